Source: an optimization exercise on an open RTL-to-GDS flow (aim: small area). Production flows keep margins and buffers that such runs may drop.
Where RTL was checked, it was by simulation tests only, not by an equivalence proof against the original.
Order is by start time. A run may have started before the one above it ended, and the first run may already hold edits.
Some runs may be left out. An edit can pass the tests and still lose a function that they never use.
Function not checked in run 3: the RTL went through the layout flow alone.
The clock port is modelled as an ideal driver; clocking choices that lean on that would not hold on a real chip.
Power figures rest on the tool's default switching activity, not on a simulated workload.

--- run.sh ---
#!/bin/bash
# synth_recipe.tcl (not shown) runs the flow's synth.tcl, then flattens the netlist and writes it again
# the make line also repeats each setting of config.mk as NAME=value (left out here)
make -C /OpenROAD-flow-scripts/flow DESIGN_CONFIG=/design/flow/config.mk WORK_HOME=/design/flow/orfs CLKGATE_MAP_FILE= SYNTH_SCRIPT=/design/flow/synth_recipe.tcl finish
--- constraint.sdc ---
create_clock -name core_clock -period 10.0 [get_ports {clk}]
set_input_delay 2.0000 -clock core_clock [delete_from_list [all_inputs] [get_ports {clk}]]
set_output_delay 2.0000 -clock core_clock [all_outputs]
set_load 0.01 [all_outputs]
--- config.mk ---
export PLATFORM = sky130hd
export DESIGN_NAME = FSM_top
export DESIGN_NICKNAME = FSM_top
export VERILOG_FILES = /design/flow/design.v
export SDC_FILE = /design/flow/constraint.sdc
export NUM_CORES = 4
export LEC_CHECK = 0
export CAP_MARGIN = 20
export CORE_MARGIN = 2
export CORE_UTILIZATION = 40
export SLEW_MARGIN = 20
--- design.v ---
`timescale 1ns / 1ps
module seven_seg_display (
input [3:0] bcd,  
output reg [6:0] seg  
);
always @(*) begin
case (bcd)
    4'b0000: seg = 7'b0000001;  
    4'b0001: seg = 7'b1001111;  
    4'b0010: seg = 7'b0010010;  
    4'b0011: seg = 7'b0000110;  
    4'b0100: seg = 7'b1001100;  
    4'b0101: seg = 7'b0100100;  
    4'b0110: seg = 7'b0100000;  
    4'b0111: seg = 7'b0001111;  
    4'b1000: seg = 7'b0000000;  
    4'b1001: seg = 7'b0000100;  
    default: seg = 7'b1111111;  
    endcase
end
endmodule
`timescale 1ns / 1ps
module clock_divider #(parameter DIVISOR = 50000000) (  
input clk_in,
input reset,
output reg clk_out,
output tick  
);
reg [31:0] counter;
assign tick = (counter == (DIVISOR - 1)) && !clk_out;
always @(posedge clk_in or posedge reset) begin
    if (reset) begin
        counter <= 0;
        clk_out <= 0;
    end else begin
        if (counter == (DIVISOR - 1)) begin
        counter <= 0;
        clk_out <= ~clk_out;  
    end else
        counter <= counter + 1;
    end
end
endmodule
`timescale 1ns / 1ps
module FSM(emerg_in, g_f,f_f,s_f,emerg_out,reset,clk,tick,Disp_1,Disp_2);
input emerg_in, g_f,f_f,s_f,reset,clk;
input tick;  
output reg emerg_out;
output reg [3:0] Disp_1;  
output reg [3:0] Disp_2;  
reg [1:0] state;
parameter[1:0] GROUND=2'b00, FIRST=2'b01, SECOND=2'b10, EMERGENCY=2'b11;
parameter[3:0] D_ZERO = 4'b0000, D_ONE=4'b0001,D_TWO=4'b0010,D_THREE=4'b0011;
always@(posedge clk or posedge reset) begin
if (reset) begin  
    emerg_out <= 0;
    state <= GROUND;
    Disp_1 <= D_ZERO; 
    Disp_2 <= D_ZERO;
end
else if (!tick) begin
end
else if (emerg_in) begin
    state <= EMERGENCY;
    emerg_out <= 1;
    Disp_1 <= 4'b0000;
    Disp_2 <= 4'b0000;
end
else
    case(state)
    GROUND: begin
        Disp_1 <= D_ZERO;  
        if (f_f) begin
        state <= FIRST;
        Disp_2 <= D_ONE;
        end
        else if (s_f) begin
        state <= SECOND;
        Disp_2 <= D_TWO;
        end
        else begin
        state <= GROUND;
        Disp_2 <= D_ZERO;
        end
        end
    FIRST: begin
        Disp_1 <= D_ONE;
        if (g_f) begin
        state <= GROUND;
        Disp_2 <= D_ZERO;
        end
        else if (s_f) begin
        state <= SECOND;
        Disp_2 <= D_TWO;
        end
        else begin
        state <= FIRST;
        Disp_2 <= D_ONE;
        end
        end
    SECOND: begin
        Disp_1 <= D_TWO;
        if (g_f) begin
        state <= GROUND;
        Disp_2 <= D_ZERO;
        end
        else if (f_f) begin
        state <= FIRST; 
        Disp_2 <= D_ONE;
        end
        else begin
        state <= SECOND;
        Disp_2 <= D_TWO;
        end
        end
    EMERGENCY: begin  
        emerg_out <= 1;
        Disp_2 <= Disp_1;  
        end
    endcase
end
endmodule
`timescale 1ns / 1ps
module LED(
    input  [3:0] Disp_2,        
    input clk,
    input reset,
    input new_clock,  
    output reg [2:0] next_LED
    );
    always@(posedge clk or posedge reset) begin
        if (reset)
        next_LED <= 3'b001;
        else if (new_clock)
        case (Disp_2)
        4'b0000 : next_LED <= 3'b001;
        4'b0001 : next_LED <= 3'b010;
        4'b0010 : next_LED <= 3'b100;
    endcase
end
endmodule
`timescale 1ns / 1ps
module display_multiplexing(clk,reset,Disp_1,Disp_2, seg,an);
input clk;
input reset;
input [3:0] Disp_1;
input [3:0] Disp_2;
output [6:0] seg;
output reg [7:0] an;
reg clk_usable;
wire clk_usable_rise;  
parameter DIVISOR = 50000; 
reg [16:0] count;
assign clk_usable_rise = (count == DIVISOR - 1) && !clk_usable;
    always @(posedge clk or posedge reset) 
    begin
        if (reset)
        begin
            count <= 0;
            clk_usable <= 0;
        end
        else if (count == DIVISOR - 1)
        begin
            count <= 0;
            clk_usable <= ~clk_usable;
        end 
        else 
        begin
            count <= count + 1;
        end
    end
reg [3:0] Disp_Current;
seven_seg_display ss_disp (.bcd(Disp_Current),.seg(seg));
always @(posedge clk or posedge reset) begin
if (reset) begin
    an <= 8'b0111_1111;
    Disp_Current <= 4'b1111;
end
else if (clk_usable_rise)
case (an)
        8'b1111_1110: begin  
            an <= 8'b1111_1101;
            Disp_Current <= Disp_2;  
        end
        8'b1111_1101: begin  
            an <= 8'b1111_1011;
            Disp_Current <= 4'b1111; 
        end
        8'b1111_1011: begin  
            an <= 8'b1111_0111;
            Disp_Current <= 4'b1111; 
        end
        8'b1111_0111: begin  
            an <= 8'b1110_1111;
            Disp_Current <= 4'b1111; 
        end
        8'b1110_1111: begin  
            an <= 8'b1101_1111;
            Disp_Current <= 4'b1111; 
        end
        8'b1101_1111: begin  
            an <= 8'b1011_1111;
            Disp_Current <= 4'b1111;
        end
        8'b1011_1111: begin  
            an <= 8'b0111_1111;
            Disp_Current <= 4'b1111; 
        end
        8'b0111_1111: begin  
            an <= 8'b1111_1110; 
            Disp_Current <= Disp_1;  
        end
        default: begin  
            an <= 8'b1111_1110; 
            Disp_Current <= 4'b1001;  
        end
    endcase
end
endmodule
`timescale 1ns / 1ps
module motor_driver(
    input clk,           
    input reset,
    input [1:0] c_f,  
    input [1:0] n_f,  
    output [2:0] motor
);
    reg [2:0] control;  
    localparam integer periodLength = 1000;  
    localparam integer fastPulse = 700;  
    localparam integer slowPulse = 400;
    integer pulseLength;  
    integer counter;
    always@(posedge clk or posedge reset) begin
        if (reset) begin
            counter <= 0;
            control <= 3'b000;
            pulseLength <= 0;
        end
        else begin
        if(counter<periodLength) 
            counter <= counter + 1;
        else
            counter <= 0;
        case({c_f, n_f})   
            4'b0001: control <= 3'b001;
            4'b0010: control <= 3'b101;
            4'b0100: control <= 3'b010;
            4'b0110: control <= 3'b001;            
            4'b1000: control <= 3'b110;
            4'b1001: control <= 3'b010;
            default: control <= 3'b000;  
         endcase
         pulseLength <= (control[2])? fastPulse : slowPulse;
        end
    end
    assign motor[0] = control[0];
    assign motor[1] = control[1];
    assign motor[2] = (pulseLength>counter)? 1'b1: 1'b0;
endmodule
`timescale 1ns / 1ps
module FSM_top(emerg_in, g_f,f_f,s_f,emerg_out,motor, reset,clk,seg,next_LED, an);
input emerg_in, g_f,f_f,s_f,reset,clk;
output [6:0] seg;
output [7:0] an;
output wire emerg_out;
output wire [2:0] motor;
output wire [2:0] next_LED;  
wire [3:0] Disp_1;  
wire [3:0] Disp_2;  
wire new_clock;  
wire new_clock_tick;  
clock_divider #(.DIVISOR(5000)) d (.clk_in(clk), .reset(reset), .clk_out(new_clock), .tick(new_clock_tick));
FSM f (.emerg_in(emerg_in), .g_f(g_f),.f_f(f_f),.s_f(s_f),.emerg_out(emerg_out),.reset(reset),.clk(clk),.tick(new_clock_tick),.Disp_1(Disp_1),.Disp_2(Disp_2));
LED l (.Disp_2(Disp_2),.clk(clk),.reset(reset),.new_clock(new_clock_tick), .next_LED(next_LED));
display_multiplexing #(.DIVISOR(50)) d2 (.clk(clk),.reset(reset),.Disp_1(Disp_1),.Disp_2(Disp_2), .seg(seg),.an(an));
motor_driver mdrv (
    .clk(clk),
    .reset(reset),
    .c_f(Disp_1[1:0]),
    .n_f(Disp_2[1:0]),
    .motor(motor)
);
endmodule
==> notes.md, run 1 <==
outcome=finished clean; max cap viols=0; first-pass GRT wire length=19.83 mm; share of layout cells above drive strength 1=7.974%; number of buffers inserted by hold repair at cts=0; crit path DAT=2.54 ns; Worst Skew=0.01157 ns; Die H=124.8 um; Longest Clk Path Bufs=2; yosys warns=6; slowest stage delay, CP=0.53 ns; cell area after synthesis=5839 um^2; Layout Cells excl Fill=811; CORE AREA=14420 um^2; Clock Sink Count=111; Peak VDD IR=0.07695 mV; worst slew pin tran=0.7828 ns; Root Driver=clkbuf_16; insertion delay to the later sink of the worst-skew pair=0.35 ns; Setup Fix Bufs, Post-CTS=0; CP Class=flop to output port; WL final=11.30 mm; GPL Wtd Cong=0.8345; worst min-delay path class=flop to flop; Syn Nets=630; CP dominant cell by count=nor4_1; P_leak=2.911 nW; grt ovf=0; Distinct cells, synth=56; Max-slew headroom=47.81%; diode count=0; Syn Area/Cell=9.781 um^2; Via density=5.189; commonest non-fill, non-tap cell in the layout=dfrtp_1; H-Tree Depth=3; Layout area overhead=12.96%; Initial Util=40.48%; Clock transition at path regs=0.07 ns; largest fanout on the critical path=5; gr usage total=15.25%; setup violators final=0; Slowest cell on crit path=clkdlybuf4s50_1; final worst path period need=4.540 ns; TritonCTS clock tree=yes; worst hold margin=0.3722 ns; RR Endpoint=l.next_LED[2]$_DFFE_PP0P_; Slew Viols, Final=0; # rows=44; drt pass-1 iters=4; reg2reg start=d.counter[28]$_DFF_PP0_; Num CTS Buffers=9; main flop type after synthesis=dfrtp_1; vias in the first global route=4176; Critical path origin=mdrv.counter[10]$_DFF_PP0_; Worst R2R Path Depth=6; drt drc=0; asr flop ratio synth=100.0%; Seq/Total Area, Yosys=47.83%; cells after synthesis=597; Port Buffers=27; Setup TNS Final=0 ns; critical path required time=8.00 ns; most frequent cells in the layout=dfrtp_1 (99), nor2_1 (86), nand2_1 (52); nets=655; CP delay by family, top=simple AND/OR/NAND/NOR gates; CP Capture Type=output port; antenna viol nets, final=0; fin crit share=45.40%; Hold Crit Start=mdrv.control[2]$_DFF_PP0_; IO Count=28; largest net degree at the start of global routing=64; WP buf/inv=1; EDFF count, synth=0; Iter 0 DRT Violations=248; HPWL after DPL=7.878 mm; flop-to-flop setup slack=7.44 ns; post-CTS sizing=0; RSZ-0062 raised after global routing=false; Worst Setup EP=motor[2]; Seq cells post-synth=111; crit path cell chain=nor4_1, nand4_1, nor4_1, a31o_2, clkdlybuf4s50_1; vias=4208; Avg WL per Cell=13.94 um; crit path launch type=flop; power per cell area=125.9 nW/um^2; die area=15580 um^2; critical path depth=5; Die X=124.8 um; fmax=220.3 MHz; dpl cells=795; antenna violations before repair=0; Hold Violations, Final=0
## layer usage
| metal | track usage [%] | part of all wire, % |
|---|---|---|
| met3 | 3.823 | 3.3 |
| met1 | 19.88 | 48 |
| met2 | 25.75 | 48 |
| met5 | 0 | 0 |
| met4 | 3.399 | 0.96 |
## power breakdown
group	leakage, nW	switching [mW]	internal (mW)
combinational	1.32	0.0104	0.00305
clock	0.150	0.159	0.208
sequential	1.44	0.000120	0.449
## synth_stat cells, types with 14 or more instances
master | number | area share (%)
nor3_1 | 14 | 1.2
nor4_1 | 18 | 1.9
nand4_1 | 23 | 2.5
a21oi_1 | 16 | 1.4
xor2_1 | 34 | 5.1
ha_1 | 27 | 5.8
nand2_1 | 52 | 3.3
xnor2_1 | 41 | 6.1
nand3_1 | 26 | 2.2
dfrtp_1 | 99 | 42
nor2_1 | 86 | 5.5
inv_1 | 27 | 1.7
## worst register-to-register path: cells and delay by family (launching register included)
kind,cells,cell delay (ns)
DFF,1,0.42
and+or+nand+nor,4,1.38
buffers and inverters,1,0.27
muxes,1,0.37
## area by class of cell
type / count / area (um^2)
clock buffer: 13 / 260.3
clock inverter: 3 / 43.79
fill: 1370 / 7828
inverter: 27 / 103.9
multi-input combinational: 443 / 2873
sequential: 111 / 2793
tap: 184 / 230.2
timing repair buffer: 30 / 292.8
## kinds of logic (layout without fill, tap and decap cells)
kind of cell / after synthesis / in the layout / share of synthesized area [%]
other: 1 / 1 / 0.06422
muxes: 11 / 11 / 1.971
DFF: 111 / 111 / 47.83
AOI/OAI and AO/OA: 50 / 50 / 5.400
and+or+nand+nor: 279 / 279 / 24.66
xor gates and xnor gates: 75 / 75 / 11.25
buffers and inverters: 43 / 73 / 3.043
adders and majority gates: 27 / 27 / 5.785
## sequential cells by signal (all words and copies together), names as in the netlist
signal / cells
d.clk_out: 1
d.counter: 32
d2.Disp_Current: 4
d2.an: 8
d2.clk_usable: 1
d2.count: 17
f.Disp_1: 2
f.Disp_2: 2
f.emerg_out: 1
f.state: 2
l.next_LED: 3
mdrv.control: 3
mdrv.counter: 32
mdrv.pulseLength: 3
## how the worst min path moves through the flow
stage / endpoint / slack, ns / cells after the start
after detailed placement: mdrv.pulseLength[5]$_DFF_PP0_ / 0.37 / 0
after global routing: mdrv.pulseLength[5]$_DFF_PP0_ / 0.40 / 0
after CTS: mdrv.pulseLength[5]$_DFF_PP0_ / 0.38 / 0
final: mdrv.pulseLength[5]$_DFF_PP0_ / 0.37 / 0
after floorplan: mdrv.pulseLength[5]$_DFF_PP0_ / 0.35 / 0
after global placement: mdrv.pulseLength[5]$_DFF_PP0_ / 0.37 / 0
## through the flow
step	setup WS (ns)	util (%)	area, um^2	total power, mW
after CTS	5.437	45.73	6596	0.8418
after global routing	5.306	45.73	6596	0.8621
after detailed placement	5.835	43.62	6292	0.4720
after global placement	5.844	43.62	6292	0.4717
final	5.460	45.73	6596	0.8302
after floorplan	5.089	-	5839	0.4660
==> run 2, diff against run 1 <==
==> design.v (replaced) <==
`timescale 1ns / 1ps
module FSM_top(emerg_in, g_f, f_f, s_f, emerg_out, motor, reset, clk, seg, next_LED, an);
input emerg_in, g_f, f_f, s_f, reset, clk;
output [6:0] seg;
output [7:0] an;
output emerg_out;
output [2:0] motor;
output [2:0] next_LED;
reg [6:0] a;      
reg [2:0] r;      
reg [4:0] q;      
reg [1:0] d2;
reg [1:0] lf;
reg [9:0] pc;     
reg [2:0] ctl;    
reg m2;           
wire scan = (a == 7'd49);
wire wrap = (a == 7'd99);
wire step = wrap & (q == 5'd0) & (r[1:0] == 2'd2);
wire emerg = (d2 == 2'd3);
wire [1:0] disp1 = emerg ? 2'd0 : lf;
wire [1:0] disp2 = emerg ? 2'd0 : d2;
reg [1:0] nf;
always @(*) begin
    case (d2)
    2'd0: nf = f_f ? 2'd1 : s_f ? 2'd2 : 2'd0;
    2'd1: nf = g_f ? 2'd0 : s_f ? 2'd2 : 2'd1;
    default: nf = g_f ? 2'd0 : f_f ? 2'd1 : 2'd2;
    endcase
end
reg [2:0] ctl_n;
always @(*) begin
    case ({disp1, disp2})
    4'b0001: ctl_n = 3'b001;
    4'b0010: ctl_n = 3'b101;
    4'b0100: ctl_n = 3'b010;
    4'b0110: ctl_n = 3'b001;
    4'b1000: ctl_n = 3'b110;
    4'b1001: ctl_n = 3'b010;
    default: ctl_n = 3'b000;
    endcase
end
wire [9:0] pc_n = (pc == 10'd1000) ? 10'd0 : pc + 10'd1;
always @(posedge clk or posedge reset) begin
    if (reset) begin
        a <= 7'd0;
        r <= 3'd0;
        q <= 5'd0;
        d2 <= 2'd0;
        lf <= 2'd0;
        pc <= 10'd0;
        ctl <= 3'd0;
        m2 <= 1'b0;
    end else begin
        a <= wrap ? 7'd0 : a + 7'd1;
        if (scan) begin
            r <= r + 3'd1;
            q <= (q == 5'd24) ? 5'd0 : q + 5'd1;
        end
        if (step) begin
            lf <= disp2;
            d2 <= (emerg_in | emerg) ? 2'd3 : nf;
        end
        pc <= pc_n;
        ctl <= ctl_n;
        m2 <= ctl[2] ? (pc_n < 10'd700) : (pc_n < 10'd400);
    end
end
assign emerg_out = emerg;
assign next_LED = {lf == 2'd2, lf == 2'd1, lf == 2'd0};
assign motor = {m2, ctl[1:0]};
assign an = ~{r == 3'd0, r == 3'd7, r == 3'd6, r == 3'd5, r == 3'd4, r == 3'd3, r == 3'd2, r == 3'd1};
wire [1:0] dv2 = ((q == 5'd0) & (a < 7'd50)) ? lf : disp2;
wire [1:0] dv = (r == 3'd1) ? disp1 : dv2;
wire blank = (r != 3'd1) & (r != 3'd2);
assign seg = blank ? 7'b1111111 :
             (dv == 2'd0) ? 7'b0000001 :
             (dv == 2'd1) ? 7'b1001111 : 7'b0010010;
endmodule
==> notes.md, run 2 <==
Longest Clk Path Bufs=2 (unchanged); crit path cell chain=inv_1, ha_1, or4b_4, or3_4, a32oi_2, nor2_2, nor2_1, clkdlybuf4s50_1; Peak VDD IR=0.05409 mV (-30%); outcome=finished clean; Via density=5.126 (-1.2%); Clock transition at path regs=0.06 ns (about the same); Distinct cells, synth=53 (-5.4%); register area=825.8 um^2 (-70%); worst slew pin tran=0.6766 ns (-0.1063 ns); Slew Viols, Final=0 (unchanged); yosys warns=1 (-5); insertion delay to the later sink of the worst-skew pair=0.27 ns (-0.08 ns); nets=278 (-58%); Hold Violations, Final=0 (unchanged); gr usage total=14.75% (-0.50 points); drt drc=0 (unchanged); Syn Nets=255 (-60%); RSZ-0062 raised after global routing=false; Setup TNS Final=0 ns (unchanged); power consumption=0.2439 mW (-71%); Syn Area/Cell=9.055 um^2 (-7.4%); GPL Wtd Cong=0.8094 (-3.0%); Avg WL per Cell=12.92 um (-7.3%); antenna viol nets, final=0 (unchanged); number of fill cells=502 (-63%); final worst path period need=4.962 ns (+0.4221 ns); fmax=201.5 MHz (-8.5%); Root Driver=clkbuf_8; largest area contributor in the netlist=dfrtp_1; worst hold margin=0.5271 ns (+0.1549 ns); Port Buffers=27 (unchanged); first-pass GRT wire length=7.231 mm (-64%); commonest non-fill, non-tap cell in the layout=dfrtp_1; P_leak=1.051 nW (-64%); Worst Skew=0.003649 ns (-0.007920 ns); top cell type's share of synthesized area=39.31% (-3.1 points); Initial Util=41.40% (+0.91 points); drt pass-1 iters=4 (unchanged); crit path launch type=flop; Die H=76.47 um (-39%); vias=1671 (-60%); # rows=26 (-41%); CP Class=flop to output port; asr flop ratio synth=100.0% (unchanged); top flop regs=pc x10, a x7, q x5; fin crit share=49.62% (+4.2 points); die area=5848 um^2 (-62%); post-CTS sizing=0 (unchanged); setup violators final=0 (unchanged); CORE AREA=5075 um^2 (-65%); Max-slew headroom=54.55% (+6.7 points); CP Capture Type=output port; cell area after synthesis=2101 um^2 (-64%); largest net degree at the start of global routing=34 (-47%); share of layout cells above drive strength 1=7.813% (-0.16 points); top-count cell post-synth=dfrtp_1; Setup Fix Bufs, Post-CTS=0 (unchanged); crit path DAT=2.96 ns (+0.42 ns); main flop type after synthesis=dfrtp_1; Slowest cell on crit path=clkdlybuf4s50_1; Layout area overhead=18.11%; worst min-delay path class=flop to flop; max reg flops=10; Core Util, Final=48.89% (+3.2 points); synth cell count leaders=dfrtp_1 (33), inv_1 (25), nor2_1 (22), nand2_1 (20), ha_1 (17); largest fanout on the critical path=5 (unchanged); Seq/Total Area, Yosys=39.31% (-8.5 points); Die X=76.47 um (-39%); power per cell area=98.28 nW/um^2 (-22%); top cells by area, synth=dfrtp_1 (39%), ha_1 (10%), inv_1 (4.5%); Top reg by flops=pc; HPWL after DPL=3.018 mm (-62%); TritonCTS clock tree=yes; Num CTS Buffers=5 (-4); WL final=4.211 mm (-63%); Seq cells post-synth=33 (-70%); IO Count=28 (unchanged); Iter 0 DRT Violations=31 (-88%); most frequent cells in the layout=dfrtp_1 (33), clkdlybuf4s50_1 (27), inv_1 (25); critical path required time=8.00 ns (about the same); slowest stage delay, CP=0.56 ns (+0.03 ns); EDFF count, synth=0 (unchanged); diode count=0 (unchanged); H-Tree Depth=2 (-1); max cap viols=0 (unchanged); area of the multi-input gates=1109 um^2 (-61%); vias in the first global route=1602 (-62%); antenna violations before repair=0 (unchanged); number of buffers inserted by hold repair at cts=0 (unchanged); cells after synthesis=232 (-61%); grt ovf=0 (unchanged); Clock Sink Count=33 (-70%)
run 2: cell types whose count changed in the layout (fill, tap and decap cells not counted), sizes merged, moves of 13 or more:
cell / previous run / this run
nand2: 53 / 20
dfrtp: 99 / 33
xor2: 34 / 3
nand4: 23 / 3
nand3: 28 / 10
nor2: 86 / 23
nor3: 15 / 2
nor4: 19 / 4
xnor2: 41 / 8
run 2: worst paths after layout:
| path | from | endpoint | slack (ns) | cells after the start |
|---|---|---|---|---|
| setup / recovery | q[0]$_DFFE_PP0N_ | seg[3] | 5.04 | 8 |
| hold / removal | pc[0]$_DFF_PP0_ | pc[0]$_DFF_PP0_ | 0.53 | 1 |
| setup reg to reg | a[0]$_DFF_PP0_ | lf[1]$_DFFE_PP0P_ | 7.90 | 5 |
| hold reg to reg | pc[0]$_DFF_PP0_ | pc[0]$_DFF_PP0_ | 0.53 | 1 |
| max in group asynchronous | reset | q[2]$_DFFE_PP0N_ | 7.57 | 3 |
| min in group asynchronous | reset | pc[4]$_DFF_PP0_ | 2.12 | 3 |
run 2: logic make-up (layout without fill, tap and decap cells):
group | Yosys count | after routing | synth area share [%]
compound gates | 46 | 46 | 15.49
xor+xnor | 11 | 11 | 4.586
fa+ha+maj | 17 | 17 | 10.12
buf+inv | 38 | 62 | 7.921
flops | 33 | 33 | 39.31
mux | 4 | 4 | 2.025
simple gates | 83 | 83 | 20.55
run 2: worst max-delay path, delay by kind of cell (launching register included):
family	cells	cell delay [ns]
buffers and inverters	2	0.66
flip-flops	1	0.39
adder cells (fa/ha/maj)	1	0.23
AO/OA/AOI/OAI	1	0.28
AND/OR/NAND/NOR	4	1.12
run 2: cell type report:
class                   instances  area share (%)
clock buffers                   6           2.925
clock inverters                 2          0.4034
inverters                      25           3.782
multi-input cells             161           44.68
flip-flops and latches         33           33.28
well taps                      70           3.530
repair buffers                 29           11.40
run 2: power by group:
part	switching [mW]	internal (mW)	leakage, nW
combinational	0.00848	0.00617	0.587
clock	0.0455	0.0482	0.0450
sequential	0.000795	0.135	0.419
total	0.0547	0.189	1.05
run 2: through the flow:
stage	std cells	cell area [um^2]	setup WS, ns
after floorplan	232	2101	5.733
after global placement	317	2394	5.362
after detailed placement	318	2399	5.331
after CTS	326	2481	5.004
after global routing	326	2481	4.904
final	326	2481	5.038
run 2: routing by layer:
layer,track usage [%],share of wire (%)
met1,19.25,49
met2,25.13,47
met5,0,0
met3,3.081,3.0
met4,3.455,0.85
==> run 3, diff against run 2 <==
--- a/design.v
+++ b/design.v
@@ -7,5 +7,6 @@
 output [2:0] motor;
 output [2:0] next_LED;
-reg [6:0] a;      
+reg [5:0] a;      
+reg h;            
 reg [2:0] r;      
 reg [4:0] q;      
@@ -15,7 +16,7 @@
 reg [2:0] ctl;    
 reg m2;           
-wire scan = (a == 7'd49);
-wire wrap = (a == 7'd99);
-wire step = wrap & (q == 5'd0) & (r[1:0] == 2'd2);
+wire alast = (a[4:0] == 5'b01110);
+wire scan = alast & ~h;
+wire step = alast & h & (q == 5'd0) & (r[1:0] == 2'd2);
 wire emerg = (d2 == 2'd3);
 wire [1:0] disp1 = emerg ? 2'd0 : lf;
@@ -44,5 +45,6 @@
 always @(posedge clk or posedge reset) begin
     if (reset) begin
-        a <= 7'd0;
+        a <= 6'b011100;
+        h <= 1'b0;
         r <= 3'd0;
         q <= 5'd0;
@@ -53,5 +55,6 @@
         m2 <= 1'b0;
     end else begin
-        a <= wrap ? 7'd0 : a + 7'd1;
+        a <= {a[4:0], a[5] ^ a[0] ^ alast};
+        h <= h ^ alast;
         if (scan) begin
             r <= r + 3'd1;
@@ -71,5 +74,5 @@
 assign motor = {m2, ctl[1:0]};
 assign an = ~{r == 3'd0, r == 3'd7, r == 3'd6, r == 3'd5, r == 3'd4, r == 3'd3, r == 3'd2, r == 3'd1};
-wire [1:0] dv2 = ((q == 5'd0) & (a < 7'd50)) ? lf : disp2;
+wire [1:0] dv2 = ((q == 5'd0) & ~h) ? lf : disp2;
 wire [1:0] dv = (r == 3'd1) ? disp1 : dv2;
 wire blank = (r != 3'd1) & (r != 3'd2);
==> notes.md, run 3 <==
register area=829.5 um^2 (+0.45%); Num CTS Buffers=5 (unchanged); H-Tree Depth=2 (unchanged); antenna viol nets, final=0 (unchanged); Via density=4.947 (-3.5%); number of fill cells=445 (-11%); WL final=3.807 mm (-9.6%); drt pass-1 iters=4 (unchanged); Port Buffers=27 (unchanged); die area=5630 um^2 (-3.7%); Avg WL per Cell=12.69 um (-1.8%); worst min-delay path class=flop to flop; top flop regs=pc x10, a x6, q x5; Slew Viols, Final=0 (unchanged); Clock Sink Count=33 (unchanged); Seq/Total Area, Yosys=41.10% (+1.8 points); largest area contributor in the netlist=dfrtp_1; fin crit share=47.17% (-2.5 points); Die X=75.03 um (-1.9%); Distinct cells, synth=53 (unchanged); commonest non-fill, non-tap cell in the layout=dfrtp_1; TritonCTS clock tree=yes; Placed Area=2278 um^2 (-5.0%); Die H=75.03 um (-1.9%); HPWL after DPL=2.663 mm (-12%); final worst path period need=4.717 ns (-0.2451 ns); crit path launch type=flop; diode count=0 (unchanged); main flop type after synthesis=dfrtp_1; top cell type's share of synthesized area=37.20% (-2.1 points); number of buffers inserted by hold repair at cts=0 (unchanged); insertion delay to the later sink of the worst-skew pair=0.28 ns (about the same); grt ovf=0 (unchanged); Syn Nets=234 (-8.2%); top-count cell post-synth=dfrtp_1; cells after synthesis=211 (-9.1%); CORE AREA=4786 um^2 (-5.7%); worst slew pin tran=0.4684 ns (-0.2082 ns); Setup Fix Bufs, Post-CTS=0 (unchanged); Iter 0 DRT Violations=26 (-16%); CP Capture Type=output port; max cap viols=0 (unchanged); Top reg by flops=pc; crit path DAT=2.72 ns (-0.24 ns); setup violators final=0 (unchanged); vias in the first global route=1449 (-9.6%); design area=2370 um^2 (-4.5%); nets=255 (-8.3%); critical path required time=8.00 ns (about the same); drt drc=0 (unchanged); fmax=212.0 MHz (+5.2%); top cells by area, synth=dfrtp_1 (37%), ha_1 (11%), inv_1 (4.5%); Hold Violations, Final=0 (unchanged); CP Class=flop to output port; IO Count=28 (unchanged); max reg flops=10 (unchanged); synth cell count leaders=dfrtp_1 (30), inv_1 (24), nand2_1 (18), ha_1 (17); vias=1484 (-11%); Max-slew headroom=68.34% (+14 points); Longest Clk Path Bufs=2 (unchanged); first-pass GRT wire length=6.589 mm (-8.9%); cell area after synthesis=2018 um^2 (-3.9%); # rows=25 (-3.8%); most frequent cells in the layout=dfrtp_1 (30), clkdlybuf4s50_1 (27), inv_1 (24); largest fanout on the critical path=4 (-1); yosys warns=1 (unchanged); share of layout cells above drive strength 1=10.73% (+2.9 points); Clock transition at path regs=0.07 ns (about the same); gr usage total=15.39% (+0.64 points); Layout area overhead=17.42%; asr flop ratio synth=100.0% (unchanged); post-CTS sizing=0 (unchanged); antenna violations before repair=0 (unchanged); Setup TNS Final=0 ns (unchanged); largest net degree at the start of global routing=34 (unchanged); Initial Util=42.17% (+0.77 points); area of the multi-input gates=997.2 um^2 (-10%); Root Driver=clkbuf_8; Syn Area/Cell=9.565 um^2 (+5.6%); RSZ-0062 raised after global routing=false; Worst Skew=0.002397 ns (-0.001252 ns); EDFF count, synth=0 (unchanged); GPL Wtd Cong=0.8052 (-0.52%); outcome=finished clean; Seq cells post-synth=33 (unchanged)
-- run 3: area by class of cell --
cell class / instances / area share, %
clock buffer: 5 / 2.904
sequential: 33 / 35.01
tap: 67 / 3.537
multi-input combinational: 140 / 42.08
timing repair buffer: 28 / 11.72
inverter: 24 / 3.801
clock inverter: 3 / 0.9504
-- run 3: cells by family after synthesis --
logic type,count (synthesis),synth area share (%)
adder cells (fa/ha/maj),17,10.54
AO/OA/AOI/OAI,43,14.38
multiplexers,5,2.604
buffers and inverters,38,9.485
XOR/XNOR,7,3.038
AND/OR/NAND/NOR,68,18.85
flip-flops,33,41.10
-- run 3: metal layers --
metal	global-route usage (%)	vias up	part of all wire (%)
met5	0	-	0
met1	20.00	696	48
met2	24.76	34	46
met4	5.952	0	0.50
met3	3.882	2	5.3
li1	-	752	-
-- run 3: worst paths after layout --
kind / startpoint / endpoint / slack (ns) / cells after the start
hold reg to reg: a[2]$_DFF_PP1_ / a[3]$_DFF_PP1_ / 0.37 / 0
hold / removal: a[2]$_DFF_PP1_ / a[3]$_DFF_PP1_ / 0.37 / 0
max in group asynchronous: reset / a[4]$_DFF_PP1_ / 7.57 / 3
min in group asynchronous: reset / pc[3]$_DFF_PP0_ / 2.10 / 3
setup reg to reg: q[0]$_DFFE_PP0P_ / lf[1]$_DFFE_PP0P_ / 8.02 / 5
setup / recovery: q[0]$_DFFE_PP0P_ / seg[3] / 5.28 / 8
-- run 3: critical path, stage by stage, from the launching register on --
cell and delay [ns]:
dfrtp_1 0.39, inv_1 0.12, ha_1 0.22, nor4b_1 0.42, nand2_1 0.13, a32oi_1 0.30
nor2_1 0.09, nor2_1 0.18, clkdlybuf4s50_1 0.57
-- run 3: stage by stage --
step / instances / util [%] / worst slack, ns / hold slack, ns
5_1_grt: 300 / 49.52 / 5.068 / 0.3748
2_1_floorplan: 211 / - / 6.119 / 0.3540
3_5_place_dp: 292 / 47.61 / 5.606 / 0.3575
3_3_place_gp: 292 / 47.61 / 5.691 / 0.3569
6_report: 300 / 49.52 / 5.283 / 0.3666
4_1_cts: 300 / 49.52 / 5.262 / 0.3683
Power of run 3 is not shown: the default activity estimate is doubtful for this run.
==> run 4, diff against run 3 <==
--- a/design.v
+++ b/design.v
@@ -13,5 +13,6 @@
 reg [1:0] d2;
 reg [1:0] lf;
-reg [9:0] pc;     
+reg [8:0] ps;     
+reg [1:0] pg;     
 reg [2:0] ctl;    
 reg m2;           
@@ -42,5 +43,8 @@
     endcase
 end
-wire [9:0] pc_n = (pc == 10'd1000) ? 10'd0 : pc + 10'd1;
+wire pend = (pg == 2'b00) ? ((ps & 9'b111101111) == 9'b000100111) :
+            (pg == 2'b01) ? ((ps & 9'b110110101) == 9'b100100101) :
+                            ((ps & 9'b111110101) == 9'b100000100);
+wire [1:0] pg_n = pend ? {pg[0] & ~pg[1], ~pg[1]} : pg;
 always @(posedge clk or posedge reset) begin
     if (reset) begin
@@ -51,5 +55,6 @@
         d2 <= 2'd0;
         lf <= 2'd0;
-        pc <= 10'd0;
+        ps <= 9'b000001100;
+        pg <= 2'b00;
         ctl <= 3'd0;
         m2 <= 1'b0;
@@ -65,7 +70,8 @@
             d2 <= (emerg_in | emerg) ? 2'd3 : nf;
         end
-        pc <= pc_n;
+        ps <= {ps[7:0], ps[8] ^ ps[4] ^ pend};
+        pg <= pg_n;
         ctl <= ctl_n;
-        m2 <= ctl[2] ? (pc_n < 10'd700) : (pc_n < 10'd400);
+        m2 <= ctl[2] ? ~pg_n[1] : ~pg_n[0];
     end
 end
==> notes.md, run 4 <==
EDFF count, synth=0 (unchanged); largest fanout on the critical path=4 (unchanged); worst hold margin=0.3691 ns (+0.002489 ns); fin crit share=47.68% (+0.51 points); crit path launch type=flop; setup violators final=0 (unchanged); first-pass GRT wire length=5.989 mm (-9.1%); Setup TNS Final=0 ns (unchanged); asr flop ratio synth=100.0% (unchanged); slowest stage delay, CP=0.61 ns (+0.04 ns); top cells by area, synth=dfrtp_1 (41%), ha_1 (10%), dfstp_2 (7.5%); Simple-Gate Fraction of Synth Area=16.87% (-2.0 points); CP Capture Type=output port; Root Driver=clkbuf_8; number of fill cells=389 (-13%); drt pass-1 iters=4 (unchanged); vias in the first global route=1296 (-11%); Clock Power Share=47.0%; number of buffers inserted by hold repair at cts=0 (unchanged); Num CTS Buffers=5 (unchanged); WL final=3.514 mm (-7.7%); Hold Violations, Final=0 (unchanged); final worst path period need=4.768 ns (+0.05103 ns); die area=4941 um^2 (-12%); RSZ-0062 raised after global routing=false; vias=1261 (-15%); Via density=5.105 (+3.2%); # rows=24 (-4.0%); Setup Fix Bufs, Post-CTS=0 (unchanged); Seq/Total Area, Yosys=48.75% (+7.7 points); crit path DAT=2.77 ns (+0.05 ns); worst min-delay path class=flop to flop; antenna violations before repair=0 (unchanged); Synth Area in XOR/XNOR=1.495% (-1.5 points); power per cell area=124.7 nW/um^2; cell area after synthesis=1758 um^2 (-13%); H-Tree Depth=2 (unchanged); max reg flops=9 (-1); share of layout cells above drive strength 1=12.82% (+2.1 points); GPL Wtd Cong=0.7505 (-6.8%); sw frac=20.80%; post-synthesis mux area share=3.559% (+0.95 points); Pint=0.2140 mW; critical path required time=8.00 ns (about the same); Die X=70.30 um (-6.3%); largest area contributor in the netlist=dfrtp_1; crit path cell chain=inv_1, ha_1, or4b_4, o31ai_4, nand2_1, a22oi_1, clkdlybuf4s50_1; Iter 0 DRT Violations=62 (+140%); Longest Clk Path Bufs=2 (unchanged); Slew Viols, Final=0 (unchanged); synth cell count leaders=dfrtp_1 (29), nand2_1 (18), inv_1 (17), ha_1 (14), nor2_1 (11); CORE AREA=4294 um^2 (-10%); Avg WL per Cell=14.23 um (+12%); Syn Nets=186 (-21%); Flop pwr share=50.9%; yosys warns=1 (unchanged); largest net degree at the start of global routing=35 (+2.9%); Layout area overhead=23.20%; Seq cells post-synth=34 (+3.0%); worst slew pin tran=0.5587 ns (+0.09030 ns); CP Class=flop to output port; fmax=209.7 MHz (-1.1%); HPWL after DPL=2.582 mm (-3.0%); cells after synthesis=166 (-21%); Distinct cells, synth=46 (-13%); Initial Util=40.94% (-1.2 points); max cap viols=0 (unchanged); P_leak=0.9913 nW; outcome=finished clean; Clock transition at path regs=0.07 ns (about the same); top cell type's share of synthesized area=41.28% (+4.1 points); most frequent cells in the layout=dfrtp_1 (29), clkdlybuf4s50_1 (27), nand2_1 (18); main combinational cell family by area after synthesis=simple AND/OR/NAND/NOR gates; post-CTS sizing=0 (unchanged); TritonCTS clock tree=yes; insertion delay to the later sink of the worst-skew pair=0.28 ns (about the same); Slowest cell on crit path=clkdlybuf4s50_1; Psw=0.05618 mW; Max-slew headroom=62.23% (-6.1 points); combinational power share=2.1%; antenna viol nets, final=0 (unchanged); drt drc=0 (unchanged); Clock Sink Count=34 (+3.0%); compound-gate portion of the synthesized area=12.95% (-1.4 points); post-synthesis adder-cell area fraction=9.964% (-0.57 points); commonest non-fill, non-tap cell in the layout=dfrtp_1; gr usage total=15.59% (+0.19 points); Top reg by flops=ps; Worst Skew=0.003487 ns (+0.001090 ns); grt ovf=0 (unchanged); Die H=70.30 um (-6.3%); Peak VDD IR=0.08081 mV; nets=214 (-16%); Syn Area/Cell=10.59 um^2 (+11%); top flop regs=ps x9, a x6, q x5; top-count cell post-synth=dfrtp_1; IO Count=28 (unchanged); diode count=0 (unchanged); main flop type after synthesis=dfrtp_1; Port Buffers=27 (unchanged)
[run 4: cell count changes in the layout (fill, tap and decap cells not counted), moves of 3 or more]
| cell | change |
|---|---|
| nand3_1 | -6 |
| ha_1 | -3 |
| o21ai_0 | -5 |
| inv_1 | -7 |
[run 4: kinds of logic after synthesis]
family | Yosys count
buf+inv | 24
fa+ha+maj | 14
flops | 34
simple gates | 54
mux | 6
xor+xnor | 3
compound gates | 31
[run 4: path summary, 6_finish.rpt]
path	start	end	slack (ns)	cells past startpoint
hold reg to reg	a[2]$_DFF_PP1_	a[3]$_DFF_PP1_	0.37	0
min in group asynchronous	reset	a[0]$_DFF_PP0_	2.10	3
hold / removal	a[2]$_DFF_PP1_	a[3]$_DFF_PP1_	0.37	0
max in group asynchronous	reset	a[4]$_DFF_PP1_	7.58	3
setup / recovery	q[0]$_DFFE_PP0P_	seg[2]	5.23	7
setup reg to reg	a[2]$_DFF_PP1_	q[4]$_DFFE_PP0P_	8.11	5
[run 4: critical path: cells and delay by family (launching register included)]
family,cells,cell delay (ns)
AND/OR/NAND/NOR,2,0.63
AO/OA/AOI/OAI,2,0.57
flip-flops,1,0.40
buffers and inverters,2,0.69
adder cells (fa/ha/maj),1,0.19
[run 4: area by class of cell]
type	count	area, um^2	area share [%]
clock buffers	5	68.82	3.177
clock inverters	3	45.04	2.080
inverters	17	63.81	2.946
multi-input cells	108	788.3	36.40
flip-flops and latches	34	857.1	39.57
well taps	52	65.06	3.004
repair buffers	28	277.8	12.82
[run 4: routing by layer]
metal / wire length (um) / global-route usage, %
met1: 1595 / 17.96
met2: 1772 / 27.04
met3: 115 / 5.195
met4: 30 / 5.128
met5: 0 / 0
[run 4: power by group through the flow]
stage | logic, mW | clock network, mW | registers, mW
final | 0.00572 | 0.127 | 0.138
after global placement | 0.00578 | 0 | 0.140
after floorplan | 0.00253 | 0 | 0.140
after CTS | 0.00601 | 0.131 | 0.137
after global routing | 0.00662 | 0.138 | 0.137
after detailed placement | 0.00603 | 0 | 0.140
[run 4: metrics by stage]
stage / cells / instance area (um^2) / utilization (%) / power [mW] / setup slack, ns
2_1_floorplan: 166 / 1758 / - / 0.1426 / 6.043
3_3_place_gp: 239 / 2052 / 47.79 / 0.1459 / 5.571
3_5_place_dp: 239 / 2052 / 47.79 / 0.1461 / 5.512
4_1_cts: 247 / 2166 / 50.44 / 0.2746 / 5.169
5_1_grt: 247 / 2166 / 50.44 / 0.2826 / 5.049
6_report: 247 / 2166 / 50.44 / 0.2701 / 5.232
==> run 5, diff against run 4 <==
==> flow/run.sh (new file) <==
#!/bin/bash
# Own layout flow: the standard ORFS flow (standard.sh) with
#  - synthesis: the standard script, but no adder extraction (ADDER_MAP_FILE empty) and an
#    area-oriented ABC script for the final mapping (flow/synth_wrap.tcl, flow/abc_area.script);
#  - port buffers: buf_1 instead of the default choice;
#  - CTS: small clock buffers and no dummy loads.
# Each tool's output goes to logs in the work folder (ORFS's own logs are under orfs/logs).
set -euo pipefail
W=$(cd "$(dirname "${BASH_SOURCE[0]}")/.." && pwd)
cd "$W"
export AREA_ABC_SCRIPT="$W/flow/abc_area.script"
export FLOW_SYNTH_TCL="$W/synth_recipe.tcl"
bash standard.sh \
  SYNTH_SCRIPT="$W/flow/synth_wrap.tcl" \
  ADDER_MAP_FILE= \
  BUFFER_PORTS_ARGS="-buffer_cell sky130_fd_sc_hd__buf_1" \
  CTS_ARGS="-sink_clustering_enable -repair_clock_nets -dont_use_dummy_load -buf_list sky130_fd_sc_hd__clkbuf_4 -sink_clustering_size 40 -sink_clustering_max_diameter 100" \
  finish > "$W/flow_standard.log" 2>&1
==> flow/abc_area.script (new file) <==
&get -n
&st
&dch
&nf -R 1000
&st
&syn2
&dch
&nf -R 1000
&st
&dch -f
&nf -R 1000
&put
==> flow/synth_wrap.tcl (new file) <==
# Standard synthesis (the work folder's synth_recipe.tcl), with the final ABC mapping run
# with an area-oriented script instead of ORFS's speed script.
proc abc {args} {
  set i [lsearch -exact $args -script]
  if { $i >= 0 } {
    set args [lreplace $args [expr {$i + 1}] [expr {$i + 1}] $::env(AREA_ABC_SCRIPT)]
  }
  puts "abc (area script): $args"
  yosys abc {*}$args
}
source $::env(FLOW_SYNTH_TCL)
==> standard.sh (new file) <==
#!/bin/bash
# synth_recipe.tcl (not shown) runs the flow's synth.tcl, then flattens the netlist and writes it again
# the make line also repeats each setting of config.mk as NAME=value (left out here)
make -C /OpenROAD-flow-scripts/flow DESIGN_CONFIG=/design/flow/config.mk WORK_HOME=/design/flow/orfs CLKGATE_MAP_FILE= SYNTH_SCRIPT=/design/flow/synth_recipe.tcl "${@:-finish}"
removed: run.sh
==> notes.md, run 5 <==
outcome=finished clean; fmax=239.9 MHz (+14%); Slew Viols, Final=0 (unchanged); Syn Nets=146 (-22%); vias in the first global route=1003 (-23%); P_leak=0.7044 nW (-29%); top cells by area, synth=dfrtp_1 (49%), dfstp_2 (9.0%), a21oi_1 (5.1%); most frequent cells in the layout=dfrtp_1 (29), buf_1 (27), a21oi_1 (15); largest area contributor in the netlist=dfrtp_1; antenna viol nets, final=0 (unchanged); TritonCTS clock tree=yes; worst hold margin=0.3684 ns (-0.0007220 ns); number of buffers inserted by hold repair at cts=0 (unchanged); Syn Area/Cell=10.47 um^2 (-1.1%); diode count=0 (unchanged); drt pass-1 iters=4 (unchanged); CP Class=flop to output port; asr flop ratio synth=100.0% (unchanged); Avg WL per Cell=11.76 um (-17%); Die H=64.55 um (-8.2%); post-CTS sizing=0 (unchanged); insertion delay to the later sink of the worst-skew pair=0.32 ns (+0.04 ns); CORE AREA=3416 um^2 (-20%); reg2reg start=a[2]$_DFF_PP1_; final worst path period need=4.168 ns (-0.6002 ns); Seq/Total Area, Yosys=58.45% (+9.7 points); top cell type's share of synthesized area=49.49% (+8.2 points); Hold EP=ps[8]$_DFF_PP0_; Top reg by flops=ps; HPWL after DPL=1.775 mm (-31%); Clock transition at path regs=0.09 ns (+0.02 ns); Via density=5.033 (-1.4%); Place WS=6.205 ns (+0.6929 ns); commonest non-fill, non-tap cell in the layout=dfrtp_1; crit path DAT=2.17 ns (-0.60 ns); antenna violations before repair=0 (unchanged); Max-slew headroom=45.63% (-17 points); first-pass GRT wire length=4.271 mm (-29%); top-count cell post-synth=dfrtp_1; Worst Skew=0.01257 ns (+0.009079 ns); setup violators final=0 (unchanged); Seq cells post-synth=34 (unchanged); Hold Crit Start=ps[7]$_DFF_PP0_; Root Driver=clkbuf_4; RSZ-0062 raised after global routing=false; crit path launch type=flop; worst slew pin tran=0.8094 ns (+0.2507 ns); Worst Slack Setup Final=5.832 ns (+0.6002 ns); critical path required time=8.00 ns (about the same); nets=175 (-18%); Iter 0 DRT Violations=52 (-16%); GPL Wtd Cong=0.7733 (+3.0%); hold path depth=0 (unchanged); Hold Violations, Final=0 (unchanged); RR Endpoint=q[4]$_DFFE_PP0P_; main flop type after synthesis=dfrtp_1; fin crit share=41.68% (-6.0 points); number of fill cells=331 (-15%); Setup Fix Bufs, Post-CTS=0 (unchanged); cells after synthesis=140 (-16%); yosys warns=1 (unchanged); IO Count=28 (unchanged); grt ovf=0 (unchanged); Port Buffers=27 (unchanged); vias=1072 (-15%); cell area after synthesis=1466 um^2 (-17%); share of layout cells above drive strength 1=6.587% (-6.2 points); CP Capture Type=output port; worst min-delay path class=flop to flop; drt drc=0 (unchanged); area of the multi-input gates=541.8 um^2 (-31%); max reg flops=9 (unchanged); die area=4166 um^2 (-16%); Longest Clk Path Bufs=2 (unchanged); Setup TNS Final=0 ns (unchanged); synth cell count leaders=dfrtp_1 (29), a21oi_1 (15), nor2_1 (14), nand2_1 (11); # rows=21 (-13%); flop-to-flop setup slack=7.60 ns (-0.51 ns); power consumption=0.2034 mW (-25%); top flop regs=ps x9, a x6, q x5; Initial Util=42.93% (+2.0 points); EDFF count, synth=0 (unchanged); Worst R2R Path Depth=7 (+2); power per cell area=125.2 nW/um^2 (+0.35%); Peak VDD IR=0.04652 mV (-42%); gr usage total=13.58% (-2.0 points); Distinct cells, synth=31 (-33%); H-Tree Depth=2 (unchanged); Clock Sink Count=34 (unchanged); WL final=2.505 mm (-29%); largest net degree at the start of global routing=35 (unchanged); Die X=64.55 um (-8.2%); max cap viols=0 (unchanged); register area=857.1 um^2 (unchanged); largest fanout on the critical path=11 (+7); Layout area overhead=10.84%; Num CTS Buffers=5 (unchanged)
[run 5: changes by cell type in the layout (fill, tap and decap cells not counted), sizes merged, moves of 3 or more]
cell / delta
mux2i: -4
xor2: +3
clkdlybuf4s50: -27
a21oi: +9
ha: -14
nand2b: +5
inv: -17
buf: +27
clkinv: +6
o21ai: -4
nand2: -7
nand3: +4
a21o: -3
[run 5: layout make-up]
cell class	count	area share (%)
Timing Repair Buffer	28	6.697
Sequential cell	34	52.73
Multi-Input combinational cell	94	33.33
Tap cell	46	3.541
Inverter	6	1.386
Clock buffer	5	2.309
[run 5: cell families (layout without fill, tap and decap cells)]
logic type	after synthesis	after routing	synth area share, %
xor+xnor	8	8	4.778
flops	34	34	58.45
buf+inv	12	39	4.607
compound gates	28	28	11.26
simple gates	58	58	20.90
[run 5: stage by stage]
step                instance area (um^2)  util, %  cells
finish                              1625    47.58    213
global route                        1625    47.58    213
CTS                                 1625    47.58    213
detailed placement                  1588    46.48    208
global placement                    1588    46.48    208
floorplan                           1466        -    140
[run 5: how the worst max path moves through the flow]
stage,startpoint,cells after the start,to
2_1_floorplan,q[1]$_DFFE_PP0P_,8,seg[3]
3_3_place_gp,r[0]$_DFFE_PP0P_,6,seg[6]
3_5_place_dp,r[0]$_DFFE_PP0P_,6,seg[3]
4_1_cts,r[0]$_DFFE_PP0P_,6,seg[3]
5_1_grt,r[0]$_DFFE_PP0P_,6,seg[6]
6_report,r[0]$_DFFE_PP0P_,6,seg[2]
[run 5: critical path, stage by stage (launching register included)]
cell and delay (ns):
dfrtp_1 0.53, nor3b_1 0.44, nor2_1 0.16, a21oi_1 0.15, o22ai_1 0.12, o21ai_0 0.27
buf_1 0.19
[run 5: layer usage]
layer	GRT usage [%]	vias up	wire (um)
met5	0	-	0
met4	7.979	0	57
met3	4.167	7	115
met2	21.61	26	1141
met1	16.21	501	1191
li1	-	538	-
[run 5: where the power goes]
| group | switching (mW) | leakage (nW) | internal (mW) |
|---|---|---|---|
| combinational | 0.00334 | 0.245 | 0.00112 |
| sequential | 0 | 0.436 | 0.137 |
| clock | 0.0381 | 0.0230 | 0.0234 |
==> run 6, diff against run 5 <==
--- a/flow/run.sh
+++ b/flow/run.sh
@@ -15,4 +15,4 @@
   ADDER_MAP_FILE= \
   BUFFER_PORTS_ARGS="-buffer_cell sky130_fd_sc_hd__buf_1" \
-  CTS_ARGS="-sink_clustering_enable -repair_clock_nets -dont_use_dummy_load -buf_list sky130_fd_sc_hd__clkbuf_4 -sink_clustering_size 40 -sink_clustering_max_diameter 100" \
+  CTS_ARGS="-repair_clock_nets -dont_use_dummy_load -buf_list sky130_fd_sc_hd__clkbuf_8 -root_buf sky130_fd_sc_hd__clkbuf_16 -distance_between_buffers 500 -branching_point_buffers_distance 500" \
   finish > "$W/flow_standard.log" 2>&1
==> notes.md, run 6 <==
EDFF count, synth=0 (unchanged); antenna violations before repair=0 (unchanged); share of layout cells above drive strength 1=6.587% (unchanged); RSZ-0062 raised after global routing=false; top cell type's share of synthesized area=49.49% (unchanged); Worst R2R Path Depth=7 (unchanged); H-Tree Depth=2 (unchanged); Via density=5.103 (+1.4%); Layout Cells excl Fill=213 (unchanged); final worst path period need=4.101 ns (-0.06687 ns); cell area after synthesis=1466 um^2 (unchanged); compound-gate portion of the synthesized area=11.26% (unchanged); Clock transition at path regs=0.05 ns (-0.04 ns); Clock Sink Count=34 (unchanged); IO Count=28 (unchanged); post-synthesis adder-cell area fraction=0% (unchanged); TritonCTS clock tree=yes; fmax=243.9 MHz (+1.6%); Setup Fix Bufs, Post-CTS=0 (unchanged); post-synthesis mux area share=0% (unchanged); reg2reg start=a[2]$_DFF_PP1_; worst slew pin tran=0.8174 ns (+0.007998 ns); # rows=21 (unchanged); yosys warns=1 (unchanged); max reg flops=9 (unchanged); largest fanout on the critical path=11 (unchanged); Distinct cells, synth=31 (unchanged); RR Endpoint=q[4]$_DFFE_PP0P_; power per cell area=161.2 nW/um^2 (+29%); vias in the first global route=1002 (-0.10%); Slew Viols, Final=0 (unchanged); largest area contributor in the netlist=dfrtp_1; drt drc=0 (unchanged); outcome=finished clean; Pint=0.2265 mW (+40%); GPL Wtd Cong=0.7733 (unchanged); max cap viols=0 (unchanged); Flop pwr share=50.0% (-18 points); Hold Violations, Final=0 (unchanged); CP Class=flop to output port; gr usage total=13.80% (+0.23 points); Peak VDD IR=0.08125 mV (+75%); Port Buffers=27 (unchanged); Root Driver=clkbuf_16; Max-slew headroom=45.09% (-0.54 points); top flop regs=ps x9, a x6, q x5; vias=1087 (+1.4%); CP Capture Type=output port; Iter 0 DRT Violations=56 (+7.7%); nets=175 (unchanged); Num CTS Buffers=5 (unchanged); Top reg by flops=ps; Die X=64.55 um (unchanged); worst min-delay path class=flop to flop; synth cell count leaders=dfrtp_1 (29), a21oi_1 (15), nor2_1 (14), nand2_1 (11); grt ovf=0 (unchanged); top-count cell post-synth=dfrtp_1; diode count=0 (unchanged); drt pass-1 iters=4 (unchanged); flop-to-flop setup slack=7.61 ns (about the same); sw frac=17.94% (-2.4 points); Layout area overhead=16.81%; Seq/Total Area, Yosys=58.45% (unchanged); Clock Power Share=48.4% (+18 points); Simple-Gate Fraction of Synth Area=20.90% (unchanged); WL final=2.549 mm (+1.8%); critical path required time=8.00 ns (about the same); most frequent cells in the layout=dfrtp_1 (29), buf_1 (27), a21oi_1 (15); Seq cells post-synth=34 (unchanged); CORE AREA=3416 um^2 (unchanged); Die H=64.55 um (unchanged); number of buffers inserted by hold repair at cts=0 (unchanged); Initial Util=42.93% (unchanged); Syn Area/Cell=10.47 um^2 (unchanged); main combinational cell family by area after synthesis=simple AND/OR/NAND/NOR gates; Synth Area in XOR/XNOR=4.778% (unchanged); dpl cells=208 (unchanged); post-CTS sizing=0 (unchanged); Psw=0.04952 mW (+20%); fin crit share=41.01% (-0.67 points); top cells by area, synth=dfrtp_1 (49%), dfstp_2 (9.0%), a21oi_1 (5.1%); setup violators final=0 (unchanged); P_leak=0.7431 nW (+5.5%); Setup TNS Final=0 ns (unchanged); die area=4166 um^2 (unchanged); Worst Skew=0.005879 ns (-0.006688 ns); largest net degree at the start of global routing=35 (unchanged); Syn Nets=146 (unchanged); Place WS=6.205 ns (unchanged); commonest non-fill, non-tap cell in the layout=dfrtp_1; Longest Clk Path Bufs=2 (unchanged); insertion delay to the later sink of the worst-skew pair=0.27 ns (-0.05 ns); first-pass GRT wire length=4.333 mm (+1.5%); HPWL after DPL=1.775 mm (unchanged); Avg WL per Cell=11.97 um (+1.8%); asr flop ratio synth=100.0% (unchanged); hold path depth=0 (unchanged); Worst Slack Setup Final=5.899 ns (+0.06687 ns); antenna viol nets, final=0 (unchanged); Hold EP=ps[8]$_DFF_PP0_; main flop type after synthesis=dfrtp_1; power consumption=0.2761 mW (+36%); cells after synthesis=140 (unchanged); crit path DAT=2.10 ns (-0.07 ns); worst hold margin=0.3586 ns (-0.009712 ns); Hold Crit Start=ps[7]$_DFF_PP0_; combinational power share=1.6% (-0.6 points); crit path launch type=flop
==> run 6: through the flow <==
stage / util, % / area [um^2]
finish: 50.15 / 1713
global route: 50.15 / 1713
CTS: 50.15 / 1713
detailed placement: 46.48 / 1588
global placement: 46.48 / 1588
floorplan: - / 1466
==> run 6: logic make-up (layout without fill, tap and decap cells) <==
kind of cell,count (synthesis),count (layout)
simple gates,58,58
flops,34,34
buf+inv,12,39
xor+xnor,8,8
compound gates,28,28
==> run 6: power by group through the flow <==
stage / clock, mW / combinational (mW) / sequential (mW)
6_report: 0.134 / 0.00451 / 0.138
5_1_grt: 0.144 / 0.00536 / 0.138
2_1_floorplan: 0 / 0.00269 / 0.140
4_1_cts: 0.138 / 0.00474 / 0.138
3_5_place_dp: 0 / 0.00467 / 0.140
3_3_place_gp: 0 / 0.00453 / 0.140
==> run 6: how the worst max path moves through the flow <==
stage                     start  endpoint  slack, ns
2_1_floorplan  q[1]$_DFFE_PP0P_    seg[3]       6.21
3_3_place_gp   r[0]$_DFFE_PP0P_    seg[6]       6.22
3_5_place_dp   r[0]$_DFFE_PP0P_    seg[3]       6.20
4_1_cts        r[0]$_DFFE_PP0P_    seg[3]       5.88
5_1_grt        r[0]$_DFFE_PP0P_    seg[6]       5.60
6_report       r[0]$_DFFE_PP0P_    seg[2]       5.90
==> run 6: layout make-up <==
type | count | area [um^2]
clock buffers | 5 | 125.1
fillers | 317 | 1703
inverters | 6 | 22.52
multi-input cells | 94 | 541.8
flip-flops and latches | 34 | 857.1
well taps | 46 | 57.56
repair buffers | 28 | 108.9
==> run 6: worst max-delay path: stages (launching register included) <==
cell and delay (ns):
dfrtp_1 0.51, nor3b_1 0.44, nor2_1 0.16, a21oi_1 0.15, o22ai_1 0.12, o21ai_0 0.27, buf_1 0.19
==> run 6: layer usage <==
| layer | share of wire (%) | wire (um) | global-route usage [%] |
|---|---|---|---|
| met2 | 45 | 1151 | 21.09 |
| met3 | 6.3 | 160 | 5.208 |
| met1 | 46 | 1185 | 17.25 |
| met5 | 0 | 0 | 0 |
| met4 | 2.0 | 52 | 6.649 |
==> run 7, diff against run 6 <==
--- a/flow/run.sh
+++ b/flow/run.sh
@@ -15,4 +15,4 @@
   ADDER_MAP_FILE= \
   BUFFER_PORTS_ARGS="-buffer_cell sky130_fd_sc_hd__buf_1" \
-  CTS_ARGS="-repair_clock_nets -dont_use_dummy_load -buf_list sky130_fd_sc_hd__clkbuf_8 -root_buf sky130_fd_sc_hd__clkbuf_16 -distance_between_buffers 500 -branching_point_buffers_distance 500" \
+  CTS_ARGS="-sink_clustering_enable -repair_clock_nets -dont_use_dummy_load -buf_list sky130_fd_sc_hd__clkbuf_8 -root_buf sky130_fd_sc_hd__clkbuf_8 -sink_clustering_size 50 -sink_clustering_max_diameter 1000 -sink_clustering_levels 1" \
   finish > "$W/flow_standard.log" 2>&1
==> notes.md, run 7 <==
EDFF count, synth=0 (unchanged); TritonCTS clock tree=yes; cells after synthesis=140 (unchanged); largest fanout on the critical path=11 (unchanged); highest metal used=met4; final worst path period need=4.114 ns (+0.01356 ns); first-pass GRT wire length=4.278 mm (-1.3%); most frequent cells in the layout=dfrtp_1 (29), buf_1 (27), a21oi_1 (15); antenna viol nets, final=0 (unchanged); asr flop ratio synth=100.0% (unchanged); Max-slew headroom=44.98% (-0.11 points); nets=175 (unchanged); Die H=64.55 um (unchanged); worst min-delay path class=flop to flop; drt pass-1 iters=5 (+1); yosys warns=1 (unchanged); vias in the first global route=995 (-0.70%); commonest non-fill, non-tap cell in the layout=dfrtp_1; number of fill cells=324 (+2.2%); Longest Clk Path Bufs=2 (unchanged); Seq/Total Area, Yosys=58.45% (unchanged); insertion delay to the later sink of the worst-skew pair=0.28 ns (about the same); Hold EP=ps[8]$_DFF_PP0_; fmax=243.1 MHz (-0.33%); Clock Sink Count=34 (unchanged); reg2reg start=a[2]$_DFF_PP1_; top-count cell post-synth=dfrtp_1; cell area after synthesis=1466 um^2 (unchanged); top flop regs=ps x9, a x6, q x5; die area=4166 um^2 (unchanged); crit path launch type=flop; diode count=0 (unchanged); Seq cells post-synth=34 (unchanged); # rows=21 (unchanged); Iter 0 DRT Violations=66 (+18%); RR Endpoint=q[4]$_DFFE_PP0P_; share of layout cells above drive strength 1=6.587% (unchanged); WL final=2.504 mm (-1.8%); Worst Skew=0.01107 ns (+0.005193 ns); Worst R2R Path Depth=7 (unchanged); Layout area overhead=12.97%; H-Tree Depth=2 (unchanged); power per cell area=137.9 nW/um^2 (-14%); top cells by area, synth=dfrtp_1 (49%), dfstp_2 (9.0%), a21oi_1 (5.1%); slowest stage delay, CP=0.52 ns (about the same); Top reg by flops=ps; largest area contributor in the netlist=dfrtp_1; worst hold margin=0.3637 ns (+0.005040 ns); antenna violations before repair=0 (unchanged); Syn Area/Cell=10.47 um^2 (unchanged); vias=1069 (-1.7%); Syn Nets=146 (unchanged); Clock transition at path regs=0.06 ns (about the same); Flop pwr share=60.3% (+10 points); Place WS=6.205 ns (unchanged); Hold Crit Start=ps[7]$_DFF_PP0_; Avg WL per Cell=11.76 um (-1.8%); M1 wire length=1.196 mm (+0.93%); main flop type after synthesis=dfrtp_1; Num CTS Buffers=5 (unchanged); Clock Power Share=37.8% (-11 points); Setup Fix Bufs, Post-CTS=0 (unchanged); P_leak=0.7174 nW (-3.5%); critical path required time=8.00 ns (about the same); Initial Util=42.93% (unchanged); power consumption=0.2285 mW (-17%); post-CTS sizing=0 (unchanged); wire length on met2=1.110 mm (-3.6%); RSZ-0062 raised after global routing=false; Root Driver=clkbuf_8; CP Class=flop to output port; gr usage total=13.61% (-0.19 points); CORE AREA=3416 um^2 (unchanged); Peak VDD IR=0.05261 mV (-35%); Slowest cell on crit path=dfrtp_1; Worst Slack Setup Final=5.886 ns (-0.01356 ns); Hold Violations, Final=0 (unchanged); CP Capture Type=output port; largest net degree at the start of global routing=35 (unchanged); hold path depth=0 (unchanged); HPWL after DPL=1.775 mm (unchanged); crit path cell chain=nor3b_1, nor2_1, a21oi_1, o22ai_1, o21ai_0, buf_1; top cell type's share of synthesized area=49.49% (unchanged); Via density=5.019 (-1.7%); wire length on met3=145 um (-9.4%); drt drc=0 (unchanged); Slew Viols, Final=0 (unchanged); Pint=0.1836 mW (-19%); number of buffers inserted by hold repair at cts=0 (unchanged); setup violators final=0 (unchanged); GPL Wtd Cong=0.7733 (unchanged); crit path DAT=2.11 ns (about the same); fin crit share=41.14% (+0.14 points); max cap viols=0 (unchanged); IO Count=28 (unchanged); combinational power share=2.0% (+0.4 points); outcome=finished clean; grt ovf=0 (unchanged); flop-to-flop setup slack=7.60 ns (about the same); max reg flops=9 (unchanged); Die X=64.55 um (unchanged); sw frac=19.66% (+1.7 points); Psw=0.04491 mW (-9.3%); Setup TNS Final=0 ns (unchanged); worst slew pin tran=0.8190 ns (+0.001617 ns); Port Buffers=27 (unchanged); Distinct cells, synth=31 (unchanged); synth cell count leaders=dfrtp_1 (29), a21oi_1 (15), nor2_1 (14), nand2_1 (11)
[run 7: cell counts after synthesis]
Identical to the previous run, type by type.
[run 7: power by group through the flow]
stage	logic (mW)	registers [mW]	clock network [mW]
finish	0.00447	0.138	0.0863
floorplan	0.00269	0.140	0
global placement	0.00453	0.140	0
global route	0.00529	0.138	0.0948
CTS	0.00471	0.138	0.0895
detailed placement	0.00467	0.140	0
[run 7: layout make-up]
type                            instances  area [um^2]  share of cell area (%)
Clock buffer                            5        68.82                   4.154
Sequential cell                        34        857.1                   51.74
Timing Repair Buffer                   28        108.9                   6.571
Multi-Input combinational cell         94        541.8                   32.70
Inverter                                6        22.52                   1.360
Tap cell                               46        57.56                   3.474
[run 7: critical path: cells and delay by family (launching register included)]
family                 cells  cell delay (ns)
buffers and inverters      1             0.19
AND/OR/NAND/NOR            2             0.60
flip-flops                 1             0.52
AO/OA/AOI/OAI              3             0.54
[run 7: cells by family after synthesis]
family | count (synthesis) | share of synthesized area, %
compound gates | 28 | 11.26
xor+xnor | 8 | 4.778
simple gates | 58 | 20.90
buf+inv | 12 | 4.607
flops | 34 | 58.45
[run 7: how the worst max path moves through the flow]
stage,start,endpoint,slack (ns),cells after the start
finish,r[0]$_DFFE_PP0P_,seg[2],5.89,6
CTS,r[0]$_DFFE_PP0P_,seg[3],5.86,6
global placement,r[0]$_DFFE_PP0P_,seg[6],6.22,6
detailed placement,r[0]$_DFFE_PP0P_,seg[3],6.20,6
global route,r[0]$_DFFE_PP0P_,seg[6],5.58,6
floorplan,q[1]$_DFFE_PP0P_,seg[3],6.21,8
[run 7: stage by stage]
stage / util [%] / cells / cell area [um^2]
floorplan: - / 140 / 1466
global placement: 46.48 / 208 / 1588
detailed placement: 46.48 / 208 / 1588
CTS: 48.50 / 213 / 1657
global route: 48.50 / 213 / 1657
finish: 48.50 / 213 / 1657
[run 7: routing by layer]
metal	track usage, %	vias to the layer above
met5	0	-
met1	16.33	496
met3	5.729	8
met4	6.383	0
li1	-	534
met2	21.22	31
==> run 8, diff against run 7 <==
==> design.v (replaced) <==
`timescale 1ns / 1ps
module FSM_top(emerg_in, g_f, f_f, s_f, emerg_out, motor, reset, clk, seg, next_LED, an);
input emerg_in, g_f, f_f, s_f, reset, clk;
output [6:0] seg;
output [7:0] an;
output emerg_out;
output [2:0] motor;
output [2:0] next_LED;
reg [5:0] a;      
reg h;            
reg [2:0] r;      
reg [4:0] q;      
reg [1:0] d2;
reg [1:0] lf;
reg [8:0] ps;     
reg [1:0] pg;     
reg [2:0] ctl;    
reg m2;           
wire alast = (a[4:0] == 5'b01110);
wire scan = alast & ~h;
wire q0 = (q == 5'd0);
wire step = alast & h & q0 & r[1] & ~r[0];
wire emerg = d2[1] & d2[0];
wire c1 = lf[0] & ~emerg;
wire c2 = lf[1] & ~emerg;
wire n1 = d2[0] & ~d2[1];
wire n2 = d2[1] & ~d2[0];
wire c0 = ~c1 & ~c2;
wire n0 = ~d2[0] & ~d2[1];
wire [1:0] nf;
assign nf[0] = d2[1] ? (~g_f & f_f) : d2[0] ? (~g_f & ~s_f) : f_f;
assign nf[1] = d2[1] ? (~g_f & ~f_f) : d2[0] ? (~g_f & s_f) : (~f_f & s_f);
wire [2:0] ctl_n;
assign ctl_n[0] = (c0 & (n1 | n2)) | (c1 & n2);
assign ctl_n[1] = (c1 & n0) | (c2 & ~d2[1]);
assign ctl_n[2] = (c0 & n2) | (c2 & n0);
wire pend = ~pg[0] ? ((ps & 9'b111101111) == 9'b000100111) :
            ~pg[1] ? ((ps & 9'b110110101) == 9'b100100101) :
                     ((ps & 9'b111110101) == 9'b100000100);
wire [1:0] pg_n = pend ? {pg[0] & ~pg[1], ~pg[1]} : pg;
always @(posedge clk or posedge reset) begin
    if (reset) begin
        a <= 6'b011100;
        h <= 1'b0;
        r <= 3'd0;
        q <= 5'd0;
        d2 <= 2'd0;
        lf <= 2'd0;
        ps <= 9'b000001100;
        pg <= 2'b00;
        ctl <= 3'd0;
        m2 <= 1'b0;
    end else begin
        a <= {a[4:0], a[5] ^ a[0] ^ alast};
        h <= h ^ alast;
        if (scan) begin
            r <= r + 3'd1;
            q <= (q[4] & q[3]) ? 5'd0 : q + 5'd1;
        end
        if (step) begin
            lf <= {n2, n1};
            d2 <= (emerg_in | emerg) ? 2'd3 : nf;
        end
        ps <= {ps[7:0], ps[8] ^ ps[4] ^ pend};
        pg <= pg_n;
        ctl <= ctl_n;
        m2 <= ctl[2] ? ~pg_n[1] : ~pg_n[0];
    end
end
assign emerg_out = emerg;
assign next_LED = {lf[1], lf[0], ~(lf[1] | lf[0])};
assign motor = {m2, ctl[1:0]};
assign an = ~{r == 3'd0, r == 3'd7, r == 3'd6, r == 3'd5, r == 3'd4, r == 3'd3, r == 3'd2, r == 3'd1};
wire sel = q0 & ~h;
wire blank = r[2] | ~(r[1] ^ r[0]);
wire is1 = r[0] ? c1 : sel ? lf[0] : n1;
wire is2 = r[0] ? c2 : sel ? lf[1] : n2;
assign seg = {blank | is1, blank, blank | is2, blank | is1, blank | is1, blank | is1 | is2, blank | ~is2};
endmodule
==> flow/run.sh (replaced) <==
#!/bin/bash
# Own layout flow: the standard ORFS flow (standard.sh) with
#  - synthesis: the standard script, but no adder extraction (ADDER_MAP_FILE empty) and an
#    area-oriented ABC script for the final mapping (flow/synth_wrap.tcl). Synthesis is run
#    once with each flow/abc_*.script and the script giving the smallest cell area is kept;
#  - port buffers: buf_1 instead of the default choice;
#  - CTS: clkbuf_4 clock buffers and no dummy loads.
# Each run's output goes to a log in the work folder (ORFS's own logs are under orfs/logs).
set -euo pipefail
W=$(cd "$(dirname "${BASH_SOURCE[0]}")/.." && pwd)
cd "$W"
export FLOW_SYNTH_TCL="$W/synth_recipe.tcl"
SYNTH_ARGS=(SYNTH_SCRIPT="$W/flow/synth_wrap.tcl" ADDER_MAP_FILE=)
STAT="$W/orfs/reports/${FLOW_PLATFORM:-sky130hd}/FSM_top/base/synth_stat.txt"

best=""
best_area=""
for s in "$W"/flow/abc_*.script; do
  name=$(basename "$s" .script)
  rm -rf "$W/orfs"
  if AREA_ABC_SCRIPT="$s" bash standard.sh "${SYNTH_ARGS[@]}" synth > "$W/synth_$name.log" 2>&1; then
    area=$(awk '/Chip area for module/ {print $NF}' "$STAT" | tail -1)
    echo "$name: $area" >> "$W/synth_choice.log"
    if [[ -n "$area" ]] && { [[ -z "$best" ]] || awk -v a="$area" -v b="$best_area" 'BEGIN { exit !(a < b) }'; }; then
      best="$s"
      best_area="$area"
    fi
  else
    echo "$name: failed" >> "$W/synth_choice.log"
  fi
done
[[ -n "$best" ]] || best="$W/flow/abc_a5.script"
echo "chosen: $(basename "$best") $best_area" >> "$W/synth_choice.log"

rm -rf "$W/orfs"
AREA_ABC_SCRIPT="$best" bash standard.sh "${SYNTH_ARGS[@]}" \
  BUFFER_PORTS_ARGS="-buffer_cell sky130_fd_sc_hd__buf_1" \
  CTS_ARGS="-sink_clustering_enable -repair_clock_nets -dont_use_dummy_load -buf_list sky130_fd_sc_hd__clkbuf_4 -sink_clustering_size 40 -sink_clustering_max_diameter 100" \
  finish > "$W/flow_standard.log" 2>&1
==> flow/abc_a11.script (new file) <==
strash
dc2
balance; rewrite; refactor; balance; rewrite; rewrite -z; balance; refactor -z; rewrite -z; balance
&get -n
&st
&dch -f
&nf -R 1000
&put
mfs2
strash
&get -n
&dch -f
&nf -R 1000
&put
==> flow/abc_a2.script (new file) <==
&get -n
&st
&dch
&nf -R 1000
&put
==> flow/abc_a5.script (new file) <==
&get -n
&st
&dch
&nf -R 1000
&st
&syn2
&dch
&nf -R 1000
&st
&dch -f
&nf -R 1000
&put
==> flow/abc_a6.script (new file) <==
strash
dc2
strash
dch -f
amap
topo
==> flow/abc_a9.script (new file) <==
&get -n
&st
&dch
&nf -R 1000
&st
&dc2
&dch -f
&nf -R 1000
&st
&dc2
&dch -f
&nf -R 1000
&st
&dc2
&dch -f
&nf -R 1000
&st
&dc2
&dch -f
&nf -R 1000
&st
&dc2
&dch -f
&nf -R 1000
&put
removed: flow/abc_area.script
==> notes.md, run 8 <==
hold path depth=0 (unchanged); number of buffers inserted by hold repair at cts=0 (unchanged); Root Driver=clkbuf_4; Simple-Gate Fraction of Synth Area=19.88% (-1.0 points); EDFF count, synth=0 (unchanged); CP delay by family, top=simple AND/OR/NAND/NOR gates; Seq/Total Area, Yosys=58.95% (+0.50 points); asr flop ratio synth=100.0% (unchanged); Psw=0.04297 mW (-4.3%); vias in the first global route=991 (-0.40%); reg2reg start=a[2]$_DFF_PP1_; combinational power share=2.3% (+0.3 points); slowest stage delay, CP=0.42 ns (-0.10 ns); CP Capture Type=output port; antenna violations before repair=0 (unchanged); Syn Nets=143 (-2.1%); HPWL after DPL=1.863 mm (+4.9%); Clock transition at path regs=0.11 ns (+0.05 ns); crit path cell chain=or2_0, nor4_1, a21oi_1, o21ai_0, nand2b_1, buf_1; RSZ-0062 raised after global routing=false; Setup Fix Bufs, Post-CTS=0 (unchanged); critical path required time=8.00 ns (about the same); insertion delay to the later sink of the worst-skew pair=0.33 ns (+0.05 ns); setup violators final=0 (unchanged); number of fill cells=332 (+2.5%); Clock Sink Count=34 (unchanged); TritonCTS clock tree=yes; Max-slew headroom=53.55% (+8.6 points); synth cell count leaders=dfrtp_1 (29), nand2_1 (16), nor2_1 (12), a21oi_1 (10), o21ai_0 (9); Hold Violations, Final=0 (unchanged); cell area after synthesis=1454 um^2 (-0.85%); WL final=2.601 mm (+3.9%); compound-gate portion of the synthesized area=11.62% (+0.36 points); power per cell area=127.2 nW/um^2 (-7.8%); final worst path period need=4.065 ns (-0.04951 ns); main combinational cell family by area after synthesis=simple AND/OR/NAND/NOR gates; Top reg by flops=ps; Synth Area in XOR/XNOR=4.217% (-0.56 points); Slowest cell on crit path=dfrtp_1; Flop pwr share=67.0% (+6.7 points); Num CTS Buffers=5 (unchanged); GPL Wtd Cong=0.7733 (unchanged); gr usage total=13.70% (+0.090 points); worst slew pin tran=0.6871 ns (-0.1319 ns); max cap viols=0 (unchanged); Longest Clk Path Bufs=2 (unchanged); worst min-delay path class=flop to flop; diode count=0 (unchanged); grt ovf=0 (unchanged); Die X=64.29 um (-0.40%); Worst Setup EP=seg[1]; # rows=21 (unchanged); Peak VDD IR=0.06589 mV (+25%); IO Count=28 (unchanged); Slew Viols, Final=0 (unchanged); drt pass-1 iters=4 (-1); fmax=246.0 MHz (+1.2%); RR Endpoint=q[3]$_DFFE_PP0P_; largest net degree at the start of global routing=20 (-43%); post-synthesis mux area share=1.463% (+1.5 points); commonest non-fill, non-tap cell in the layout=dfrtp_1; first-pass GRT wire length=4.305 mm (+0.63%); Pint=0.1622 mW (-12%); drt drc=0 (unchanged); fin crit share=40.65% (-0.50 points); post-synthesis adder-cell area fraction=0% (unchanged); cells after synthesis=137 (-2.1%); Seq cells post-synth=34 (unchanged); WP buf/inv=1 (unchanged); P_leak=0.6664 nW (-7.1%); Layout area overhead=10.93%; Clock Power Share=30.7% (-7.1 points); Die H=64.29 um (-0.40%); largest area contributor in the netlist=dfrtp_1; yosys warns=1 (unchanged); most frequent cells in the layout=dfrtp_1 (29), buf_1 (27), nand2_1 (16); top-count cell post-synth=dfrtp_1; flop-to-flop setup slack=7.63 ns (+0.03 ns); CP Class=flop to output port; sw frac=20.94% (+1.3 points); Worst R2R Path Depth=6 (-1); main flop type after synthesis=dfrtp_1; max reg flops=9 (unchanged); vias=1068 (-0.094%); Initial Util=42.56% (-0.37 points); Critical path origin=q[3]$_DFFE_PP0P_; top flop regs=ps x9, a x6, q x5; CORE AREA=3416 um^2 (unchanged); crit path DAT=2.06 ns (-0.05 ns); power consumption=0.2052 mW (-10%); Core Util, Final=47.22% (-1.3 points); nets=172 (-1.7%); Port Buffers=27 (unchanged); Via density=5.086 (+1.3%); Avg WL per Cell=12.39 um (+5.4%); top cells by area, synth=dfrtp_1 (50%), dfstp_2 (9.0%), nand2_1 (4.1%); H-Tree Depth=2 (unchanged); critical path depth=6 (unchanged); antenna viol nets, final=0 (unchanged); Worst Skew=0.03131 ns (+0.02024 ns); Setup TNS Final=0 ns (unchanged); top cell type's share of synthesized area=49.91% (+0.43 points); Distinct cells, synth=33 (+6.5%); post-CTS sizing=0 (unchanged); crit path launch type=flop; die area=4133 um^2 (-0.79%); Syn Area/Cell=10.61 um^2 (+1.3%); largest fanout on the critical path=6 (-5); share of layout cells above drive strength 1=6.707% (+0.12 points); outcome=finished clean; Iter 0 DRT Violations=63 (-4.5%)
run 8: cell types whose count changed in the layout (fill, tap and decap cells not counted), sizes merged, moves of 3 or more:
cell,previous run,this run
clkinv,6,3
xnor2,3,6
xor2,5,1
o21ai,4,9
a21oi,15,10
nand2b,6,3
nand2,11,16
run 8: kinds of logic after synthesis:
group / after synthesis
simple gates: 57
compound gates: 28
buf+inv: 9
mux: 2
xor+xnor: 7
flops: 34
run 8: final cells by class:
cell class	instances	area (um^2)	share of cell area [%]
multi-input combinational	94	540.5	33.51
sequential	34	857.1	53.14
clock buffer	5	37.54	2.327
timing repair buffer	28	108.9	6.749
tap	46	57.56	3.569
inverter	3	11.26	0.6982
run 8: routing by layer:
metal  share of wire (%)  routed length [um]  GRT usage, %
met1                  46                1202         17.14
met5                   0                   0             0
met4                 1.2                  32         6.383
met3                 4.5                 117         4.754
met2                  48                1248         21.22
run 8: worst min-delay path by stage:
stage	slack, ns	end	startpoint
floorplan	0.35	a[2]$_DFF_PP1_	a[1]$_DFF_PP0_
global placement	0.36	a[4]$_DFF_PP1_	a[3]$_DFF_PP1_
detailed placement	0.36	a[4]$_DFF_PP1_	a[3]$_DFF_PP1_
CTS	0.36	a[2]$_DFF_PP1_	a[1]$_DFF_PP0_
global route	0.35	a[2]$_DFF_PP1_	a[1]$_DFF_PP0_
finish	0.35	a[2]$_DFF_PP1_	a[1]$_DFF_PP0_
run 8: stage by stage:
step           setup slack, ns  std cells  hold slack, ns  instance area (um^2)
2_1_floorplan            6.354        137          0.3472                  1454
3_3_place_gp             6.333        205          0.3556                  1575
3_5_place_dp             6.257        205          0.3575                  1575
4_1_cts                  5.910        210          0.3570                  1613
5_1_grt                  5.682        210          0.3519                  1613
6_report                 5.935        210          0.3517                  1613
run 8: power by group through the flow:
| stage | Combinational, mW | Clock [mW] | Sequential [mW] |
|---|---|---|---|
| after detailed placement | 0.00485 | 0 | 0.140 |
| after global placement | 0.00457 | 0 | 0.140 |
| after CTS | 0.00485 | 0.0659 | 0.138 |
| after floorplan | 0.00278 | 0 | 0.140 |
| after global routing | 0.00543 | 0.0719 | 0.138 |
| final | 0.00469 | 0.0630 | 0.138 |
==> run 9, diff against run 8 <==
--- a/design.v
+++ b/design.v
@@ -19,5 +19,6 @@
 wire alast = (a[4:0] == 5'b01110);
 wire scan = alast & ~h;
-wire q0 = (q == 5'd0);
+wire q0 = q[4] & (q[2:0] == 3'b010);
+wire qlast = (q[3:0] == 4'b1001);
 wire step = alast & h & q0 & r[1] & ~r[0];
 wire emerg = d2[1] & d2[0];
@@ -44,5 +45,5 @@
         h <= 1'b0;
         r <= 3'd0;
-        q <= 5'd0;
+        q <= 5'b10010;
         d2 <= 2'd0;
         lf <= 2'd0;
@@ -56,5 +57,5 @@
         if (scan) begin
             r <= r + 3'd1;
-            q <= (q[4] & q[3]) ? 5'd0 : q + 5'd1;
+            q <= {q[3:0], q[4] ^ q[1] ^ qlast};
         end
         if (step) begin
==> flow/abc_d3.script (new file) <==
&get -n
&st
&deepsyn -I 1 -J 50
&dch -f
&nf -R 1000
&put
==> flow/abc_d7.script (new file) <==
&get -n
&st
&deepsyn -I 1 -J 50
&dch
&nf -R 1000
&put
==> flow/abc_d8.script (new file) <==
&get -n
&st
&deepsyn -I 1 -J 50 -S 7
&dch -f
&nf -R 1000
&put
==> flow/abc_d9.script (new file) <==
&get -n
&st
&deepsyn -I 2 -J 100 -S 3
&dch -f
&nf -R 1000
&st
&dch -f
&nf -R 1000
&put
removed: flow/abc_a2.script
removed: flow/abc_a6.script
removed: flow/abc_a9.script
==> notes.md, run 9 <==
outcome=finished clean; Slew Viols, Final=0 (unchanged); Seq cells post-synth=34 (unchanged); Initial Util=42.30% (-0.27 points); largest area contributor in the netlist=dfrtp_1; WL final=2.196 mm (-16%); crit path DAT=1.88 ns (-0.18 ns); Distinct cells, synth=33 (unchanged); P_leak=0.7053 nW (+5.8%); Peak VDD IR=0.05862 mV (-11%); synth cell count leaders=dfrtp_1 (27), nand2_1 (11), nor2_1 (9), a21oi_1 (7), dfstp_2 (7); insertion delay to the later sink of the worst-skew pair=0.33 ns (about the same); Core Util, Final=46.99% (-0.23 points); largest fanout on the critical path=4 (-2); IO Count=28 (unchanged); Syn Area/Cell=11.29 um^2 (+6.4%); Worst Skew=0.02624 ns (-0.005071 ns); Via density=4.955 (-2.6%); combinational power share=2.0% (-0.3 points); power per cell area=129.0 nW/um^2 (+1.4%); cells after synthesis=126 (-8.0%); Syn Nets=132 (-7.7%); Hold Crit Start=a[2]$_DFF_PP1_; Worst R2R Path Depth=7 (+1); nets=160 (-7.0%); Place WS=6.460 ns (+0.2028 ns); Root Driver=clkbuf_4; first-pass GRT wire length=3.919 mm (-9.0%); RR Endpoint=m2$_DFF_PP0_; top flop regs=ps x9, a x6, q x5; setup violators final=0 (unchanged); # rows=21 (unchanged); Clock Power Share=30.5% (-0.2 points); Hold Violations, Final=0 (unchanged); die area=4049 um^2 (-2.0%); flop-to-flop setup slack=7.96 ns (+0.33 ns); worst slew pin tran=0.6892 ns (+0.002158 ns); Port Buffers=27 (unchanged); most frequent cells in the layout=dfrtp_1 (27), buf_1 (27), nand2_1 (11); critical path required time=8.00 ns (about the same); main flop type after synthesis=dfrtp_1; largest net degree at the start of global routing=35 (+75%); sw frac=20.63% (-0.31 points); Hold EP=a[3]$_DFF_PP1_; worst min-delay path class=flop to flop; drt drc=0 (unchanged); antenna violations before repair=0 (unchanged); Clock transition at path regs=0.07 ns (-0.04 ns); CP Class=flop to output port; register area=859.6 um^2 (+0.29%); number of buffers inserted by hold repair at cts=0 (unchanged); reg2reg start=pg[1]$_DFF_PP0_; Longest Clk Path Bufs=2 (unchanged); final worst path period need=3.878 ns (-0.1871 ns); H-Tree Depth=2 (unchanged); max cap viols=0 (unchanged); Layout area overhead=11.08%; CP Capture Type=output port; grt ovf=0 (unchanged); EDFF count, synth=0 (unchanged); top cell type's share of synthesized area=47.49% (-2.4 points); crit path launch type=flop; Worst Slack Setup Final=6.122 ns (+0.1871 ns); share of layout cells above drive strength 1=9.211% (+2.5 points); top cells by area, synth=dfrtp_1 (47%), dfstp_2 (13%), buf_4 (3.2%); number of fill cells=325 (-2.1%); post-CTS sizing=0 (unchanged); HPWL after DPL=1.570 mm (-16%); Top reg by flops=ps; diode count=0 (unchanged); Max-slew headroom=53.80% (+0.25 points); Setup TNS Final=0 ns (unchanged); vias in the first global route=892 (-10%); Num CTS Buffers=5 (unchanged); Flop pwr share=67.4% (+0.4 points); top-count cell post-synth=dfrtp_1; asr flop ratio synth=100.0% (unchanged); Clock Sink Count=34 (unchanged); Pint=0.1619 mW (-0.21%); worst hold margin=0.3674 ns (+0.01575 ns); Iter 0 DRT Violations=72 (+14%); hold path depth=0 (unchanged); gr usage total=12.71% (-0.99 points); TritonCTS clock tree=yes; cell area after synthesis=1423 um^2 (-2.2%); area of the multi-input gates=500.5 um^2 (-7.4%); drt pass-1 iters=4 (unchanged); GPL Wtd Cong=0.7688 (-0.58%); max reg flops=9 (unchanged); antenna viol nets, final=0 (unchanged); yosys warns=1 (unchanged); Setup Fix Bufs, Post-CTS=0 (unchanged); Seq/Total Area, Yosys=60.42% (+1.5 points); Psw=0.04206 mW (-2.1%); fmax=257.9 MHz (+4.8%); Die X=63.64 um (-1.0%); CORE AREA=3363 um^2 (-1.5%); vias=981 (-8.1%); Die H=63.64 um (-1.0%); RSZ-0062 raised after global routing=false; Avg WL per Cell=11.09 um (-10%); fin crit share=38.78% (-1.9 points)
## run 9: changes by cell type after synthesis, sizes merged, moves of 3 or more
| cell | delta |
|---|---|
| nand2 | -5 |
| o21ai | -4 |
| a21oi | -3 |
| clkinv | +3 |
| mux2 | +3 |
| nor2 | -3 |
| nor2b | +3 |
| xnor2 | -3 |
| xor2 | +3 |
## run 9: cell families after synthesis
group | after synthesis | synth area share [%]
simple gates | 47 | 17.33
flops | 34 | 60.42
compound gates | 21 | 9.323
buf+inv | 12 | 4.749
xor+xnor | 7 | 4.310
mux | 5 | 3.870
## run 9: how the worst max path moves through the flow
| stage | from | to | slack, ns | cells past startpoint |
|---|---|---|---|---|
| 4_1_cts | q[1]$_DFFE_PP1P_ | seg[0] | 6.11 | 7 |
| 2_1_floorplan | r[0]$_DFFE_PP0P_ | seg[3] | 6.61 | 4 |
| 3_3_place_gp | q[1]$_DFFE_PP1P_ | seg[0] | 6.50 | 7 |
| 5_1_grt | q[1]$_DFFE_PP1P_ | seg[0] | 5.91 | 7 |
| 3_5_place_dp | q[1]$_DFFE_PP1P_ | seg[0] | 6.46 | 7 |
| 6_report | q[1]$_DFFE_PP1P_ | seg[0] | 6.12 | 7 |
## run 9: routing by layer
| metal | up-vias | track usage (%) | part of all wire, % |
|---|---|---|---|
| li1 | 487 | - | - |
| met1 | 469 | 15.92 | 46 |
| met2 | 19 | 18.95 | 48 |
| met3 | 6 | 5.000 | 4.3 |
| met4 | 0 | 6.522 | 2.0 |
| met5 | - | 0 | 0 |
## run 9: final cells by class
class / count / area share, %
clock buffers: 5 / 2.375
repair buffers: 27 / 6.413
well taps: 46 / 3.642
multi-input cells: 80 / 31.67
flip-flops and latches: 34 / 54.39
inverters: 6 / 1.504
## run 9: power by group through the flow
stage	logic, mW	clock network, mW	registers [mW]
global placement	0.00415	0	0.140
floorplan	0.00264	0	0.140
global route	0.00504	0.0717	0.138
CTS	0.00441	0.0646	0.138
finish	0.00415	0.0622	0.138
detailed placement	0.00446	0	0.140
## run 9: worst max-delay path, stage by stage, from the launching register on
cell	delay (ns)
dfstp_2	0.55
nand2_1	0.05
nor3_1	0.19
a21oi_1	0.14
a21oi_1	0.18
a22oi_1	0.12
or2_0	0.21
buf_1	0.13
## run 9: stage by stage
stage,cells,power (mW),instance area (um^2)
floorplan,126,0.1428,1423
global route,198,0.2143,1580
finish,198,0.2039,1580
CTS,198,0.2065,1575
detailed placement,193,0.1446,1538
global placement,193,0.1443,1536
==> run 10, diff against run 9 <==
--- a/flow/run.sh
+++ b/flow/run.sh
@@ -34,6 +34,7 @@
 
 rm -rf "$W/orfs"
+export MANUAL_CLKBUF=sky130_fd_sc_hd__clkbuf_16 MANUAL_CLK_GROUPS=1
 AREA_ABC_SCRIPT="$best" bash standard.sh "${SYNTH_ARGS[@]}" \
   BUFFER_PORTS_ARGS="-buffer_cell sky130_fd_sc_hd__buf_1" \
-  CTS_ARGS="-sink_clustering_enable -repair_clock_nets -dont_use_dummy_load -buf_list sky130_fd_sc_hd__clkbuf_4 -sink_clustering_size 40 -sink_clustering_max_diameter 100" \
+  PRE_CTS_TCL="$W/flow/clock_buffers.tcl" CTS_ARGS="-clk_nets clk" \
   finish > "$W/flow_standard.log" 2>&1
==> flow/clock_buffers.tcl (new file) <==
# Clock buffering by hand (run as ORFS's PRE_CTS_TCL hook; clock_tree_synthesis is then
# told to build on the clock port's net only, which it skips as it has one sink): the clock
# sinks are split into MANUAL_CLK_GROUPS groups by position (k-means), each group is driven
# by one MANUAL_CLKBUF buffer at its centroid, and, with MANUAL_CLK_ROOT set, the clock port
# drives one root buffer of that cell which drives the group buffers.
set block [ord::get_db_block]
set master [[ord::get_db] findMaster $::env(MANUAL_CLKBUF)]
set k $::env(MANUAL_CLK_GROUPS)
set clknet [$block findNet clk]
set sinks {}
foreach it [$clknet getITerms] {
  set bb [[$it getInst] getBBox]
  lappend sinks [list $it [expr {([$bb xMin] + [$bb xMax]) / 2.0}] [expr {([$bb yMin] + [$bb yMax]) / 2.0}]]
}
set sinks [lsort -real -index 1 $sinks]
set n [llength $sinks]
# start centres: spread along x
set cs {}
for {set i 0} {$i < $k} {incr i} {
  set s [lindex $sinks [expr {int(($i + 0.5) * $n / $k)}]]
  lappend cs [list [lindex $s 1] [lindex $s 2]]
}
for {set iter 0} {$iter < 50} {incr iter} {
  set groups {}
  for {set i 0} {$i < $k} {incr i} { lappend groups {} }
  foreach s $sinks {
    set best 0; set bd 1e30
    for {set i 0} {$i < $k} {incr i} {
      set c [lindex $cs $i]
      set d [expr {abs([lindex $s 1] - [lindex $c 0]) + abs([lindex $s 2] - [lindex $c 1])}]
      if {$d < $bd} { set bd $d; set best $i }
    }
    lset groups $best [concat [lindex $groups $best] [list $s]]
  }
  set ncs {}
  for {set i 0} {$i < $k} {incr i} {
    set g [lindex $groups $i]
    if {[llength $g] == 0} { lappend ncs [lindex $cs $i]; continue }
    set sx 0; set sy 0
    foreach s $g { set sx [expr {$sx + [lindex $s 1]}]; set sy [expr {$sy + [lindex $s 2]}] }
    lappend ncs [list [expr {$sx / [llength $g]}] [expr {$sy / [llength $g]}]]
  }
  set cs $ncs
}
set rootnet $clknet
if {[info exists ::env(MANUAL_CLK_ROOT)] && $::env(MANUAL_CLK_ROOT) ne ""} {
  set rootnet [odb::dbNet_create $block clknet_root]
  $rootnet setSigType CLOCK
  set root [odb::dbInst_create $block [[ord::get_db] findMaster $::env(MANUAL_CLK_ROOT)] clkbuf_root]
  [$root findITerm A] connect $clknet
  [$root findITerm X] connect $rootnet
  set sx 0; set sy 0
  foreach c $cs { set sx [expr {$sx + [lindex $c 0]}]; set sy [expr {$sy + [lindex $c 1]}] }
  $root setLocation [expr {int($sx / $k)}] [expr {int($sy / $k)}]
  $root setPlacementStatus PLACED
}
for {set i 0} {$i < $k} {incr i} {
  set g [lindex $groups $i]
  if {[llength $g] == 0} { continue }
  set net [odb::dbNet_create $block clknet_leaf_$i]
  $net setSigType CLOCK
  foreach s $g { set it [lindex $s 0]; $it disconnect; $it connect $net }
  set buf [odb::dbInst_create $block $master clkbuf_leaf_$i]
  [$buf findITerm A] connect $rootnet
  [$buf findITerm X] connect $net
  set c [lindex $cs $i]
  $buf setLocation [expr {int([lindex $c 0])}] [expr {int([lindex $c 1])}]
  $buf setPlacementStatus PLACED
  puts "clock buffer $i: [llength $g] sinks"
}
==> notes.md, run 10 <==
die area=4049 um^2 (unchanged); HPWL after DPL=1.570 mm (unchanged); Clock transition at path regs=0.11 ns (+0.04 ns); Seq/Total Area, Yosys=60.42% (unchanged); outcome=finished clean; IO Count=28 (unchanged); Critical path origin=q[1]$_DFFE_PP1P_; WL final=2.119 mm (-3.5%); drt pass-1 iters=4 (unchanged); slowest stage delay, CP=0.57 ns (+0.02 ns); CP dominant cell by count=a21oi_1; power per cell area=121.8 nW/um^2 (-5.6%); crit path cell chain=nand2_1, nor3_1, a21oi_1, a21oi_1, a22oi_1, or2_0, buf_1; main flop type after synthesis=dfrtp_1; final worst path period need=3.752 ns (-0.1262 ns); Setup TNS Final=0 ns (unchanged); worst slew pin tran=0.6885 ns (-0.0007517 ns); design area=1568 um^2 (-0.79%); max cap viols=0 (unchanged); Max-slew headroom=53.85% (about the same); CP Capture Type=output port; largest area contributor in the netlist=dfrtp_1; flop-to-flop setup slack=7.97 ns (about the same); Iter 0 DRT Violations=76 (+5.6%); Placed Area=1538 um^2 (unchanged); fin crit share=37.52% (-1.3 points); reg2reg start=pg[1]$_DFF_PP0_; nets=156 (-2.5%); Die H=63.64 um (unchanged); vias=946 (-3.6%); number of buffers inserted by hold repair at cts=0 (unchanged); top cell type's share of synthesized area=47.49% (unchanged); largest fanout on the critical path=4 (unchanged); Peak VDD IR=0.08623 mV (+47%); RSZ-0062 raised after global routing=false; CORE AREA=3363 um^2 (unchanged); fmax=266.6 MHz (+3.4%); Port Buffers=27 (unchanged); critical path required time=8.00 ns (about the same); Distinct cells, synth=33 (unchanged); Initial Util=42.30% (unchanged); crit path DAT=1.75 ns (-0.13 ns); EDFF count, synth=0 (unchanged); asr flop ratio synth=100.0% (unchanged); first-pass GRT wire length=3.774 mm (-3.7%); Worst Setup EP=seg[0]; top-count cell post-synth=dfrtp_1; largest net degree at the start of global routing=35 (unchanged); Via density=4.876 (-1.6%); # rows=21 (unchanged); Slew Viols, Final=0 (unchanged); Hold Violations, Final=0 (unchanged); Die X=63.64 um (unchanged); Avg WL per Cell=10.92 um (-1.5%); Top reg by flops=ps; RR Endpoint=m2$_DFF_PP0_; Worst R2R Path Depth=7 (unchanged); top flop regs=ps x9, a x6, q x5; grt ovf=0 (unchanged); worst min-delay path class=flop to flop; cells after synthesis=126 (unchanged); vias in the first global route=858 (-3.8%); Syn Nets=132 (unchanged); yosys warns=1 (unchanged); drt drc=0 (unchanged); insertion delay to the later sink of the worst-skew pair=0.17 ns (-0.16 ns); max reg flops=9 (unchanged); P_leak=0.6946 nW (-1.5%); synth cell count leaders=dfrtp_1 (27), nand2_1 (11), nor2_1 (9), a21oi_1 (7), dfstp_2 (7); gr usage total=10.93% (-1.8 points); Worst Skew=0.004185 ns (-0.02205 ns); GPL Wtd Cong=0.7688 (unchanged); CP Class=flop to output port; setup violators final=0 (unchanged); post-CTS sizing=0 (unchanged); crit path launch type=flop; Seq cells post-synth=34 (unchanged); antenna viol nets, final=0 (unchanged); share of layout cells above drive strength 1=6.757% (-2.5 points); Slowest cell on crit path=dfstp_2; cell area after synthesis=1423 um^2 (unchanged); Syn Area/Cell=11.29 um^2 (unchanged); Layout area overhead=10.20%; most frequent cells in the layout=dfrtp_1 (27), buf_1 (27), nand2_1 (11); diode count=0 (unchanged); Setup Fix Bufs, Post-CTS=0 (unchanged); top cells by area, synth=dfrtp_1 (47%), dfstp_2 (13%), buf_4 (3.2%); antenna violations before repair=0 (unchanged)
==> run 10: cells by family after synthesis <==
| logic type | Yosys count | synth area share (%) |
|---|---|---|
| AOI/OAI and AO/OA | 21 | 9.323 |
| xor gates and xnor gates | 7 | 4.310 |
| buffers and inverters | 12 | 4.749 |
| DFF | 34 | 60.42 |
| muxes | 5 | 3.870 |
| and+or+nand+nor | 47 | 17.33 |
==> run 10: through the flow <==
stage	setup WS (ns)	hold slack [ns]	cells	util, %	total power, mW
6_report	6.249	0.3725	194	46.61	0.1909
5_1_grt	6.046	0.3810	194	46.61	0.2002
4_1_cts	6.454	0.3562	194	46.47	0.1834
3_5_place_dp	6.460	0.3562	193	45.72	0.1446
3_3_place_gp	6.504	0.3502	193	45.68	0.1443
2_1_floorplan	6.608	0.3456	126	-	0.1428
==> run 10: how the worst min path moves through the flow <==
stage / from / end / slack [ns] / depth (start not counted)
after floorplan: ps[7]$_DFF_PP0_ / ps[8]$_DFF_PP0_ / 0.35 / 0
after global placement: ps[7]$_DFF_PP0_ / ps[8]$_DFF_PP0_ / 0.35 / 0
after detailed placement: ps[2]$_DFF_PP1_ / ps[3]$_DFF_PP1_ / 0.36 / 0
after CTS: ps[2]$_DFF_PP1_ / ps[3]$_DFF_PP1_ / 0.36 / 0
after global routing: ps[2]$_DFF_PP1_ / ps[3]$_DFF_PP1_ / 0.38 / 0
final: ps[2]$_DFF_PP1_ / ps[3]$_DFF_PP1_ / 0.37 / 0
==> run 10: power by group <==
part	internal (mW)	total [mW]	leakage [nW]	switching, mW
clock	0.0187	0.0492	0.0123	0.0305
sequential	0.138	0.138	0.444	0
combinational	0.000870	0.00416	0.238	0.00329
==> run 10: worst max-delay path: cells and delay by family (launching register included) <==
kind	cells	cell delay [ns]
flops	1	0.57
buf+inv	1	0.13
compound gates	3	0.44
simple gates	3	0.45
==> run 10: per-layer routing <==
| layer | up-vias | part of all wire, % | GRT usage [%] |
|---|---|---|---|
| met2 | 16 | 49 | 18.95 |
| met5 | - | 0 | 0 |
| met4 | 0 | 0.76 | 0.8152 |
| li1 | 475 | - | - |
| met3 | 2 | 4.3 | 0.8929 |
| met1 | 453 | 46 | 15.57 |
==> run 10: final cells by class <==
| cell class | count | area [um^2] |
|---|---|---|
| plain buffers | 1 | 25.02 |
| multi-input cells | 80 | 500.5 |
| fillers | 328 | 1795 |
| well taps | 46 | 57.56 |
| repair buffers | 27 | 101.3 |
| flip-flops and latches | 34 | 859.6 |
| inverters | 6 | 23.77 |
==> run 11, diff against run 10 <==
--- a/flow/run.sh
+++ b/flow/run.sh
@@ -34,5 +34,5 @@
 
 rm -rf "$W/orfs"
-export MANUAL_CLKBUF=sky130_fd_sc_hd__clkbuf_16 MANUAL_CLK_GROUPS=1
+export MANUAL_CLKBUF=sky130_fd_sc_hd__clkbuf_8 MANUAL_CLK_GROUPS=2 MANUAL_CLK_ROOT=sky130_fd_sc_hd__clkbuf_1
 AREA_ABC_SCRIPT="$best" bash standard.sh "${SYNTH_ARGS[@]}" \
   BUFFER_PORTS_ARGS="-buffer_cell sky130_fd_sc_hd__buf_1" \
==> notes.md, run 11 <==
top-count cell post-synth=dfrtp_1; CP Capture Type=output port; grt ovf=0 (unchanged); HPWL after DPL=1.570 mm (unchanged); number of fill cells=324 (-1.2%); crit path launch type=flop; critical path required time=8.00 ns (about the same); top cell type's share of synthesized area=47.49% (unchanged); Setup Fix Bufs, Post-CTS=0 (unchanged); slowest stage delay, CP=0.56 ns (about the same); Syn Area/Cell=11.29 um^2 (unchanged); Die X=63.64 um (unchanged); Clock transition at path regs=0.09 ns (-0.02 ns); final worst path period need=3.937 ns (+0.1851 ns); power per cell area=125.3 nW/um^2 (+2.9%); Seq/Total Area, Yosys=60.42% (unchanged); vias in the first global route=885 (+3.1%); max reg flops=9 (unchanged); GPL Wtd Cong=0.7688 (unchanged); Worst Skew=0.01250 ns (+0.008315 ns); Place WS=6.460 ns (unchanged); asr flop ratio synth=100.0% (unchanged); Syn Nets=132 (unchanged); RSZ-0062 raised after global routing=false; crit path cell chain=nand2_1, nor3_1, a21oi_1, a21oi_1, a22oi_1, or2_0, buf_1; CP delay by family, top=flip-flops; Iter 0 DRT Violations=55 (-28%); Layout area overhead=10.64%; post-CTS sizing=0 (unchanged); # rows=21 (unchanged); top flop regs=ps x9, a x6, q x5; yosys warns=1 (unchanged); gr usage total=11.15% (+0.23 points); Initial Util=42.30% (unchanged); first-pass GRT wire length=3.836 mm (+1.6%); CORE AREA=3363 um^2 (unchanged); vias=948 (+0.21%); Setup TNS Final=0 ns (unchanged); Slew Viols, Final=0 (unchanged); Die H=63.64 um (unchanged); number of buffers inserted by hold repair at cts=0 (unchanged); Hold Violations, Final=0 (unchanged); EDFF count, synth=0 (unchanged); Port Buffers=27 (unchanged); main flop type after synthesis=dfrtp_1; crit path DAT=1.94 ns (+0.19 ns); Layout Cells excl Fill=196 (+1.0%); fin crit share=39.37% (+1.9 points); Worst Slack Setup Final=6.063 ns (-0.1851 ns); synth cell count leaders=dfrtp_1 (27), nand2_1 (11), nor2_1 (9), a21oi_1 (7), dfstp_2 (7); WP buf/inv=1 (unchanged); dpl cells=193 (unchanged); top cells by area, synth=dfrtp_1 (47%), dfstp_2 (13%), buf_4 (3.2%); P_leak=0.6979 nW (+0.47%); drt pass-1 iters=4 (unchanged); antenna viol nets, final=0 (unchanged); Seq cells post-synth=34 (unchanged); largest net degree at the start of global routing=35 (unchanged); Via density=4.837 (-0.81%); largest fanout on the critical path=4 (unchanged); Distinct cells, synth=33 (unchanged); outcome=finished clean; setup violators final=0 (unchanged); drt drc=0 (unchanged); die area=4049 um^2 (unchanged); insertion delay to the later sink of the worst-skew pair=0.38 ns (+0.21 ns); WL final=2.158 mm (+1.8%); Slowest cell on crit path=dfstp_2; IO Count=28 (unchanged); critical path depth=7 (unchanged); cell area after synthesis=1423 um^2 (unchanged); nets=158 (+1.3%); antenna violations before repair=0 (unchanged); fmax=254.0 MHz (-4.7%); Worst R2R Path Depth=7 (unchanged); diode count=0 (unchanged); Max-slew headroom=53.78% (-0.075 points); worst slew pin tran=0.6896 ns (+0.001119 ns); hold path depth=0 (unchanged); CP dominant cell by count=a21oi_1; worst min-delay path class=flop to flop; largest area contributor in the netlist=dfrtp_1; Top reg by flops=ps; Peak VDD IR=0.07332 mV (-15%); CP Class=flop to output port; max cap viols=0 (unchanged); most frequent cells in the layout=dfrtp_1 (27), buf_1 (27), nand2_1 (11); Avg WL per Cell=11.01 um (+0.80%); share of layout cells above drive strength 1=7.333% (+0.58 points); cells after synthesis=126 (unchanged)
run 11: cell counts after synthesis:
Identical to the previous run, type by type.
run 11: final timing paths:
| check | startpoint | endpoint | slack [ns] |
|---|---|---|---|
| min in group asynchronous | reset | ps[7]$_DFF_PP0_ | 1.62 |
| hold / removal | a[2]$_DFF_PP1_ | a[3]$_DFF_PP1_ | 0.37 |
| setup / recovery | q[1]$_DFFE_PP1P_ | seg[0] | 6.06 |
| hold reg to reg | a[2]$_DFF_PP1_ | a[3]$_DFF_PP1_ | 0.37 |
| max in group asynchronous | reset | q[4]$_DFFE_PP1P_ | 8.00 |
| setup reg to reg | pg[1]$_DFF_PP0_ | m2$_DFF_PP0_ | 7.97 |
run 11: logic make-up after synthesis:
| kind of cell | synth area share (%) |
|---|---|
| and+or+nand+nor | 17.33 |
| buffers and inverters | 4.749 |
| DFF | 60.42 |
| muxes | 3.870 |
| AOI/OAI and AO/OA | 9.323 |
| xor gates and xnor gates | 4.310 |
run 11: per-layer routing:
metal	track usage, %	share of wire, %
met5	0	0
met4	1.359	1.2
met3	1.607	4.7
met2	19.47	48
met1	15.11	46
run 11: area by class of cell:
| type | count | area [um^2] | area share, % |
|---|---|---|---|
| Sequential cell | 34 | 859.6 | 54.61 |
| Tap cell | 46 | 57.56 | 3.657 |
| Inverter | 6 | 23.77 | 1.510 |
| Timing Repair Buffer | 27 | 101.3 | 6.439 |
| Multi-Input combinational cell | 80 | 500.5 | 31.80 |
| Buffer | 3 | 31.28 | 1.987 |
run 11: where the power goes:
part	internal [mW]	switching (mW)	leakage, nW
Clock	0.0197	0.0358	0.0156
Sequential	0.138	0	0.444
Combinational	0.000870	0.00330	0.238
Total	0.158	0.0391	0.698
run 11: metrics by stage:
stage	cell area (um^2)	hold WS [ns]	util, %	power [mW]
2_1_floorplan	1423	0.3456	-	0.1428
3_3_place_gp	1536	0.3502	45.68	0.1443
3_5_place_dp	1538	0.3562	45.72	0.1446
4_1_cts	1569	0.3562	46.65	0.1878
5_1_grt	1574	0.3786	46.80	0.2065
6_report	1574	0.3699	46.80	0.1972
==> run 12, diff against run 11 <==
--- a/flow/run.sh
+++ b/flow/run.sh
@@ -34,5 +34,5 @@
 
 rm -rf "$W/orfs"
-export MANUAL_CLKBUF=sky130_fd_sc_hd__clkbuf_8 MANUAL_CLK_GROUPS=2 MANUAL_CLK_ROOT=sky130_fd_sc_hd__clkbuf_1
+export MANUAL_CLKBUF=sky130_fd_sc_hd__clkbuf_16 MANUAL_CLK_GROUPS=1
 AREA_ABC_SCRIPT="$best" bash standard.sh "${SYNTH_ARGS[@]}" \
   BUFFER_PORTS_ARGS="-buffer_cell sky130_fd_sc_hd__buf_1" \
--- a/config.mk
+++ b/config.mk
@@ -6,6 +6,6 @@
 export NUM_CORES = 4
 export LEC_CHECK = 0
-export CAP_MARGIN = 20
+export CAP_MARGIN = 0
 export CORE_MARGIN = 2
 export CORE_UTILIZATION = 40
-export SLEW_MARGIN = 20
+export SLEW_MARGIN = 0
==> notes.md, run 12 <==
outcome=finished clean; Die X=63.64 um (unchanged); gr usage total=10.93% (-0.23 points); Worst Skew=0.004174 ns (-0.008325 ns); Hold Crit Start=ps[2]$_DFF_PP1_; crit path DAT=1.75 ns (-0.19 ns); GPL Wtd Cong=0.7688 (unchanged); largest net degree at the start of global routing=35 (unchanged); Syn Area/Cell=11.29 um^2 (unchanged); Psw=0.03374 mW (-14%); Slowest cell on crit path=dfstp_2; max reg flops=9 (unchanged); sw frac=17.68% (-2.2 points); number of buffers inserted by hold repair at cts=0 (unchanged); fin crit share=37.50% (-1.9 points); Avg WL per Cell=10.90 um (-1.0%); reg2reg start=a[2]$_DFF_PP1_; Clock transition at path regs=0.11 ns (+0.02 ns); Clock Power Share=25.7% (-2.4 points); drt drc=0 (unchanged); crit path launch type=flop; compound-gate portion of the synthesized area=9.323% (unchanged); WL final=2.114 mm (-2.0%); CP Capture Type=output port; drt pass-1 iters=4 (unchanged); Seq/Total Area, Yosys=60.42% (unchanged); worst min-delay path class=flop to flop; # rows=21 (unchanged); crit path cell chain=nand2_1, nor3_1, a21oi_1, a21oi_1, a22oi_1, or2_0, buf_1; max cap viols=0 (unchanged); die area=4049 um^2 (unchanged); Layout area overhead=9.763%; power per cell area=122.2 nW/um^2 (-2.4%); cell area after synthesis=1423 um^2 (unchanged); main combinational cell family by area after synthesis=simple AND/OR/NAND/NOR gates; most frequent cells in the layout=dfrtp_1 (27), buf_1 (27), nand2_1 (11); post-CTS sizing=0 (unchanged); CP Class=flop to output port; top cells by area, synth=dfrtp_1 (47%), dfstp_2 (13%), buf_4 (3.2%); Peak VDD IR=0.08173 mV (+11%); insertion delay to the later sink of the worst-skew pair=0.17 ns (-0.21 ns); grt ovf=0 (unchanged); P_leak=0.6873 nW (-1.5%); Hold Violations, Final=0 (unchanged); Flop pwr share=72.1% (+2.4 points); cells after synthesis=126 (unchanged); Seq cells post-synth=34 (unchanged); post-synthesis adder-cell area fraction=0% (unchanged); top flop regs=ps x9, a x6, q x5; Max-slew headroom=22.17% (-32 points); WP buf/inv=1 (unchanged); asr flop ratio synth=100.0% (unchanged); Slew Viols, Final=0 (unchanged); Setup TNS Final=0 ns (unchanged); EDFF count, synth=0 (unchanged); Via density=4.871 (+0.71%); post-synthesis mux area share=3.870% (unchanged); Syn Nets=132 (unchanged); Pint=0.1571 mW (-0.62%); critical path required time=8.00 ns (about the same); main flop type after synthesis=dfrtp_1; CP dominant cell by count=a21oi_1; Initial Util=42.30% (unchanged); antenna viol nets, final=0 (unchanged); slowest stage delay, CP=0.56 ns (about the same); design area=1562 um^2 (-0.79%); Critical path origin=q[1]$_DFFE_PP1P_; fmax=266.7 MHz (+5.0%); final worst path period need=3.750 ns (-0.1865 ns); nets=156 (-1.3%); top-count cell post-synth=dfrtp_1; top cell type's share of synthesized area=47.49% (unchanged); largest fanout on the critical path=4 (unchanged); first-pass GRT wire length=3.774 mm (-1.6%); Distinct cells, synth=33 (unchanged); setup violators final=0 (unchanged); CORE AREA=3363 um^2 (unchanged); Simple-Gate Fraction of Synth Area=17.33% (unchanged); worst hold margin=0.3724 ns (+0.002522 ns); Top reg by flops=ps; synth cell count leaders=dfrtp_1 (27), nand2_1 (11), nor2_1 (9), a21oi_1 (7), dfstp_2 (7); antenna violations before repair=0 (unchanged); Synth Area in XOR/XNOR=4.310% (unchanged); share of layout cells above drive strength 1=5.405% (-1.9 points); CP delay by family, top=flip-flops; Iter 0 DRT Violations=70 (+27%); largest area contributor in the netlist=dfrtp_1; vias=945 (-0.32%); Placed Area=1536 um^2 (about the same); vias in the first global route=858 (-3.1%); yosys warns=1 (unchanged); Port Buffers=27 (unchanged); RSZ-0062 raised after global routing=false; combinational power share=2.1% (about the same); Die H=63.64 um (unchanged); IO Count=28 (unchanged); HPWL after DPL=1.570 mm (about the same); worst slew pin tran=1.158 ns (+0.4689 ns); diode count=0 (unchanged); Setup Fix Bufs, Post-CTS=0 (unchanged)
run 12: cell counts after synthesis:
Identical to the previous run, type by type.
run 12: worst paths after layout:
path | end | slack [ns] | depth (start not counted)
worst max-delay path | seg[0] | 6.25 | 7
worst min-delay path | ps[3]$_DFF_PP1_ | 0.37 | 0
worst max register to register | q[0]$_DFFE_PP0P_ | 7.71 | 5
worst min register to register | ps[3]$_DFF_PP1_ | 0.37 | 0
max in group asynchronous | m2$_DFF_PP0_ | 7.56 | 2
min in group asynchronous | a[5]$_DFF_PP0_ | 1.94 | 2
run 12: routing by layer:
layer  vias to the layer above  GRT usage, %  share of wire (%)
met5                         -             0                  0
met4                         0        0.8152               0.76
met3                         2        0.8929                4.4
met2                        16         18.95                 49
met1                       453         15.57                 46
li1                        474             -                  -
run 12: cells by family (layout without fill, tap and decap cells):
family          count (synthesis)  after routing
buf+inv                        12             34
flops                          34             34
mux                             5              5
xor+xnor                        7              7
compound gates                 21             21
simple gates                   47             47
run 12: final cells by class:
| type | instances | area (um^2) |
|---|---|---|
| fillers | 328 | 1802 |
| flip-flops and latches | 34 | 859.6 |
| multi-input cells | 80 | 495.5 |
| repair buffers | 27 | 101.3 |
| well taps | 46 | 57.56 |
| plain buffers | 1 | 25.02 |
| inverters | 6 | 22.52 |
run 12: metrics by stage:
stage               cells  power [mW]  worst slack [ns]  utilization (%)
finish                194      0.1908             6.250            46.43
global placement      193      0.1443             6.504            45.68
detailed placement    193      0.1445             6.460            45.68
floorplan             126      0.1428             6.608                -
global route          194      0.2001             6.046            46.43
CTS                   194      0.1833             6.454            46.43
run 12: power groups by stage:
stage          Clock (mW)  Combinational (mW)  Sequential (mW)
2_1_floorplan           0             0.00264            0.140
3_3_place_gp            0             0.00415            0.140
3_5_place_dp            0             0.00440            0.140
4_1_cts            0.0388             0.00435            0.140
5_1_grt            0.0575             0.00498            0.138
6_report           0.0491             0.00410            0.138
==> run 13, diff against run 12 <==
--- a/flow/run.sh
+++ b/flow/run.sh
@@ -5,6 +5,4 @@
 #    once with each flow/abc_*.script and the script giving the smallest cell area is kept;
 #  - port buffers: buf_1 instead of the default choice;
-#  - CTS: clkbuf_4 clock buffers and no dummy loads.
-# Each run's output goes to a log in the work folder (ORFS's own logs are under orfs/logs).
 set -euo pipefail
 W=$(cd "$(dirname "${BASH_SOURCE[0]}")/.." && pwd)
==> notes.md, run 13 <==
gr usage total=10.93% (unchanged); crit path DAT=1.75 ns (about the same); top cell type's share of synthesized area=47.49% (unchanged); critical path required time=8.00 ns (about the same); nets=156 (unchanged); top-count cell post-synth=dfrtp_1; vias=945 (unchanged); synth cell count leaders=dfrtp_1 (27), nand2_1 (11), nor2_1 (9), a21oi_1 (7), dfstp_2 (7); diode count=0 (unchanged); largest fanout on the critical path=4 (unchanged); drt pass-1 iters=4 (unchanged); antenna viol nets, final=0 (unchanged); grt ovf=0 (unchanged); asr flop ratio synth=100.0% (unchanged); fin crit share=37.50% (unchanged); main flop type after synthesis=dfrtp_1; number of buffers inserted by hold repair at cts=0 (unchanged); antenna violations before repair=0 (unchanged); # rows=21 (unchanged); Distinct cells, synth=33 (unchanged); crit path launch type=flop; insertion delay to the later sink of the worst-skew pair=0.17 ns (about the same); Layout area overhead=9.763% (unchanged); Top reg by flops=ps; P_leak=0.6873 nW (unchanged); Setup Fix Bufs, Post-CTS=0 (unchanged); RSZ-0062 raised after global routing=false; WL final=2.114 mm (unchanged); largest area contributor in the netlist=dfrtp_1; final worst path period need=3.750 ns (unchanged); IO Count=28 (unchanged); post-CTS sizing=0 (unchanged); drt drc=0 (unchanged); fmax=266.7 MHz (unchanged); top flop regs=ps x9, a x6, q x5; worst slew pin tran=1.158 ns (unchanged); Setup TNS Final=0 ns (unchanged); max cap viols=0 (unchanged); GPL Wtd Cong=0.7688 (unchanged); GRT met1 Usage=15.57% (unchanged); met2 Resource Use GR=18.95% (unchanged); Avg WL per Cell=10.90 um (unchanged); Worst Skew=0.004174 ns (unchanged); Die X=63.64 um (unchanged); design area=1562 um^2 (unchanged); vias in the first global route=858 (unchanged); cell area after synthesis=1423 um^2 (unchanged); most frequent cells in the layout=dfrtp_1 (27), buf_1 (27), nand2_1 (11); M3 GR Usage=0.8929% (unchanged); Slew Viols, Final=0 (unchanged); Via density=4.871 (unchanged); power per cell area=122.2 nW/um^2 (unchanged); HPWL after DPL=1.570 mm (unchanged); CP Capture Type=output port; Max-slew headroom=22.17% (unchanged); Placed Area=1536 um^2 (unchanged); Seq cells post-synth=34 (unchanged); top cells by area, synth=dfrtp_1 (47%), dfstp_2 (13%), buf_4 (3.2%); CORE AREA=3363 um^2 (unchanged); Syn Area/Cell=11.29 um^2 (unchanged); Die H=63.64 um (unchanged); CP Class=flop to output port; Peak VDD IR=0.08173 mV (unchanged); Port Buffers=27 (unchanged); first-pass GRT wire length=3.774 mm (unchanged); setup violators final=0 (unchanged); Hold Violations, Final=0 (unchanged); EDFF count, synth=0 (unchanged); Syn Nets=132 (unchanged); cells after synthesis=126 (unchanged); yosys warns=1 (unchanged); worst min-delay path class=flop to flop; outcome=finished clean; Seq/Total Area, Yosys=60.42% (unchanged); GRT busiest layer=met2; Initial Util=42.30% (unchanged); max reg flops=9 (unchanged); share of layout cells above drive strength 1=5.405% (unchanged); largest net degree at the start of global routing=35 (unchanged); Iter 0 DRT Violations=70 (unchanged); Clock transition at path regs=0.11 ns (about the same); die area=4049 um^2 (unchanged)
run 13: cell counts in the layout (fill, tap and decap cells not counted):
No cell type changed its count.
run 13: logic make-up after synthesis:
kind of cell	after synthesis	share of synthesized area, %
AO/OA/AOI/OAI	21	9.323
XOR/XNOR	7	4.310
buffers and inverters	12	4.749
flip-flops	34	60.42
multiplexers	5	3.870
AND/OR/NAND/NOR	47	17.33
run 13: stage by stage:
stage / hold WS, ns / utilization, % / std cells / total power, mW / setup slack (ns)
after global placement: 0.3502 / 45.68 / 193 / 0.1443 / 6.504
after CTS: 0.3562 / 46.43 / 194 / 0.1833 / 6.454
after global routing: 0.3810 / 46.43 / 194 / 0.2001 / 6.046
after detailed placement: 0.3562 / 45.68 / 193 / 0.1445 / 6.460
final: 0.3724 / 46.43 / 194 / 0.1908 / 6.250
after floorplan: 0.3456 / - / 126 / 0.1428 / 6.608
run 13: path summary, 6_finish.rpt:
kind | startpoint | endpoint | slack (ns) | cells past startpoint
min in group asynchronous | reset | a[5]$_DFF_PP0_ | 1.94 | 2
max in group asynchronous | reset | m2$_DFF_PP0_ | 7.56 | 2
worst min-delay path | ps[2]$_DFF_PP1_ | ps[3]$_DFF_PP1_ | 0.37 | 0
worst max register to register | a[2]$_DFF_PP1_ | q[0]$_DFFE_PP0P_ | 7.71 | 5
worst min register to register | ps[2]$_DFF_PP1_ | ps[3]$_DFF_PP1_ | 0.37 | 0
worst max-delay path | q[1]$_DFFE_PP1P_ | seg[0] | 6.25 | 7
run 13: layout make-up:
cell class              instances  area [um^2]
multi-input cells              80        495.5
well taps                      46        57.56
inverters                       6        22.52
repair buffers                 27        101.3
flip-flops and latches         34        859.6
fillers                       328         1802
plain buffers                   1        25.02
run 13: critical path: stages (launching register included):
cell,delay [ns]
dfstp_2,0.56
nand2_1,0.05
nor3_1,0.19
a21oi_1,0.14
a21oi_1,0.18
a22oi_1,0.12
or2_0,0.21
buf_1,0.13
run 13: metal layers:
metal / part of all wire (%) / wire length (um)
met1: 46 / 964
met2: 49 / 1041
met3: 4.4 / 92
met4: 0.76 / 16
met5: 0 / 0
run 13: report_power, final:
group | switching, mW | internal [mW] | total [mW]
clock | 0.0305 | 0.0187 | 0.0491
sequential | 0 | 0.138 | 0.138
combinational | 0.00326 | 0.000845 | 0.00410
==> run 14, diff against run 13 <==
--- a/flow/run.sh
+++ b/flow/run.sh
@@ -28,5 +28,5 @@
   fi
 done
-[[ -n "$best" ]] || best="$W/flow/abc_a5.script"
+[[ -n "$best" ]] || best="$W/flow/abc_d3.script"
 echo "chosen: $(basename "$best") $best_area" >> "$W/synth_choice.log"
 
==> flow/abc_dl2.script (new file) <==
&get -n
&st
&deepsyn -I 20 -J 300 -S 5
&dch -f
&nf -R 1000
&put
==> flow/abc_ds1.script (new file) <==
&get -n
&st
&deepsyn -I 1 -J 50 -S 1
&dch -f
&nf -R 1000
&put
==> flow/abc_ds12.script (new file) <==
&get -n
&st
&deepsyn -I 1 -J 50 -S 12
&dch -f
&nf -R 1000
&put
==> flow/abc_ds5.script (new file) <==
&get -n
&st
&deepsyn -I 1 -J 50 -S 5
&dch -f
&nf -R 1000
&put
removed: flow/abc_a5.script
removed: flow/abc_d7.script
==> notes.md, run 14 <==
HPWL after DPL=1.570 mm (unchanged); crit path launch type=flop; outcome=finished clean; drt drc=0 (unchanged); cells after synthesis=126 (unchanged); Clock transition at path regs=0.11 ns (about the same); diode count=0 (unchanged); Peak VDD IR=0.08173 mV (unchanged); crit path cell chain=nand2_1, nor3_1, a21oi_1, a21oi_1, a22oi_1, or2_0, buf_1; Avg WL per Cell=10.90 um (unchanged); Hold Crit Start=ps[2]$_DFF_PP1_; number of buffers inserted by hold repair at cts=0 (unchanged); largest fanout on the critical path=4 (unchanged); Layout area overhead=9.763% (unchanged); Top reg by flops=ps; Die H=63.64 um (unchanged); Setup TNS Final=0 ns (unchanged); Syn Area/Cell=11.29 um^2 (unchanged); antenna violations before repair=0 (unchanged); Seq/Total Area, Yosys=60.42% (unchanged); critical path required time=8.00 ns (about the same); main flop type after synthesis=dfrtp_1; design area=1562 um^2 (unchanged); first-pass GRT wire length=3.774 mm (unchanged); fmax=266.7 MHz (unchanged); cell area after synthesis=1423 um^2 (unchanged); GPL Wtd Cong=0.7688 (unchanged); Hold Violations, Final=0 (unchanged); Critical path origin=q[1]$_DFFE_PP1P_; power consumption=0.1908 mW (unchanged); WL final=2.114 mm (unchanged); CP dominant cell by count=a21oi_1; vias in the first global route=858 (unchanged); Seq cells post-synth=34 (unchanged); Iter 0 DRT Violations=70 (unchanged); top cell type's share of synthesized area=47.49% (unchanged); crit path DAT=1.75 ns (about the same); top cells by area, synth=dfrtp_1 (47%), dfstp_2 (13%), buf_4 (3.2%); fin crit share=37.50% (unchanged); worst min-delay path class=flop to flop; Core Util, Final=46.43% (unchanged); largest net degree at the start of global routing=35 (unchanged); dpl cells=193 (unchanged); Die X=63.64 um (unchanged); setup violators final=0 (unchanged); Worst Skew=0.004174 ns (unchanged); # rows=21 (unchanged); P_leak=0.6873 nW (unchanged); max cap viols=0 (unchanged); drt pass-1 iters=4 (unchanged); reg2reg start=a[2]$_DFF_PP1_; yosys warns=1 (unchanged); insertion delay to the later sink of the worst-skew pair=0.17 ns (about the same); Port Buffers=27 (unchanged); Initial Util=42.30% (unchanged); RSZ-0062 raised after global routing=false; top-count cell post-synth=dfrtp_1; Layout Cells excl Fill=194 (unchanged); post-CTS sizing=0 (unchanged); largest area contributor in the netlist=dfrtp_1; Placed Area=1536 um^2 (unchanged); top flop regs=ps x9, a x6, q x5; CP Capture Type=output port; synth cell count leaders=dfrtp_1 (27), nand2_1 (11), nor2_1 (9), a21oi_1 (7), dfstp_2 (7); CP Class=flop to output port; asr flop ratio synth=100.0% (unchanged); antenna viol nets, final=0 (unchanged); EDFF count, synth=0 (unchanged); Max-slew headroom=22.17% (unchanged); WP buf/inv=1 (unchanged); slowest stage delay, CP=0.56 ns (about the same); max reg flops=9 (unchanged); Setup Fix Bufs, Post-CTS=0 (unchanged); grt ovf=0 (unchanged); die area=4049 um^2 (unchanged); Slowest cell on crit path=dfstp_2; Distinct cells, synth=33 (unchanged); CP delay by family, top=flip-flops; worst slew pin tran=1.158 ns (unchanged); vias=945 (unchanged); CORE AREA=3363 um^2 (unchanged); number of fill cells=328 (unchanged); power per cell area=122.2 nW/um^2 (unchanged); gr usage total=10.93% (unchanged); Via density=4.871 (unchanged); Slew Viols, Final=0 (unchanged); final worst path period need=3.750 ns (unchanged); Syn Nets=132 (unchanged); most frequent cells in the layout=dfrtp_1 (27), buf_1 (27), nand2_1 (11); nets=156 (unchanged); share of layout cells above drive strength 1=5.405% (unchanged); IO Count=28 (unchanged)
==> run 14: cell counts in the layout (fill, tap and decap cells not counted) <==
Identical to the previous run, type by type.
==> run 14: final timing paths <==
check	endpoint	slack [ns]	depth (start not counted)
hold / removal	ps[3]$_DFF_PP1_	0.37	0
min in group asynchronous	a[5]$_DFF_PP0_	1.94	2
max in group asynchronous	m2$_DFF_PP0_	7.56	2
hold reg to reg	ps[3]$_DFF_PP1_	0.37	0
setup / recovery	seg[0]	6.25	7
setup reg to reg	q[0]$_DFFE_PP0P_	7.71	5
==> run 14: final cells by class <==
type | count | area, um^2 | share of cell area (%)
plain buffers | 1 | 25.02 | 1.603
well taps | 46 | 57.56 | 3.686
multi-input cells | 80 | 495.5 | 31.73
inverters | 6 | 22.52 | 1.442
flip-flops and latches | 34 | 859.6 | 55.05
repair buffers | 27 | 101.3 | 6.490
==> run 14: layer usage <==
layer | track usage [%] | vias up | share of wire (%)
li1 | - | 474 | -
met5 | 0 | - | 0
met1 | 15.57 | 453 | 46
met4 | 0.8152 | 0 | 0.76
met2 | 18.95 | 16 | 49
met3 | 0.8929 | 2 | 4.4
==> run 14: per-stage QoR <==
| step | setup slack (ns) | hold WS (ns) |
|---|---|---|
| 2_1_floorplan | 6.608 | 0.3456 |
| 3_3_place_gp | 6.504 | 0.3502 |
| 3_5_place_dp | 6.460 | 0.3562 |
| 4_1_cts | 6.454 | 0.3562 |
| 5_1_grt | 6.046 | 0.3810 |
| 6_report | 6.250 | 0.3724 |
==> run 14: power by group <==
part / internal [mW] / total (mW) / switching (mW)
Combinational: 0.000845 / 0.00410 / 0.00326
Sequential: 0.138 / 0.138 / 0
Clock: 0.0187 / 0.0491 / 0.0305
Total: 0.157 / 0.191 / 0.0337
==> run 14: logic make-up (layout without fill, tap and decap cells) <==
| group | count (synthesis) | in the layout | share of synthesized area [%] |
|---|---|---|---|
| AOI/OAI and AO/OA | 21 | 21 | 9.323 |
| xor gates and xnor gates | 7 | 7 | 4.310 |
| buffers and inverters | 12 | 34 | 4.749 |
| DFF | 34 | 34 | 60.42 |
| muxes | 5 | 5 | 3.870 |
| and+or+nand+nor | 47 | 47 | 17.33 |
==> run 15, diff against run 14 <==
--- a/flow/run.sh
+++ b/flow/run.sh
@@ -28,9 +28,9 @@
   fi
 done
-[[ -n "$best" ]] || best="$W/flow/abc_d3.script"
+[[ -n "$best" ]] || best="$W/flow/abc_a5.script"
 echo "chosen: $(basename "$best") $best_area" >> "$W/synth_choice.log"
 
 rm -rf "$W/orfs"
-export MANUAL_CLKBUF=sky130_fd_sc_hd__clkbuf_16 MANUAL_CLK_GROUPS=1
+export MANUAL_CLKBUF=sky130_fd_sc_hd__buf_12 MANUAL_CLK_GROUPS=1
 AREA_ABC_SCRIPT="$best" bash standard.sh "${SYNTH_ARGS[@]}" \
   BUFFER_PORTS_ARGS="-buffer_cell sky130_fd_sc_hd__buf_1" \
==> flow/abc_a5.script (new file) <==
&get -n
&st
&dch
&nf -R 1000
&st
&syn2
&dch
&nf -R 1000
&st
&dch -f
&nf -R 1000
&put
==> flow/abc_d7.script (new file) <==
&get -n
&st
&deepsyn -I 1 -J 50
&dch
&nf -R 1000
&put
removed: flow/abc_dl2.script
removed: flow/abc_ds1.script
removed: flow/abc_ds12.script
removed: flow/abc_ds5.script
==> notes.md, run 15 <==
asr flop ratio synth=100.0% (unchanged); HPWL after DPL=1.570 mm (unchanged); Worst R2R Path Depth=5 (unchanged); drt drc=0 (unchanged); slowest stage delay, CP=0.57 ns (about the same); share of layout cells above drive strength 1=5.405% (unchanged); drt pass-1 iters=4 (unchanged); synth cell count leaders=dfrtp_1 (27), nand2_1 (11), nor2_1 (9), a21oi_1 (7), dfstp_2 (7); GPL Wtd Cong=0.7688 (unchanged); antenna violations before repair=0 (unchanged); EDFF count, synth=0 (unchanged); antenna viol nets, final=0 (unchanged); worst min-delay path class=flop to flop; insertion delay to the later sink of the worst-skew pair=0.15 ns (-0.02 ns); Syn Area/Cell=11.29 um^2 (unchanged); Core Util, Final=46.28% (-0.15 points); diode count=0 (unchanged); gr usage total=10.93% (unchanged); number of buffers inserted by hold repair at cts=0 (unchanged); cells after synthesis=126 (unchanged); final worst path period need=3.726 ns (-0.02448 ns); crit path cell chain=nand2_1, nor3_1, a21oi_1, a21oi_1, a22oi_1, or2_0, buf_1; Via density=4.881 (+0.21%); max cap viols=0 (unchanged); Initial Util=42.30% (unchanged); Worst Skew=0.003459 ns (-0.0007149 ns); Setup Fix Bufs, Post-CTS=0 (unchanged); Hold Violations, Final=0 (unchanged); # rows=21 (unchanged); Clock transition at path regs=0.11 ns (about the same); top-count cell post-synth=dfrtp_1; setup violators final=0 (unchanged); RSZ-0062 raised after global routing=false; Top reg by flops=ps; die area=4049 um^2 (unchanged); top cells by area, synth=dfrtp_1 (47%), dfstp_2 (13%), buf_4 (3.2%); worst slew pin tran=1.158 ns (+0.0000004470 ns); WL final=2.106 mm (-0.38%); CP Capture Type=output port; Seq/Total Area, Yosys=60.42% (unchanged); Setup TNS Final=0 ns (unchanged); hold path depth=0 (unchanged); Port Buffers=27 (unchanged); power per cell area=120.8 nW/um^2 (-1.1%); reg2reg start=a[2]$_DFF_PP1_; yosys warns=1 (unchanged); first-pass GRT wire length=3.774 mm (unchanged); crit path DAT=1.73 ns (-0.02 ns); Placed Area=1536 um^2 (unchanged); RR Endpoint=q[0]$_DFFE_PP0P_; flop-to-flop setup slack=7.70 ns (about the same); max reg flops=9 (unchanged); Max-slew headroom=22.17% (unchanged); critical path required time=8.00 ns (about the same); most frequent cells in the layout=dfrtp_1 (27), buf_1 (27), nand2_1 (11); vias in the first global route=858 (unchanged); power consumption=0.1881 mW (-1.4%); Hold Crit Start=ps[2]$_DFF_PP1_; largest fanout on the critical path=4 (unchanged); outcome=finished clean; number of fill cells=329 (+0.30%); CORE AREA=3363 um^2 (unchanged); Die H=63.64 um (unchanged); IO Count=28 (unchanged); Syn Nets=132 (unchanged); Distinct cells, synth=33 (unchanged); nets=156 (unchanged); Avg WL per Cell=10.86 um (-0.38%); CP Class=flop to output port; Die X=63.64 um (unchanged); Iter 0 DRT Violations=70 (unchanged); CP dominant cell by count=a21oi_1; cell area after synthesis=1423 um^2 (unchanged); largest area contributor in the netlist=dfrtp_1; largest net degree at the start of global routing=35 (unchanged); area of the multi-input gates=495.5 um^2 (unchanged); Layout area overhead=9.411%; Seq cells post-synth=34 (unchanged); Hold EP=ps[3]$_DFF_PP1_; WP buf/inv=1 (unchanged); main flop type after synthesis=dfrtp_1; Peak VDD IR=0.07260 mV (-11%); fmax=268.4 MHz (+0.66%); register area=859.6 um^2 (unchanged); CP delay by family, top=flip-flops; vias=947 (+0.21%); top cell type's share of synthesized area=47.49% (unchanged); Slew Viols, Final=0 (unchanged); grt ovf=0 (unchanged); Critical path origin=q[1]$_DFFE_PP1P_; crit path launch type=flop; Slowest cell on crit path=dfstp_2; P_leak=0.6844 nW (-0.43%); top flop regs=ps x9, a x6, q x5; design area=1556 um^2 (-0.32%); fin crit share=37.26% (-0.24 points); post-CTS sizing=0 (unchanged)
## run 15: final cells by class
cell class,instances,share of cell area [%]
well taps,46,3.698
multi-input cells,80,31.83
inverters,6,1.447
flip-flops and latches,34,55.23
repair buffers,27,6.511
plain buffers,1,1.286
## run 15: cell families after synthesis
logic type             after synthesis  share of synthesized area [%]
multiplexers                         5                          3.870
flip-flops                          34                          60.42
XOR/XNOR                             7                          4.310
AO/OA/AOI/OAI                       21                          9.323
buffers and inverters               12                          4.749
AND/OR/NAND/NOR                     47                          17.33
## run 15: routing by layer
metal  vias to the layer above  global-route usage [%]  routed length, um
li1                        474                       -                  -
met4                         0                  0.8152                 16
met5                         -                       0                  0
met1                       455                   15.57                957
met3                         2                  0.8929                 92
met2                        16                   18.95               1041
## run 15: per-stage QoR
step / instances / hold slack, ns / setup slack (ns)
floorplan: 126 / 0.3456 / 6.608
global placement: 193 / 0.3502 / 6.504
detailed placement: 193 / 0.3562 / 6.460
CTS: 194 / 0.3562 / 6.454
global route: 194 / 0.3817 / 6.068
finish: 194 / 0.3730 / 6.274
## run 15: how the worst max path moves through the flow
stage | slack, ns | end | cells past startpoint
4_1_cts | 6.45 | seg[0] | 7
5_1_grt | 6.07 | seg[0] | 7
2_1_floorplan | 6.61 | seg[3] | 4
6_report | 6.27 | seg[0] | 7
3_5_place_dp | 6.46 | seg[0] | 7
3_3_place_gp | 6.50 | seg[0] | 7
## run 15: report_power, final
group          total, mW  leakage [nW]  internal, mW  switching [mW]
Clock             0.0464       0.00940        0.0164          0.0301
Sequential         0.138         0.444         0.138               0
Combinational    0.00410         0.231      0.000845         0.00326
==> run 16, diff against run 15 <==
--- a/config.mk
+++ b/config.mk
@@ -8,4 +8,5 @@
 export CAP_MARGIN = 0
 export CORE_MARGIN = 2
-export CORE_UTILIZATION = 40
+export CORE_UTILIZATION = 70
+export PLACE_DENSITY = 0.85
 export SLEW_MARGIN = 0
==> notes.md, run 16 <==
outcome=finished clean; Placed Area=1520 um^2 (-1.1%); Initial Util=73.26% (+31 points); top cells by area, synth=dfrtp_1 (47%), dfstp_2 (13%), buf_4 (3.2%); most frequent cells in the layout=dfrtp_1 (27), buf_1 (27), nand2_1 (11); Port Buffers=27 (unchanged); combinational power share=2.2% (about the same); Distinct cells, synth=33 (unchanged); GPL Wtd Cong=0.8149 (+6.0%); Clock transition at path regs=0.12 ns (about the same); CP dominant cell by count=a21oi_1; dpl cells=175 (-9.3%); Core Util, Final=79.32% (+33 points); drt pass-1 iters=4 (unchanged); top-count cell post-synth=dfrtp_1; cell area after synthesis=1423 um^2 (unchanged); Layout area overhead=8.268%; Syn Nets=132 (unchanged); number of fill cells=118 (-64%); Slew Viols, Final=0 (unchanged); sw frac=18.25% (+0.53 points); crit path launch type=flop; grt ovf=0 (unchanged); Flop pwr share=72.7% (-0.4 points); vias=970 (+2.4%); power per cell area=122.9 nW/um^2 (+1.7%); main flop type after synthesis=dfrtp_1; fin crit share=37.21% (-0.046 points); largest fanout on the critical path=4 (unchanged); Iter 0 DRT Violations=17 (-76%); antenna violations before repair=0 (unchanged); final worst path period need=3.721 ns (-0.004630 ns); worst hold margin=0.3740 ns (+0.0009950 ns); Setup Fix Bufs, Post-CTS=0 (unchanged); Psw=0.03455 mW (+3.7%); gr usage total=22.72% (+12 points); IO Count=28 (unchanged); register area=859.6 um^2 (unchanged); Hold Violations, Final=0 (unchanged); max cap viols=0 (unchanged); max reg flops=9 (unchanged); number of buffers inserted by hold repair at cts=0 (unchanged); design area=1540 um^2 (-1.0%); EDFF count, synth=0 (unchanged); Top reg by flops=ps; Setup TNS Final=0 ns (unchanged); share of layout cells above drive strength 1=6.040% (+0.63 points); synth cell count leaders=dfrtp_1 (27), nand2_1 (11), nor2_1 (9), a21oi_1 (7), dfstp_2 (7); antenna viol nets, final=0 (unchanged); Slowest cell on crit path=dfstp_2; post-CTS sizing=0 (unchanged); slowest stage delay, CP=0.57 ns (about the same); yosys warns=1 (unchanged); diode count=0 (unchanged); vias in the first global route=985 (+15%); worst min-delay path class=flop to flop; largest net degree at the start of global routing=35 (unchanged); setup violators final=0 (unchanged); insertion delay to the later sink of the worst-skew pair=0.15 ns (about the same); fmax=268.7 MHz (+0.12%); Clock Power Share=25.2% (+0.5 points); drt drc=0 (unchanged); largest area contributor in the netlist=dfrtp_1; Pint=0.1548 mW (about the same); Via density=5.511 (+13%); nets=157 (+0.64%); asr flop ratio synth=100.0% (unchanged); flop-to-flop setup slack=7.88 ns (+0.18 ns); crit path cell chain=nand2_1, nor3_1, a21oi_1, a21oi_1, a22oi_1, or2_0, buf_1; crit path DAT=1.72 ns (about the same); Peak VDD IR=0.1586 mV (+120%); Syn Area/Cell=11.29 um^2 (unchanged); worst slew pin tran=1.095 ns (-0.06383 ns); area of the multi-input gates=495.5 um^2 (unchanged); first-pass GRT wire length=4.360 mm (+16%); top cell type's share of synthesized area=47.49% (unchanged); P_leak=0.6899 nW (+0.80%); Worst Skew=0.002307 ns (-0.001153 ns); critical path required time=8.00 ns (about the same); Layout Cells excl Fill=176 (-9.3%); die area=2409 um^2 (-41%); cells after synthesis=126 (unchanged); CORE AREA=1942 um^2 (-42%); CP Capture Type=output port; Max-slew headroom=26.57% (+4.4 points); # rows=16 (-24%); HPWL after DPL=1.803 mm (+15%); Avg WL per Cell=13.36 um (+23%); Die H=49.08 um (-23%); top flop regs=ps x9, a x6, q x5; WL final=2.352 mm (+12%); Seq cells post-synth=34 (unchanged); RSZ-0062 raised after global routing=false; Die X=49.08 um (-23%); CP Class=flop to output port; Seq/Total Area, Yosys=60.42% (unchanged)
run 16: cell counts after synthesis:
No cell type changed its count.
run 16: area by class of cell:
cell class,count,share of cell area [%]
repair buffers,28,7.067
inverters,6,1.462
multi-input cells,80,32.17
flip-flops and latches,34,55.81
plain buffers,1,1.300
well taps,27,2.193
run 16: stage by stage:
step | setup slack, ns | power, mW
after global placement | 6.524 | 0.1442
final | 6.279 | 0.1893
after floorplan | 6.608 | 0.1428
after detailed placement | 6.478 | 0.1445
after global routing | 6.120 | 0.1962
after CTS | 6.475 | 0.1814
run 16: cell families (layout without fill, tap and decap cells):
logic type	Yosys count	count (layout)	synth area share [%]
compound gates	21	21	9.323
mux	5	5	3.870
xor+xnor	7	7	4.310
flops	34	34	60.42
simple gates	47	47	17.33
buf+inv	12	35	4.749
run 16: worst paths after layout:
kind                                       start               to  cells after the start
max in group asynchronous                  reset  ps[8]$_DFF_PP0_                      2
worst max register to register   pg[1]$_DFF_PP0_     m2$_DFF_PP0_                      7
worst max-delay path            q[1]$_DFFE_PP1P_           seg[0]                      7
min in group asynchronous                  reset   a[5]$_DFF_PP0_                      2
worst min register to register   ps[2]$_DFF_PP1_  ps[3]$_DFF_PP1_                      0
worst min-delay path             ps[2]$_DFF_PP1_  ps[3]$_DFF_PP1_                      0
run 16: critical path, delay by kind of cell (launching register included):
| kind | cells | cell delay, ns |
|---|---|---|
| compound gates | 3 | 0.43 |
| buf+inv | 1 | 0.13 |
| flops | 1 | 0.57 |
| simple gates | 3 | 0.44 |
run 16: metal layers:
layer	vias up	GRT usage [%]	part of all wire (%)
li1	479	-	-
met1	464	29.57	42
met4	0	8.095	3.9
met5	-	0	0
met3	10	1.227	2.2
met2	17	40.32	51
run 16: power groups by stage:
stage	Sequential (mW)	Clock (mW)	Combinational (mW)
6_report	0.138	0.0476	0.00416
5_1_grt	0.138	0.0535	0.00504
4_1_cts	0.140	0.0369	0.00441
3_5_place_dp	0.140	0	0.00440
3_3_place_gp	0.140	0	0.00403
2_1_floorplan	0.140	0	0.00264
==> run 17, diff against run 16 <==
--- a/config.mk
+++ b/config.mk
@@ -8,5 +8,4 @@
 export CAP_MARGIN = 0
 export CORE_MARGIN = 2
-export CORE_UTILIZATION = 70
-export PLACE_DENSITY = 0.85
+export CORE_UTILIZATION = 40
 export SLEW_MARGIN = 0
==> notes.md, run 17 <==
outcome=finished clean; Clock transition at path regs=0.11 ns (about the same); fin crit share=37.26% (+0.046 points); post-CTS sizing=0 (unchanged); Setup TNS Final=0 ns (unchanged); Pint=0.1548 mW (about the same); Via density=4.881 (-11%); Avg WL per Cell=10.86 um (-19%); critical path required time=8.00 ns (about the same); number of buffers inserted by hold repair at cts=0 (unchanged); setup violators final=0 (unchanged); largest net degree at the start of global routing=35 (unchanged); CORE AREA=3363 um^2 (+73%); P_leak=0.6844 nW (-0.79%); vias=947 (-2.4%); power consumption=0.1881 mW (-0.67%); Layout Cells excl Fill=194 (+10%); diode count=0 (unchanged); Flop pwr share=73.1% (+0.4 points); top cell type's share of synthesized area=47.49% (unchanged); drt drc=0 (unchanged); sw frac=17.71% (-0.53 points); vias in the first global route=858 (-13%); Iter 0 DRT Violations=70 (+53); Die X=63.64 um (+30%); asr flop ratio synth=100.0% (unchanged); Max-slew headroom=22.17% (-4.4 points); top cells by area, synth=dfrtp_1 (47%), dfstp_2 (13%), buf_4 (3.2%); gr usage total=10.93% (-12 points); dpl cells=193 (+10%); Place WS=6.460 ns (-0.01827 ns); Port Buffers=27 (unchanged); synth cell count leaders=dfrtp_1 (27), nand2_1 (11), nor2_1 (9), a21oi_1 (7), dfstp_2 (7); Setup Fix Bufs, Post-CTS=0 (unchanged); most frequent cells in the layout=dfrtp_1 (27), buf_1 (27), nand2_1 (11); nets=156 (-0.64%); combinational power share=2.2% (about the same); max reg flops=9 (unchanged); yosys warns=1 (unchanged); Slew Viols, Final=0 (unchanged); insertion delay to the later sink of the worst-skew pair=0.15 ns (about the same); largest fanout on the critical path=4 (unchanged); register area=859.6 um^2 (unchanged); # rows=21 (+5); Worst Skew=0.003459 ns (+0.001153 ns); largest area contributor in the netlist=dfrtp_1; Syn Area/Cell=11.29 um^2 (unchanged); RSZ-0062 raised after global routing=false; antenna viol nets, final=0 (unchanged); cells after synthesis=126 (unchanged); top-count cell post-synth=dfrtp_1; power per cell area=120.8 nW/um^2 (-1.7%); CP Class=flop to output port; final worst path period need=3.726 ns (+0.004630 ns); worst min-delay path class=flop to flop; grt ovf=0 (unchanged); Syn Nets=132 (unchanged); IO Count=28 (unchanged); die area=4049 um^2 (+68%); Psw=0.03332 mW (-3.6%); Distinct cells, synth=33 (unchanged); top flop regs=ps x9, a x6, q x5; drt pass-1 iters=4 (unchanged); WL final=2.106 mm (-10%); Clock Power Share=24.7% (-0.5 points); CP Capture Type=output port; share of layout cells above drive strength 1=5.405% (-0.63 points); main flop type after synthesis=dfrtp_1; area of the multi-input gates=495.5 um^2 (unchanged); fmax=268.4 MHz (-0.12%); crit path launch type=flop; Hold Violations, Final=0 (unchanged); Seq/Total Area, Yosys=60.42% (unchanged); Top reg by flops=ps; first-pass GRT wire length=3.774 mm (-13%); EDFF count, synth=0 (unchanged); Initial Util=42.30% (-31 points); worst slew pin tran=1.158 ns (+0.06383 ns); Layout area overhead=9.411%; GPL Wtd Cong=0.7688 (-5.7%); Die H=63.64 um (+30%); number of fill cells=329 (+180%); cell area after synthesis=1423 um^2 (unchanged); Peak VDD IR=0.07260 mV (-54%); max cap viols=0 (unchanged); crit path DAT=1.73 ns (about the same); Worst Slack Setup Final=6.274 ns (-0.004630 ns); HPWL after DPL=1.570 mm (-13%); antenna violations before repair=0 (unchanged); Seq cells post-synth=34 (unchanged)
## run 17: cell families (layout without fill, tap and decap cells)
logic type / count (synthesis) / count (layout) / synth area share (%)
buf+inv: 12 / 34 / 4.749
mux: 5 / 5 / 3.870
compound gates: 21 / 21 / 9.323
xor+xnor: 7 / 7 / 4.310
simple gates: 47 / 47 / 17.33
flops: 34 / 34 / 60.42
## run 17: routing by layer
metal / share of wire (%) / global-route usage [%]
met1: 45 / 15.57
met5: 0 / 0
met4: 0.76 / 0.8152
met3: 4.4 / 0.8929
met2: 49 / 18.95
## run 17: cell type report
cell class,instances,area share (%)
Timing Repair Buffer,27,6.511
Tap cell,46,3.698
Inverter,6,1.447
Buffer,1,1.286
Sequential cell,34,55.23
Multi-Input combinational cell,80,31.83
## run 17: worst paths after layout
kind                                   from          endpoint  slack [ns]  depth (start not counted)
max in group asynchronous             reset   pg[1]$_DFF_PP0_        7.54                          2
min in group asynchronous             reset    a[5]$_DFF_PP0_        1.96                          2
max reg2reg                  a[2]$_DFF_PP1_  q[0]$_DFFE_PP0P_        7.70                          5
min reg2reg                 ps[2]$_DFF_PP1_   ps[3]$_DFF_PP1_        0.37                          0
max                        q[1]$_DFFE_PP1P_            seg[0]        6.27                          7
min                         ps[2]$_DFF_PP1_   ps[3]$_DFF_PP1_        0.37                          0
## run 17: critical path: stages, from the launching register on
cell and delay, ns:
dfstp_2 0.57, nand2_1 0.05, nor3_1 0.19, a21oi_1 0.14
a21oi_1 0.18, a22oi_1 0.12, or2_0 0.21, buf_1 0.13
## run 17: stage by stage
step	util [%]	hold WS [ns]	instance area, um^2
2_1_floorplan	-	0.3456	1423
3_3_place_gp	45.68	0.3502	1536
3_5_place_dp	45.68	0.3562	1536
4_1_cts	46.28	0.3562	1556
5_1_grt	46.28	0.3817	1556
6_report	46.28	0.3730	1556
## run 17: power by group through the flow
stage | Sequential [mW] | Clock (mW) | Combinational [mW]
after global placement | 0.140 | 0 | 0.00415
after detailed placement | 0.140 | 0 | 0.00440
after global routing | 0.138 | 0.0550 | 0.00498
final | 0.138 | 0.0464 | 0.00410
after CTS | 0.140 | 0.0369 | 0.00435
after floorplan | 0.140 | 0 | 0.00264

afterwards: timing with drivers on the ports:
The flow's constraints put no driver on any port. The routed layouts listed below were extracted and timed again, unchanged, in two steps.
Step 1: set_driving_cell puts a clkbuf_16 on clk and a buf_2 on each other input, an assumption about the parent block.
Step 2 also shifts input and output timing later by t, the mid clock arrival at the registers, as if the neighbouring blocks saw the same clock.
Slacks: ideal ports / drivers / drivers and shift; pairs: ideal ports / drivers.
run	t, ns	slack for setup (ns)	worst setup path after step 2	clock arrival spread, ns	worst register clock-pin slew, ns
run 1	0.385	5.460 / 5.421 / 5.806	register to output	0.011 / 0.011	0.07 / 0.07
run 2	0.297	5.038 / 5.013 / 5.310	register to output	0.003 / 0.004	0.07 / 0.07
run 3	0.308	5.283 / 5.257 / 5.565	register to output	0.003 / 0.002	0.07 / 0.07
run 4	0.308	5.232 / 5.208 / 5.516	register to output	0.004 / 0.004	0.07 / 0.07
run 5	0.340	5.832 / 5.809 / 6.149	register to output	0.012 / 0.013	0.09 / 0.09
run 6	0.297	5.899 / 5.869 / 6.166	register to output	0.005 / 0.006	0.05 / 0.05
run 7	0.299	5.886 / 5.860 / 6.159	register to output	0.011 / 0.011	0.06 / 0.06
run 8	0.342	5.935 / 5.913 / 6.255	register to output	0.031 / 0.031	0.11 / 0.11
run 9	0.342	6.122 / 6.100 / 6.441	register to output	0.026 / 0.027	0.10 / 0.10
run 10	0.200	6.248 / 6.218 / 6.418	register to output	0.004 / 0.005	0.11 / 0.11
run 11	0.394	6.063 / 6.040 / 6.434	register to output	0.013 / 0.013	0.10 / 0.10
run 12	0.199	6.250 / 6.220 / 6.419	register to output	0.005 / 0.004	0.11 / 0.11
run 13	0.199	6.250 / 6.220 / 6.419	register to output	0.005 / 0.004	0.11 / 0.11
run 14	0.199	6.250 / 6.220 / 6.419	register to output	0.005 / 0.004	0.11 / 0.11
run 15	0.175	6.274 / 6.242 / 6.417	register to output	0.005 / 0.006	0.11 / 0.11
run 16	0.176	6.279 / 6.248 / 6.424	register to output	0.003 / 0.003	0.12 / 0.12
run 17	0.175	6.274 / 6.242 / 6.417	register to output	0.005 / 0.006	0.11 / 0.11
After both steps setup and hold are still met in every run listed.
